From an optimization exercise on the open Yosys and OpenROAD flow, aimed at small area; shortcuts taken in it are not production practice. At most, simulation tests tie the RTL to the original design; equivalence was not proved. The runs stand in the order in which they began. Some may have run side by side, so a run need not build on the results above it, and the first need not be the original design. Some runs may be left out. An edit can pass the tests and still lose a function that they never use. No functional check of the RTL was part of run 2. Power figures rest on the tool's default switching activity, not on a simulated workload.

==> flow/design.v <==
package tx_subsystem_pkg;
  localparam int DMA_DATA_W   = 256;
  localparam int DMA_VALID_W  = 32;
  localparam int PCS_DATA_W   = 64;
  localparam int PCS_VALID_W  = 8;
  localparam int BEATS_PER_ENTRY = DMA_DATA_W / PCS_DATA_W;
  typedef struct packed {
    logic [DMA_DATA_W-1:0]  data;
    logic [DMA_VALID_W-1:0] valid;
    logic                   last;
  } fifo_entry_t;
  localparam int FIFO_ENTRY_W = DMA_DATA_W + DMA_VALID_W + 1;
endpackage
package pcs_pkg;
localparam logic [7:0] IDLE_BLK = 8'h1E;  
localparam logic [7:0] SOF_L0   = 8'h78;  
localparam logic [7:0] SOF_L4   = 8'h33;  
localparam logic [7:0] TERM_L0 = 8'h87;  
localparam logic [7:0] TERM_L1 = 8'h99;  
localparam logic [7:0] TERM_L2 = 8'hAA;  
localparam logic [7:0] TERM_L3 = 8'hB4;  
localparam logic [7:0] TERM_L4 = 8'hCC;  
localparam logic [7:0] TERM_L5 = 8'hD2;  
localparam logic [7:0] TERM_L6 = 8'hE1;  
localparam logic [7:0] TERM_L7 = 8'hFF;  
localparam logic [7:0] OS_D6  = 8'h66;  
localparam logic [7:0] OS_D5  = 8'h55;  
localparam logic [7:0] OS_D3T = 8'h4B;  
localparam logic [7:0] OS_D3B = 8'h2D;  
localparam logic [1:0] CTRL_HDR = 2'b10;  
localparam logic [1:0] DATA_HDR = 2'b01;  
localparam int BYTE_W     = 8;
localparam int CONTROL_W  = 2;
localparam int NUM_BYTES  = 8; 
localparam int DATA_W     = NUM_BYTES * BYTE_W;
localparam int PIPE_DEPTH = 1;
typedef struct packed {  
    logic [BYTE_W-1:0] byte0;  
    logic [BYTE_W-1:0] byte1;
    logic [BYTE_W-1:0] byte2;
    logic [BYTE_W-1:0] byte3;
    logic [BYTE_W-1:0] byte4;  
} leftover_bytes_t;
typedef struct packed {
    logic [DATA_W-1:0]    data;
    logic [NUM_BYTES-1:0] valid_bytes_mask;
    logic                 last_byte;
    logic                 valid_data_i;
} skid_entry_t; 
localparam LEFTOVER_T_W = 5 * BYTE_W;
endpackage
module tx_async_fifo #(
    parameter int DATA_W = 8,
    parameter int DEPTH  = 16
) (
    input  logic              wr_clk_i,
    input  logic              wr_rst_i,
    input  logic [DATA_W-1:0] wr_data_i,
    input  logic              wr_valid_i,
    output logic              wr_ready_o,
    output logic              wr_full_o,
    input  logic              rd_clk_i,
    input  logic              rd_rst_i,
    output logic [DATA_W-1:0] rd_data_o,
    output logic              rd_valid_o,
    input  logic              rd_ready_i,
    output logic              rd_empty_o
);
  localparam int ADDR_W     = (DEPTH > 1) ? $clog2(DEPTH) : 1;
  localparam int PTR_W      = ADDR_W + 1;
  localparam int PHYS_DEPTH = 1 << ADDR_W;
  logic [DATA_W-1:0] mem [PHYS_DEPTH];
  logic [PTR_W-1:0] wr_bin_q, wr_bin_d;
  logic [PTR_W-1:0] wr_gray_q, wr_gray_d;
  logic [PTR_W-1:0] rd_bin_q, rd_bin_d;
  logic [PTR_W-1:0] rd_gray_q, rd_gray_d;
  logic [PTR_W-1:0] rd_gray_wr_sync_q1, rd_gray_wr_sync_q2;
  logic [PTR_W-1:0] wr_gray_rd_sync_q1, wr_gray_rd_sync_q2;
  logic wr_full_q, wr_full_d;
  logic wr_push;
  logic rd_empty;
  logic rd_pop;
  function automatic logic [PTR_W-1:0] bin_to_gray(input logic [PTR_W-1:0] bin);
    bin_to_gray = (bin >> 1) ^ bin;
  endfunction
  function automatic logic [PTR_W-1:0] invert_gray_msb2(input logic [PTR_W-1:0] gray);
    invert_gray_msb2 = gray;
    invert_gray_msb2[PTR_W-1] = ~gray[PTR_W-1];
    invert_gray_msb2[PTR_W-2] = ~gray[PTR_W-2];
  endfunction
  assign wr_ready_o = !wr_full_q;
  assign wr_full_o  = wr_full_q;
  assign wr_push    = wr_valid_i && wr_ready_o;
  assign rd_empty_o = rd_empty;
  assign rd_valid_o = !rd_empty;
  assign rd_data_o  = mem[rd_bin_q[ADDR_W-1:0]];
  assign rd_pop     = rd_valid_o && rd_ready_i;
  always_comb begin
    wr_bin_d  = wr_bin_q + PTR_W'(wr_push);
    wr_gray_d = bin_to_gray(wr_bin_d);
    wr_full_d = (wr_gray_d == invert_gray_msb2(rd_gray_wr_sync_q2));
    rd_bin_d  = rd_bin_q + PTR_W'(rd_pop);
    rd_gray_d = bin_to_gray(rd_bin_d);
    rd_empty  = (rd_gray_q == wr_gray_rd_sync_q2);
  end
  always_ff @(posedge wr_clk_i) begin
    if (wr_rst_i) begin
      wr_bin_q           <= '0;
      wr_gray_q          <= '0;
      wr_full_q          <= 1'b0;
      rd_gray_wr_sync_q1 <= '0;
      rd_gray_wr_sync_q2 <= '0;
    end else begin
      rd_gray_wr_sync_q1 <= rd_gray_q;
      rd_gray_wr_sync_q2 <= rd_gray_wr_sync_q1;
      wr_bin_q           <= wr_bin_d;
      wr_gray_q          <= wr_gray_d;
      wr_full_q          <= wr_full_d;
      if (wr_push) begin
        mem[wr_bin_q[ADDR_W-1:0]] <= wr_data_i;
      end
    end
  end
  always_ff @(posedge rd_clk_i) begin
    if (rd_rst_i) begin
      rd_bin_q           <= '0;
      rd_gray_q          <= '0;
      wr_gray_rd_sync_q1 <= '0;
      wr_gray_rd_sync_q2 <= '0;
    end else begin
      wr_gray_rd_sync_q1 <= wr_gray_q;
      wr_gray_rd_sync_q2 <= wr_gray_rd_sync_q1;
      rd_bin_q           <= rd_bin_d;
      rd_gray_q          <= rd_gray_d;
    end
  end
endmodule
import tx_subsystem_pkg::*;
module tx_subsystem #(
    parameter int FIFO_DEPTH = 64,
    parameter int DESC_DEPTH = 32
) (
    input  logic                   dma_clk,
    input  logic                   dma_rst,
    input  logic [DMA_DATA_W-1:0]  s_axis_dma_tdata_i,
    input  logic [DMA_VALID_W-1:0] s_axis_dma_tkeep_i,
    input  logic                   s_axis_dma_tvalid_i,
    input  logic                   s_axis_dma_tlast_i,
    output logic                   s_axis_dma_tready_o,
    input  logic                   tx_clk,
    input  logic                   tx_rst,
    output logic [PCS_DATA_W-1:0]  m_axis_pcs_tdata_o,
    output logic [PCS_VALID_W-1:0] m_axis_pcs_tkeep_o,
    output logic                   m_axis_pcs_tvalid_o,
    output logic                   m_axis_pcs_tlast_o,
    input  logic                   m_axis_pcs_tready_i
);
  localparam int WORD_CNT_W = (FIFO_DEPTH > 1) ? $clog2(FIFO_DEPTH + 1) : 1;
  localparam int LANE_W     = (BEATS_PER_ENTRY > 1) ? $clog2(BEATS_PER_ENTRY) : 1;
  logic [FIFO_ENTRY_W-1:0] data_wr_payload;
  logic [FIFO_ENTRY_W-1:0] data_rd_payload;
  logic                    data_wr_valid;
  logic                    data_wr_ready;
  logic                    data_rd_valid;
  logic                    data_rd_ready;
  logic                    data_fifo_full;
  logic                    data_fifo_empty;
  logic [WORD_CNT_W-1:0] desc_wr_payload;
  logic [WORD_CNT_W-1:0] desc_rd_payload;
  logic                  desc_wr_valid;
  logic                  desc_wr_ready;
  logic                  desc_rd_valid;
  logic                  desc_rd_ready;
  logic                  desc_fifo_full;
  logic                  desc_fifo_empty;
  tx_subsystem_pkg::fifo_entry_t data_rd_entry;
  logic [WORD_CNT_W-1:0] dma_packet_words_q, dma_packet_words_d;
  logic                  axis_accept;
  logic [DMA_DATA_W-1:0]  word_data_q, word_data_d;
  logic [DMA_VALID_W-1:0] word_keep_q, word_keep_d;
  logic                   word_last_q, word_last_d;
  logic                   word_valid_q, word_valid_d;
  logic [LANE_W-1:0]      lane_idx_q, lane_idx_d;
  logic [LANE_W-1:0]      terminal_lane_q, terminal_lane_d;
  logic                   packet_active_q, packet_active_d;
  logic [WORD_CNT_W-1:0]  words_remaining_q, words_remaining_d;
  logic desc_accept;
  logic load_word;
  logic output_accept;
  logic output_terminal_lane;
  function automatic logic [LANE_W-1:0] terminal_lane_from_keep(
      input logic [DMA_VALID_W-1:0] keep,
      input logic                   last
  );
    logic [PCS_VALID_W-1:0] lane_keep;
    begin
      terminal_lane_from_keep = LANE_W'(BEATS_PER_ENTRY - 1);
      if (last) begin
        terminal_lane_from_keep = '0;
        for (int i = 0; i < BEATS_PER_ENTRY; i++) begin
          lane_keep = keep[i * PCS_VALID_W +: PCS_VALID_W];
          if (lane_keep != '0) begin
            terminal_lane_from_keep = LANE_W'(i);
          end
        end
      end
    end
  endfunction
  assign axis_accept        = s_axis_dma_tvalid_i && s_axis_dma_tready_o;
  assign data_wr_payload    = {s_axis_dma_tdata_i, s_axis_dma_tkeep_i, s_axis_dma_tlast_i};
  assign desc_wr_payload    = dma_packet_words_q + WORD_CNT_W'(1);
  assign data_wr_valid      = axis_accept;
  assign desc_wr_valid      = axis_accept && s_axis_dma_tlast_i;
  assign s_axis_dma_tready_o = !dma_rst && data_wr_ready &&
                               (!s_axis_dma_tlast_i || desc_wr_ready);
  tx_async_fifo #(
      .DATA_W(FIFO_ENTRY_W),
      .DEPTH (FIFO_DEPTH)
  ) data_fifo (
      .wr_clk_i  (dma_clk),
      .wr_rst_i  (dma_rst),
      .wr_data_i (data_wr_payload),
      .wr_valid_i(data_wr_valid),
      .wr_ready_o(data_wr_ready),
      .wr_full_o (data_fifo_full),
      .rd_clk_i  (tx_clk),
      .rd_rst_i  (tx_rst),
      .rd_data_o (data_rd_payload),
      .rd_valid_o(data_rd_valid),
      .rd_ready_i(data_rd_ready),
      .rd_empty_o(data_fifo_empty)
  );
  tx_async_fifo #(
      .DATA_W(WORD_CNT_W),
      .DEPTH (DESC_DEPTH)
  ) desc_fifo (
      .wr_clk_i  (dma_clk),
      .wr_rst_i  (dma_rst),
      .wr_data_i (desc_wr_payload),
      .wr_valid_i(desc_wr_valid),
      .wr_ready_o(desc_wr_ready),
      .wr_full_o (desc_fifo_full),
      .rd_clk_i  (tx_clk),
      .rd_rst_i  (tx_rst),
      .rd_data_o (desc_rd_payload),
      .rd_valid_o(desc_rd_valid),
      .rd_ready_i(desc_rd_ready),
      .rd_empty_o(desc_fifo_empty)
  );
  assign {data_rd_entry.data, data_rd_entry.valid, data_rd_entry.last} = data_rd_payload;
  assign desc_rd_ready       = !packet_active_q && !word_valid_q;
  assign desc_accept         = desc_rd_valid && desc_rd_ready;
  assign output_accept       = word_valid_q && m_axis_pcs_tready_i;
  assign output_terminal_lane = output_accept && (lane_idx_q == terminal_lane_q);
  assign data_rd_ready       = packet_active_q && (words_remaining_q != '0) &&
                               (!word_valid_q || output_terminal_lane);
  assign load_word           = data_rd_valid && data_rd_ready;
  assign m_axis_pcs_tvalid_o = word_valid_q;
  assign m_axis_pcs_tdata_o  = word_data_q[lane_idx_q * PCS_DATA_W +: PCS_DATA_W];
  assign m_axis_pcs_tkeep_o  = word_keep_q[lane_idx_q * PCS_VALID_W +: PCS_VALID_W];
  assign m_axis_pcs_tlast_o  = word_valid_q && word_last_q && (lane_idx_q == terminal_lane_q);
  always_comb begin
    dma_packet_words_d = dma_packet_words_q;
    if (axis_accept) begin
      if (s_axis_dma_tlast_i) begin
        dma_packet_words_d = '0;
      end else begin
        dma_packet_words_d = dma_packet_words_q + WORD_CNT_W'(1);
      end
    end
  end
  always_comb begin
    word_data_d       = word_data_q;
    word_keep_d       = word_keep_q;
    word_last_d       = word_last_q;
    word_valid_d      = word_valid_q;
    lane_idx_d        = lane_idx_q;
    terminal_lane_d   = terminal_lane_q;
    packet_active_d   = packet_active_q;
    words_remaining_d = words_remaining_q;
    if (desc_accept) begin
      packet_active_d   = 1'b1;
      words_remaining_d = desc_rd_payload;
    end
    if (output_accept) begin
      if (lane_idx_q == terminal_lane_q) begin
        word_valid_d = 1'b0;
        lane_idx_d   = '0;
        if (word_last_q) begin
          packet_active_d = 1'b0;
        end
      end else begin
        lane_idx_d = lane_idx_q + LANE_W'(1);
      end
    end
    if (load_word) begin
      word_data_d       = data_rd_entry.data;
      word_keep_d       = data_rd_entry.valid;
      word_last_d       = data_rd_entry.last;
      word_valid_d      = 1'b1;
      lane_idx_d        = '0;
      terminal_lane_d   = terminal_lane_from_keep(data_rd_entry.valid, data_rd_entry.last);
      words_remaining_d = words_remaining_q - WORD_CNT_W'(1);
    end
  end
  always_ff @(posedge dma_clk) begin
    if (dma_rst) begin
      dma_packet_words_q <= '0;
    end else begin
      dma_packet_words_q <= dma_packet_words_d;
    end
  end
  always_ff @(posedge tx_clk) begin
    if (tx_rst) begin
      word_data_q       <= '0;
      word_keep_q       <= '0;
      word_last_q       <= 1'b0;
      word_valid_q      <= 1'b0;
      lane_idx_q        <= '0;
      terminal_lane_q   <= '0;
      packet_active_q   <= 1'b0;
      words_remaining_q <= '0;
    end else begin
      word_data_q       <= word_data_d;
      word_keep_q       <= word_keep_d;
      word_last_q       <= word_last_d;
      word_valid_q      <= word_valid_d;
      lane_idx_q        <= lane_idx_d;
      terminal_lane_q   <= terminal_lane_d;
      packet_active_q   <= packet_active_d;
      words_remaining_q <= words_remaining_d;
    end
  end
endmodule
module crc_inserter #(
    parameter DATA_W = 64, 
    parameter MASK_W = DATA_W / 8  
) (
    input  logic              clk,
    input  logic              rst,
    input  logic [DATA_W-1:0] data_i,
    input  logic [MASK_W-1:0] mask_i, 
    input  logic              valid_i,
    input  logic              last_i, 
    input  logic              ready_i,
    output logic              ready_o,  
    output logic [DATA_W-1:0] data_o,
    output logic [MASK_W-1:0] mask_o,
    output logic              valid_o,
    output logic              last_o   
);
localparam logic [31:0] CRC32_POLY = 32'h04C11DB7;
localparam logic [31:0] CRC_INIT   = 32'hFFFFFFFF;
localparam logic [31:0] CRC_XOR    = 32'hFFFFFFFF;  
typedef enum logic [1:0] {
    S_IDLE, 
    S_STREAM, 
    S_APPEND, 
    S_TAIL   
} state_e;
state_e state_q, state_d;
function automatic logic [31:0] crc32_byte(
    input logic [31:0] crc_in,
    input logic [7:0]  byte_in
);
    logic [31:0] crc;
    logic        fb;
    crc = crc_in;
    for (int i = 0; i < 8; i++) begin
        fb  = crc[31] ^ byte_in[7-i];
        crc = {crc[30:0], 1'b0} ^ (fb ? CRC32_POLY : 32'h0);
    end
    crc32_byte = crc;
endfunction
function automatic logic [31:0] crc32_word(
    input logic [31:0]        crc_in,
    input logic [DATA_W-1:0]  data,
    input logic [MASK_W-1:0]  mask
);
    logic [31:0] crc;
    crc = crc_in;
    for (int b = 0; b < MASK_W; b++)
        if (mask[b])
            crc = crc32_byte(crc, data[b*8 +: 8]);
    crc32_word = crc;
endfunction
logic [31:0]       crc_q;       
logic [31:0]       crc_d;  
logic [DATA_W-1:0] held_data_q;
logic [DATA_W-1:0] held_data_d; 
logic [MASK_W-1:0] held_mask_q; 
logic [MASK_W-1:0] held_mask_d;
logic [2:0]        free_bytes_q;
logic [2:0]        free_bytes_d; 
logic [DATA_W-1:0] data_d;
logic [MASK_W-1:0] mask_d;
logic              valid_d;
logic              last_d;
function automatic logic [2:0] free_slots(input logic [MASK_W-1:0] mask);
    logic [2:0] cnt;
    cnt = '0;
    for (int i = 0; i < MASK_W; i++)
        cnt += {2'b0, ~mask[i]};
    free_slots = cnt;
endfunction
logic [31:0] crc_final;   
logic [31:0] crc_next; 
logic        output_ready;
assign crc_final = ~crc_q;  
assign output_ready = ready_i || !valid_o;
always_comb begin
    state_d      = state_q;
    crc_d        = crc_q;
    held_data_d  = held_data_q;
    held_mask_d  = held_mask_q;
    free_bytes_d = free_bytes_q;
    ready_o = 1'b0;
    data_d = data_i;
    mask_d = mask_i;
    valid_d = 1'b0;
    last_d  = 1'b0;
    crc_next = crc32_word(crc_q, data_i, mask_i);
    case (state_q)
        S_IDLE: begin
            ready_o = output_ready;
            crc_d      = CRC_INIT;
            if (valid_i && output_ready) begin
                crc_d        = crc32_word(CRC_INIT, data_i, mask_i);
                free_bytes_d = free_slots(mask_i);
                held_data_d  = data_i;
                held_mask_d  = mask_i;
                valid_d = 1'b1;
                state_d = S_STREAM;
            end
        end
        S_STREAM: begin
            ready_o = output_ready;
            if (valid_i && output_ready) begin
                crc_d        = crc_next;
                held_data_d  = data_i;
                held_mask_d  = mask_i;
                free_bytes_d = free_slots(mask_i);
                valid_d = 1'b1;
                if (last_i) begin
                    if (free_bytes_q >= 3'd4) begin
                        logic [DATA_W-1:0] out_data;
                        logic [MASK_W-1:0] out_mask;
                        int                slot;
                        out_data = data_i;
                        out_mask = mask_i;
                        slot     = 0;
                        for (int b = 0; b < MASK_W; b++) begin
                            if (!mask_i[b] && slot < 4) begin
                                case (slot)
                                    0: out_data[b*8 +: 8] = crc_d[31:24];
                                    1: out_data[b*8 +: 8] = crc_d[23:16];
                                    2: out_data[b*8 +: 8] = crc_d[15:8];
                                    3: out_data[b*8 +: 8] = crc_d[7:0];
                                endcase
                                out_mask[b] = 1'b1;
                                slot++;
                            end
                        end
                        data_d = out_data;
                        mask_d = out_mask;
                        last_d = 1'b1;
                        state_d = S_IDLE;
                    end else begin
                        logic [DATA_W-1:0] out_data;
                        logic [MASK_W-1:0] out_mask;
                        int                slot;
                        out_data = data_i;
                        out_mask = mask_i;
                        slot     = 0;
                        for (int b = 0; b < MASK_W; b++) begin
                            if (!mask_i[b]) begin
                                case (slot)
                                    0: out_data[b*8 +: 8] = crc_d[31:24];
                                    1: out_data[b*8 +: 8] = crc_d[23:16];
                                    2: out_data[b*8 +: 8] = crc_d[15:8];
                                    3: out_data[b*8 +: 8] = crc_d[7:0];
                                    default: ;
                                endcase
                                out_mask[b] = 1'b1;
                                slot++;
                            end
                        end
                        data_d = out_data;
                        mask_d = out_mask;
                        last_d = 1'b0;  
                        free_bytes_d = free_bytes_q;
                        state_d      = S_TAIL;
                    end
                end
            end
        end
        S_TAIL: begin
            logic [DATA_W-1:0] out_data;
            logic [MASK_W-1:0] out_mask;
            int                remaining;
            int                sent;
            ready_o = 1'b0;
            valid_d = 1'b1;
            last_d  = 1'b1;
            out_data  = '0;
            out_mask  = '0;
            sent      = int'(free_bytes_q); 
            remaining = 4 - sent;
            for (int b = 0; b < 4; b++) begin
                if (b < remaining) begin
                    case (sent + b)
                        0: out_data[b*8 +: 8] = crc_q[31:24];
                        1: out_data[b*8 +: 8] = crc_q[23:16];
                        2: out_data[b*8 +: 8] = crc_q[15:8];
                        3: out_data[b*8 +: 8] = crc_q[7:0];
                    endcase
                    out_mask[b] = 1'b1;
                end
            end
            data_d = out_data;
            mask_d = out_mask;
            state_d = S_IDLE;
        end
    endcase
end
always_ff @(posedge clk) begin
    if (rst) begin
        state_q      <= S_IDLE;
        crc_q        <= CRC_INIT;
        held_data_q  <= '0;
        held_mask_q  <= '0;
        free_bytes_q <= '0;
        data_o       <= '0;
        mask_o       <= '0;
        valid_o      <= 1'b0;
        last_o       <= 1'b0;
    end else if (output_ready) begin
        data_o       <= data_d;
        mask_o       <= mask_d;
        valid_o      <= valid_d;
        last_o       <= last_d;
        state_q      <= state_d;
        crc_q        <= crc_d;
        held_data_q  <= held_data_d;
        held_mask_q  <= held_mask_d;
        free_bytes_q <= free_bytes_d;
    end
end
endmodule
module data_pipeline #(
    parameter int                DATA_W     = 32,
    parameter int                PIPE_DEPTH = 1,
    parameter int                RST_EN     = 1,
    parameter logic [DATA_W-1:0] RST_VAL    = '0
) (
    input  logic              clk,
    input  logic              rst,
    input  logic [DATA_W-1:0] data_i,
    output logic [DATA_W-1:0] data_o
);
  generate
    if (PIPE_DEPTH >= 1) begin : gen_delay
      logic [DATA_W-1:0] data_shift_reg_q[PIPE_DEPTH];
      always_ff @(posedge clk) begin
        if (rst && RST_EN) begin
          for (int i = 0; i < PIPE_DEPTH; i++) begin
            data_shift_reg_q[i] <= RST_VAL;
          end
        end else begin
          data_shift_reg_q[0] <= data_i;
          for (int i = 1; i < PIPE_DEPTH; i++) begin
            data_shift_reg_q[i] <= data_shift_reg_q[i-1];
          end
        end
      end
      assign data_o = data_shift_reg_q[PIPE_DEPTH-1];
    end else begin : gen_no_delay
      assign data_o = data_i;
    end
  endgenerate
endmodule
import pcs_pkg::*;
module pcs_generator
(
    input  logic                 clk,
    input  logic                 rst,
    input  logic                 out_ready_i,  
    output logic [DATA_W-1:0]    out_data_o,
    output logic [CONTROL_W-1:0] out_control_o,  
    output logic                 out_valid_o,
    input  logic [DATA_W-1:0]    s_tdata_i,
    input  logic [NUM_BYTES-1:0] s_tkeep_i,
    input  logic                 s_tvalid_i,
    input  logic                 s_tlast_i,
    output logic                 s_tready_o
);
function automatic logic [3:0] count_valid (input logic[BYTE_W-1:0] mask);
    logic [3:0] cnt;
    logic       stop;
    cnt  = 4'd0;
    stop = 1'b0;
    for (int i = 0; i < BYTE_W; i++) begin
        if (!stop && mask[i]) cnt = cnt + 4'd1;
        else                  stop = 1'b1;
    end
    count_valid = cnt;
endfunction
pcs_pkg::skid_entry_t              skid_value_q;
pcs_pkg::skid_entry_t              skid_value_d;
pcs_pkg::leftover_bytes_t          leftover_bytes_q;
pcs_pkg::leftover_bytes_t          leftover_bytes_d;
typedef enum logic [3:0] {WAIT_START, DATA, EOF, IDLE_OUT} state_t;
state_t current_state, next_state;
logic       can_read;
logic       use_sof0;
logic       next_is_last;
logic [2:0] held_byte_cnt_d, held_byte_cnt_q;  
logic [3:0] num_incoming_d, num_incoming_q;  
logic                 get_axi;
logic [CONTROL_W-1:0] out_control_d;
logic [DATA_W-1:0]    out_data_d;
logic                 out_valid_d;
logic                 tready_d;
assign can_read     = skid_value_q.valid_data_i  && out_ready_i;
assign next_is_last = get_axi && s_tlast_i;  
assign get_axi      = s_tvalid_i && s_tready_o;
always_comb begin
    skid_value_d.data             = s_tdata_i;  
    skid_value_d.valid_bytes_mask = s_tkeep_i;
    skid_value_d.last_byte        = s_tlast_i;
    skid_value_d.valid_data_i     = s_tvalid_i;
end
always_comb begin
    next_state       = current_state;
    out_data_d       = out_data_o;
    out_control_d    = out_control_o;
    held_byte_cnt_d  = held_byte_cnt_q;
    leftover_bytes_d = leftover_bytes_q;
    num_incoming_d   = num_incoming_q;
    use_sof0         = 1'b0;
    out_valid_d      = 1'b0;
    tready_d = (!skid_value_q.valid_data_i || can_read) && !(get_axi && !can_read);
    case(current_state) 
        WAIT_START : begin 
            if(can_read)begin
                next_state    = DATA;
                out_control_d = CTRL_HDR;
                leftover_bytes_d = {skid_value_q.data[DATA_W-1 -: (5*BYTE_W)]};
                if(held_byte_cnt_q == 3'd5) begin 
                    out_data_d      = {skid_value_q.data[(3*BYTE_W)-1:0], {4{8'd0}}, SOF_L4};  
                    held_byte_cnt_d = 3'd5;
                end else begin  
                    out_data_d      = {skid_value_q.data[(7*BYTE_W)-1:0], SOF_L0};  
                    held_byte_cnt_d = 3'd1;
                end
                out_valid_d = 1'b1;
            end else if(out_ready_i) begin  
                out_control_d   = CTRL_HDR;
                out_data_d      = {{7{8'd0}}, IDLE_BLK};
                out_valid_d     = 1'b1;
                held_byte_cnt_d = 1'b1;
            end
        end
        DATA : begin
            if(can_read) begin
                out_control_d    = DATA_HDR;
                leftover_bytes_d = {skid_value_q.data[DATA_W-1 -: (5*BYTE_W)]};  
                if(held_byte_cnt_q == 3'd5) begin  
                    out_data_d = {skid_value_q.data[(BYTE_W*3)-1:0], leftover_bytes_q};
                end else begin 
                    out_data_d = {skid_value_q.data[(BYTE_W*7)-1:0], leftover_bytes_q[LEFTOVER_T_W-1 -: BYTE_W]};
                end
                out_valid_d = 1'b1; 
            end
            if(next_is_last) begin
                next_state     = EOF;
                num_incoming_d = count_valid(skid_value_d.valid_bytes_mask);
            end
        end
        EOF : begin  
            if(out_ready_i) begin
                if(num_incoming_q + held_byte_cnt_q <= 7) begin  
                    out_control_d = CTRL_HDR;
                    if(num_incoming_q == 4'd0) begin  
                        case(held_byte_cnt_q)
                            3'd0 : begin out_data_d = {{7{8'd0}}, TERM_L0}; use_sof0 = 1'b1; end
                            3'd1 : begin out_data_d = {{6{8'd0}}, leftover_bytes_q[LEFTOVER_T_W-1 -: BYTE_W], TERM_L1}; use_sof0 = 1'b1; end
                            3'd2 : begin out_data_d = {{5{8'd0}}, leftover_bytes_q[LEFTOVER_T_W-1 -: BYTE_W*2], TERM_L2}; use_sof0 = 1'b1; end
                            3'd3 : begin out_data_d = {{4{8'd0}}, leftover_bytes_q[LEFTOVER_T_W-1 -: BYTE_W*3], TERM_L3}; use_sof0 = 1'b1;end
                            3'd4 : out_data_d = {{3{8'd0}}, leftover_bytes_q[LEFTOVER_T_W-1 -: BYTE_W*4], TERM_L4};
                            3'd5 : out_data_d = {{2{8'd0}}, leftover_bytes_q[LEFTOVER_T_W-1 -: BYTE_W*5], TERM_L5};
                        endcase
                    end else if(held_byte_cnt_q == 3'd5) begin  
                        case(num_incoming_q + 5)
                            3'd0 : begin out_data_d = {{7{8'd0}}, TERM_L0}; use_sof0 = 1'b1; end
                            3'd5 : out_data_d = {{2{8'd0}}, leftover_bytes_q[LEFTOVER_T_W-1 -: BYTE_W*5], TERM_L5};
                            3'd6 : out_data_d = {{1{8'd0}}, skid_value_q.data[0 +: BYTE_W], leftover_bytes_q[LEFTOVER_T_W-1 -: BYTE_W*5], TERM_L6};
                            3'd7 : out_data_d = {skid_value_q.data[0 +: BYTE_W*2], leftover_bytes_q[LEFTOVER_T_W-1 -: BYTE_W*5], TERM_L7};
                        endcase
                    end else begin
                        case(num_incoming_q + 1)
                            3'd0 : begin out_data_d = {{7{8'd0}}, TERM_L0}; use_sof0 = 1'b1; end
                            3'd1 : begin out_data_d = {{6{8'd0}}, leftover_bytes_q[LEFTOVER_T_W-1 -: BYTE_W], TERM_L1}; use_sof0 = 1'b1; end
                            3'd2 : begin out_data_d = {{5{8'd0}}, skid_value_q.data[0 +: BYTE_W], leftover_bytes_q[LEFTOVER_T_W-1 -: BYTE_W], TERM_L2}; use_sof0 = 1'b1; end
                            3'd3 : begin out_data_d = {{4{8'd0}}, skid_value_q.data[0 +: BYTE_W*2], leftover_bytes_q[LEFTOVER_T_W-1 -: BYTE_W], TERM_L3}; use_sof0 = 1'b1; end
                            3'd4 : out_data_d = {{3{8'd0}}, skid_value_q.data[0 +: BYTE_W*3], leftover_bytes_q[LEFTOVER_T_W-1 -: BYTE_W], TERM_L4};
                            3'd5 : out_data_d = {{2{8'd0}}, skid_value_q.data[0 +: BYTE_W*4], leftover_bytes_q[LEFTOVER_T_W-1 -: BYTE_W], TERM_L5};
                            3'd6 : out_data_d = {{1{8'd0}}, skid_value_q.data[0 +: BYTE_W*5], leftover_bytes_q[LEFTOVER_T_W-1 -: BYTE_W], TERM_L6};
                            3'd7 : out_data_d = {skid_value_q.data[0 +: BYTE_W*6],  leftover_bytes_q[LEFTOVER_T_W-1 -: BYTE_W], TERM_L7};
                        endcase
                    end
                    out_valid_d     = 1'b1;
                    held_byte_cnt_d = 3'd0;
                    next_state      = IDLE_OUT;
                    tready_d        = '0;
                end else begin  
                    out_control_d  = DATA_HDR;
                    tready_d       = 1'b0;  
                    num_incoming_d = 4'd0;  
                    if(held_byte_cnt_q == 3'd5) begin
                        held_byte_cnt_d = num_incoming_q - 4'd3;
                        out_data_d      = {skid_value_q.data[(BYTE_W*3)-1:0], leftover_bytes_q[(5*BYTE_W)-1:0]};
                        case(num_incoming_q - 4'd3)
                            3'd0 : leftover_bytes_d = '0;
                            3'd1 : leftover_bytes_d = {skid_value_q.data[(BYTE_W*3) +: BYTE_W], {4{8'd0}}};
                            3'd2 : leftover_bytes_d = {skid_value_q.data[(BYTE_W*3) +: BYTE_W*2], {3{8'd0}}};
                            3'd3 : leftover_bytes_d = {skid_value_q.data[(BYTE_W*3) +: BYTE_W*3], {2{8'd0}}};
                            3'd4 : leftover_bytes_d = {skid_value_q.data[(BYTE_W*3) +: BYTE_W*4], {1{8'd0}}};
                            3'd5 : leftover_bytes_d = skid_value_q.data[(BYTE_W*3) +: BYTE_W*5];
                        endcase
                    end else begin 
                        held_byte_cnt_d = num_incoming_q - 4'd7;
                        out_data_d      = {skid_value_q.data[(BYTE_W*7)-1:0], leftover_bytes_q[LEFTOVER_T_W-1 -: BYTE_W]};
                        case(num_incoming_q - 4'd7)
                            3'd0 : leftover_bytes_d = '0;
                            3'd1 : leftover_bytes_d = {skid_value_q.data[(BYTE_W*7) +: BYTE_W], {4{8'd0}}};
                        endcase
                    end
                    out_valid_d = 1'b1;
                end
            end
        end
        IDLE_OUT : begin
            tready_d      = '0;
            if(out_ready_i) begin
                next_state    = WAIT_START;
                out_control_d = CTRL_HDR;
                out_data_d    = {{7{8'd0}}, IDLE_BLK};
                out_valid_d   = 1'b1;
                if (skid_value_q.valid_data_i || get_axi) begin
                    if (use_sof0) begin
                        held_byte_cnt_d = 3'd1;
                    end else begin
                        held_byte_cnt_d = 3'd5;
                    end
                end else begin
                    held_byte_cnt_d = 3'd1;
                end
            end
        end
        default : begin
            next_state = WAIT_START;
        end
    endcase
end 
always_ff@(posedge clk)begin
    if(rst)begin
        current_state    <= WAIT_START;
        skid_value_q     <= '0;
        held_byte_cnt_q  <= '0;
        leftover_bytes_q <= '0;
        num_incoming_q   <= '0;
    end else begin
        current_state <= next_state;
        if(get_axi == 1'b1) begin
            skid_value_q <= skid_value_d;
        end else if (can_read && current_state != IDLE_OUT) begin
            skid_value_q.valid_data_i <= '0;
        end
        held_byte_cnt_q  <= held_byte_cnt_d;
        leftover_bytes_q <= leftover_bytes_d;
        num_incoming_q   <= num_incoming_d;
    end
end
data_pipeline #(
    .DATA_W    (1),
    .PIPE_DEPTH(PIPE_DEPTH),
    .RST_EN    (1)
) data_pipeline_inst0 (
    .clk   (clk),
    .rst   (rst),
    .data_i(tready_d),
    .data_o(s_tready_o)
);
data_pipeline #(
    .DATA_W    (DATA_W),
    .PIPE_DEPTH(PIPE_DEPTH),
    .RST_EN    (0)
) data_pipeline_inst1 (
    .clk   (clk),
    .rst   (rst),
    .data_i(out_data_d),
    .data_o(out_data_o)
);
data_pipeline #(
    .DATA_W    (CONTROL_W),
    .PIPE_DEPTH(PIPE_DEPTH),
    .RST_EN    (0)
) data_pipeline_inst2 (
    .clk   (clk),
    .rst   (rst),
    .data_i(out_control_d),
    .data_o(out_control_o)
);
data_pipeline #(
    .DATA_W    (1),
    .PIPE_DEPTH(PIPE_DEPTH),
    .RST_EN    (1)
) data_pipeline_inst3 (
    .clk   (clk),
    .rst   (rst),
    .data_i(out_valid_d),
    .data_o(out_valid_o)
);
endmodule
module scrambler #(
    parameter BIT_IN_W  = 64,
    parameter BIT_OUT_W = 66,
    parameter HEAD_W    = 2,
    parameter STATE_W   = 58
)(
    input  logic                     clk,
    input  logic                     rst,
    input  logic [BIT_IN_W-1:0]      _64b_i,
    input  logic                     valid_i,
    input  logic [HEAD_W-1:0]        _2b_header_i,
    output logic [BIT_OUT_W-1:0]     _66b_o,
    output logic                     valid_o
);
localparam TAP_1 = 19;
localparam TAP_2 = 0;
logic [BIT_IN_W-1:0] scrambled_d, scrambled_q;
logic [STATE_W-1:0]  state_d, state_q, state_intermediate;
logic                valid_o_d, valid_o_q;
logic                valid_state_d, valid_state_q;
logic [HEAD_W-1:0]   header_prop_d, header_prop_q;
always_comb begin
    scrambled_d          = '0;
    state_d              = state_q;
    state_intermediate   = state_q;
    valid_o_d            = 1'b0;
    valid_state_d        = valid_state_q;
    header_prop_d        = header_prop_q;
    if (valid_i) begin
        header_prop_d = _2b_header_i;
        for (int i = 0; i < BIT_IN_W; i++) begin
            scrambled_d[i]     = _64b_i[i] ^ state_intermediate[TAP_1] ^ state_intermediate[TAP_2];
            state_intermediate = {state_intermediate[STATE_W-2:0], (_64b_i[i] ^ state_intermediate[TAP_1] ^ state_intermediate[TAP_2])};
        end
        state_d = state_intermediate;
        valid_o_d          = 1'b1;
        valid_state_d      = 1'b1;
    end
end
always_ff @(posedge clk) begin
    if (rst == 1'b1) begin
        scrambled_q        <= '0;
        state_q            <= '1;  
        valid_state_q      <= '0;
        valid_o_q          <= '0;
        header_prop_q      <= '0;
    end else begin
        scrambled_q        <= scrambled_d;
        state_q            <= state_d;
        valid_state_q      <= valid_state_d;
        valid_o_q          <= valid_o_d;
        header_prop_q      <= header_prop_d;
    end
end
assign valid_o       = valid_o_q;
assign _66b_o        = {header_prop_q[HEAD_W-1:0], scrambled_q[BIT_IN_W-1:0]};
endmodule
module debubbler #(
    parameter BIT_IN_W   = 66,
    parameter BIT_OUT_W  = 64
)(
    input logic                              clk,
    input logic                              rst,
    input logic [BIT_IN_W-1:0]               _66b_i,
    input logic                              valid_i,
    output logic [BIT_OUT_W-1:0]             _64b_o,
    output logic                             valid_o,
    output logic                             ready_o
);
localparam BIT_OUT_COUNT_W = $clog2(BIT_IN_W);
logic [BIT_OUT_W-1:0]           remainder_d, remainder_q;
logic [BIT_OUT_COUNT_W-1:0]     bits_remaining_d, bits_remaining_q;
logic [BIT_OUT_W-1:0]           output_d, output_q;
logic                           valid_d, valid_q;
logic                           ready_d, ready_q;
logic [BIT_IN_W-1:0]            pending_66b_d, pending_66b_q;
logic                           pending_valid_d, pending_valid_q;
logic [BIT_IN_W-1:0]            selected_66b;
logic                           selected_valid;
assign selected_66b   = pending_valid_q ? pending_66b_q : _66b_i;
assign selected_valid = pending_valid_q || valid_i;
always_comb begin
    output_d         = output_q;
    remainder_d      = remainder_q;
    bits_remaining_d = bits_remaining_q;
    valid_d          = 1'b0;
    ready_d          = 1'b1;
    pending_66b_d    = pending_66b_q;
    pending_valid_d  = pending_valid_q;
    if(bits_remaining_q == 64) begin
        output_d         = remainder_q;
        remainder_d      = '0;
        bits_remaining_d = '0;
        ready_d          = '0;
        valid_d          = '1;
        if(valid_i) begin
            pending_66b_d   = _66b_i;
            pending_valid_d = 1'b1;
        end
    end else if(selected_valid) begin
        output_d         = remainder_q | 64'(selected_66b << bits_remaining_q);
        remainder_d      = 64'(selected_66b >> (BIT_OUT_W-bits_remaining_q));
        bits_remaining_d = bits_remaining_q + (BIT_IN_W - BIT_OUT_W);
        valid_d          = 1'b1;
        if(pending_valid_q) begin
            pending_66b_d   = _66b_i;
            pending_valid_d = valid_i;
        end
    end
end
always_ff @(posedge clk) begin
    if(rst == 1'b1)begin
        output_q         <= '0;
        remainder_q      <= '0;
        bits_remaining_q <= '0;
        valid_q          <= '0;
        ready_q          <= '0;
        pending_66b_q    <= '0;
        pending_valid_q  <= '0;
    end else begin
        ready_q          <= ready_d;
        valid_q          <= valid_d;
        bits_remaining_q <= bits_remaining_d;
        remainder_q      <= remainder_d;
        output_q         <= output_d;
        pending_66b_q    <= pending_66b_d;
        pending_valid_q  <= pending_valid_d;
    end
end
assign _64b_o  = output_q;
assign valid_o = valid_q;
assign ready_o = ready_d && !pending_valid_q;
endmodule
module tx_top #(
    parameter int FIFO_DEPTH      = 8,
    parameter int DESC_DEPTH      = 4,
    parameter int NUM_QUEUES      = 4,
    parameter int MAX_BURST_BEATS = 256,
    parameter int QID_W           = (NUM_QUEUES > 1) ? $clog2(NUM_QUEUES) : 1
) (
    input logic clk,
    input logic rst,
    input  logic [255:0]     s_axis_dma_tdata_i,
    input  logic [31:0]      s_axis_dma_tkeep_i,
    input  logic             s_axis_dma_tvalid_i,
    input  logic             s_axis_dma_tlast_i,
    input  logic [QID_W-1:0] s_axis_dma_tdest_i,
    output logic             s_axis_dma_tready_o,
    output logic [63:0] raw_data_o,
    output logic        raw_valid_o,
    output logic        raw_ready_o,
    output logic [63:0] pcs_data_o,
    output logic [1:0]  pcs_control_o,
    output logic        pcs_valid_o
);
  logic [63:0] pcs_in_tdata;
  logic [7:0]  pcs_in_tkeep;
  logic        pcs_in_tvalid;
  logic        pcs_in_tlast;
  logic        pcs_in_tready;
  logic [63:0] subsystem_tdata;
  logic [7:0]  subsystem_tkeep;
  logic        subsystem_tvalid;
  logic        subsystem_tlast;
  logic        subsystem_tready;
  logic [63:0] crc_tdata;
  logic [7:0]  crc_tkeep;
  logic        crc_tvalid;
  logic        crc_tlast;
  logic        crc_ready;
  logic [65:0] scrambled_66b;
  logic        scrambled_valid;
  logic        debubbler_ready;
  tx_subsystem #(
      .FIFO_DEPTH(FIFO_DEPTH),
      .DESC_DEPTH(DESC_DEPTH)
  ) u_tx_subsystem (
      .dma_clk(clk),
      .dma_rst(rst),
      .s_axis_dma_tdata_i(s_axis_dma_tdata_i),
      .s_axis_dma_tkeep_i(s_axis_dma_tkeep_i),
      .s_axis_dma_tvalid_i(s_axis_dma_tvalid_i),
      .s_axis_dma_tlast_i(s_axis_dma_tlast_i),
      .s_axis_dma_tready_o(s_axis_dma_tready_o),
      .tx_clk(clk),
      .tx_rst(rst),
      .m_axis_pcs_tdata_o(subsystem_tdata),
      .m_axis_pcs_tkeep_o(subsystem_tkeep),
      .m_axis_pcs_tvalid_o(subsystem_tvalid),
      .m_axis_pcs_tlast_o(subsystem_tlast),
      .m_axis_pcs_tready_i(subsystem_tready)
  );
  crc_inserter u_crc_inserter (
      .clk(clk),
      .rst(rst),
      .data_i(subsystem_tdata),
      .mask_i(subsystem_tkeep),
      .valid_i(subsystem_tvalid),
      .last_i(subsystem_tlast),
      .ready_i(pcs_in_tready),
      .ready_o(crc_ready),
      .data_o(crc_tdata),
      .mask_o(crc_tkeep),
      .valid_o(crc_tvalid),
      .last_o(crc_tlast)
  );
  assign subsystem_tready = crc_ready;
  assign pcs_in_tdata  = crc_tdata;
  assign pcs_in_tkeep  = crc_tkeep;
  assign pcs_in_tvalid = crc_tvalid;
  assign pcs_in_tlast  = crc_tlast;
  pcs_generator u_pcs_generator (
      .clk(clk),
      .rst(rst),
      .out_ready_i(debubbler_ready),
      .out_data_o(pcs_data_o),
      .out_control_o(pcs_control_o),
      .out_valid_o(pcs_valid_o),
      .s_tdata_i(pcs_in_tdata),
      .s_tkeep_i(pcs_in_tkeep),
      .s_tvalid_i(pcs_in_tvalid),
      .s_tlast_i(pcs_in_tlast),
      .s_tready_o(pcs_in_tready)
  );
  scrambler #(
      .BIT_IN_W (64),
      .BIT_OUT_W(66),
      .HEAD_W   (2),
      .STATE_W  (58)
  ) u_scrambler (
      .clk(clk),
      .rst(rst),
      ._64b_i(pcs_data_o),
      .valid_i(pcs_valid_o),
      ._2b_header_i(pcs_control_o),
      ._66b_o(scrambled_66b),
      .valid_o(scrambled_valid)
  );
  debubbler #(
      .BIT_IN_W (66),
      .BIT_OUT_W(64)
  ) u_debubbler (
      .clk(clk),
      .rst(rst),
      ._66b_i(scrambled_66b),
      .valid_i(scrambled_valid),
      ._64b_o(raw_data_o),
      .valid_o(raw_valid_o),
      .ready_o(debubbler_ready)
  );
  assign raw_ready_o = debubbler_ready;
endmodule
==> flow/run.sh <==
#!/bin/bash
# synth_recipe.tcl (not shown) runs the flow's synth.tcl, then flattens the netlist and writes it again
# the make line also repeats each setting of config.mk as NAME=value (left out here)
make -C /OpenROAD-flow-scripts/flow DESIGN_CONFIG=/design/flow/config.mk WORK_HOME=/design/flow/orfs CLKGATE_MAP_FILE= SYNTH_SCRIPT=/design/flow/synth_recipe.tcl finish
==> flow/config.mk <==
export PLATFORM = sky130hd
export DESIGN_NAME = tx_top
export DESIGN_NICKNAME = tx_top
export VERILOG_FILES = /design/flow/design.v
export SDC_FILE = /design/flow/constraint.sdc
export NUM_CORES = 4
export LEC_CHECK = 0
export ABC_CLOCK_PERIOD_IN_PS = 10000
export CAP_MARGIN = 20
export CORE_MARGIN = 2
export CORE_UTILIZATION = 40
export SLEW_MARGIN = 20
==> flow/constraint.sdc <==
create_clock -name core_clock -period 15.0 [get_ports {clk}]
set_input_delay 3.0000 -clock core_clock [delete_from_list [all_inputs] [get_ports {clk}]]
set_output_delay 3.0000 -clock core_clock [all_outputs]
set_load 0.01 [all_outputs]
==> impl_metrics.ini, run 1 <==
[run_status]
status = complete, no violations

[floorplanning]
die_x_um = 644
start_util_pct = 40.2
row_count = 234
fp.dieH_um = 644
die_area_mm2 = 0.415
num_io_pins = 428
core_area_mm2 = 0.407

[cells_and_area]
post-route-util_pct = 45.5
num-fill-cells = 36525
finalNetCount = 13403
layout-drive-gt1-share_pct = 13.5
finalNonFillerCells = 18774
syn2layout_area_growth_pct = 13.1

[synth]
ys_types = 132
synth_top_area_share_pct = 43.9
synth-simple-area-share_pct = 8.33
yosysWarnings = 13
avgSynthCellArea_um2 = 12.7
yosysSeqAreaShare_pct = 54.6
syn_area_mm2 = 0.164
synth_nets = 13317
yosys.area_share.xor_xnor_pct = 8.18
yosys-top-cells-count = edfxtp_1 (2394), nor2_1 (1317), nand2_1 (935), dfxtp_1 (873), a21oi_1 (758)
ys.flop_type = edfxtp_1
synth_top_cell_by_area = edfxtp_1
ys_ff_latch = 3267
synth.area.top_cells = edfxtp_1 (44%), dfxtp_1 (11%), mux4_2 (10%)
synth_top_family_by_area = multiplexers
synth-compound-area-share_pct = 11.0
syn_inst = 12941
synthAdderAreaFrac_pct = 0.654
synth.most_common_cell = edfxtp_1
synthMuxAreaShare_pct = 14.7
async_reset_ff_share_pct = 0
synth_edf_count = 2394

[timing]
hold_ws_ps = 419
finalSetupViolations = 0
rsz0062_at_grt = false
fmax_mhz = 73.4
finalClockSkew_ps = 105
drv_slew = 0
fin_crit_sh_pct = 90.9
min_period_ps = 13630
fin_ws_ps = 1370
tightestPinTransition_ps = 1230
hold_viol_final = 0
slew_headroom_pct = 16.9

[global_route]
grt-ovfl-total = 0
grtUsageTotal_pct = 25.1
grt_use_met3_pct = 4.49
antenna_found_initial = 86
grt_pass1_wl_um = 771000
first_global_vias = 106730
grtUsageMet1_pct = 33.5
top_usage_layer = met2
gr-usage-met2_pct = 39.7
grt_max_degree = 162

[clock_tree]
cts_tree = yes
cts_max_path_buffers = 4
postCtsHoldBufs = 0
clkSlewWorstSetupHoldPaths_ps = 70
ctsResizeCount = 0
htree_num_levels = 5
cts_setup_buffers = 0
cts_sinks = 3267
cts_made_buffers = 347
cts_root_buf = clkbuf_16
clock_latency_ps = 990

[worst_setup_path]
worst-setup-path-type = reg -> reg
cp.required_ps = 15850
slowest_stage = dfxtp_4
critical_path.max_fanout = 31
r2r-start = u_tx_subsystem.lane_idx_q[0]
start_kind = flip-flop
rrSetupSlack_ps = 1370
critPathLaunch = u_tx_subsystem.lane_idx_q[0]
crit_arrival_ps = 14480
cpPeakStageDelay_ps = 860
critPathMostFrequentCell = xnor2_1
crit_path_end_kind = flip-flop

[hold_path]
min_from = u_tx_subsystem.desc_fifo.rd_gray_wr_sync_q1[1]
worst_hold_path_type = reg -> reg

[place]
dp_cells = 18106
dp_hpwl_um = 369000
gp_congestion = 0.984
place_ws_ps = 1700
io_buffers = 425

[detailed_routing]
vias = 111696
routed_wl_um = 537000
dr.pass1.iters = 13
wire_per_inst_um = 28.6
routed_via_density = 5.95
remaining_drc_errors = 0
drtIter0Drc = 12617
ant_nets = 0

[power]
power_mw = 33.2
worst_ir_drop_vdd_uv = 1270
power_density_mw_per_mm2 = 179
leakage_nw = 59.5

[flow_run]
drv_cap = 0
## worst paths after layout
check,to,cells past startpoint
setup / recovery,u_crc_inserter.data_o[9],32
hold / removal,u_tx_subsystem.desc_fifo.rd_gray_wr_sync_q2[1],1
setup reg to reg,u_crc_inserter.data_o[9],32
hold reg to reg,u_tx_subsystem.desc_fifo.rd_gray_wr_sync_q2[1],1
## area by class of cell
| cell class | count | area [um2] | share of cell area [%] |
|---|---|---|---|
| flip-flops and latches | 3267 | 89400 | 48.2 |
| multi-input cells | 8584 | 70500 | 38.1 |
| clock buffers | 486 | 9620 | 5.19 |
| well taps | 5428 | 6790 | 3.67 |
| repair buffers | 716 | 6750 | 3.64 |
| clock inverters | 154 | 1720 | 0.928 |
| inverters | 111 | 427 | 0.230 |
| diodes | 28 | 70.1 | 0.0378 |
## registers in the layout, indices dropped and copies added (netlist names), 6 cells and up, named ones only
signal / flops
u_debubbler.output_q: 64
u_scrambler.scrambled_q: 64
u_pcs_generator.leftover_bytes_q: 40
u_tx_subsystem.data_fifo.mem: 2312
u_debubbler.bits_remaining_q: 6
u_crc_inserter.data_o: 64
u_debubbler.remainder_q: 64
u_debubbler.pending_66b_q: 66
u_pcs_generator.skid_value_q: 65
u_tx_subsystem.desc_fifo.mem: 16
u_scrambler.state_q: 20
u_tx_subsystem.word_keep_q: 32
u_crc_inserter.mask_o: 8
u_tx_subsystem.word_data_q: 256
u_crc_inserter.crc_q: 32
## power breakdown
part	internal (mW)	switching [mW]
combinational	5.33	8.84
sequential	10.2	0.361
clock	4.90	3.63
## cell usage in the layout (no fill, tap or decap), types with 41 or more instances in the layout
| cell type | n |
|---|---|
| edfxtp_1 | 2394 |
| nor2_1 | 1306 |
| nand2_1 | 931 |
| dfxtp_1 | 864 |
| a21oi_1 | 756 |
| mux4_2 | 746 |
| xnor2_1 | 715 |
| mux2i_1 | 635 |
| a211oi_1 | 469 |
| clkdlybuf4s50_1 | 424 |
| o21ai_0 | 416 |
| clkbuf_16 | 356 |
| xor2_1 | 298 |
| buf_4 | 266 |
| nor3_1 | 205 |
| a22oi_1 | 186 |
| nand3_1 | 160 |
| xnor3_1 | 138 |
| clkbuf_1 | 108 |
| and2_1 | 102 |
| inv_1 | 98 |
| a221oi_1 | 89 |
| o22ai_1 | 88 |
| o211ai_1 | 88 |
| a31oi_1 | 78 |
| ha_1 | 74 |
| mux2_2 | 72 |
| o221ai_1 | 63 |
| nor2b_1 | 60 |
| clkinv_1 | 56 |
| nand2b_1 | 44 |
| and3_1 | 44 |
| or3_1 | 42 |
| a222oi_1 | 41 |
## routing by layer
metal	vias to the layer above	share of wire [%]
met5	-	0.085
met4	68	5.5
met3	1134	7.5
met2	4699	46
met1	56255	41
li1	49540	-
## metrics by stage
step	cell area (um2)	setup TNS (ps)
2_1_floorplan	164000	-2269790
3_3_place_gp	174000	0
3_5_place_dp	174000	0
4_1_cts	185000	0
5_1_grt	185000	0
6_report	185000	0
## worst max-delay path, delay by kind of cell, from the launching register on
kind	cells	cell delay, ps
AOI/OAI and AO/OA	10	3950
and+or+nand+nor	4	1010
muxes	3	1640
xor gates and xnor gates	15	5920
DFF	1	860
## kinds of logic after synthesis
group                      Yosys count
adders and majority gates           82
DFF                               3267
xor gates and xnor gates          1224
buffers and inverters             1090
AOI/OAI and AO/OA                 2705
and+or+nand+nor                   3116
muxes                             1457
==> inputs of run 2 (changes only) <==
==> flow/design.v (replaced) <==
package tx_subsystem_pkg;
  localparam int DMA_DATA_W   = 256;
  localparam int DMA_VALID_W  = 32;
  localparam int PCS_DATA_W   = 64;
  localparam int PCS_VALID_W  = 8;
  localparam int BEATS_PER_ENTRY = DMA_DATA_W / PCS_DATA_W;
  typedef struct packed {
    logic [DMA_DATA_W-1:0]  data;
    logic [DMA_VALID_W-1:0] valid;
    logic                   last;
  } fifo_entry_t;
  localparam int FIFO_ENTRY_W = DMA_DATA_W + DMA_VALID_W + 1;
endpackage
package pcs_pkg;
localparam logic [7:0] IDLE_BLK = 8'h1E;  
localparam logic [7:0] SOF_L0   = 8'h78;  
localparam logic [7:0] SOF_L4   = 8'h33;  
localparam logic [7:0] TERM_L0 = 8'h87;  
localparam logic [7:0] TERM_L1 = 8'h99;  
localparam logic [7:0] TERM_L2 = 8'hAA;  
localparam logic [7:0] TERM_L3 = 8'hB4;  
localparam logic [7:0] TERM_L4 = 8'hCC;  
localparam logic [7:0] TERM_L5 = 8'hD2;  
localparam logic [7:0] TERM_L6 = 8'hE1;  
localparam logic [7:0] TERM_L7 = 8'hFF;  
localparam logic [7:0] OS_D6  = 8'h66;  
localparam logic [7:0] OS_D5  = 8'h55;  
localparam logic [7:0] OS_D3T = 8'h4B;  
localparam logic [7:0] OS_D3B = 8'h2D;  
localparam logic [1:0] CTRL_HDR = 2'b10;  
localparam logic [1:0] DATA_HDR = 2'b01;  
localparam int BYTE_W     = 8;
localparam int CONTROL_W  = 2;
localparam int NUM_BYTES  = 8; 
localparam int DATA_W     = NUM_BYTES * BYTE_W;
localparam int PIPE_DEPTH = 1;
typedef struct packed {  
    logic [BYTE_W-1:0] byte0;  
    logic [BYTE_W-1:0] byte1;
    logic [BYTE_W-1:0] byte2;
    logic [BYTE_W-1:0] byte3;
    logic [BYTE_W-1:0] byte4;  
} leftover_bytes_t;
typedef struct packed {
    logic [DATA_W-1:0]    data;
    logic [NUM_BYTES-1:0] valid_bytes_mask;
    logic                 last_byte;
    logic                 valid_data_i;
} skid_entry_t; 
localparam LEFTOVER_T_W = 5 * BYTE_W;
endpackage
module tx_subsystem (
    input  logic         clk,
    input  logic         rst,
    input  logic [255:0] s_tdata_i,
    input  logic [31:0]  s_tkeep_i,
    input  logic         s_tvalid_i,
    input  logic         s_tlast_i,
    output logic         s_tready_o,
    output logic [63:0]  m_data_o,
    output logic [2:0]   m_cnt_o,     
    output logic         m_valid_o,
    output logic         m_last_o,
    input  logic         m_ready_i
);
  logic [2:0] beats_q;           
  logic [2:0] wp_q;              
  logic [3:0] wocc_q;            
  logic [2:0] pop_dly_q;         
  logic [1:0] dwp_q;             
  logic [2:0] dwocc_q;           
  logic [2:0] dpop_dly_q;
  logic       push, dpush;
  logic       data_full, desc_full;
  assign data_full  = wocc_q[3];
  assign desc_full  = dwocc_q[2];
  assign s_tready_o = !rst && !data_full && (!s_tlast_i || !desc_full);
  assign push       = s_tvalid_i && s_tready_o;
  assign dpush      = push && s_tlast_i;
  logic [4:0] last_m;
  always_comb begin
    for (int b = 0; b < 5; b++) begin
      last_m[b] = 1'b0;
      for (int q = 0; q < (32 >> (b + 1)); q++) begin
        if ((q + 1) * (2 << b) < 32)
          last_m[b] = last_m[b] | (s_tkeep_i[q * (2 << b) + (1 << b)] & ~s_tkeep_i[(q + 1) * (2 << b)]);
        else
          last_m[b] = last_m[b] | s_tkeep_i[q * (2 << b) + (1 << b)];
      end
    end
  end
  logic [255:0] mem [8];
  logic [7:0]   desc_mem [4];
  logic [2:0] rp_q;
  logic [3:0] rocc_q;            
  logic [1:0] push_dly_q;
  logic [1:0] drp_q;
  logic [2:0] drocc_q;
  logic [1:0] dpush_dly_q;
  logic [255:0] word_q;
  logic         word_valid_q;
  logic [1:0]   lane_q;
  logic         active_q;
  logic [3:0]   remain_q;        
  logic [4:0]   fm_q;            
  logic pop, dpop;
  logic word_last, term, out_acc, out_term;
  logic [1:0] term_lane;
  assign word_last = (remain_q == 4'd0);
  assign term_lane = word_last ? fm_q[4:3] : 2'd3;
  assign term      = (lane_q == term_lane);
  assign out_acc   = word_valid_q && m_ready_i;
  assign out_term  = out_acc && term;
  assign dpop      = (drocc_q != 3'd0) && !active_q && !word_valid_q;
  assign pop       = (rocc_q != 4'd0) && active_q && !word_last && (!word_valid_q || out_term);
  logic [7:0] rsel;
  always_comb for (int i = 0; i < 8; i++) rsel[i] = (rp_q == 3'(i));
  logic [255:0] rd_word;
  always_comb begin
    rd_word = '0;
    for (int i = 0; i < 8; i++) rd_word = rd_word | (mem[i] & {256{rsel[i]}});
  end
  logic [7:0] drd;
  always_comb begin
    drd = '0;
    for (int i = 0; i < 4; i++) drd = drd | (desc_mem[i] & {8{drp_q == 2'(i)}});
  end
  always_comb begin
    m_data_o = '0;
    for (int i = 0; i < 4; i++) m_data_o = m_data_o | (word_q[i*64 +: 64] & {64{lane_q == 2'(i)}});
  end
  assign m_cnt_o   = fm_q[2:0];
  assign m_valid_o = word_valid_q;
  assign m_last_o  = word_valid_q && word_last && term;
  always_ff @(posedge clk) begin
    if (push) mem[wp_q] <= s_tdata_i;
    if (dpush) desc_mem[dwp_q] <= {beats_q, last_m};
    if (pop) word_q <= rd_word;
    if (dpop) fm_q <= drd[4:0];
  end
  always_ff @(posedge clk) begin
    if (rst) begin
      beats_q      <= '0;
      wp_q         <= '0;
      wocc_q       <= '0;
      pop_dly_q    <= '0;
      dwp_q        <= '0;
      dwocc_q      <= '0;
      dpop_dly_q   <= '0;
      rp_q         <= '0;
      rocc_q       <= '0;
      push_dly_q   <= '0;
      drp_q        <= '0;
      drocc_q      <= '0;
      dpush_dly_q  <= '0;
      word_valid_q <= 1'b0;
      lane_q       <= '0;
      active_q     <= 1'b0;
      remain_q     <= '0;
    end else begin
      if (push) beats_q <= s_tlast_i ? 3'd0 : beats_q + 3'd1;
      wp_q       <= wp_q + 3'(push);
      wocc_q     <= wocc_q + 4'(push) - 4'(pop_dly_q[2]);
      pop_dly_q  <= {pop_dly_q[1:0], pop};
      dwp_q      <= dwp_q + 2'(dpush);
      dwocc_q    <= dwocc_q + 3'(dpush) - 3'(dpop_dly_q[2]);
      dpop_dly_q <= {dpop_dly_q[1:0], dpop};
      rp_q        <= rp_q + 3'(pop);
      rocc_q      <= rocc_q + 4'(push_dly_q[1]) - 4'(pop);
      push_dly_q  <= {push_dly_q[0], push};
      drp_q       <= drp_q + 2'(dpop);
      drocc_q     <= drocc_q + 3'(dpush_dly_q[1]) - 3'(dpop);
      dpush_dly_q <= {dpush_dly_q[0], dpush};
      if (dpop) begin
        active_q <= 1'b1;
        remain_q <= {1'b0, drd[7:5]} + 4'd1;
      end
      if (out_acc) begin
        if (term) begin
          word_valid_q <= 1'b0;
          lane_q       <= '0;
          if (word_last) active_q <= 1'b0;
        end else begin
          lane_q <= lane_q + 2'd1;
        end
      end
      if (pop) begin
        word_valid_q <= 1'b1;
        lane_q       <= '0;
        remain_q     <= remain_q - 4'd1;
      end
    end
  end
endmodule
module crc_inserter (
    input  logic        clk,
    input  logic        rst,
    input  logic [63:0] data_i,
    input  logic [2:0]  cnt_i,      
    input  logic        valid_i,
    input  logic        last_i,
    input  logic        ready_i,
    output logic        ready_o,
    output logic [63:0] data_o,
    output logic        valid_o,
    output logic        last_o      
);
  localparam logic [31:0] CRC32_POLY = 32'h04C11DB7;
  function automatic logic [31:0] crc32_byte(input logic [31:0] crc_in, input logic [7:0] byte_in);
    logic [31:0] crc;
    logic        fb;
    crc = crc_in;
    for (int i = 0; i < 8; i++) begin
      fb  = crc[31] ^ byte_in[7-i];
      crc = {crc[30:0], 1'b0} ^ (fb ? CRC32_POLY : 32'h0);
    end
    crc32_byte = crc;
  endfunction
  logic        stream_q, tail_q;
  logic [31:0] crc_q;
  logic [31:0] crc_next;
  logic        output_ready;
  logic        take;
  assign output_ready = ready_i || !valid_o;
  assign ready_o      = output_ready && !tail_q;
  assign take         = valid_i && output_ready && !tail_q;
  logic [31:0] ck [9];
  always_comb begin
    ck[0] = stream_q ? crc_q : 32'hFFFFFFFF;
    for (int b = 0; b < 8; b++) ck[b+1] = crc32_byte(ck[b], data_i[b*8 +: 8]);
    crc_next = ck[8];
    if (last_i)
      for (int b = 0; b < 7; b++)
        if (cnt_i == 3'(b)) crc_next = ck[b+1];
  end
  logic [63:0] ins;
  always_comb begin
    ins = '0;
    for (int b = 1; b < 8; b++)
      for (int s = 0; s < 4; s++)
        if (b - 1 - s >= 0 && b - 1 - s < 8)
          if (cnt_i == 3'(b - 1 - s)) ins[b*8 +: 8] = crc_next[31 - 8*s -: 8];
  end
  always_ff @(posedge clk) begin
    if (rst) begin
      stream_q <= 1'b0;
      tail_q   <= 1'b0;
      valid_o  <= 1'b0;
    end else if (output_ready) begin
      valid_o  <= take || tail_q;
      if (tail_q) begin
        tail_q <= 1'b0;
      end else if (take && stream_q && last_i) begin
        stream_q <= 1'b0;
        tail_q   <= 1'b1;
      end else if (take) begin
        stream_q <= 1'b1;
      end
    end
  end
  always_ff @(posedge clk) begin
    if (output_ready) begin
      last_o <= tail_q;
      if (take) crc_q <= crc_next;
      if (tail_q)
        data_o <= {32'h0, crc_q[7:0], crc_q[15:8], crc_q[23:16], crc_q[31:24]};
      else if (stream_q && last_i)
        data_o <= data_i | ins;
      else
        data_o <= data_i;
    end
  end
endmodule
import pcs_pkg::*;
module pcs_generator
(
    input  logic                 clk,
    input  logic                 rst,
    input  logic                 out_ready_i,
    output logic [DATA_W-1:0]    out_data_o,
    output logic [CONTROL_W-1:0] out_control_o,
    output logic                 out_valid_o,
    input  logic [DATA_W-1:0]    s_tdata_i,
    input  logic                 s_tvalid_i,
    input  logic                 s_tlast_i,
    output logic                 s_tready_o
);
logic [DATA_W-1:0] skid_data_q;
logic              skid_valid_q;
logic [39:0]       leftover_q, leftover_d;
localparam logic [1:0] WAIT_START = 2'd0, DATA = 2'd1, EOF = 2'd2, IDLE_OUT = 2'd3;
logic [1:0] current_state, next_state;
logic       can_read;
logic       get_axi;
logic       next_is_last;
logic       held5_d, held5_q;      
logic       num4_d, num4_q;        
logic [CONTROL_W-1:0] out_control_d;
logic [DATA_W-1:0]    out_data_d;
logic                 out_valid_d;
logic                 tready_d;
assign can_read     = skid_valid_q && out_ready_i;
assign get_axi      = s_tvalid_i && s_tready_o;
assign next_is_last = get_axi && s_tlast_i;
always_comb begin
    next_state      = current_state;
    out_data_d      = out_data_o;
    out_control_d   = out_control_o;
    held5_d         = held5_q;
    leftover_d      = leftover_q;
    num4_d          = num4_q;
    out_valid_d     = 1'b0;
    tready_d = (!skid_valid_q || can_read) && !(get_axi && !can_read);
    case (current_state)
        WAIT_START: begin
            if (can_read) begin
                next_state    = DATA;
                out_control_d = CTRL_HDR;
                leftover_d    = skid_data_q[63:24];
                if (held5_q)
                    out_data_d = {skid_data_q[23:0], 32'd0, SOF_L4};
                else
                    out_data_d = {skid_data_q[55:0], SOF_L0};
                out_valid_d = 1'b1;
            end else if (out_ready_i) begin
                out_control_d   = CTRL_HDR;
                out_data_d      = {56'd0, IDLE_BLK};
                out_valid_d     = 1'b1;
                held5_d         = 1'b0;
            end
        end
        DATA: begin
            if (can_read) begin
                out_control_d = DATA_HDR;
                leftover_d    = skid_data_q[63:24];
                if (held5_q)
                    out_data_d = {skid_data_q[23:0], leftover_q};
                else
                    out_data_d = {skid_data_q[55:0], leftover_q[39:32]};
                out_valid_d = 1'b1;
            end
            if (next_is_last) begin
                next_state = EOF;
                num4_d     = 1'b1;
            end
        end
        EOF: begin
            if (out_ready_i) begin
                if (num4_q && held5_q) begin
                    out_control_d   = DATA_HDR;
                    tready_d        = 1'b0;
                    num4_d          = 1'b0;
                    held5_d         = 1'b0;
                    out_data_d      = {skid_data_q[23:0], leftover_q};
                    leftover_d      = {skid_data_q[31:24], 32'd0};
                    out_valid_d     = 1'b1;
                end else begin
                    out_control_d = CTRL_HDR;
                    if (num4_q)
                        out_data_d = {16'd0, skid_data_q[31:0], leftover_q[39:32], TERM_L5};
                    else
                        out_data_d = {48'd0, leftover_q[39:32], TERM_L1};
                    out_valid_d     = 1'b1;
                    held5_d         = 1'b0;
                    next_state      = IDLE_OUT;
                    tready_d        = 1'b0;
                end
            end
        end
        IDLE_OUT: begin
            tready_d = 1'b0;
            if (out_ready_i) begin
                next_state    = WAIT_START;
                out_control_d = CTRL_HDR;
                out_data_d    = {56'd0, IDLE_BLK};
                out_valid_d   = 1'b1;
                held5_d       = skid_valid_q || get_axi;
            end
        end
    endcase
end
always_ff @(posedge clk) begin
    if (rst) begin
        current_state   <= WAIT_START;
        skid_valid_q    <= 1'b0;
        held5_q         <= 1'b0;
        num4_q          <= 1'b0;
        s_tready_o      <= 1'b0;
        out_valid_o     <= 1'b0;
    end else begin
        current_state <= next_state;
        if (get_axi)
            skid_valid_q <= 1'b1;
        else if (can_read && current_state != IDLE_OUT)
            skid_valid_q <= 1'b0;
        held5_q         <= held5_d;
        num4_q          <= num4_d;
        s_tready_o      <= tready_d;
        out_valid_o     <= out_valid_d;
    end
end
always_ff @(posedge clk) begin
    if (get_axi) skid_data_q <= s_tdata_i;
    leftover_q    <= leftover_d;
    out_data_o    <= out_data_d;
    out_control_o <= out_control_d;
end
endmodule
module scrambler (
    input  logic [63:0] data_i,
    input  logic [19:0] prev_i,
    output logic [63:0] data_o
);
  logic [83:0] e;    
  always_comb begin
    e[19:0] = prev_i;
    for (int i = 0; i < 64; i++)
      e[i + 20] = data_i[i] ^ e[i + 19] ^ e[i];
    data_o = e[83:20];
  end
endmodule
module debubbler (
    input  logic        clk,
    input  logic        rst,
    input  logic [63:0] pcs_data_i,
    input  logic [1:0]  pcs_ctrl_i,
    input  logic        pcs_valid_i,
    output logic [63:0] raw_data_o,
    output logic        raw_valid_o,
    output logic        ready_o
);
  logic [65:0] d_q;       
  logic        sv_q;      
  logic        pv_q;      
  logic [5:0]  r2_q;      
  logic [63:0] rem_q;
  logic [63:0] scr;
  scrambler u_scr (.data_i(pcs_data_i), .prev_i(d_q[63:44]), .data_o(scr));
  logic r64, sel_valid, consume, load;
  assign r64       = r2_q[5];
  assign sel_valid = pv_q || sv_q;
  assign consume   = !r64 && sel_valid;
  assign load      = pv_q ? sv_q : (pcs_valid_i && !(r64 && sv_q));
  assign ready_o   = !r64 && !pv_q;
  logic [63:0] rot, m, out_d, rem_d;
  always_comb begin
    rot = d_q[63:0];
    for (int s = 0; s < 5; s++)
      if (r2_q[s]) rot = (rot << (2 << s)) | (rot >> (64 - (2 << s)));
    for (int k = 0; k < 64; k++) begin
      m[k]     = 6'(k >> 1) < r2_q;
      out_d[k] = m[k] ? rem_q[k] : rot[k];
      rem_d[k] = m[k] ? rot[k] : d_q[64 + (k & 1)];
    end
  end
  always_ff @(posedge clk) begin
    if (rst) begin
      d_q[63:44]  <= '1;
      sv_q        <= 1'b0;
      pv_q        <= 1'b0;
      r2_q        <= '0;
      raw_valid_o <= 1'b0;
    end else begin
      if (load) d_q[63:44] <= scr[63:44];
      sv_q        <= pcs_valid_i;
      pv_q        <= r64 ? (sv_q || pv_q) : (pv_q && sv_q);
      raw_valid_o <= r64 || consume;
      if (r64) r2_q <= '0;
      else if (consume) r2_q <= r2_q + 6'd1;
    end
  end
  always_ff @(posedge clk) begin
    if (load) {d_q[65:64], d_q[43:0]} <= {pcs_ctrl_i, scr[43:0]};
    if (r64 || sel_valid) rem_q <= rem_d;
    raw_data_o <= out_d;
  end
endmodule
module tx_top #(
    parameter int FIFO_DEPTH      = 8,
    parameter int DESC_DEPTH      = 4,
    parameter int NUM_QUEUES      = 4,
    parameter int MAX_BURST_BEATS = 256,
    parameter int QID_W           = (NUM_QUEUES > 1) ? $clog2(NUM_QUEUES) : 1
) (
    input logic clk,
    input logic rst,
    input  logic [255:0]     s_axis_dma_tdata_i,
    input  logic [31:0]      s_axis_dma_tkeep_i,
    input  logic             s_axis_dma_tvalid_i,
    input  logic             s_axis_dma_tlast_i,
    input  logic [QID_W-1:0] s_axis_dma_tdest_i,
    output logic             s_axis_dma_tready_o,
    output logic [63:0] raw_data_o,
    output logic        raw_valid_o,
    output logic        raw_ready_o,
    output logic [63:0] pcs_data_o,
    output logic [1:0]  pcs_control_o,
    output logic        pcs_valid_o
);
  logic [63:0] sub_data;
  logic [2:0]  sub_cnt;
  logic        sub_valid, sub_last, sub_ready;
  logic [63:0] crc_data;
  logic        crc_valid, crc_last, pcs_ready;
  tx_subsystem u_tx_subsystem (
      .clk       (clk),
      .rst       (rst),
      .s_tdata_i (s_axis_dma_tdata_i),
      .s_tkeep_i (s_axis_dma_tkeep_i),
      .s_tvalid_i(s_axis_dma_tvalid_i),
      .s_tlast_i (s_axis_dma_tlast_i),
      .s_tready_o(s_axis_dma_tready_o),
      .m_data_o  (sub_data),
      .m_cnt_o   (sub_cnt),
      .m_valid_o (sub_valid),
      .m_last_o  (sub_last),
      .m_ready_i (sub_ready)
  );
  crc_inserter u_crc_inserter (
      .clk    (clk),
      .rst    (rst),
      .data_i (sub_data),
      .cnt_i  (sub_cnt),
      .valid_i(sub_valid),
      .last_i (sub_last),
      .ready_i(pcs_ready),
      .ready_o(sub_ready),
      .data_o (crc_data),
      .valid_o(crc_valid),
      .last_o (crc_last)
  );
  pcs_generator u_pcs_generator (
      .clk          (clk),
      .rst          (rst),
      .out_ready_i  (raw_ready_o),
      .out_data_o   (pcs_data_o),
      .out_control_o(pcs_control_o),
      .out_valid_o  (pcs_valid_o),
      .s_tdata_i    (crc_data),
      .s_tvalid_i   (crc_valid),
      .s_tlast_i    (crc_last),
      .s_tready_o   (pcs_ready)
  );
  debubbler u_debubbler (
      .clk        (clk),
      .rst        (rst),
      .pcs_data_i (pcs_data_o),
      .pcs_ctrl_i (pcs_control_o),
      .pcs_valid_i(pcs_valid_o),
      .raw_data_o (raw_data_o),
      .raw_valid_o(raw_valid_o),
      .ready_o    (raw_ready_o)
  );
endmodule
==> flow/flow/run.sh (new file) <==
#!/bin/bash
set -euo pipefail
cd "$(dirname "$0")/.."
export BUFFER_PORTS_ARGS="-buffer_cell sky130_fd_sc_hd__buf_1"
export CTS_ARGS="-sink_clustering_enable -repair_clock_nets -buf_list sky130_fd_sc_hd__clkbuf_8 -root_buf sky130_fd_sc_hd__clkbuf_16 -sink_clustering_size 20 -dont_use_dummy_load"
export RECOVER_POWER=100
bash standard.sh > flow.log 2>&1
==> flow/standard.sh (new file) <==
#!/bin/bash
# synth_recipe.tcl (not shown) runs the flow's synth.tcl, then flattens the netlist and writes it again
# the make line also repeats each setting of config.mk as NAME=value (left out here)
make -C /OpenROAD-flow-scripts/flow DESIGN_CONFIG=/design/flow/config.mk WORK_HOME=/design/flow/orfs CLKGATE_MAP_FILE= SYNTH_SCRIPT=/design/flow/synth_recipe.tcl "${@:-finish}"
--- a/flow/config.mk
+++ b/flow/config.mk
@@ -9,4 +9,5 @@
 export CAP_MARGIN = 20
 export CORE_MARGIN = 2
-export CORE_UTILIZATION = 40
+export CORE_UTILIZATION = 60
+export PLACE_DENSITY = 0.7
 export SLEW_MARGIN = 20
removed: flow/run.sh
==> run 2 against run 1 <==
Net effect:
- die area shrank 50%
- critical path type unchanged
- fmax is 3.9% higher
- via count shrank 33%
- cell area is 28% lower
- the layout now fails its checks (capacitance limit, slew limit)
- critical endpoint is now u_crc_inserter.data_o[53]
- highest routed layer unchanged
- sequential cell count is 401 lower
- sequential share of layout area increased by 15 points
==> impl_metrics.ini, run 2 <==
[run_status]
status = finished with violations
so.violations = capacitance limit, slew limit

[clock_tree]
cts_sinks = 2866
cts_root_buf = clkbuf_16
cts_setup_buffers = 0
clkSlewWorstSetupHoldPaths_ps = 60
cts_made_buffers = 447
ctsResizeCount = 0
postCtsHoldBufs = 0
cts_max_path_buffers = 4
clock_latency_ps = 940
htree_num_levels = 5
cts_tree = yes

[hold_path]
worst_hold_path_type = reg -> reg
min_to = u_pcs_generator.skid_data_q[47]
min_path_cells = 0
min_from = u_crc_inserter.data_o[47]

[timing]
drv_slew = 3198
rsz0062_at_grt = false
finalClockSkew_ps = 124
fin_crit_sh_pct = 87.5
hold_viol_final = 0
fmax_mhz = 76.2
tightestPinTransition_ps = 9800
min_period_ps = 13130
finalSetupViolations = 0
slew_headroom_pct = -553

[floorplanning]
row_count = 165
fp.dieH_um = 455
die_x_um = 455
core_area_mm2 = 0.202
die_area_mm2 = 0.207
start_util_pct = 60.4
num_io_pins = 428

[detailed_routing]
route.met3.wl_um = 39700
remaining_drc_errors = 0
drtIter0Drc = 10076
dr.pass1.iters = 8
routed_via_density = 6.82
routed_wl_um = 368000
routed-wl-met2_um = 167000
vias = 75065
wire_per_inst_um = 33.4
ant_nets = 0
dr.max_layer_used = met5
wl_met1_um = 143000

[synth]
async_reset_ff_share_pct = 0
synth_edf_count = 2718
ys.flop_type = edfxtp_1
yosys-top-cells-count = edfxtp_1 (2718), a22oi_1 (1136), xnor2_1 (476), clkbuf_1 (373), nand2_1 (352)
synth_nets = 8056
yosysSeqAreaShare_pct = 69.3
avgSynthCellArea_um2 = 15.8
syn_area_mm2 = 0.122
ys_types = 103
syn_inst = 7724
ys_ff_latch = 2866
synth_top_area_share_pct = 66.9
synth.area.top_cells = edfxtp_1 (67%), a22oi_1 (7.0%), xnor2_1 (3.4%)
synth_top_cell_by_area = edfxtp_1
yosysWarnings = 6
synth.most_common_cell = edfxtp_1

[worst_setup_path]
crit_arrival_ps = 13750
r2r-start = u_tx_subsystem.lane_q[0]
slowest_stage = xnor2_1
crit_path_end_kind = flip-flop
critical_path.max_fanout = 52
critical_path_buf_inv_count = 2
cpPeakStageDelay_ps = 1100
crit_chain = inv_1 -> ha_4 -> buf_12 -> a22oi_1 -> nand2_1 -> xnor2_1 -> xnor2_1 -> xor3_1 -> xnor3_1 -> xnor2_1 -> xor2_1 -> xnor3_1 -> xor2_4 -> xnor3_1 -> xor2_1 -> xnor3_2 -> xor3_2 -> xnor3_1 -> xnor3_1 -> and2_0 -> o31ai_1 -> and3_1 -> a21oi_1 -> o31ai_2
rr_worst_depth = 24
rrSetupSlack_ps = 1870
path_delay_family = XOR/XNOR gates
critPathMostFrequentCell = xnor3_1
critPathCapture = u_crc_inserter.data_o[53]
worst-setup-path-type = reg -> reg
cp.required_ps = 15630
critPathLaunch = u_tx_subsystem.lane_q[0]
start_kind = flip-flop
regToRegEndpoint = u_crc_inserter.data_o[53]
crit_cells = 24

[place]
io_buffers = 424
dp_cells = 10518
dp_hpwl_um = 231000
gp_congestion = 1.00

[cells_and_area]
finalNonFillerCells = 11000
layout_commonest_cell = edfxtp_1
finalNetCount = 8628
syn2layout_area_growth_pct = 9.00
final_cell_mix = edfxtp_1 (2718), a22oi_1 (1136), xnor2_1 (478), clkbuf_8 (414), nand2_1 (353)
largest_reg_flops = 2048
layout-drive-gt1-share_pct = 10.3

[global_route]
grt_pass1_wl_um = 518000
grtUsageTotal_pct = 35.1
grt-ovfl-total = 0
grt_max_degree = 147
first_global_vias = 70826
antenna_found_initial = 64

[flow_run]
drv_cap = 57
-- run 2: cell types whose count changed after synthesis, moves of 546 or more --
| cell | change |
|---|---|
| dfxtp_1 | -725 |
| a21oi_1 | -546 |
| mux4_2 | -674 |
| a22oi_1 | +950 |
| nand2_1 | -583 |
| nor2_1 | -1064 |
-- run 2: area by class of cell --
cell class / count / area [um2]
Tap cell: 2672 / 3340
Antenna cell: 34 / 85.1
Sequential cell: 2866 / 84600
Clock buffer: 447 / 6520
Timing Repair Buffer: 584 / 2760
Multi-Input combinational cell: 4303 / 35300
Fill cell: 14034 / 69100
Inverter: 94 / 354
-- run 2: how the worst min path moves through the flow --
| stage | startpoint | endpoint |
|---|---|---|
| after detailed placement | u_crc_inserter.data_o[17] | u_pcs_generator.skid_data_q[17] |
| after CTS | u_crc_inserter.data_o[47] | u_pcs_generator.skid_data_q[47] |
| after global placement | u_crc_inserter.data_o[13] | u_pcs_generator.skid_data_q[13] |
| after floorplan | u_crc_inserter.data_o[0] | u_pcs_generator.skid_data_q[0] |
-- run 2: cell families (layout without fill, tap and decap cells) --
| logic type | after synthesis | count (layout) | synth area share [%] |
|---|---|---|---|
| AND/OR/NAND/NOR | 1077 | 1077 | 4.26 |
| multiplexers | 319 | 319 | 3.48 |
| flip-flops | 2866 | 2866 | 69.3 |
| adder cells (fa/ha/maj) | 38 | 38 | 0.414 |
| XOR/XNOR | 908 | 908 | 9.34 |
| AO/OA/AOI/OAI | 1961 | 1961 | 11.4 |
| other | 0 | 34 | 0 |
| buffers and inverters | 555 | 1125 | 1.81 |
-- run 2: metal layers --
metal / vias to the layer above / track usage, %
met4: 54 / 15.5
met1: 37839 / 50.0
met3: 792 / 7.35
li1: 31528 / -
met2: 4852 / 52.7
met5: - / 0
-- run 2: through the flow --
stage / instance area [um2] / hold slack [ps] / utilization [%] / setup slack (ps) / TNS [ps]
2_1_floorplan: 122000 / 400 / - / -612 / -462390
3_3_place_gp: 127000 / 406 / 62.7 / 3710 / 0
3_5_place_dp: 127000 / 405 / 62.8 / 3650 / 0
4_1_cts: 133000 / 347 / 66.0 / 3540 / 0
5_1_grt: 133000 / 348 / 65.8 / 1580 / 0
6_report: 133000 / 350 / 65.8 / 1870 / 0
Power of run 2 is not shown: the default activity estimate is doubtful for this run.
==> inputs of run 3 (changes only) <==
--- a/flow/design.v
+++ b/flow/design.v
@@ -225,12 +225,10 @@
   assign ready_o      = output_ready && !tail_q;
   assign take         = valid_i && output_ready && !tail_q;
-  logic [31:0] ck [9];
   always_comb begin
-    ck[0] = stream_q ? crc_q : 32'hFFFFFFFF;
-    for (int b = 0; b < 8; b++) ck[b+1] = crc32_byte(ck[b], data_i[b*8 +: 8]);
-    crc_next = ck[8];
-    if (last_i)
-      for (int b = 0; b < 7; b++)
-        if (cnt_i == 3'(b)) crc_next = ck[b+1];
+    logic [31:0] c;
+    c = stream_q ? crc_q : 32'hFFFFFFFF;
+    for (int b = 0; b < 8; b++)
+      if (b == 0 || !last_i || 3'(b) <= cnt_i) c = crc32_byte(c, data_i[b*8 +: 8]);
+    crc_next = c;
   end
   logic [63:0] ins;
==> flow/run.sh (new file) <==
#!/bin/bash
# synth_recipe.tcl (not shown) runs the flow's synth.tcl, then flattens the netlist and writes it again
# the make line also repeats each setting of config.mk as NAME=value (left out here)
make -C /OpenROAD-flow-scripts/flow DESIGN_CONFIG=/design/flow/config.mk WORK_HOME=/design/flow/orfs CLKGATE_MAP_FILE= SYNTH_SCRIPT=/design/flow/synth_recipe.tcl finish
removed: flow/flow/run.sh
removed: flow/standard.sh
==> run 3 against run 2 <==
Net effect:
- now clean on timing, DRC and antenna
- final cell count increased by 4.0%
- largest cell class unchanged
- synthesized cell count increased by 5.5%
- highest routed layer unchanged
- setup slack got worse by 510 ps
- die area rose by 0.11%
- sequential cell count stayed put
- critical path depth is 8 higher
- non-clock buffer count down 4
- cell area grew 4.4%
==> impl_metrics.ini, run 3 <==
[synth]
async_reset_ff_share_pct = 0
syn_inst = 8152
yosysSeqAreaShare_pct = 69.2
synth.most_common_cell = edfxtp_1
synth.area.top_cells = edfxtp_1 (67%), a22oi_1 (7.0%), xnor2_1 (2.8%)
ys.flop_type = edfxtp_1
yosysWarnings = 5
ys_ff_latch = 2866
synth_nets = 8484
avgSynthCellArea_um2 = 15.0
yosys-top-cells-count = edfxtp_1 (2718), a22oi_1 (1146), nand2_1 (514), clkbuf_1 (420), xnor2_1 (391)
synth_top_area_share_pct = 66.8
synth_top_cell_by_area = edfxtp_1
syn_area_mm2 = 0.122
synth_edf_count = 2718
ys_types = 112

[clock_tree]
cts_root_buf = clkbuf_16
cts_made_buffers = 300
cts_sinks = 2866
clkSlewWorstSetupHoldPaths_ps = 60
cts_max_path_buffers = 4
htree_num_levels = 5
ctsResizeCount = 0
cts_tree = yes
postCtsHoldBufs = 0
clock_latency_ps = 970
cts_setup_buffers = 0

[global_route]
grt_max_degree = 126
first_global_vias = 71853
grtUsageTotal_pct = 35.2
antenna_found_initial = 54
grt-ovfl-total = 0
grt_pass1_wl_um = 522000

[cells_and_area]
layout_commonest_cell = edfxtp_1
finalNetCount = 8868
final-seq-area_mm2 = 0.0846
final_cell_mix = edfxtp_1 (2718), a22oi_1 (1146), nand2_1 (513), clkdlybuf4s50_1 (423), xnor2_1 (391)
layout-drive-gt1-share_pct = 10.1
multi_input_area_mm2 = 0.0355
num-fill-cells = 13671
syn2layout_area_growth_pct = 13.7
largest_reg_flops = 2048
design_area_mm2 = 0.139

[worst_setup_path]
crit_arrival_ps = 14250
critical_path.max_fanout = 19
crit_path_end_kind = flip-flop
cpPeakStageDelay_ps = 900
critPathMostFrequentCell = xnor3_1
worst-setup-path-type = reg -> reg
cp.required_ps = 15610
start_kind = flip-flop
slowest_stage = xnor3_1

[timing]
min_period_ps = 13640
hold_ws_ps = 415
slew_headroom_pct = 12.9
tns_ps = 0
rsz0062_at_grt = false
finalClockSkew_ps = 72.2
finalSetupViolations = 0
hold_viol_final = 0
drv_slew = 0
fin_crit_sh_pct = 90.9
fmax_mhz = 73.3
tightestPinTransition_ps = 1310

[flow_run]
drv_cap = 0

[run_status]
status = complete, no violations

[detailed_routing]
vias = 77020
routed_wl_um = 370000
ant_nets = 0
dr.pass1.iters = 6
routed_via_density = 6.73
wire_per_inst_um = 32.3
remaining_drc_errors = 0
drtIter0Drc = 9770

[place]
io_buffers = 424
postPlaceCellArea_mm2 = 0.129
gp_congestion = 1.00
dp_hpwl_um = 236000

[floorplanning]
die_x_um = 455
row_count = 165
die_area_mm2 = 0.207
start_util_pct = 60.4
fp.dieH_um = 455
core_area_mm2 = 0.202
num_io_pins = 428

[hold_path]
worst_hold_path_type = reg -> reg
run 3: cell count changes after synthesis, moves of 47 or more:
| cell | delta |
|---|---|
| clkbuf_1 | +47 |
| mux2i_1 | +54 |
| nand2_1 | +162 |
| nor2_1 | +80 |
| xnor2_1 | -85 |
| xnor3_1 | -60 |
run 3: stage by stage:
stage | util (%) | setup WS (ps) | instances
2_1_floorplan | - | -8750 | 8152
3_3_place_gp | 64.0 | 1730 | 10904
3_5_place_dp | 64.0 | 1710 | 10905
4_1_cts | 68.6 | 1660 | 11423
5_1_grt | 68.6 | 916 | 11433
6_report | 68.6 | 1360 | 11444
run 3: path summary, 6_finish.rpt:
check                                               start                              end  slack [ps]  depth (start not counted)
worst min register to register  u_crc_inserter.data_o[17]  u_pcs_generator.skid_data_q[17]         420                          0
worst min-delay path            u_crc_inserter.data_o[17]  u_pcs_generator.skid_data_q[17]         420                          0
worst max-delay path             u_tx_subsystem.lane_q[0]        u_crc_inserter.data_o[44]        1360                         32
worst max register to register   u_tx_subsystem.lane_q[0]        u_crc_inserter.data_o[44]        1360                         32
run 3: area by class of cell:
type,instances,area share (%)
Timing Repair Buffer,580,4.08
Clock buffer,368,5.76
Clock inverter,150,0.947
Antenna cell,20,0.0360
Multi-Input combinational cell,4686,25.6
Inverter,102,0.281
Sequential cell,2866,60.9
Tap cell,2672,2.41
run 3: metal layers:
metal / vias up / track usage [%] / wire (um)
met1: 38853 / 50.0 / 145000
met2: 4380 / 53.0 / 168000
met5: - / 0 / 270
li1: 33035 / - / -
met3: 708 / 6.28 / 36300
met4: 44 / 17.3 / 20100
run 3: kinds of logic after synthesis:
group	after synthesis	share of synthesized area, %
flops	2866	69.2
mux	350	3.72
fa+ha+maj	38	0.414
buf+inv	600	1.89
xor+xnor	716	6.71
simple gates	1505	5.93
compound gates	2077	12.1
run 3: critical path: cells and delay by family, from the launching register on:
| kind | cells | cell delay [ps] |
|---|---|---|
| compound gates | 6 | 2630 |
| xor+xnor | 17 | 7190 |
| fa+ha+maj | 1 | 330 |
| buf+inv | 2 | 390 |
| flops | 1 | 510 |
| mux | 2 | 510 |
| simple gates | 4 | 1680 |
Power of run 3 is not shown: default switching activity piles up to over one toggle a cycle in this logic, so the estimate is an artifact.
==> inputs of run 4 (changes only) <==
--- a/flow/design.v
+++ b/flow/design.v
@@ -225,10 +225,14 @@
   assign ready_o      = output_ready && !tail_q;
   assign take         = valid_i && output_ready && !tail_q;
+  logic [31:0] ck [9];    
+  assign ck[0] = stream_q ? crc_q : 32'hFFFFFFFF;
+  for (genvar g = 0; g < 8; g++) begin : g_step
+    crc_byte_step u_step (.c(ck[g]), .b(data_i[g*8 +: 8]), .o(ck[g+1]));
+  end
   always_comb begin
-    logic [31:0] c;
-    c = stream_q ? crc_q : 32'hFFFFFFFF;
-    for (int b = 0; b < 8; b++)
-      if (b == 0 || !last_i || 3'(b) <= cnt_i) c = crc32_byte(c, data_i[b*8 +: 8]);
-    crc_next = c;
+    crc_next = ck[8];
+    if (last_i)
+      for (int b = 0; b < 7; b++)
+        if (cnt_i == 3'(b)) crc_next = ck[b+1];
   end
   logic [63:0] ins;
@@ -270,4 +274,61 @@
   end
 endmodule
+module crc_byte_step(input logic [31:0] c, input logic [7:0] b, output logic [31:0] o);
+  logic [7:0] y;
+  logic [23:8] t;
+  logic [31:0] tv;
+always_comb begin
+  y = c[31:24] ^ b;
+  t[8] = y[0] ^ y[6];
+  t[9] = y[1] ^ y[7];
+  t[10] = y[2] ^ y[3];
+  t[11] = y[4] ^ y[5];
+  t[12] = t[8] ^ t[9];
+  t[13] = y[2] ^ y[6];
+  t[14] = y[5] ^ t[10];
+  t[15] = y[3] ^ y[4];
+  t[16] = y[3] ^ y[7];
+  t[17] = y[4] ^ t[10];
+  t[18] = t[9] ^ t[11];
+  t[19] = y[0] ^ t[14];
+  t[20] = y[0] ^ y[1];
+  t[21] = t[15] ^ t[20];
+  t[22] = y[1] ^ y[2];
+  t[23] = t[11] ^ t[22];
+  tv[0] = t[8];
+  tv[1] = t[12];
+  tv[2] = y[2] ^ t[12];
+  tv[3] = t[9] ^ t[10];
+  tv[4] = t[8] ^ t[17];
+  tv[5] = y[3] ^ t[11] ^ t[12];
+  tv[6] = t[13] ^ t[18];
+  tv[7] = y[7] ^ t[19];
+  tv[8] = t[21];
+  tv[9] = t[23];
+  tv[10] = t[19];
+  tv[11] = t[21];
+  tv[12] = t[8] ^ t[23];
+  tv[13] = y[6] ^ t[9] ^ t[14];
+  tv[14] = y[6] ^ y[7] ^ t[17];
+  tv[15] = t[11] ^ t[16];
+  tv[16] = y[0] ^ t[11];
+  tv[17] = y[1] ^ y[5] ^ y[6];
+  tv[18] = y[7] ^ t[13];
+  tv[19] = t[16];
+  tv[20] = y[4];
+  tv[21] = y[5];
+  tv[22] = y[0];
+  tv[23] = y[1] ^ t[8];
+  tv[24] = y[2] ^ t[9];
+  tv[25] = t[10];
+  tv[26] = t[8] ^ t[15];
+  tv[27] = t[18];
+  tv[28] = y[5] ^ t[13];
+  tv[29] = y[6] ^ t[16];
+  tv[30] = y[4] ^ y[7];
+  tv[31] = y[5];
+end
+assign o = {c[23:0], 8'h00} ^ tv;
+endmodule
 import pcs_pkg::*;
 module pcs_generator
--- a/flow/config.mk
+++ b/flow/config.mk
@@ -9,5 +9,8 @@
 export CAP_MARGIN = 20
 export CORE_MARGIN = 2
-export CORE_UTILIZATION = 60
-export PLACE_DENSITY = 0.7
+export CORE_UTILIZATION = 65
+export CTS_BUF_LIST = sky130_fd_sc_hd__clkbuf_16
+export CTS_CLUSTER_DIAMETER = 180
+export CTS_CLUSTER_SIZE = 22
+export PLACE_DENSITY = 0.72
 export SLEW_MARGIN = 20
==> run 4 against run 3 <==
Net effect:
- first-iteration DRC count grew 5.5%
- via count shrank 3.6%
- die area is 8.0% lower
- register-to-register slack better by 1600 ps
- clock skew down 17 ps
- non-clock buffer count is 6 higher
- area after synthesis decreased by 0.40%
- wire length grew 2.2%
- clock-buffer cell count fell by 217
==> impl_metrics.ini, run 4 <==
[detailed_routing]
vias = 74284
routed-wl-met2_um = 178000
remaining_drc_errors = 0
drtIter0Drc = 10307
routed_wl_um = 378000
wire_per_inst_um = 35.9
route.met3.wl_um = 39900
routed_via_density = 7.07
dr.max_layer_used = met5
wl_met1_um = 132000
dr.pass1.iters = 9
ant_nets = 0

[worst_setup_path]
critPathLaunch = u_tx_subsystem.lane_q[0]
crit_arrival_ps = 12570
crit_path_end_kind = flip-flop
critical_path.max_fanout = 64
regToRegEndpoint = u_crc_inserter.data_o[62]
critPathCapture = u_crc_inserter.data_o[62]
cp.required_ps = 15580
start_kind = flip-flop
cpPeakStageDelay_ps = 1040
slowest_stage = a22oi_1
crit_chain = inv_1 -> ha_2 -> buf_12 -> a22oi_1 -> nand2_2 -> xor2_4 -> xnor3_2 -> xnor3_1 -> xnor3_1 -> xnor3_1 -> xnor2_2 -> xor2_2 -> xnor3_1 -> xnor2_2 -> xnor2_2 -> xor2_1 -> xnor2_2 -> xnor3_2 -> xnor2_1 -> xnor2_1 -> a21oi_1 -> o21ai_1 -> nor2_1 -> o22ai_1
rrSetupSlack_ps = 3000
rr_worst_depth = 24
worst-setup-path-type = reg -> reg
r2r-start = u_tx_subsystem.lane_q[0]

[timing]
slew_headroom_pct = 15.0
rsz0062_at_grt = false
fin_ws_ps = 3000
fin_crit_sh_pct = 80.0
min_period_ps = 12000
drv_slew = 0
hold_viol_final = 0
fmax_mhz = 83.4
tightestPinTransition_ps = 1270
finalClockSkew_ps = 55.7
finalSetupViolations = 0

[global_route]
grt-ovfl-total = 0
first_global_vias = 69842
antenna_found_initial = 77
grt_pass1_wl_um = 524000
grtUsageTotal_pct = 39.0
grt_max_degree = 140

[synth]
syn_inst = 7660
ys_ff_latch = 2866
synth_edf_count = 2718
yosysSeqAreaShare_pct = 69.5
ys_types = 88
ys.flop_type = edfxtp_1
yosys-top-cells-count = edfxtp_1 (2718), a22oi_1 (1129), xnor2_1 (437), clkbuf_1 (383), nand2_1 (337)
yosysWarnings = 8
synth.most_common_cell = edfxtp_1
synth_top_area_share_pct = 67.1
synth_top_cell_by_area = edfxtp_1
avgSynthCellArea_um2 = 15.9
synth_nets = 7992
async_reset_ff_share_pct = 0
syn_area_mm2 = 0.122
synth.area.top_cells = edfxtp_1 (67%), a22oi_1 (7.0%), xnor2_1 (3.1%)

[hold_path]
worst_hold_path_type = reg -> reg
min_from = u_crc_inserter.data_o[23]

[cells_and_area]
num-fill-cells = 11649
syn2layout_area_growth_pct = 9.42
final_cell_mix = edfxtp_1 (2718), a22oi_1 (1129), xnor2_1 (437), clkdlybuf4s50_1 (423), nand2_1 (337)
layout_commonest_cell = edfxtp_1
finalNetCount = 8275
design_area_mm2 = 0.133
post-route-util_pct = 71.7
layout-drive-gt1-share_pct = 8.77
largest_reg_flops = 2048

[floorplanning]
start_util_pct = 65.5
core_area_mm2 = 0.186
row_count = 158
die_x_um = 437
die_area_mm2 = 0.191
num_io_pins = 428
fp.dieH_um = 437

[clock_tree]
postCtsHoldBufs = 0
cts_sinks = 2866
cts_max_path_buffers = 3
cts_setup_buffers = 0
cts_tree = yes
clock_latency_ps = 850
htree_num_levels = 4
ctsResizeCount = 0
clkSlewWorstSetupHoldPaths_ps = 90
cts_root_buf = clkbuf_16
cts_made_buffers = 148

[place]
dp_hpwl_um = 249000
place_ws_ps = 3650
gp_congestion = 1.03
io_buffers = 424
postPlaceCellArea_mm2 = 0.129

[flow_run]
drv_cap = 0

[run_status]
status = complete, no violations
==> run 4: cell types whose count changed after synthesis, moves of 21 or more <==
cell	previous run	this run
nor2_1	333	254
xnor3_1	93	147
mux2_2	96	121
mux2i_1	177	126
o211ai_1	51	23
clkbuf_1	420	383
nand2_1	514	337
nand3_1	60	18
xnor2_2	22	43
a21oi_1	229	200
and2_1	34	12
nor3_1	66	38
xnor2_1	391	437
==> run 4: routing by layer <==
layer / vias up / track usage (%)
met5: - / 0
met3: 967 / 8.54
li1: 30824 / -
met1: 37527 / 50.7
met4: 42 / 24.6
met2: 4924 / 60.4
==> run 4: kinds of logic after synthesis <==
group	synth area share, %
compound gates	11.2
fa+ha+maj	0.415
buf+inv	1.78
xor+xnor	9.34
flops	69.5
simple gates	4.18
mux	3.53
==> run 4: worst min path at each step <==
stage / to / slack (ps) / cells past startpoint
2_1_floorplan: u_pcs_generator.skid_data_q[0] / 400 / 0
3_3_place_gp: u_pcs_generator.skid_data_q[19] / 410 / 0
3_5_place_dp: u_pcs_generator.skid_data_q[13] / 400 / 0
4_1_cts: u_pcs_generator.skid_data_q[23] / 420 / 0
5_1_grt: u_pcs_generator.skid_data_q[23] / 420 / 0
6_report: u_pcs_generator.skid_data_q[23] / 420 / 0
==> run 4: critical path: cells and delay by family, from the launching register on <==
family          cells  cell delay [ps]
xor+xnor           15             7530
fa+ha+maj           1              220
flops               1              460
simple gates        2              470
buf+inv             2              300
compound gates      4             2500
==> run 4: stage by stage <==
stage | TNS [ps] | cells | hold WS [ps]
final | 0 | 10508 | 424
after global routing | 0 | 10494 | 425
after CTS | 0 | 10457 | 424
after detailed placement | 0 | 10269 | 405
after global placement | 0 | 10264 | 406
after floorplan | -480940 | 7660 | 400
==> run 4: area by class of cell <==
cell class / count / area, um2 / share of cell area [%]
clock buffers: 151 / 3780 / 2.84
clock inverters: 37 / 333 / 0.250
multi-input cells: 4235 / 35100 / 26.4
well taps: 2480 / 3100 / 2.33
diodes: 47 / 118 / 0.0883
flip-flops and latches: 2866 / 84600 / 63.5
inverters: 106 / 405 / 0.304
repair buffers: 586 / 5670 / 4.26
Power of run 4 is left out for the same reason.
==> inputs of run 5 (changes only) <==
==> flow/flow/run.sh (new file) <==
#!/bin/bash

# Each tool writes its full log under orfs/logs/; make's own output goes to flow.log here.
set -euo pipefail
cd "$(dirname "$0")/.."
export BUFFER_PORTS_ARGS="-buffer_cell sky130_fd_sc_hd__buf_1"
export CTS_ARGS="-sink_clustering_enable -repair_clock_nets -buf_list sky130_fd_sc_hd__clkbuf_16 -sink_clustering_size 22 -sink_clustering_max_diameter 180 -dont_use_dummy_load"
bash standard.sh > flow.log 2>&1
==> flow/standard.sh (new file) <==
#!/bin/bash
# synth_recipe.tcl (not shown) runs the flow's synth.tcl, then flattens the netlist and writes it again
# the make line also repeats each setting of config.mk as NAME=value (left out here)
make -C /OpenROAD-flow-scripts/flow DESIGN_CONFIG=/design/flow/config.mk WORK_HOME=/design/flow/orfs CLKGATE_MAP_FILE= SYNTH_SCRIPT=/design/flow/synth_recipe.tcl "${@:-finish}"
--- a/flow/config.mk
+++ b/flow/config.mk
@@ -10,7 +10,4 @@
 export CORE_MARGIN = 2
 export CORE_UTILIZATION = 65
-export CTS_BUF_LIST = sky130_fd_sc_hd__clkbuf_16
-export CTS_CLUSTER_DIAMETER = 180
-export CTS_CLUSTER_SIZE = 22
 export PLACE_DENSITY = 0.72
 export SLEW_MARGIN = 20
removed: flow/run.sh
==> run 5 against run 4 <==
Net effect:
- still clean on timing, DRC and antenna
- first-iteration DRC count up 0.74%
- fmax down 0.23%
- non-clock buffer count up 9
- global-route usage up 0.23 points
- die area stayed put
- cell area down 2.2%
- clock skew grew 17 ps
- wire length rose by 0.14%
- critical endpoint is now u_crc_inserter.data_o[43]
- largest cell class unchanged
- highest routed layer unchanged
==> impl_metrics.ini, run 5 <==
[run_status]
status = complete, no violations

[clock_tree]
cts_made_buffers = 148
cts_max_path_buffers = 3
cts_sinks = 2866
postCtsHoldBufs = 0
htree_num_levels = 4
ctsResizeCount = 0
cts_tree = yes
clock_latency_ps = 850
cts_root_buf = clkbuf_16
clkSlewWorstSetupHoldPaths_ps = 90
cts_setup_buffers = 0

[floorplanning]
fp.dieH_um = 437
start_util_pct = 65.5
die_area_mm2 = 0.191
core_area_mm2 = 0.186
row_count = 158
die_x_um = 437
num_io_pins = 428

[timing]
finalSetupViolations = 0
slew_headroom_pct = 15.6
drv_slew = 0
fin_crit_sh_pct = 80.2
fmax_mhz = 83.2
tightestPinTransition_ps = 1270
hold_viol_final = 0
rsz0062_at_grt = false
min_period_ps = 12020
finalClockSkew_ps = 73.1

[cells_and_area]
design_area_mm2 = 0.130
finalNetCount = 8284
syn2layout_area_growth_pct = 6.97
layout-drive-gt1-share_pct = 8.83
layout_commonest_cell = edfxtp_1
largest_reg_flops = 2048
final_cell_mix = edfxtp_1 (2718), a22oi_1 (1129), xnor2_1 (436), buf_1 (423), nand2_1 (337)
post-route-util_pct = 70.1
num-fill-cells = 11991

[worst_setup_path]
rr_worst_depth = 24
regToRegEndpoint = u_crc_inserter.data_o[43]
crit_path_end_kind = flip-flop
cpPeakStageDelay_ps = 890
crit_chain = inv_1 -> ha_2 -> buf_4 -> a22oi_1 -> nand2_1 -> xor2_1 -> xnor3_1 -> xor2_1 -> xnor3_1 -> xnor2_1 -> xnor2_1 -> xnor2_2 -> xnor3_1 -> xor3_1 -> xnor3_1 -> xnor2_1 -> xor3_1 -> xnor2_2 -> xnor3_1 -> and4_1 -> o21ai_0 -> a32o_1 -> o21ai_1 -> a31oi_1
critPathMostFrequentCell = xnor3_1
start_kind = flip-flop
critical_path_buf_inv_count = 2
critical_path.max_fanout = 28
slowest_stage = o21ai_0
worst-setup-path-type = reg -> reg
rrSetupSlack_ps = 2980
path_delay_family = XOR/XNOR gates
r2r-start = u_tx_subsystem.lane_q[0]
cp.required_ps = 15620
crit_arrival_ps = 12640

[synth]
yosys-top-cells-count = edfxtp_1 (2718), a22oi_1 (1129), xnor2_1 (437), clkbuf_1 (383), nand2_1 (337)
yosysWarnings = 8
syn_inst = 7660
ys.flop_type = edfxtp_1
synth.area.top_cells = edfxtp_1 (67%), a22oi_1 (7.0%), xnor2_1 (3.1%)
synth_top_cell_by_area = edfxtp_1
synth.most_common_cell = edfxtp_1
ys_ff_latch = 2866
synth_nets = 7992
synth_top_area_share_pct = 67.1
avgSynthCellArea_um2 = 15.9
yosysSeqAreaShare_pct = 69.5
synth_edf_count = 2718
async_reset_ff_share_pct = 0
syn_area_mm2 = 0.122
ys_types = 88

[hold_path]
min_path_cells = 0
min_to = u_pcs_generator.skid_data_q[6]
worst_hold_path_type = reg -> reg
min_from = u_crc_inserter.data_o[6]

[global_route]
grt-ovfl-total = 0
grtUsageTotal_pct = 39.2
first_global_vias = 69468
antenna_found_initial = 79
grt_max_degree = 138
grt_pass1_wl_um = 526000

[detailed_routing]
routed_via_density = 7.08
vias = 74235
drtIter0Drc = 10383
routed_wl_um = 378000
wire_per_inst_um = 36.1
remaining_drc_errors = 0
dr.pass1.iters = 7
ant_nets = 0

[place]
postPlaceCellArea_mm2 = 0.126
gp_congestion = 1.06
io_buffers = 424
dp_hpwl_um = 253000

[flow_run]
drv_cap = 0
==> run 5: cell count changes in the layout (fill, tap and decap cells not counted), sizes merged <==
cell / change
buf: +432
clkdlybuf4s50: -423
inv: -31
clkinv: -6
diode: +4
clkbuf: -3
==> run 5: how the worst max path moves through the flow <==
stage,startpoint,slack (ps),depth (start not counted),to
after floorplan,s_axis_dma_tlast_i,-630,5,u_tx_subsystem.mem[7][0]
final,u_tx_subsystem.lane_q[0],2980,24,u_crc_inserter.data_o[43]
after detailed placement,u_tx_subsystem.lane_q[0],3330,24,u_crc_inserter.data_o[43]
after global placement,u_tx_subsystem.lane_q[0],3300,24,u_crc_inserter.data_o[43]
after CTS,u_tx_subsystem.lane_q[0],3250,24,u_crc_inserter.data_o[43]
after global routing,u_tx_subsystem.lane_q[0],2970,24,u_crc_inserter.data_o[43]
==> run 5: cells by family after synthesis <==
| family | after synthesis | synth area share (%) |
|---|---|---|
| AOI/OAI and AO/OA | 1934 | 11.2 |
| xor gates and xnor gates | 887 | 9.34 |
| adders and majority gates | 38 | 0.415 |
| buffers and inverters | 559 | 1.78 |
| DFF | 2866 | 69.5 |
| muxes | 321 | 3.53 |
| and+or+nand+nor | 1055 | 4.18 |
==> run 5: cell type report <==
cell class | instances | area (um2) | area share [%]
inverter | 106 | 407 | 0.312
antenna | 51 | 128 | 0.0981
tap | 2480 | 3100 | 2.38
timing repair buffer | 595 | 3060 | 2.35
sequential | 2866 | 84600 | 65.0
multi-input combinational | 4235 | 35200 | 27.0
clock buffer | 148 | 3700 | 2.85
==> run 5: per-layer routing <==
metal	routed length (um)	share of wire (%)	track usage (%)	vias to the layer above
met5	302	0.080	0	-
met2	180000	48	61.9	4819
li1	-	-	-	30806
met4	23300	6.2	20.5	44
met3	40700	11	8.87	825
met1	134000	35	51.6	37741
==> run 5: metrics by stage <==
stage                     TNS, ps  std cells  hold slack, ps  worst slack [ps]
after floorplan           -480940       7660             400              -626
after global placement          0      10275             405              3300
after detailed placement        0      10280             405              3330
after CTS                       0      10428             383              3250
after global routing            0      10461             404              2970
final                           0      10481             378              2980
Power of run 5 is left out for the same reason.
==> inputs of run 6 (changes only) <==
==> flow/run.sh (new file) <==
#!/bin/bash
# synth_recipe.tcl (not shown) runs the flow's synth.tcl, then flattens the netlist and writes it again
# the make line also repeats each setting of config.mk as NAME=value (left out here)
make -C /OpenROAD-flow-scripts/flow DESIGN_CONFIG=/design/flow/config.mk WORK_HOME=/design/flow/orfs CLKGATE_MAP_FILE= SYNTH_SCRIPT=/design/flow/synth_recipe.tcl finish
--- a/flow/config.mk
+++ b/flow/config.mk
@@ -6,8 +6,12 @@
 export NUM_CORES = 4
 export LEC_CHECK = 0
+export ABC_AREA = 1
 export ABC_CLOCK_PERIOD_IN_PS = 10000
 export CAP_MARGIN = 20
 export CORE_MARGIN = 2
-export CORE_UTILIZATION = 65
-export PLACE_DENSITY = 0.72
+export CORE_UTILIZATION = 68
+export CTS_BUF_LIST = sky130_fd_sc_hd__clkbuf_16
+export CTS_CLUSTER_DIAMETER = 180
+export CTS_CLUSTER_SIZE = 22
+export PLACE_DENSITY = 0.76
 export SLEW_MARGIN = 20
removed: flow/flow/run.sh
removed: flow/standard.sh
==> run 6 against run 5 <==
Net effect:
- wire length shrank 6.7%
- synthesized cell count grew 17%
- cell area increased by 0.77%
- clock-buffer cell count up 3
- critical path type unchanged
==> impl_metrics.ini, run 6 <==
[floorplanning]
die_area_mm2 = 0.180
fp.dieH_um = 424
row_count = 154
num_io_pins = 428
die_x_um = 424
core_area_mm2 = 0.176
start_util_pct = 68.2

[timing]
finalClockSkew_ps = 55.1
tightestPinTransition_ps = 1220
fin_crit_sh_pct = 88.1
rsz0062_at_grt = false
drv_slew = 0
slew_headroom_pct = 18.1
finalSetupViolations = 0
min_period_ps = 13210
tns_ps = 0
hold_viol_final = 0
hold_ws_ps = 391
fmax_mhz = 75.7

[worst_setup_path]
r2r-start = u_tx_subsystem.lane_q[0]
slowest_stage = ha_2
rrSetupSlack_ps = 1790
start_kind = flip-flop
regToRegEndpoint = u_crc_inserter.data_o[52]
cp.required_ps = 15540
rr_worst_depth = 51
worst-setup-path-type = reg -> reg
critPathLaunch = u_tx_subsystem.lane_q[0]
critical_path.max_fanout = 17
critical_path_buf_inv_count = 3
cpPeakStageDelay_ps = 720
critPathMostFrequentCell = nand2_1
path_delay_family = XOR/XNOR gates
crit_arrival_ps = 13750
crit_path_end_kind = flip-flop

[cells_and_area]
syn2layout_area_growth_pct = 9.39
num-fill-cells = 11155
layout_commonest_cell = edfxtp_1
largest_reg_flops = 2048
final_cell_mix = edfxtp_1 (2718), nand2_1 (1659), inv_1 (464), o21ai_0 (430), clkdlybuf4s50_1 (423)
finalNetCount = 9556
layout-drive-gt1-share_pct = 6.55
design_area_mm2 = 0.131
post-route-util_pct = 74.6

[global_route]
grt-ovfl-total = 0
first_global_vias = 72511
grtUsageTotal_pct = 38.7
grt_pass1_wl_um = 501000
antenna_found_initial = 71
grt_max_degree = 139

[clock_tree]
cts_max_path_buffers = 3
postCtsHoldBufs = 0
htree_num_levels = 4
cts_tree = yes
cts_root_buf = clkbuf_16
cts_made_buffers = 148
ctsResizeCount = 0
clkSlewWorstSetupHoldPaths_ps = 100
clock_latency_ps = 860
cts_sinks = 2866
cts_setup_buffers = 0

[synth]
synth-simple-area-share_pct = 9.31
yosysSeqAreaShare_pct = 70.5
ys_ff_latch = 2866
synthAdderAreaFrac_pct = 0.422
avgSynthCellArea_um2 = 13.4
synth_top_area_share_pct = 68.1
synth.most_common_cell = edfxtp_1
synth_top_family_by_area = compound AO/OA/AOI/OAI gates
synth-compound-area-share_pct = 10.7
synthMuxAreaShare_pct = 0.768
synth_nets = 9290
ys.flop_type = edfxtp_1
syn_area_mm2 = 0.120
synth_top_cell_by_area = edfxtp_1
yosysWarnings = 8
async_reset_ff_share_pct = 0
syn_inst = 8958
yosys-top-cells-count = edfxtp_1 (2718), nand2_1 (1664), inv_1 (437), o21ai_0 (430), clkbuf_1 (374)
ys_types = 65
synth.area.top_cells = edfxtp_1 (68%), nand2_1 (5.2%), dfxtp_1 (2.5%)
synth_edf_count = 2718
yosys.area_share.xor_xnor_pct = 5.30

[hold_path]
worst_hold_path_type = reg -> reg
min_path_cells = 0
min_to = u_pcs_generator.skid_data_q[33]
min_from = u_crc_inserter.data_o[33]

[detailed_routing]
routed_wl_um = 353000
wire_per_inst_um = 30.2
remaining_drc_errors = 0
routed_via_density = 6.71
ant_nets = 0
dr.pass1.iters = 8
vias = 78300
drtIter0Drc = 11727

[place]
gp_congestion = 1.03
postPlaceCellArea_mm2 = 0.127
io_buffers = 424
dp_hpwl_um = 228000

[flow_run]
drv_cap = 0

[run_status]
status = complete, no violations
run 6: cell count changes after synthesis, moves of 198 or more:
cell     change
inv_1      +333
nand3_1    +251
a22o_1     +279
o21ai_0    +198
nand2_1   +1327
a22oi_1    -782
xnor2_1    -260
run 6: cell families after synthesis:
logic type               after synthesis
XOR/XNOR                             609
flip-flops                          2866
AO/OA/AOI/OAI                       1826
AND/OR/NAND/NOR                     2595
multiplexers                          92
buffers and inverters                932
adder cells (fa/ha/maj)               38
run 6: worst max-delay path by stage:
stage,cells past startpoint,slack [ps],end
2_1_floorplan,7,-370,u_tx_subsystem.mem[0][0]
3_3_place_gp,51,2170,u_crc_inserter.data_o[52]
3_5_place_dp,52,2110,u_crc_inserter.data_o[51]
4_1_cts,52,2090,u_crc_inserter.data_o[51]
5_1_grt,54,1140,u_crc_inserter.data_o[52]
6_report,51,1790,u_crc_inserter.data_o[52]
run 6: per-layer routing:
metal  vias to the layer above  global-route usage (%)  share of wire (%)
met3                       822                    8.01                 11
li1                      33666                       -                  -
met2                      5184                    59.0                 46
met5                         -                       0              0.082
met1                     38584                    53.4                 37
met4                        44                    20.1                5.9
run 6: per-stage QoR:
stage | setup WS [ps] | cells
final | 1790 | 11664
after detailed placement | 2110 | 11413
after global placement | 2170 | 11411
after CTS | 2090 | 11612
after floorplan | -374 | 8958
after global routing | 1140 | 11648
run 6: final cells by class:
class	count	area, um2	share of cell area [%]
sequential	2866	84600	64.5
multi-input combinational	5160	31900	24.4
timing repair buffer	576	5580	4.25
clock buffer	151	3780	2.88
tap	2340	2930	2.23
inverter	472	1790	1.37
clock inverter	48	422	0.322
antenna	51	128	0.0973
Power of run 6 is left out for the same reason.
==> inputs of run 7 (changes only) <==
==> flow/flow/run.sh (new file) <==
#!/bin/bash

# Each tool writes its full log under orfs/logs/; make's own output goes to flow.log here.
set -euo pipefail
cd "$(dirname "$0")/.."
export BUFFER_PORTS_ARGS="-buffer_cell sky130_fd_sc_hd__buf_1"
export CTS_ARGS="-sink_clustering_enable -repair_clock_nets -buf_list sky130_fd_sc_hd__clkbuf_16 -sink_clustering_size 22 -sink_clustering_max_diameter 180 -dont_use_dummy_load"
bash standard.sh > flow.log 2>&1
==> flow/standard.sh (new file) <==
#!/bin/bash
# synth_recipe.tcl (not shown) runs the flow's synth.tcl, then flattens the netlist and writes it again
# the make line also repeats each setting of config.mk as NAME=value (left out here)
make -C /OpenROAD-flow-scripts/flow DESIGN_CONFIG=/design/flow/config.mk WORK_HOME=/design/flow/orfs CLKGATE_MAP_FILE= SYNTH_SCRIPT=/design/flow/synth_recipe.tcl "${@:-finish}"
--- a/flow/config.mk
+++ b/flow/config.mk
@@ -11,7 +11,4 @@
 export CORE_MARGIN = 2
 export CORE_UTILIZATION = 68
-export CTS_BUF_LIST = sky130_fd_sc_hd__clkbuf_16
-export CTS_CLUSTER_DIAMETER = 180
-export CTS_CLUSTER_SIZE = 22
 export PLACE_DENSITY = 0.76
 export SLEW_MARGIN = 20
removed: flow/run.sh
==> run 7 against run 6 <==
Net effect:
- worst hold slack gained 22 ps
- sequential cell count is the same
- setup slack lost 220 ps
- non-clock buffer count grew 7
- die area is the same
- clock skew grew 24 ps
- sequential share of layout area grew 1.6 points
- critical path type unchanged
==> impl_metrics.ini, run 7 <==
[run_status]
status = complete, no violations

[worst_setup_path]
critPathMostFrequentCell = nand2_1
slowest_stage = ha_2
cpPeakStageDelay_ps = 730
worst-setup-path-type = reg -> reg
crit_arrival_ps = 14080
cp.required_ps = 15650
rrSetupSlack_ps = 1570
critPathLaunch = u_tx_subsystem.lane_q[0]
regToRegEndpoint = u_crc_inserter.data_o[34]
rr_worst_depth = 59
crit_path_end_kind = flip-flop
start_kind = flip-flop
r2r-start = u_tx_subsystem.lane_q[0]
critical_path.max_fanout = 11

[floorplanning]
num_io_pins = 428
die_area_mm2 = 0.180
start_util_pct = 68.2
row_count = 154
die_x_um = 424
core_area_mm2 = 0.176
fp.dieH_um = 424

[timing]
rsz0062_at_grt = false
hold_viol_final = 0
fin_crit_sh_pct = 89.6
drv_slew = 0
fmax_mhz = 74.4
slew_headroom_pct = 14.8
tightestPinTransition_ps = 1280
finalClockSkew_ps = 78.9
min_period_ps = 13430
finalSetupViolations = 0
hold_ws_ps = 413

[clock_tree]
cts_tree = yes
cts_setup_buffers = 0
postCtsHoldBufs = 0
ctsResizeCount = 0
cts_sinks = 2866
htree_num_levels = 4
cts_max_path_buffers = 3
clock_latency_ps = 850
cts_made_buffers = 148
cts_root_buf = clkbuf_16
clkSlewWorstSetupHoldPaths_ps = 100

[synth]
ys.flop_type = edfxtp_1
syn_area_mm2 = 0.120
avgSynthCellArea_um2 = 13.4
ys_ff_latch = 2866
ys_types = 65
async_reset_ff_share_pct = 0
syn_inst = 8958
synth_edf_count = 2718
synth_top_area_share_pct = 68.1
yosysSeqAreaShare_pct = 70.5
yosysWarnings = 8
yosys-top-cells-count = edfxtp_1 (2718), nand2_1 (1664), inv_1 (437), o21ai_0 (430), clkbuf_1 (374)
synth_top_cell_by_area = edfxtp_1
synth.area.top_cells = edfxtp_1 (68%), nand2_1 (5.2%), dfxtp_1 (2.5%)
synth_nets = 9290
synth.most_common_cell = edfxtp_1

[cells_and_area]
multi_input_area_mm2 = 0.0319
layout-drive-gt1-share_pct = 6.49
final_cell_mix = edfxtp_1 (2718), nand2_1 (1659), inv_1 (430), o21ai_0 (430), buf_1 (423)
final-seq-area_mm2 = 0.0846
syn2layout_area_growth_pct = 6.81
layout_commonest_cell = edfxtp_1
finalNetCount = 9563
num-fill-cells = 11246
largest_reg_flops = 2048

[detailed_routing]
routed_via_density = 6.73
ant_nets = 0
routed_wl_um = 355000
dr.pass1.iters = 8
wire_per_inst_um = 30.5
vias = 78231
remaining_drc_errors = 0
drtIter0Drc = 11891

[global_route]
grt-ovfl-total = 0
antenna_found_initial = 75
grt_max_degree = 148
first_global_vias = 72727
grtUsageTotal_pct = 39.0
grt_pass1_wl_um = 504000

[hold_path]
min_from = u_tx_subsystem.dpop_dly_q[1]
worst_hold_path_type = reg -> reg
min_path_cells = 2
min_to = u_tx_subsystem.dpop_dly_q[2]

[place]
dp_hpwl_um = 229000
io_buffers = 424
gp_congestion = 1.04

[flow_run]
drv_cap = 0
==> run 7: per-layer routing <==
metal  GRT usage, %  routed length, um  share of wire (%)  vias to the layer above
met1           53.8             129000                 36                    38574
met4           21.0              22100                6.2                       32
met2           59.1             162000                 46                     5223
li1               -                  -                  -                    33610
met3           8.05              41100                 12                      792
met5              0                188              0.053                        -
==> run 7: logic make-up (layout without fill, tap and decap cells) <==
kind of cell / count (synthesis) / after routing / synth area share [%]
flops: 2866 / 2866 / 70.5
simple gates: 2595 / 2595 / 9.31
compound gates: 1826 / 1826 / 10.7
buf+inv: 932 / 1203 / 3.00
xor+xnor: 609 / 609 / 5.30
mux: 92 / 92 / 0.768
fa+ha+maj: 38 / 38 / 0.422
other cells: 0 / 56 / 0
==> run 7: final cells by class <==
type	count	share of cell area, %
diodes	56	0.109
clock buffers	148	2.89
inverters	472	1.40
multi-input cells	5160	24.9
flip-flops and latches	2866	66.1
well taps	2340	2.29
repair buffers	583	2.31
==> run 7: how the worst max path moves through the flow <==
stage | endpoint | slack [ps] | cells past startpoint
after floorplan | u_tx_subsystem.mem[0][0] | -370 | 7
after global placement | u_crc_inserter.data_o[34] | 1910 | 59
after detailed placement | u_crc_inserter.data_o[34] | 1850 | 60
after CTS | u_crc_inserter.data_o[34] | 1770 | 60
after global routing | u_crc_inserter.data_o[34] | 990 | 62
final | u_crc_inserter.data_o[34] | 1570 | 59
==> run 7: per-stage QoR <==
step	utilization, %	setup WS, ps	std cells	area [um2]	setup TNS (ps)
after global routing	72.8	989	11610	128000	0
after global placement	70.6	1910	11415	124000	0
after floorplan	-	-374	8958	120000	-685490
after detailed placement	70.7	1850	11420	124000	0
after CTS	72.8	1770	11568	128000	0
final	72.9	1570	11625	128000	0
==> run 7: worst max-delay path, delay by kind of cell, from the launching register on <==
family                     cells  cell delay, ps
adders and majority gates      1             730
AOI/OAI and AO/OA             12            2060
buffers and inverters          7             970
xor gates and xnor gates      19            5960
DFF                            1             410
and+or+nand+nor               20            3070
Power of run 7 is left out for the same reason.
==> inputs of run 8 (changes only) <==
==> flow/flow/run.sh (replaced) <==
#!/bin/bash
# Layout with a custom technology mapping of the logic, then the standard ORFS steps.
#  3. The final DEF, as standard.sh writes it.
# Each tool's full log: orfs_ref/logs and orfs/logs (ORFS), ref_synth.log and flow.log here.
set -euo pipefail
W="$(cd "$(dirname "$0")/.." && pwd)"
cd "$W"
sed -e "s#WORK_HOME=[^ ]*#WORK_HOME=$W/orfs_ref#" -e '/^if \[\[/,$d' standard.sh > std_ref.sh
bash std_ref.sh synth > ref_synth.log 2>&1
export MY_FLOW_DIR="$W/flow"
export REF_NETLIST="$W/orfs_ref/results/sky130hd/tx_top/base/1_2_yosys.v"
sed -e "s#SYNTH_SCRIPT=[^ ]*#SYNTH_SCRIPT=$W/flow/my_synth.tcl#" standard.sh > std_mine.sh
export BUFFER_PORTS_ARGS="-buffer_cell sky130_fd_sc_hd__buf_1"
export CTS_ARGS="-sink_clustering_enable -repair_clock_nets -buf_list sky130_fd_sc_hd__clkbuf_16 -sink_clustering_size 22 -sink_clustering_max_diameter 180 -dont_use_dummy_load"
bash std_mine.sh > flow.log 2>&1
==> flow/flow/area_nf.script (new file) <==
&get -n
&st
&dch
&nf -R 1000
&put
==> flow/flow/my_synth.tcl (new file) <==
# synth_recipe.tcl (the standard synthesis) with one change: ABC maps the logic with
# area_nf.script (choices + the &nf mapper with relaxed delay) instead of ORFS's script.
# Registers are mapped before ABC, so they and their names are the standard synthesis's;
# rename_regs.py then gives the few registers yosys leaves unnamed the standard's names.
set my_dir $::env(MY_FLOW_DIR)
proc synth {args} { yosys synth -nofsm -noshare {*}$args }
proc abc {args} {
  global my_dir
  set i [lsearch -exact $args -script]
  if {$i >= 0} { lset args [expr {$i + 1}] $my_dir/area_nf.script }
  yosys abc {*}$args
}
source $::env(SCRIPTS_DIR)/synth.tcl
# left out here: clear keep_hierarchy, flatten, clean up, hide names made inside functions, write 1_2_yosys.v
exec python3 $my_dir/rename_regs.py $::env(REF_NETLIST) $::env(RESULTS_DIR)/1_2_yosys.v >@ stdout 2>@ stderr
==> flow/flow/rename_regs.py (new file) <==
#!/usr/bin/env python3
"""Give the registers yosys leaves unnamed (instance names _N_) the names the standard synthesis
gave them, pairing each by the net on its Q pin. Any other identifier already using such a name
is renamed first. Usage: rename_regs.py REFERENCE_NETLIST NETLIST (NETLIST is rewritten)."""
import re, sys

ref_text = open(sys.argv[1]).read()
text = open(sys.argv[2]).read()
INST = re.compile(r"(sky130_fd_sc_hd__\w+)\s+(\\\S+|[\w$]+)\s*\((.*?)\);", re.S)
AUTO = re.compile(r"^_\d+_$")

def regs(t):
    out = {}
    for m in INST.finditer(t):
        cell, name, body = m.group(1), m.group(2), m.group(3)
        if not re.search(r"__e?dfx|__df|__sdf|__dl", cell):
            continue
        q = re.search(r"\.Q\(\s*([^)]*?)\s*\)", body)
        out[name] = (cell, q.group(1) if q else None)
    return out

ref, mine = regs(ref_text), regs(text)
ref_auto = {q: n for n, (c, q) in ref.items() if AUTO.match(n)}
mine_auto = {q: n for n, (c, q) in mine.items() if AUTO.match(n)}
if sorted(n for n in ref if not AUTO.match(n)) != sorted(n for n in mine if not AUTO.match(n)):
    sys.exit("rename_regs: named registers differ from the standard synthesis")
if set(ref_auto) != set(mine_auto) or any(q is None or AUTO.match(q) for q in ref_auto):
    sys.exit("rename_regs: unnamed registers cannot be paired by their Q nets")

def tok(name):
    return re.compile(r"(?<![\w$\\.])" + re.escape(name) + r"(?![\w$])")

# free the target names, then rename the registers
for q, target in ref_auto.items():
    if mine_auto[q] != target and tok(target).search(text):
        text = tok(target).sub(target[:-1] + "r_", text)
for q, target in ref_auto.items():
    cur = mine_auto[q]
    if cur == target:
        continue
    text = re.sub(r"(sky130_fd_sc_hd__\w+\s+)" + re.escape(cur) + r"(\s*\()", r"\g<1>" + target + r"\g<2>", text, count=1)
open(sys.argv[2], "w").write(text)
print(f"rename_regs: {len(ref_auto)} unnamed register(s) given the standard names")
--- a/flow/config.mk
+++ b/flow/config.mk
@@ -6,5 +6,4 @@
 export NUM_CORES = 4
 export LEC_CHECK = 0
-export ABC_AREA = 1
 export ABC_CLOCK_PERIOD_IN_PS = 10000
 export CAP_MARGIN = 20
==> run 8 against run 7 <==
Net effect:
- register-to-register slack lost 640 ps
- critical endpoint is now u_debubbler.d_q[63]
- largest cell class unchanged
- die area shrank 5.0%
- highest routed layer unchanged
- area after synthesis shrank 5.0%
- clock skew shrank 6.0 ps
==> impl_metrics.ini, run 8 <==
[detailed_routing]
routed_via_density = 6.91
wire_per_inst_um = 30.2
dr.pass1.iters = 10
drtIter0Drc = 12659
remaining_drc_errors = 0
vias = 71638
routed_wl_um = 313000
ant_nets = 0

[global_route]
first_global_vias = 67642
grt_max_degree = 146
grt-ovfl-total = 0
antenna_found_initial = 44
grtUsageTotal_pct = 36.0
grt_pass1_wl_um = 449000

[worst_setup_path]
regToRegEndpoint = u_debubbler.d_q[63]
start_kind = flip-flop
cp.required_ps = 15670
crit_path_end_kind = flip-flop
critical_path.max_fanout = 3
r2r-start = u_pcs_generator.out_data_o[0]
slowest_stage = edfxtp_1
worst-setup-path-type = reg -> reg
crit_arrival_ps = 14740
cpPeakStageDelay_ps = 410
critPathMostFrequentCell = xnor2_1
rrSetupSlack_ps = 930
rr_worst_depth = 67

[synth]
yosys-top-cells-count = edfxtp_1 (2718), nand2_1 (611), a222oi_1 (591), xnor2_1 (481), a21oi_1 (414)
synth_edf_count = 2718
synth_top_cell_by_area = edfxtp_1
synth_nets = 7500
yosysSeqAreaShare_pct = 74.3
synth.most_common_cell = edfxtp_1
ys.flop_type = edfxtp_1
syn_area_mm2 = 0.114
yosysWarnings = 8
ys_ff_latch = 2866
synth.area.top_cells = edfxtp_1 (72%), a222oi_1 (5.2%), xnor2_1 (3.7%)
async_reset_ff_share_pct = 0
avgSynthCellArea_um2 = 15.9
syn_inst = 7168
synth_top_area_share_pct = 71.7
ys_types = 57

[floorplanning]
start_util_pct = 68.3
row_count = 150
die_area_mm2 = 0.171
num_io_pins = 428
die_x_um = 413
fp.dieH_um = 413
core_area_mm2 = 0.167

[timing]
drv_slew = 0
fmax_mhz = 71.1
hold_ws_ps = 398
finalSetupViolations = 0
min_period_ps = 14070
tightestPinTransition_ps = 1310
slew_headroom_pct = 12.8
hold_viol_final = 0
fin_crit_sh_pct = 93.8
finalClockSkew_ps = 72.8

[clock_tree]
htree_num_levels = 4
cts_made_buffers = 148
postCtsHoldBufs = 0
cts_sinks = 2866
clkSlewWorstSetupHoldPaths_ps = 90
clock_latency_ps = 850
cts_tree = yes
cts_max_path_buffers = 3
cts_root_buf = clkbuf_16

[place]
dp_hpwl_um = 191000
gp_congestion = 0.975
io_buffers = 424

[cells_and_area]
syn2layout_area_growth_pct = 10.4
largest_reg_flops = 2048
final_cell_mix = edfxtp_1 (2718), nand2_1 (611), a222oi_1 (591), xnor2_1 (455), buf_1 (423)
layout_commonest_cell = edfxtp_1
finalNetCount = 8475
layout-drive-gt1-share_pct = 7.80

[flow_run]
drv_cap = 0

[hold_path]
worst_hold_path_type = reg -> reg
min_from = u_crc_inserter.data_o[0]
min_to = u_pcs_generator.skid_data_q[0]
min_path_cells = 0

[run_status]
status = complete, no violations
[run 8: cell count changes after synthesis, moves of 186 or more]
cell,before,now
a22o_1,312,32
a21boi_0,0,186
a22oi_1,347,79
nand2_1,1664,611
a222oi_1,0,591
nand4_1,268,3
clkbuf_1,374,0
xnor2_1,177,481
inv_1,437,0
a21oi_1,225,414
[run 8: cell type report]
class / instances / area [um2]
Multi-Input combinational cell: 4198 / 29300
Tap cell: 2204 / 2760
Timing Repair Buffer: 825 / 4830
Sequential cell: 2866 / 84600
Antenna cell: 28 / 70.1
Clock buffer: 148 / 3700
Fill cell: 10048 / 41200
Inverter: 104 / 398
[run 8: worst max path at each step]
| stage | start | to | slack [ps] |
|---|---|---|---|
| 3_5_place_dp | u_pcs_generator.out_data_o[0] | u_debubbler.d_q[63] | 440 |
| 6_report | u_pcs_generator.out_data_o[0] | u_debubbler.d_q[63] | 930 |
| 3_3_place_gp | u_pcs_generator.out_data_o[0] | u_debubbler.d_q[63] | 680 |
| 5_1_grt | u_pcs_generator.out_data_o[0] | u_debubbler.d_q[63] | -100 |
| 2_1_floorplan | s_axis_dma_tlast_i | u_tx_subsystem.mem[2][0] | -7320 |
| 4_1_cts | u_pcs_generator.out_data_o[0] | u_debubbler.d_q[63] | 290 |
[run 8: per-stage QoR]
step | cell area (um2) | instances | setup WS, ps | TNS, ps | util [%]
2_1_floorplan | 114000 | 7168 | -7320 | -7174810 | -
3_3_place_gp | 122000 | 10195 | 677 | 0 | 72.9
3_5_place_dp | 122000 | 10197 | 436 | 0 | 73.0
4_1_cts | 125000 | 10345 | 291 | 0 | 75.2
5_1_grt | 126000 | 10361 | -104 | -104 | 75.3
6_report | 126000 | 10373 | 927 | 0 | 75.3
[run 8: worst max-delay path, delay by kind of cell, from the launching register on]
| kind | cells | cell delay (ps) |
|---|---|---|
| buffers and inverters | 1 | 200 |
| xor gates and xnor gates | 65 | 13220 |
| DFF | 1 | 410 |
| AOI/OAI and AO/OA | 1 | 120 |
[run 8: layer usage]
layer	vias to the layer above	track usage (%)	part of all wire (%)
met5	-	0	0.069
met3	615	5.84	10
met4	34	16.6	5.0
met2	4673	56.6	48
li1	30958	-	-
met1	35358	50.3	37
[run 8: cells by family after synthesis]
family,count (synthesis),synth area share [%]
AO/OA/AOI/OAI,1868,12.1
adder cells (fa/ha/maj),38,0.444
multiplexers,209,2.12
AND/OR/NAND/NOR,1371,5.26
buffers and inverters,104,0.343
flip-flops,2866,74.3
XOR/XNOR,712,5.48
[run 8: what timing repair did]
item	in CTS	in global routing
setup buffers	0	0
setup endpoints to repair	0	5
resized for setup	0	26
Power of run 8 is left out for the same reason.
==> inputs of run 9 (changes only) <==
==> flow/flow/area_nf.script (replaced) <==
&get -n
&st
&dch -f
&nf -R 1000 -p
&put
--- a/flow/flow/my_synth.tcl
+++ b/flow/flow/my_synth.tcl
@@ -1,4 +1,5 @@
 # synth_recipe.tcl (the standard synthesis) with one change: ABC maps the logic with
-# area_nf.script (choices + the &nf mapper with relaxed delay) instead of ORFS's script.
+# area_nf.script (full choices + the &nf mapper with relaxed delay and pin permutation)
+# instead of ORFS's script.
 # Registers are mapped before ABC, so they and their names are the standard synthesis's;
 # rename_regs.py then gives the few registers yosys leaves unnamed the standard's names.
--- a/flow/config.mk
+++ b/flow/config.mk
@@ -10,4 +10,4 @@
 export CORE_MARGIN = 2
 export CORE_UTILIZATION = 68
-export PLACE_DENSITY = 0.76
+export PLACE_DENSITY = 0.74
 export SLEW_MARGIN = 20
==> run 9 against run 8 <==
Net effect:
- first-iteration DRC count is 7.1% higher
- still clean on timing, DRC and antenna
- highest routed layer unchanged
- sequential cell count is the same
- clock skew fell by 9.3 ps
==> impl_metrics.ini, run 9 <==
[run_status]
status = complete, no violations

[clock_tree]
postCtsHoldBufs = 0
cts_setup_buffers = 0
cts_root_buf = clkbuf_16
ctsResizeCount = 0
clkSlewWorstSetupHoldPaths_ps = 100
cts_made_buffers = 148
clock_latency_ps = 860
htree_num_levels = 4
cts_tree = yes
cts_sinks = 2866
cts_max_path_buffers = 3

[synth]
ys_ff_latch = 2866
synth.most_common_cell = edfxtp_1
syn_area_mm2 = 0.114
yosysSeqAreaShare_pct = 74.3
synth.area.top_cells = edfxtp_1 (72%), a222oi_1 (5.2%), xnor2_1 (3.8%)
synth_top_area_share_pct = 71.7
yosysWarnings = 8
synth_top_cell_by_area = edfxtp_1
avgSynthCellArea_um2 = 15.8
synth_edf_count = 2718
yosys-top-cells-count = edfxtp_1 (2718), nand2_1 (654), a222oi_1 (597), xnor2_1 (498), a21oi_1 (412)
synth_nets = 7518
ys.flop_type = edfxtp_1
async_reset_ff_share_pct = 0
syn_inst = 7186
ys_types = 55

[detailed_routing]
vias = 71793
wire_per_inst_um = 31.2
routed_via_density = 7.00
dr.pass1.iters = 11
remaining_drc_errors = 0
routed_wl_um = 319000
ant_nets = 0
drtIter0Drc = 13562

[global_route]
antenna_found_initial = 37
grt_max_degree = 131
grtUsageTotal_pct = 36.8
grt_pass1_wl_um = 456000
first_global_vias = 67531
grt-ovfl-total = 0

[hold_path]
worst_hold_path_type = reg -> reg
min_from = u_crc_inserter.data_o[44]

[floorplanning]
die_x_um = 413
fp.dieH_um = 413
num_io_pins = 428
row_count = 150
start_util_pct = 68.3
die_area_mm2 = 0.171
core_area_mm2 = 0.167

[cells_and_area]
num-fill-cells = 10081
syn2layout_area_growth_pct = 9.50
finalNetCount = 8357
final_cell_mix = edfxtp_1 (2718), nand2_1 (654), a222oi_1 (597), xnor2_1 (460), buf_1 (423)
layout_commonest_cell = edfxtp_1
finalNonFillerCells = 10254
layout-drive-gt1-share_pct = 6.41
largest_reg_flops = 2048

[worst_setup_path]
slowest_stage = edfxtp_1
critical_path.max_fanout = 3
crit_arrival_ps = 14970
critPathLaunch = u_pcs_generator.out_data_o[0]
worst-setup-path-type = reg -> reg
rrSetupSlack_ps = 720
r2r-start = u_pcs_generator.out_data_o[0]
crit_path_end_kind = flip-flop
cp.required_ps = 15690
start_kind = flip-flop
cpPeakStageDelay_ps = 420
critPathMostFrequentCell = xnor2_2

[timing]
min_period_ps = 14280
finalSetupViolations = 0
tightestPinTransition_ps = 1220
drv_slew = 0
finalClockSkew_ps = 63.5
slew_headroom_pct = 18.6
fin_crit_sh_pct = 95.2
fmax_mhz = 70.0
hold_viol_final = 0

[place]
dp_cells = 10078
io_buffers = 424
gp_congestion = 1.01
dp_hpwl_um = 198000

[flow_run]
drv_cap = 0
## run 9: cell type report
cell class	count	area, um2	area share [%]
antenna	27	67.6	0.0542
inverter	122	465	0.373
sequential	2866	84600	67.9
multi-input combinational	4198	29300	23.5
tap	2204	2760	2.21
timing repair buffer	689	3740	3.00
clock buffer	148	3700	2.97
## run 9: worst paths after layout
check                                                  endpoint  cells past startpoint
worst max-delay path                        u_debubbler.d_q[63]                     67
worst min-delay path            u_pcs_generator.skid_data_q[44]                      0
worst max register to register              u_debubbler.d_q[63]                     67
worst min register to register  u_pcs_generator.skid_data_q[44]                      0
## run 9: metal layers
| metal | vias up | part of all wire (%) | track usage (%) |
|---|---|---|---|
| met1 | 35403 | 37 | 51.5 |
| met2 | 5000 | 48 | 58.2 |
| met3 | 672 | 10 | 5.59 |
| met5 | - | 0.062 | 0 |
| met4 | 28 | 5.0 | 16.7 |
| li1 | 30690 | - | - |
## run 9: worst max-delay path: cells and delay by family (launching register included)
family / cells / cell delay [ps]
DFF: 1 / 420
AOI/OAI and AO/OA: 1 / 100
xor gates and xnor gates: 65 / 13460
buffers and inverters: 1 / 160
## run 9: through the flow
stage	hold WS [ps]	util [%]	TNS, ps	setup slack [ps]	instance area (um2)
floorplan	400	-	-7175150	-7320	114000
global placement	404	72.3	0	235	121000
detailed placement	405	72.3	0	159	121000
CTS	419	74.6	0	3.73	124000
global route	427	74.8	-482	-278	125000
finish	415	74.8	0	720	125000
## run 9: logic make-up after synthesis
| group | share of synthesized area [%] |
|---|---|
| buffers and inverters | 0.402 |
| xor gates and xnor gates | 5.50 |
| AOI/OAI and AO/OA | 12.2 |
| muxes | 1.99 |
| adders and majority gates | 0.444 |
| and+or+nand+nor | 5.18 |
| DFF | 74.3 |
Power of run 9 is left out for the same reason.
==> inputs of run 10 (changes only) <==
--- a/flow/config.mk
+++ b/flow/config.mk
@@ -9,5 +9,5 @@
 export CAP_MARGIN = 20
 export CORE_MARGIN = 2
-export CORE_UTILIZATION = 68
-export PLACE_DENSITY = 0.74
+export CORE_UTILIZATION = 66
+export PLACE_DENSITY = 0.76
 export SLEW_MARGIN = 20
==> run 10 against run 9 <==
Net effect:
- still clean on timing, DRC and antenna
- register-to-register slack improved by 100 ps
- setup slack improved by 100 ps
- sequential cell count unchanged
- clock skew decreased by 3.8 ps
- fmax increased by 0.70%
- die area increased by 3.0%
- via count decreased by 0.96%
- non-clock buffer count increased by 42
==> impl_metrics.ini, run 10 <==
[worst_setup_path]
rr_worst_depth = 52
cpPeakStageDelay_ps = 840
crit_arrival_ps = 14870
worst-setup-path-type = reg -> reg
slowest_stage = xnor2_1
critical_path.max_fanout = 17
cp.required_ps = 15690
critPathMostFrequentCell = xnor2_1
crit_path_end_kind = flip-flop
start_kind = flip-flop

[synth]
syn_area_mm2 = 0.114
avgSynthCellArea_um2 = 15.8
synth_nets = 7518
synth_top_cell_by_area = edfxtp_1
synth_edf_count = 2718
ys.flop_type = edfxtp_1
yosys-top-cells-count = edfxtp_1 (2718), nand2_1 (654), a222oi_1 (597), xnor2_1 (498), a21oi_1 (412)
ys_types = 55
synth_top_area_share_pct = 71.7
synth.most_common_cell = edfxtp_1
yosysSeqAreaShare_pct = 74.3
synth.area.top_cells = edfxtp_1 (72%), a222oi_1 (5.2%), xnor2_1 (3.8%)
ys_ff_latch = 2866
syn_inst = 7186
yosysWarnings = 8
async_reset_ff_share_pct = 0

[flow_run]
drv_cap = 0

[place]
dp_hpwl_um = 193000
gp_congestion = 1.04
postPlaceCellArea_mm2 = 0.121
io_buffers = 424

[global_route]
antenna_found_initial = 31
first_global_vias = 67359
grt_pass1_wl_um = 449000
grt_max_degree = 145
grtUsageTotal_pct = 35.1
grt-ovfl-total = 0

[timing]
drv_slew = 0
min_period_ps = 14180
slew_headroom_pct = 26.1
tns_ps = 0
rsz0062_at_grt = true
finalSetupViolations = 0
fin_crit_sh_pct = 94.5
finalClockSkew_ps = 59.7
fmax_mhz = 70.5
tightestPinTransition_ps = 1110
hold_viol_final = 0

[cells_and_area]
syn2layout_area_growth_pct = 9.90
layout-drive-gt1-share_pct = 6.81
layout_commonest_cell = edfxtp_1
largest_reg_flops = 2048
design_area_mm2 = 0.125
final_cell_mix = edfxtp_1 (2718), nand2_1 (654), a222oi_1 (597), xnor2_1 (466), buf_1 (423)
finalNetCount = 8399

[floorplanning]
row_count = 152
die_area_mm2 = 0.176
num_io_pins = 428
core_area_mm2 = 0.172
start_util_pct = 66.4
fp.dieH_um = 419
die_x_um = 419

[clock_tree]
htree_num_levels = 4
cts_max_path_buffers = 3
cts_root_buf = clkbuf_16
cts_tree = yes
cts_made_buffers = 148
clock_latency_ps = 850
clkSlewWorstSetupHoldPaths_ps = 100
postCtsHoldBufs = 0
cts_sinks = 2866

[detailed_routing]
routed_via_density = 6.84
vias = 71104
routed_wl_um = 312000
ant_nets = 0
drtIter0Drc = 12673
remaining_drc_errors = 0
wire_per_inst_um = 30.0
dr.pass1.iters = 13

[hold_path]
min_path_cells = 0
worst_hold_path_type = reg -> reg

[run_status]
status = complete, no violations
## run 10: cell counts after synthesis
Identical to the previous run, type by type.
## run 10: metrics by stage
stage | setup slack, ps | instances | util (%) | hold WS (ps)
3_5_place_dp | 220 | 10224 | 70.6 | 405
2_1_floorplan | -7320 | 7186 | - | 400
5_1_grt | -209 | 10390 | 72.9 | 426
6_report | 820 | 10392 | 72.9 | 419
4_1_cts | 89.5 | 10372 | 72.7 | 420
3_3_place_gp | 344 | 10224 | 70.6 | 403
## run 10: layout make-up
cell class,count,area [um2]
Sequential cell,2866,84600
Tap cell,2310,2890
Timing Repair Buffer,731,4140
Multi-Input combinational cell,4198,29300
Antenna cell,17,42.5
Inverter,122,465
Clock buffer,148,3700
Fill cell,10933,46400
## run 10: final timing paths
| path | start | end | slack [ps] |
|---|---|---|---|
| worst min-delay path | u_crc_inserter.data_o[48] | u_pcs_generator.skid_data_q[48] | 420 |
| worst max-delay path | u_tx_subsystem.lane_q[0] | u_crc_inserter.data_o[18] | 820 |
| worst min register to register | u_crc_inserter.data_o[48] | u_pcs_generator.skid_data_q[48] | 420 |
| worst max register to register | u_tx_subsystem.lane_q[0] | u_crc_inserter.data_o[18] | 820 |
## run 10: cells by family (layout without fill, tap and decap cells)
| group | Yosys count | after routing | share of synthesized area [%] |
|---|---|---|---|
| muxes | 194 | 194 | 1.99 |
| and+or+nand+nor | 1354 | 1354 | 5.18 |
| other | 0 | 17 | 0 |
| xor gates and xnor gates | 715 | 715 | 5.50 |
| AOI/OAI and AO/OA | 1897 | 1897 | 12.2 |
| buffers and inverters | 122 | 1001 | 0.402 |
| adders and majority gates | 38 | 38 | 0.444 |
| DFF | 2866 | 2866 | 74.3 |
## run 10: worst max-delay path: cells and delay by family, from the launching register on
| family | cells | cell delay, ps |
|---|---|---|
| buffers and inverters | 11 | 2190 |
| xor gates and xnor gates | 27 | 8150 |
| DFF | 1 | 550 |
| adders and majority gates | 1 | 350 |
| AOI/OAI and AO/OA | 9 | 2140 |
| and+or+nand+nor | 4 | 620 |
## run 10: repair_timing
| action | 4_1_cts | 5_1_grt |
|---|---|---|
| setup buffers | 0 | 3 |
| setup endpoints to repair | 0 | 13 |
| gates resized for setup | 0 | 32 |
## run 10: metal layers
| layer | track usage [%] | vias up | wire length [um] |
|---|---|---|---|
| li1 | - | 30773 | - |
| met1 | 49.8 | 35188 | 118000 |
| met2 | 55.3 | 4532 | 148000 |
| met3 | 5.14 | 585 | 31900 |
| met4 | 14.7 | 26 | 14100 |
| met5 | 0 | - | 170 |
Power of run 10 is left out for the same reason.

==> static timing again, ports no longer ideal <==
The flow's constraints put no driver on any port. The routed layouts listed below were extracted and timed again, unchanged, in two steps. Step 1, drivers: a clkbuf_16 drives clk and a buf_2 each remaining input, both assumed. Step 2 adds t to the input delays and takes it off the output delays; t is the mean of the earliest and latest rising clock arrival at the registers after step 1. Input paths then give back, and output paths get back, about the clock's delay inside the block. a / b / c = no drivers / after step 1 / after step 2; a / b = the first two.
| run | t, ns | slack for setup (ns) | worst hold slack (ns) | latest minus earliest clock arrival (ns) | worst data-port slew with drivers (ns) |
|---|---|---|---|---|---|
| run 1 | 1.060 | 1.368 / 1.368 / 1.368 | 0.419 / 0.419 / 0.419 | 0.112 / 0.113 | 0.23 |
| run 2 | 0.972 | 1.874 / 1.874 / 1.089 | 0.350 / 0.350 / 0.350 | 0.127 / 0.128 | 0.19 |
| run 3 | 1.018 | 1.362 / 1.362 / 1.362 | 0.415 / 0.415 / 0.415 | 0.088 / 0.087 | 0.21 |
| run 4 | 0.930 | 3.004 / 3.004 / 3.004 | 0.424 / 0.424 / 0.424 | 0.072 / 0.072 | 0.20 |
| run 5 | 0.911 | 2.977 / 2.977 / 2.977 | 0.378 / 0.378 / 0.378 | 0.073 / 0.073 | 0.21 |
| run 6 | 0.936 | 1.789 / 1.789 / 1.789 | 0.391 / 0.391 / 0.391 | 0.066 / 0.066 | 0.23 |
| run 7 | 0.899 | 1.566 / 1.566 / 1.566 | 0.413 / 0.413 / 0.413 | 0.081 / 0.081 | 0.25 |
| run 8 | 0.884 | 0.927 / 0.927 / 0.927 | 0.398 / 0.398 / 0.398 | 0.106 / 0.106 | 0.13 |
| run 9 | 0.911 | 0.720 / 0.720 / 0.720 | 0.415 / 0.415 / 0.415 | 0.066 / 0.066 | 0.26 |
| run 10 | 0.907 | 0.820 / 0.820 / 0.820 | 0.419 / 0.419 / 0.419 | 0.076 / 0.075 | 0.12 |
For run 2, which loses most, drivers alone change the setup slack by 0.000 ns; drivers and shift together by -0.785 ns.
